From an optimization exercise on the open Yosys and OpenROAD flow, aimed at small area; shortcuts taken in it are not production practice.
Where RTL was checked, it was by simulation tests only, not by an equivalence proof against the original.
Runs are listed by start time; runs that overlapped did not see each other's results, and the first one shown may already differ from the original design.
Not every run is shown, and edits may drop behaviour that the tests do not exercise.
Function not checked in runs 2 to 4 and 6: the RTL went through the layout flow alone.
Power is estimated from default activity; no workload was simulated.

==> design.v <==
`timescale 1ns / 1ps
module peak_find (
    input  wire        clk,
    input  wire        reset,
    input  wire        in_v,
    input  wire        lower,
    input  wire [6:0]  idx,
    input  wire [31:0] din,
    output reg  [6:0]  peak,
    output wire        cap      
);
    wire [30:0] m;
    sqsum u_sq (.re(din[15:0]), .im(din[31:16]), .m(m));
    reg  [30:0] best;
    wire        gt  = (m > best);
    wire        upd = in_v & lower & gt;
    assign cap = upd | (in_v & lower & (best == 31'd0) & (idx == peak));
    always @(posedge clk) begin
        best <= ~in_v ? 31'd0 : upd ? m : best;
        if (reset)
            peak <= 7'd0;
        else if (upd)
            peak <= idx;
    end
endmodule
module onehot_mux #(parameter N = 32, parameter LN = 5) (
    input  wire [N*32-1:0] d,
    input  wire [LN-1:0]   sel,
    output reg  [31:0]     q
);
    wire [N-1:0] oh = {{(N-1){1'b0}}, 1'b1} << sel;
    integer i;
    always @* begin
        q = 32'd0;
        for (i = 0; i < N; i = i + 1)
            q = q | (d[i*32 +: 32] & {32{oh[i]}});
    end
endmodule
module sqsum(input wire [15:0] re, input wire [15:0] im, output wire [30:0] m);
  wire w1 = (re[0] & re[11]) ^ (re[1] & re[10]);
  wire w2 = (re[0] & re[11]) & (re[1] & re[10]);
  wire w3 = (re[0] & re[13]) ^ (re[1] & re[12]) ^ (re[2] & re[11]);
  wire w4 = ((re[0] & re[13]) & (re[1] & re[12])) | ((re[0] & re[13]) & (re[2] & re[11])) | ((re[1] & re[12]) & (re[2] & re[11]));
  wire w5 = (re[3] & re[10]) ^ (re[4] & re[9]);
  wire w6 = (re[3] & re[10]) & (re[4] & re[9]);
  wire w7 = (re[0] & re[14]) ^ (re[1] & re[13]) ^ (re[2] & re[12]);
  wire w8 = ((re[0] & re[14]) & (re[1] & re[13])) | ((re[0] & re[14]) & (re[2] & re[12])) | ((re[1] & re[13]) & (re[2] & re[12]));
  wire w9 = (re[3] & re[11]) ^ (re[4] & re[10]);
  wire w10 = (re[3] & re[11]) & (re[4] & re[10]);
  wire w11 = ~(re[15] & re[0]) ^ (re[1] & re[14]) ^ (re[2] & re[13]);
  wire w12 = (~(re[15] & re[0]) & (re[1] & re[14])) | (~(re[15] & re[0]) & (re[2] & re[13])) | ((re[1] & re[14]) & (re[2] & re[13]));
  wire w13 = (re[3] & re[12]) ^ (re[4] & re[11]) ^ (re[5] & re[10]);
  wire w14 = ((re[3] & re[12]) & (re[4] & re[11])) | ((re[3] & re[12]) & (re[5] & re[10])) | ((re[4] & re[11]) & (re[5] & re[10]));
  wire w15 = (re[6] & re[9]) ^ (re[7] & re[8]) ^ re[8];
  wire w16 = ((re[6] & re[9]) & (re[7] & re[8])) | ((re[6] & re[9]) & re[8]) | ((re[7] & re[8]) & re[8]);
  wire w17 = ~(im[15] & im[0]) ^ (im[1] & im[14]);
  wire w18 = ~(im[15] & im[0]) & (im[1] & im[14]);
  wire w19 = ~(re[15] & re[1]) ^ (re[2] & re[14]) ^ (re[3] & re[13]);
  wire w20 = (~(re[15] & re[1]) & (re[2] & re[14])) | (~(re[15] & re[1]) & (re[3] & re[13])) | ((re[2] & re[14]) & (re[3] & re[13]));
  wire w21 = (re[4] & re[12]) ^ (re[5] & re[11]) ^ (re[6] & re[10]);
  wire w22 = ((re[4] & re[12]) & (re[5] & re[11])) | ((re[4] & re[12]) & (re[6] & re[10])) | ((re[5] & re[11]) & (re[6] & re[10]));
  wire w23 = (re[7] & re[9]) ^ ~(im[15] & im[1]) ^ (im[2] & im[14]);
  wire w24 = ((re[7] & re[9]) & ~(im[15] & im[1])) | ((re[7] & re[9]) & (im[2] & im[14])) | (~(im[15] & im[1]) & (im[2] & im[14]));
  wire w25 = ~(re[15] & re[2]) ^ (re[3] & re[14]) ^ (re[4] & re[13]);
  wire w26 = (~(re[15] & re[2]) & (re[3] & re[14])) | (~(re[15] & re[2]) & (re[4] & re[13])) | ((re[3] & re[14]) & (re[4] & re[13]));
  wire w27 = (re[5] & re[12]) ^ (re[6] & re[11]) ^ (re[7] & re[10]);
  wire w28 = ((re[5] & re[12]) & (re[6] & re[11])) | ((re[5] & re[12]) & (re[7] & re[10])) | ((re[6] & re[11]) & (re[7] & re[10]));
  wire w29 = (re[8] & re[9]) ^ re[9] ^ ~(im[15] & im[2]);
  wire w30 = ((re[8] & re[9]) & re[9]) | ((re[8] & re[9]) & ~(im[15] & im[2])) | (re[9] & ~(im[15] & im[2]));
  wire w31 = ~(re[15] & re[3]) ^ (re[4] & re[14]) ^ (re[5] & re[13]);
  wire w32 = (~(re[15] & re[3]) & (re[4] & re[14])) | (~(re[15] & re[3]) & (re[5] & re[13])) | ((re[4] & re[14]) & (re[5] & re[13]));
  wire w33 = ~(re[15] & re[4]) ^ (re[5] & re[14]) ^ (re[6] & re[13]);
  wire w34 = (~(re[15] & re[4]) & (re[5] & re[14])) | (~(re[15] & re[4]) & (re[6] & re[13])) | ((re[5] & re[14]) & (re[6] & re[13]));
  wire w35 = (re[0] & re[7]) ^ (re[1] & re[6]);
  wire w36 = (re[0] & re[7]) & (re[1] & re[6]);
  wire w37 = (re[0] & re[9]) ^ (re[1] & re[8]) ^ (re[2] & re[7]);
  wire w38 = ((re[0] & re[9]) & (re[1] & re[8])) | ((re[0] & re[9]) & (re[2] & re[7])) | ((re[1] & re[8]) & (re[2] & re[7]));
  wire w39 = (re[3] & re[6]) ^ (re[4] & re[5]);
  wire w40 = (re[3] & re[6]) & (re[4] & re[5]);
  wire w41 = (re[0] & re[10]) ^ (re[1] & re[9]) ^ (re[2] & re[8]);
  wire w42 = ((re[0] & re[10]) & (re[1] & re[9])) | ((re[0] & re[10]) & (re[2] & re[8])) | ((re[1] & re[9]) & (re[2] & re[8]));
  wire w43 = (re[3] & re[7]) ^ (re[4] & re[6]);
  wire w44 = (re[3] & re[7]) & (re[4] & re[6]);
  wire w45 = (re[2] & re[9]) ^ (re[3] & re[8]) ^ (re[4] & re[7]);
  wire w46 = ((re[2] & re[9]) & (re[3] & re[8])) | ((re[2] & re[9]) & (re[4] & re[7])) | ((re[3] & re[8]) & (re[4] & re[7]));
  wire w47 = (re[5] & re[6]) ^ re[6] ^ (im[0] & im[11]);
  wire w48 = ((re[5] & re[6]) & re[6]) | ((re[5] & re[6]) & (im[0] & im[11])) | (re[6] & (im[0] & im[11]));
  wire w49 = (im[1] & im[10]) ^ (im[2] & im[9]) ^ (im[3] & im[8]);
  wire w50 = ((im[1] & im[10]) & (im[2] & im[9])) | ((im[1] & im[10]) & (im[3] & im[8])) | ((im[2] & im[9]) & (im[3] & im[8]));
  wire w51 = (re[0] & re[12]) ^ (re[1] & re[11]) ^ (re[2] & re[10]);
  wire w52 = ((re[0] & re[12]) & (re[1] & re[11])) | ((re[0] & re[12]) & (re[2] & re[10])) | ((re[1] & re[11]) & (re[2] & re[10]));
  wire w53 = (re[3] & re[9]) ^ (re[4] & re[8]) ^ (re[5] & re[7]);
  wire w54 = ((re[3] & re[9]) & (re[4] & re[8])) | ((re[3] & re[9]) & (re[5] & re[7])) | ((re[4] & re[8]) & (re[5] & re[7]));
  wire w55 = (im[0] & im[12]) ^ (im[1] & im[11]) ^ (im[2] & im[10]);
  wire w56 = ((im[0] & im[12]) & (im[1] & im[11])) | ((im[0] & im[12]) & (im[2] & im[10])) | ((im[1] & im[11]) & (im[2] & im[10]));
  wire w57 = (im[3] & im[9]) ^ (im[4] & im[8]);
  wire w58 = (im[3] & im[9]) & (im[4] & im[8]);
  wire w59 = (re[5] & re[8]) ^ (re[6] & re[7]) ^ re[7];
  wire w60 = ((re[5] & re[8]) & (re[6] & re[7])) | ((re[5] & re[8]) & re[7]) | ((re[6] & re[7]) & re[7]);
  wire w61 = (im[0] & im[13]) ^ (im[1] & im[12]) ^ (im[2] & im[11]);
  wire w62 = ((im[0] & im[13]) & (im[1] & im[12])) | ((im[0] & im[13]) & (im[2] & im[11])) | ((im[1] & im[12]) & (im[2] & im[11]));
  wire w63 = (im[3] & im[10]) ^ (im[4] & im[9]) ^ (im[5] & im[8]);
  wire w64 = ((im[3] & im[10]) & (im[4] & im[9])) | ((im[3] & im[10]) & (im[5] & im[8])) | ((im[4] & im[9]) & (im[5] & im[8]));
  wire w65 = (im[6] & im[7]) ^ im[7] ^ w3;
  wire w66 = ((im[6] & im[7]) & im[7]) | ((im[6] & im[7]) & w3) | (im[7] & w3);
  wire w67 = (re[5] & re[9]) ^ (re[6] & re[8]) ^ (im[0] & im[14]);
  wire w68 = ((re[5] & re[9]) & (re[6] & re[8])) | ((re[5] & re[9]) & (im[0] & im[14])) | ((re[6] & re[8]) & (im[0] & im[14]));
  wire w69 = (im[1] & im[13]) ^ (im[2] & im[12]) ^ (im[3] & im[11]);
  wire w70 = ((im[1] & im[13]) & (im[2] & im[12])) | ((im[1] & im[13]) & (im[3] & im[11])) | ((im[2] & im[12]) & (im[3] & im[11]));
  wire w71 = (im[4] & im[10]) ^ (im[5] & im[9]) ^ (im[6] & im[8]);
  wire w72 = ((im[4] & im[10]) & (im[5] & im[9])) | ((im[4] & im[10]) & (im[6] & im[8])) | ((im[5] & im[9]) & (im[6] & im[8]));
  wire w73 = w7 ^ w9 ^ w4;
  wire w74 = (w7 & w9) | (w7 & w4) | (w9 & w4);
  wire w75 = (im[2] & im[13]) ^ (im[3] & im[12]) ^ (im[4] & im[11]);
  wire w76 = ((im[2] & im[13]) & (im[3] & im[12])) | ((im[2] & im[13]) & (im[4] & im[11])) | ((im[3] & im[12]) & (im[4] & im[11]));
  wire w77 = (im[5] & im[10]) ^ (im[6] & im[9]) ^ (im[7] & im[8]);
  wire w78 = ((im[5] & im[10]) & (im[6] & im[9])) | ((im[5] & im[10]) & (im[7] & im[8])) | ((im[6] & im[9]) & (im[7] & im[8]));
  wire w79 = im[8] ^ w11 ^ w13;
  wire w80 = (im[8] & w11) | (im[8] & w13) | (w11 & w13);
  wire w81 = w15 ^ w17 ^ w8;
  wire w82 = (w15 & w17) | (w15 & w8) | (w17 & w8);
  wire w83 = (im[3] & im[13]) ^ (im[4] & im[12]) ^ (im[5] & im[11]);
  wire w84 = ((im[3] & im[13]) & (im[4] & im[12])) | ((im[3] & im[13]) & (im[5] & im[11])) | ((im[4] & im[12]) & (im[5] & im[11]));
  wire w85 = (im[6] & im[10]) ^ (im[7] & im[9]) ^ 1'b1;
  wire w86 = ((im[6] & im[10]) & (im[7] & im[9])) | ((im[6] & im[10]) & 1'b1) | ((im[7] & im[9]) & 1'b1);
  wire w87 = w19 ^ w21 ^ w23;
  wire w88 = (w19 & w21) | (w19 & w23) | (w21 & w23);
  wire w89 = w12 ^ w14 ^ w16;
  wire w90 = (w12 & w14) | (w12 & w16) | (w14 & w16);
  wire w91 = (im[3] & im[14]) ^ (im[4] & im[13]) ^ (im[5] & im[12]);
  wire w92 = ((im[3] & im[14]) & (im[4] & im[13])) | ((im[3] & im[14]) & (im[5] & im[12])) | ((im[4] & im[13]) & (im[5] & im[12]));
  wire w93 = (im[6] & im[11]) ^ (im[7] & im[10]) ^ (im[8] & im[9]);
  wire w94 = ((im[6] & im[11]) & (im[7] & im[10])) | ((im[6] & im[11]) & (im[8] & im[9])) | ((im[7] & im[10]) & (im[8] & im[9]));
  wire w95 = im[9] ^ w25 ^ w27;
  wire w96 = (im[9] & w25) | (im[9] & w27) | (w25 & w27);
  wire w97 = w29 ^ w20 ^ w22;
  wire w98 = (w29 & w20) | (w29 & w22) | (w20 & w22);
  wire w99 = (re[6] & re[12]) ^ (re[7] & re[11]) ^ (re[8] & re[10]);
  wire w100 = ((re[6] & re[12]) & (re[7] & re[11])) | ((re[6] & re[12]) & (re[8] & re[10])) | ((re[7] & re[11]) & (re[8] & re[10]));
  wire w101 = ~(im[15] & im[3]) ^ (im[4] & im[14]) ^ (im[5] & im[13]);
  wire w102 = (~(im[15] & im[3]) & (im[4] & im[14])) | (~(im[15] & im[3]) & (im[5] & im[13])) | ((im[4] & im[14]) & (im[5] & im[13]));
  wire w103 = (im[6] & im[12]) ^ (im[7] & im[11]) ^ (im[8] & im[10]);
  wire w104 = ((im[6] & im[12]) & (im[7] & im[11])) | ((im[6] & im[12]) & (im[8] & im[10])) | ((im[7] & im[11]) & (im[8] & im[10]));
  wire w105 = w31 ^ w26 ^ w28;
  wire w106 = (w31 & w26) | (w31 & w28) | (w26 & w28);
  wire w107 = (re[7] & re[12]) ^ (re[8] & re[11]) ^ (re[9] & re[10]);
  wire w108 = ((re[7] & re[12]) & (re[8] & re[11])) | ((re[7] & re[12]) & (re[9] & re[10])) | ((re[8] & re[11]) & (re[9] & re[10]));
  wire w109 = re[10] ^ ~(im[15] & im[4]) ^ (im[5] & im[14]);
  wire w110 = (re[10] & ~(im[15] & im[4])) | (re[10] & (im[5] & im[14])) | (~(im[15] & im[4]) & (im[5] & im[14]));
  wire w111 = (im[6] & im[13]) ^ (im[7] & im[12]) ^ (im[8] & im[11]);
  wire w112 = ((im[6] & im[13]) & (im[7] & im[12])) | ((im[6] & im[13]) & (im[8] & im[11])) | ((im[7] & im[12]) & (im[8] & im[11]));
  wire w113 = (im[9] & im[10]) ^ im[10] ^ w33;
  wire w114 = ((im[9] & im[10]) & im[10]) | ((im[9] & im[10]) & w33) | (im[10] & w33);
  wire w115 = ~(re[15] & re[5]) ^ (re[6] & re[14]) ^ (re[7] & re[13]);
  wire w116 = (~(re[15] & re[5]) & (re[6] & re[14])) | (~(re[15] & re[5]) & (re[7] & re[13])) | ((re[6] & re[14]) & (re[7] & re[13]));
  wire w117 = (re[8] & re[12]) ^ (re[9] & re[11]) ^ ~(im[15] & im[5]);
  wire w118 = ((re[8] & re[12]) & (re[9] & re[11])) | ((re[8] & re[12]) & ~(im[15] & im[5])) | ((re[9] & re[11]) & ~(im[15] & im[5]));
  wire w119 = (im[6] & im[14]) ^ (im[7] & im[13]) ^ (im[8] & im[12]);
  wire w120 = ((im[6] & im[14]) & (im[7] & im[13])) | ((im[6] & im[14]) & (im[8] & im[12])) | ((im[7] & im[13]) & (im[8] & im[12]));
  wire w121 = ~(re[15] & re[6]) ^ (re[7] & re[14]) ^ (re[8] & re[13]);
  wire w122 = (~(re[15] & re[6]) & (re[7] & re[14])) | (~(re[15] & re[6]) & (re[8] & re[13])) | ((re[7] & re[14]) & (re[8] & re[13]));
  wire w123 = (re[9] & re[12]) ^ (re[10] & re[11]) ^ re[11];
  wire w124 = ((re[9] & re[12]) & (re[10] & re[11])) | ((re[9] & re[12]) & re[11]) | ((re[10] & re[11]) & re[11]);
  wire w125 = ~(im[15] & im[6]) ^ (im[7] & im[14]) ^ (im[8] & im[13]);
  wire w126 = (~(im[15] & im[6]) & (im[7] & im[14])) | (~(im[15] & im[6]) & (im[8] & im[13])) | ((im[7] & im[14]) & (im[8] & im[13]));
  wire w127 = ~(re[15] & re[7]) ^ (re[8] & re[14]) ^ (re[9] & re[13]);
  wire w128 = (~(re[15] & re[7]) & (re[8] & re[14])) | (~(re[15] & re[7]) & (re[9] & re[13])) | ((re[8] & re[14]) & (re[9] & re[13]));
  wire w129 = ~(re[15] & re[8]) ^ (re[9] & re[14]) ^ (re[10] & re[13]);
  wire w130 = (~(re[15] & re[8]) & (re[9] & re[14])) | (~(re[15] & re[8]) & (re[10] & re[13])) | ((re[9] & re[14]) & (re[10] & re[13]));
  wire w131 = (re[0] & re[5]) ^ (re[1] & re[4]) ^ (re[2] & re[3]);
  wire w132 = ((re[0] & re[5]) & (re[1] & re[4])) | ((re[0] & re[5]) & (re[2] & re[3])) | ((re[1] & re[4]) & (re[2] & re[3]));
  wire w133 = (re[0] & re[6]) ^ (re[1] & re[5]);
  wire w134 = (re[0] & re[6]) & (re[1] & re[5]);
  wire w135 = (re[2] & re[5]) ^ (re[3] & re[4]) ^ re[4];
  wire w136 = ((re[2] & re[5]) & (re[3] & re[4])) | ((re[2] & re[5]) & re[4]) | ((re[3] & re[4]) & re[4]);
  wire w137 = (im[0] & im[7]) ^ (im[1] & im[6]) ^ (im[2] & im[5]);
  wire w138 = ((im[0] & im[7]) & (im[1] & im[6])) | ((im[0] & im[7]) & (im[2] & im[5])) | ((im[1] & im[6]) & (im[2] & im[5]));
  wire w139 = (re[0] & re[8]) ^ (re[1] & re[7]) ^ (re[2] & re[6]);
  wire w140 = ((re[0] & re[8]) & (re[1] & re[7])) | ((re[0] & re[8]) & (re[2] & re[6])) | ((re[1] & re[7]) & (re[2] & re[6]));
  wire w141 = (re[3] & re[5]) ^ (im[0] & im[8]) ^ (im[1] & im[7]);
  wire w142 = ((re[3] & re[5]) & (im[0] & im[8])) | ((re[3] & re[5]) & (im[1] & im[7])) | ((im[0] & im[8]) & (im[1] & im[7]));
  wire w143 = (im[2] & im[6]) ^ (im[3] & im[5]);
  wire w144 = (im[2] & im[6]) & (im[3] & im[5]);
  wire w145 = re[5] ^ (im[0] & im[9]) ^ (im[1] & im[8]);
  wire w146 = (re[5] & (im[0] & im[9])) | (re[5] & (im[1] & im[8])) | ((im[0] & im[9]) & (im[1] & im[8]));
  wire w147 = (im[2] & im[7]) ^ (im[3] & im[6]) ^ (im[4] & im[5]);
  wire w148 = ((im[2] & im[7]) & (im[3] & im[6])) | ((im[2] & im[7]) & (im[4] & im[5])) | ((im[3] & im[6]) & (im[4] & im[5]));
  wire w149 = im[5] ^ w37 ^ w39;
  wire w150 = (im[5] & w37) | (im[5] & w39) | (w37 & w39);
  wire w151 = (im[0] & im[10]) ^ (im[1] & im[9]) ^ (im[2] & im[8]);
  wire w152 = ((im[0] & im[10]) & (im[1] & im[9])) | ((im[0] & im[10]) & (im[2] & im[8])) | ((im[1] & im[9]) & (im[2] & im[8]));
  wire w153 = (im[3] & im[7]) ^ (im[4] & im[6]) ^ w41;
  wire w154 = ((im[3] & im[7]) & (im[4] & im[6])) | ((im[3] & im[7]) & w41) | ((im[4] & im[6]) & w41);
  wire w155 = w43 ^ w38 ^ w40;
  wire w156 = (w43 & w38) | (w43 & w40) | (w38 & w40);
  wire w157 = (im[4] & im[7]) ^ (im[5] & im[6]) ^ im[6];
  wire w158 = ((im[4] & im[7]) & (im[5] & im[6])) | ((im[4] & im[7]) & im[6]) | ((im[5] & im[6]) & im[6]);
  wire w159 = w1 ^ w45 ^ w47;
  wire w160 = (w1 & w45) | (w1 & w47) | (w45 & w47);
  wire w161 = w49 ^ w42 ^ w44;
  wire w162 = (w49 & w42) | (w49 & w44) | (w42 & w44);
  wire w163 = (im[5] & im[7]) ^ w2 ^ w51;
  wire w164 = ((im[5] & im[7]) & w2) | ((im[5] & im[7]) & w51) | (w2 & w51);
  wire w165 = w53 ^ w55 ^ w57;
  wire w166 = (w53 & w55) | (w53 & w57) | (w55 & w57);
  wire w167 = w46 ^ w48 ^ w50;
  wire w168 = (w46 & w48) | (w46 & w50) | (w48 & w50);
  wire w169 = w5 ^ w59 ^ w61;
  wire w170 = (w5 & w59) | (w5 & w61) | (w59 & w61);
  wire w171 = w63 ^ w65 ^ w52;
  wire w172 = (w63 & w65) | (w63 & w52) | (w65 & w52);
  wire w173 = w54 ^ w56 ^ w58;
  wire w174 = (w54 & w56) | (w54 & w58) | (w56 & w58);
  wire w175 = w6 ^ w67 ^ w69;
  wire w176 = (w6 & w67) | (w6 & w69) | (w67 & w69);
  wire w177 = w71 ^ w73 ^ w60;
  wire w178 = (w71 & w73) | (w71 & w60) | (w73 & w60);
  wire w179 = w62 ^ w64 ^ w66;
  wire w180 = (w62 & w64) | (w62 & w66) | (w64 & w66);
  wire w181 = w10 ^ w75 ^ w77;
  wire w182 = (w10 & w75) | (w10 & w77) | (w75 & w77);
  wire w183 = w79 ^ w81 ^ w68;
  wire w184 = (w79 & w81) | (w79 & w68) | (w81 & w68);
  wire w185 = w70 ^ w72 ^ w74;
  wire w186 = (w70 & w72) | (w70 & w74) | (w72 & w74);
  wire w187 = w18 ^ w83 ^ w85;
  wire w188 = (w18 & w83) | (w18 & w85) | (w83 & w85);
  wire w189 = w87 ^ w89 ^ w76;
  wire w190 = (w87 & w89) | (w87 & w76) | (w89 & w76);
  wire w191 = w78 ^ w80 ^ w82;
  wire w192 = (w78 & w80) | (w78 & w82) | (w80 & w82);
  wire w193 = w24 ^ w91 ^ w93;
  wire w194 = (w24 & w91) | (w24 & w93) | (w91 & w93);
  wire w195 = w95 ^ w97 ^ w84;
  wire w196 = (w95 & w97) | (w95 & w84) | (w97 & w84);
  wire w197 = w86 ^ w88 ^ w90;
  wire w198 = (w86 & w88) | (w86 & w90) | (w88 & w90);
  wire w199 = w30 ^ w99 ^ w101;
  wire w200 = (w30 & w99) | (w30 & w101) | (w99 & w101);
  wire w201 = w103 ^ w105 ^ w92;
  wire w202 = (w103 & w105) | (w103 & w92) | (w105 & w92);
  wire w203 = w94 ^ w96 ^ w98;
  wire w204 = (w94 & w96) | (w94 & w98) | (w96 & w98);
  wire w205 = w32 ^ w107 ^ w109;
  wire w206 = (w32 & w107) | (w32 & w109) | (w107 & w109);
  wire w207 = w111 ^ w113 ^ w100;
  wire w208 = (w111 & w113) | (w111 & w100) | (w113 & w100);
  wire w209 = w102 ^ w104 ^ w106;
  wire w210 = (w102 & w104) | (w102 & w106) | (w104 & w106);
  wire w211 = (im[9] & im[11]) ^ w34 ^ w115;
  wire w212 = ((im[9] & im[11]) & w34) | ((im[9] & im[11]) & w115) | (w34 & w115);
  wire w213 = w117 ^ w119 ^ w108;
  wire w214 = (w117 & w119) | (w117 & w108) | (w119 & w108);
  wire w215 = w110 ^ w112 ^ w114;
  wire w216 = (w110 & w112) | (w110 & w114) | (w112 & w114);
  wire w217 = (im[9] & im[12]) ^ (im[10] & im[11]) ^ im[11];
  wire w218 = ((im[9] & im[12]) & (im[10] & im[11])) | ((im[9] & im[12]) & im[11]) | ((im[10] & im[11]) & im[11]);
  wire w219 = w121 ^ w123 ^ w125;
  wire w220 = (w121 & w123) | (w121 & w125) | (w123 & w125);
  wire w221 = w116 ^ w118 ^ w120;
  wire w222 = (w116 & w118) | (w116 & w120) | (w118 & w120);
  wire w223 = (re[10] & re[12]) ^ ~(im[15] & im[7]) ^ (im[8] & im[14]);
  wire w224 = ((re[10] & re[12]) & ~(im[15] & im[7])) | ((re[10] & re[12]) & (im[8] & im[14])) | (~(im[15] & im[7]) & (im[8] & im[14]));
  wire w225 = (im[9] & im[13]) ^ (im[10] & im[12]) ^ w127;
  wire w226 = ((im[9] & im[13]) & (im[10] & im[12])) | ((im[9] & im[13]) & w127) | ((im[10] & im[12]) & w127);
  wire w227 = w122 ^ w124 ^ w126;
  wire w228 = (w122 & w124) | (w122 & w126) | (w124 & w126);
  wire w229 = (re[11] & re[12]) ^ re[12] ^ ~(im[15] & im[8]);
  wire w230 = ((re[11] & re[12]) & re[12]) | ((re[11] & re[12]) & ~(im[15] & im[8])) | (re[12] & ~(im[15] & im[8]));
  wire w231 = (im[9] & im[14]) ^ (im[10] & im[13]) ^ (im[11] & im[12]);
  wire w232 = ((im[9] & im[14]) & (im[10] & im[13])) | ((im[9] & im[14]) & (im[11] & im[12])) | ((im[10] & im[13]) & (im[11] & im[12]));
  wire w233 = im[12] ^ w129 ^ w128;
  wire w234 = (im[12] & w129) | (im[12] & w128) | (w129 & w128);
  wire w235 = ~(re[15] & re[9]) ^ (re[10] & re[14]) ^ (re[11] & re[13]);
  wire w236 = (~(re[15] & re[9]) & (re[10] & re[14])) | (~(re[15] & re[9]) & (re[11] & re[13])) | ((re[10] & re[14]) & (re[11] & re[13]));
  wire w237 = ~(im[15] & im[9]) ^ (im[10] & im[14]) ^ (im[11] & im[13]);
  wire w238 = (~(im[15] & im[9]) & (im[10] & im[14])) | (~(im[15] & im[9]) & (im[11] & im[13])) | ((im[10] & im[14]) & (im[11] & im[13]));
  wire w239 = ~(re[15] & re[10]) ^ (re[11] & re[14]) ^ (re[12] & re[13]);
  wire w240 = (~(re[15] & re[10]) & (re[11] & re[14])) | (~(re[15] & re[10]) & (re[12] & re[13])) | ((re[11] & re[14]) & (re[12] & re[13]));
  wire w241 = re[13] ^ ~(im[15] & im[10]) ^ (im[11] & im[14]);
  wire w242 = (re[13] & ~(im[15] & im[10])) | (re[13] & (im[11] & im[14])) | (~(im[15] & im[10]) & (im[11] & im[14]));
  wire w243 = (re[0] & re[3]) ^ (re[1] & re[2]) ^ re[2];
  wire w244 = ((re[0] & re[3]) & (re[1] & re[2])) | ((re[0] & re[3]) & re[2]) | ((re[1] & re[2]) & re[2]);
  wire w245 = (re[0] & re[4]) ^ (re[1] & re[3]);
  wire w246 = (re[0] & re[4]) & (re[1] & re[3]);
  wire w247 = re[3] ^ (im[0] & im[5]) ^ (im[1] & im[4]);
  wire w248 = (re[3] & (im[0] & im[5])) | (re[3] & (im[1] & im[4])) | ((im[0] & im[5]) & (im[1] & im[4]));
  wire w249 = (im[2] & im[3]) ^ im[3];
  wire w250 = (im[2] & im[3]) & im[3];
  wire w251 = (re[2] & re[4]) ^ (im[0] & im[6]) ^ (im[1] & im[5]);
  wire w252 = ((re[2] & re[4]) & (im[0] & im[6])) | ((re[2] & re[4]) & (im[1] & im[5])) | ((im[0] & im[6]) & (im[1] & im[5]));
  wire w253 = (im[2] & im[4]) ^ w133 ^ w132;
  wire w254 = ((im[2] & im[4]) & w133) | ((im[2] & im[4]) & w132) | (w133 & w132);
  wire w255 = (im[3] & im[4]) ^ im[4] ^ w35;
  wire w256 = ((im[3] & im[4]) & im[4]) | ((im[3] & im[4]) & w35) | (im[4] & w35);
  wire w257 = w135 ^ w137 ^ w134;
  wire w258 = (w135 & w137) | (w135 & w134) | (w137 & w134);
  wire w259 = w36 ^ w139 ^ w141;
  wire w260 = (w36 & w139) | (w36 & w141) | (w139 & w141);
  wire w261 = w143 ^ w136 ^ w138;
  wire w262 = (w143 & w136) | (w143 & w138) | (w136 & w138);
  wire w263 = w145 ^ w147 ^ w149;
  wire w264 = (w145 & w147) | (w145 & w149) | (w147 & w149);
  wire w265 = w140 ^ w142 ^ w144;
  wire w266 = (w140 & w142) | (w140 & w144) | (w142 & w144);
  wire w267 = w151 ^ w153 ^ w155;
  wire w268 = (w151 & w153) | (w151 & w155) | (w153 & w155);
  wire w269 = w146 ^ w148 ^ w150;
  wire w270 = (w146 & w148) | (w146 & w150) | (w148 & w150);
  wire w271 = w157 ^ w159 ^ w161;
  wire w272 = (w157 & w159) | (w157 & w161) | (w159 & w161);
  wire w273 = w152 ^ w154 ^ w156;
  wire w274 = (w152 & w154) | (w152 & w156) | (w154 & w156);
  wire w275 = w163 ^ w165 ^ w167;
  wire w276 = (w163 & w165) | (w163 & w167) | (w165 & w167);
  wire w277 = w158 ^ w160 ^ w162;
  wire w278 = (w158 & w160) | (w158 & w162) | (w160 & w162);
  wire w279 = w169 ^ w171 ^ w173;
  wire w280 = (w169 & w171) | (w169 & w173) | (w171 & w173);
  wire w281 = w164 ^ w166 ^ w168;
  wire w282 = (w164 & w166) | (w164 & w168) | (w166 & w168);
  wire w283 = w175 ^ w177 ^ w179;
  wire w284 = (w175 & w177) | (w175 & w179) | (w177 & w179);
  wire w285 = w170 ^ w172 ^ w174;
  wire w286 = (w170 & w172) | (w170 & w174) | (w172 & w174);
  wire w287 = w181 ^ w183 ^ w185;
  wire w288 = (w181 & w183) | (w181 & w185) | (w183 & w185);
  wire w289 = w176 ^ w178 ^ w180;
  wire w290 = (w176 & w178) | (w176 & w180) | (w178 & w180);
  wire w291 = w187 ^ w189 ^ w191;
  wire w292 = (w187 & w189) | (w187 & w191) | (w189 & w191);
  wire w293 = w182 ^ w184 ^ w186;
  wire w294 = (w182 & w184) | (w182 & w186) | (w184 & w186);
  wire w295 = w193 ^ w195 ^ w197;
  wire w296 = (w193 & w195) | (w193 & w197) | (w195 & w197);
  wire w297 = w188 ^ w190 ^ w192;
  wire w298 = (w188 & w190) | (w188 & w192) | (w190 & w192);
  wire w299 = w199 ^ w201 ^ w203;
  wire w300 = (w199 & w201) | (w199 & w203) | (w201 & w203);
  wire w301 = w194 ^ w196 ^ w198;
  wire w302 = (w194 & w196) | (w194 & w198) | (w196 & w198);
  wire w303 = w205 ^ w207 ^ w209;
  wire w304 = (w205 & w207) | (w205 & w209) | (w207 & w209);
  wire w305 = w200 ^ w202 ^ w204;
  wire w306 = (w200 & w202) | (w200 & w204) | (w202 & w204);
  wire w307 = w211 ^ w213 ^ w215;
  wire w308 = (w211 & w213) | (w211 & w215) | (w213 & w215);
  wire w309 = w206 ^ w208 ^ w210;
  wire w310 = (w206 & w208) | (w206 & w210) | (w208 & w210);
  wire w311 = w217 ^ w219 ^ w221;
  wire w312 = (w217 & w219) | (w217 & w221) | (w219 & w221);
  wire w313 = w212 ^ w214 ^ w216;
  wire w314 = (w212 & w214) | (w212 & w216) | (w214 & w216);
  wire w315 = w223 ^ w225 ^ w227;
  wire w316 = (w223 & w225) | (w223 & w227) | (w225 & w227);
  wire w317 = w218 ^ w220 ^ w222;
  wire w318 = (w218 & w220) | (w218 & w222) | (w220 & w222);
  wire w319 = w229 ^ w231 ^ w233;
  wire w320 = (w229 & w231) | (w229 & w233) | (w231 & w233);
  wire w321 = w224 ^ w226 ^ w228;
  wire w322 = (w224 & w226) | (w224 & w228) | (w226 & w228);
  wire w323 = w130 ^ w235 ^ w237;
  wire w324 = (w130 & w235) | (w130 & w237) | (w235 & w237);
  wire w325 = w230 ^ w232 ^ w234;
  wire w326 = (w230 & w232) | (w230 & w234) | (w232 & w234);
  wire w327 = (im[12] & im[13]) ^ im[13] ^ w239;
  wire w328 = ((im[12] & im[13]) & im[13]) | ((im[12] & im[13]) & w239) | (im[13] & w239);
  wire w329 = w241 ^ w236 ^ w238;
  wire w330 = (w241 & w236) | (w241 & w238) | (w236 & w238);
  wire w331 = ~(re[15] & re[11]) ^ (re[12] & re[14]) ^ ~(im[15] & im[11]);
  wire w332 = (~(re[15] & re[11]) & (re[12] & re[14])) | (~(re[15] & re[11]) & ~(im[15] & im[11])) | ((re[12] & re[14]) & ~(im[15] & im[11]));
  wire w333 = (im[12] & im[14]) ^ w240 ^ w242;
  wire w334 = ((im[12] & im[14]) & w240) | ((im[12] & im[14]) & w242) | (w240 & w242);
  wire w335 = ~(re[15] & re[12]) ^ (re[13] & re[14]) ^ re[14];
  wire w336 = (~(re[15] & re[12]) & (re[13] & re[14])) | (~(re[15] & re[12]) & re[14]) | ((re[13] & re[14]) & re[14]);
  wire w337 = ~(im[15] & im[12]) ^ (im[13] & im[14]) ^ im[14];
  wire w338 = (~(im[15] & im[12]) & (im[13] & im[14])) | (~(im[15] & im[12]) & im[14]) | ((im[13] & im[14]) & im[14]);
  wire w339 = (re[0] & re[1]) ^ re[1];
  wire w340 = (re[0] & re[1]) & re[1];
  wire w341 = (im[0] & im[3]) ^ (im[1] & im[2]);
  wire w342 = (im[0] & im[3]) & (im[1] & im[2]);
  wire w343 = (im[0] & im[4]) ^ (im[1] & im[3]) ^ w245;
  wire w344 = ((im[0] & im[4]) & (im[1] & im[3])) | ((im[0] & im[4]) & w245) | ((im[1] & im[3]) & w245);
  wire w345 = w131 ^ w247 ^ w249;
  wire w346 = (w131 & w247) | (w131 & w249) | (w247 & w249);
  wire w347 = w251 ^ w253 ^ w248;
  wire w348 = (w251 & w253) | (w251 & w248) | (w253 & w248);
  wire w349 = w255 ^ w257 ^ w252;
  wire w350 = (w255 & w257) | (w255 & w252) | (w257 & w252);
  wire w351 = w259 ^ w261 ^ w256;
  wire w352 = (w259 & w261) | (w259 & w256) | (w261 & w256);
  wire w353 = w263 ^ w265 ^ w260;
  wire w354 = (w263 & w265) | (w263 & w260) | (w265 & w260);
  wire w355 = w267 ^ w269 ^ w264;
  wire w356 = (w267 & w269) | (w267 & w264) | (w269 & w264);
  wire w357 = w271 ^ w273 ^ w268;
  wire w358 = (w271 & w273) | (w271 & w268) | (w273 & w268);
  wire w359 = w275 ^ w277 ^ w272;
  wire w360 = (w275 & w277) | (w275 & w272) | (w277 & w272);
  wire w361 = w279 ^ w281 ^ w276;
  wire w362 = (w279 & w281) | (w279 & w276) | (w281 & w276);
  wire w363 = w283 ^ w285 ^ w280;
  wire w364 = (w283 & w285) | (w283 & w280) | (w285 & w280);
  wire w365 = w287 ^ w289 ^ w284;
  wire w366 = (w287 & w289) | (w287 & w284) | (w289 & w284);
  wire w367 = w291 ^ w293 ^ w288;
  wire w368 = (w291 & w293) | (w291 & w288) | (w293 & w288);
  wire w369 = w295 ^ w297 ^ w292;
  wire w370 = (w295 & w297) | (w295 & w292) | (w297 & w292);
  wire w371 = w299 ^ w301 ^ w296;
  wire w372 = (w299 & w301) | (w299 & w296) | (w301 & w296);
  wire w373 = w303 ^ w305 ^ w300;
  wire w374 = (w303 & w305) | (w303 & w300) | (w305 & w300);
  wire w375 = w307 ^ w309 ^ w304;
  wire w376 = (w307 & w309) | (w307 & w304) | (w309 & w304);
  wire w377 = w311 ^ w313 ^ w308;
  wire w378 = (w311 & w313) | (w311 & w308) | (w313 & w308);
  wire w379 = w315 ^ w317 ^ w312;
  wire w380 = (w315 & w317) | (w315 & w312) | (w317 & w312);
  wire w381 = w319 ^ w321 ^ w316;
  wire w382 = (w319 & w321) | (w319 & w316) | (w321 & w316);
  wire w383 = w323 ^ w325 ^ w320;
  wire w384 = (w323 & w325) | (w323 & w320) | (w325 & w320);
  wire w385 = w327 ^ w329 ^ w324;
  wire w386 = (w327 & w329) | (w327 & w324) | (w329 & w324);
  wire w387 = w331 ^ w333 ^ w328;
  wire w388 = (w331 & w333) | (w331 & w328) | (w333 & w328);
  wire w389 = w335 ^ w337 ^ w332;
  wire w390 = (w335 & w337) | (w335 & w332) | (w337 & w332);
  wire w391 = ~(re[15] & re[13]) ^ ~(im[15] & im[13]) ^ w336;
  wire w392 = (~(re[15] & re[13]) & ~(im[15] & im[13])) | (~(re[15] & re[13]) & w336) | (~(im[15] & im[13]) & w336);
  wire w393 = ~(re[15] & re[14]) ^ re[15] ^ ~(im[15] & im[14]);
  wire w394 = (~(re[15] & re[14]) & re[15]) | (~(re[15] & re[14]) & ~(im[15] & im[14])) | (re[15] & ~(im[15] & im[14]));
  wire w395 = (im[0] & im[1]) ^ im[1];
  wire w396 = (im[0] & im[1]) & im[1];
  wire w397 = (re[0] & re[2]) ^ (im[0] & im[2]) ^ w340;
  wire w398 = ((re[0] & re[2]) & (im[0] & im[2])) | ((re[0] & re[2]) & w340) | ((im[0] & im[2]) & w340);
  wire w399 = im[2] ^ w243 ^ w341;
  wire w400 = (im[2] & w243) | (im[2] & w341) | (w243 & w341);
  wire w401 = w244 ^ w343 ^ w342;
  wire w402 = (w244 & w343) | (w244 & w342) | (w343 & w342);
  wire w403 = w246 ^ w345 ^ w344;
  wire w404 = (w246 & w345) | (w246 & w344) | (w345 & w344);
  wire w405 = w250 ^ w347 ^ w346;
  wire w406 = (w250 & w347) | (w250 & w346) | (w347 & w346);
  wire w407 = w254 ^ w349 ^ w348;
  wire w408 = (w254 & w349) | (w254 & w348) | (w349 & w348);
  wire w409 = w258 ^ w351 ^ w350;
  wire w410 = (w258 & w351) | (w258 & w350) | (w351 & w350);
  wire w411 = w262 ^ w353 ^ w352;
  wire w412 = (w262 & w353) | (w262 & w352) | (w353 & w352);
  wire w413 = w266 ^ w355 ^ w354;
  wire w414 = (w266 & w355) | (w266 & w354) | (w355 & w354);
  wire w415 = w270 ^ w357 ^ w356;
  wire w416 = (w270 & w357) | (w270 & w356) | (w357 & w356);
  wire w417 = w274 ^ w359 ^ w358;
  wire w418 = (w274 & w359) | (w274 & w358) | (w359 & w358);
  wire w419 = w278 ^ w361 ^ w360;
  wire w420 = (w278 & w361) | (w278 & w360) | (w361 & w360);
  wire w421 = w282 ^ w363 ^ w362;
  wire w422 = (w282 & w363) | (w282 & w362) | (w363 & w362);
  wire w423 = w286 ^ w365 ^ w364;
  wire w424 = (w286 & w365) | (w286 & w364) | (w365 & w364);
  wire w425 = w290 ^ w367 ^ w366;
  wire w426 = (w290 & w367) | (w290 & w366) | (w367 & w366);
  wire w427 = w294 ^ w369 ^ w368;
  wire w428 = (w294 & w369) | (w294 & w368) | (w369 & w368);
  wire w429 = w298 ^ w371 ^ w370;
  wire w430 = (w298 & w371) | (w298 & w370) | (w371 & w370);
  wire w431 = w302 ^ w373 ^ w372;
  wire w432 = (w302 & w373) | (w302 & w372) | (w373 & w372);
  wire w433 = w306 ^ w375 ^ w374;
  wire w434 = (w306 & w375) | (w306 & w374) | (w375 & w374);
  wire w435 = w310 ^ w377 ^ w376;
  wire w436 = (w310 & w377) | (w310 & w376) | (w377 & w376);
  wire w437 = w314 ^ w379 ^ w378;
  wire w438 = (w314 & w379) | (w314 & w378) | (w379 & w378);
  wire w439 = w318 ^ w381 ^ w380;
  wire w440 = (w318 & w381) | (w318 & w380) | (w381 & w380);
  wire w441 = w322 ^ w383 ^ w382;
  wire w442 = (w322 & w383) | (w322 & w382) | (w383 & w382);
  wire w443 = w326 ^ w385 ^ w384;
  wire w444 = (w326 & w385) | (w326 & w384) | (w385 & w384);
  wire w445 = w330 ^ w387 ^ w386;
  wire w446 = (w330 & w387) | (w330 & w386) | (w387 & w386);
  wire w447 = w334 ^ w389 ^ w388;
  wire w448 = (w334 & w389) | (w334 & w388) | (w389 & w388);
  wire w449 = w338 ^ w391 ^ w390;
  wire w450 = (w338 & w391) | (w338 & w390) | (w391 & w390);
  wire w451 = im[15] ^ w393 ^ w392;
  wire w452 = (im[15] & w393) | (im[15] & w392) | (w393 & w392);
  wire [30:0] ra = {w451, w449, w447, w445, w443, w441, w439, w437, w435, w433, w431, w429, w427, w425, w423, w421, w419, w417, w415, w413, w411, w409, w407, w405, w403, w401, w399, w397, w339, 1'b0, re[0]};
  wire [30:0] rb = {w450, w448, w446, w444, w442, w440, w438, w436, w434, w432, w430, w428, w426, w424, w422, w420, w418, w416, w414, w412, w410, w408, w406, w404, w402, w400, w398, w396, w395, 1'b0, im[0]};
  assign m = ra + rb;
endmodule
`timescale 1ns / 1ps
module pitch_correction(
    input wire clk,
    input wire reset,
    input wire [31:0] S_AXIS_DATA_0_tdata,
    input wire  S_AXIS_DATA_0_tlast,
    output wire S_AXIS_DATA_0_tready,
    input wire  S_AXIS_DATA_0_tvalid,
    output wire [31:0] m_axis_data_tdata,
    output wire        m_axis_data_tlast,
    input  wire        m_axis_data_tready,
    output wire        m_axis_data_tvalid,
    output wire [15:0] m_axis_config_tdata,
    input  wire m_axis_config_tready,
    output wire m_axis_config_tvalid,
    output wire [31:0] monitor_fft_out,
    output wire monitor_fft_vld,
    output wire [31:0] monitor_pitch_out,
    output wire monitor_pitch_vld,
    input wire pitch_enable
    );
    localparam LS = 3;               
    localparam S  = 1 << LS;
    localparam F  = S - 1;           
    localparam NT = 256 / S;         
    wire        in_v = S_AXIS_DATA_0_tvalid;
    wire [31:0] din  = S_AXIS_DATA_0_tdata;
    reg rst_d, cfg_v;
    always @(posedge clk) begin
        rst_d <= reset;
        cfg_v <= rst_d;
    end
    assign m_axis_config_tvalid = cfg_v;
    assign m_axis_config_tdata  = 16'h0001;
    assign m_axis_data_tlast    = 1'b0;
    assign monitor_fft_out      = din;
    assign monitor_fft_vld      = in_v;
    localparam FILLING = 2'd0, READY = 2'd1, EMPTYING = 2'd2;
    reg  [1:0] state;
    reg  [7:0] wp;        
    reg  [7:0] rp;        
    reg        ovld;
    wire       acc     = ovld & m_axis_data_tready;
    wire       lastacc = acc & (rp == 8'd255);
    always @(posedge clk) begin
        if (reset) begin
            state <= FILLING;
            wp    <= 8'd0;
            rp    <= 8'd0;
            ovld  <= 1'b0;
        end else begin
            if (in_v)
                wp <= wp + 8'd1;
            case (state)
                FILLING:  if (wp == 8'd255) state <= READY;
                READY:    if (acc) state <= EMPTYING;
                EMPTYING: if (lastacc) state <= FILLING;
                default:  state <= state;
            endcase
            if (state == READY)
                ovld <= 1'b1;
            else if (state == FILLING || lastacc)
                ovld <= 1'b0;
            if (acc)
                rp <= rp + 8'd1;
            else if (state == FILLING)
                rp <= 8'd0;
        end
    end
    wire [6:0] peak;
    wire       cap_p;
    peak_find u_peak (
        .clk(clk), .reset(reset), .in_v(in_v), .lower(~wp[7]),
        .idx(wp[6:0]), .din(din), .peak(peak), .cap(cap_p)
    );
    wire [31:0] dconj = {(~din[31:16]) + 16'd1, din[15:0]};
    reg [31:0] c_p, c_10, c_128p, c_138;
    always @(posedge clk) begin
        if (cap_p)
            c_p <= dconj;
        if (in_v && wp == 8'd10)
            c_10 <= dconj;
        if (in_v && wp == 8'd138)
            c_138 <= dconj;
        if (in_v && wp == {1'b1, peak})
            c_128p <= dconj;
    end
    reg  [8191:0] ring;
    always @(posedge clk)
        ring <= {ring[8159:0], in_v ? dconj : ring[8191:8160]};
    wire [NT*32-1:0] taps;
    genvar g;
    generate
        for (g = 0; g < NT; g = g + 1) begin : g_tap
            assign taps[g*32 +: 32] = ring[g*S*32 +: 32];
        end
    endgenerate
    reg  [7:0]    pf;
    reg  [LS-1:0] n;
    reg  [31:0]   q [0:F-1];
    wire          aligned = (pf[LS-1:0] == {LS{1'b0}});
    wire          empty   = (n == {LS{1'b0}});
    wire          fetch   = aligned & ((n != F[LS-1:0]) | acc);
    wire          push    = fetch & ~(empty & acc);
    wire          pop     = acc & ~empty;
    wire [LS-1:0] wpos    = n - {{(LS-1){1'b0}}, pop};
    wire [31:0]   tap;
    onehot_mux #(.N(NT), .LN(8-LS)) u_tap (.d(taps), .sel(pf[7:LS]), .q(tap));
    always @(posedge clk) begin
        if (!ovld) begin
            pf <= 8'd0;
            n  <= {LS{1'b0}};
        end else begin
            pf <= pf + {7'd0, ~fetch};
            n  <= n + {{(LS-1){1'b0}}, push} - {{(LS-1){1'b0}}, pop};
        end
    end
    generate
        for (g = 0; g < F; g = g + 1) begin : g_q
            if (g < F - 1) begin : g_mid
                always @(posedge clk)
                    if (push && wpos == g)
                        q[g] <= tap;
                    else if (pop)
                        q[g] <= q[g + 1];
            end else begin : g_last
                always @(posedge clk)
                    if (push && wpos == g)
                        q[g] <= tap;
            end
        end
    endgenerate
    wire [31:0] stream = empty ? tap : q[0];
    wire        swap_a = (rp[6:0] == 7'd10);
    wire        swap_b = (rp[6:0] == peak);
    wire [31:0] rd = swap_a ? (rp[7] ? c_128p : c_p) :
                     swap_b ? (rp[7] ? c_138  : c_10) : stream;
    assign m_axis_data_tdata    = pitch_enable ? rd : din;
    assign m_axis_data_tvalid   = pitch_enable ? ovld : in_v;
    assign S_AXIS_DATA_0_tready = pitch_enable | m_axis_data_tready;
    assign monitor_pitch_out    = rd;
    assign monitor_pitch_vld    = ovld;
endmodule
==> run.sh <==
#!/bin/bash
# synth_recipe.tcl (not shown) runs the flow's synth.tcl, then flattens the netlist and writes it again
# the make line also repeats each setting of config.mk as NAME=value (left out here)
make -C /OpenROAD-flow-scripts/flow DESIGN_CONFIG=/design/flow/config.mk WORK_HOME=/design/flow/orfs CLKGATE_MAP_FILE= SYNTH_SCRIPT=/design/flow/synth_recipe.tcl finish
==> config.mk <==
export PLATFORM = sky130hd
export DESIGN_NAME = pitch_correction
export DESIGN_NICKNAME = pitch_correction
export VERILOG_FILES = /design/flow/design.v
export SDC_FILE = /design/flow/constraint.sdc
export NUM_CORES = 8
export LEC_CHECK = 0
export CAP_MARGIN = 40
export CORE_MARGIN = 2
export CORE_UTILIZATION = 40
export SLEW_MARGIN = 50
==> constraint.sdc <==
create_clock -name core_clock -period 15.0 [get_ports {clk}]
set_input_delay 3.0000 -clock core_clock [delete_from_list [all_inputs] [get_ports {clk}]]
set_output_delay 3.0000 -clock core_clock [all_outputs]
set_load 0.01 [all_outputs]
==> out/qor.yml, run 1 <==
drive_gt1_frac: 0.1300
hold_viol_final: 0
critPathArrivalTime_ns: 11.73
crit_path_max_fanout: 32
track_usage: 0.1457
mostFrequentLayoutCell: "dfxtp_1"
hp-class: "reg2reg"
syn2layout_area_growth_pct: 17.15
top_level_ports: 157
crit_required_ns: 15.68
yosysWarnings: 4
fin_cells: 19568
fin_skew_ns: 0.05877
die_w_um: 709.3
grt_pass1_vias: 81724
ir_drop_mv: 0.3412
io_buffer_count: 137
grt_max_degree: 67
worst_hold_slack_ns: 0.2672
initial_core_util: 0.4008
grt_pass1_wl_um: 540600
drv_slew: 0
num-fill-cells: 41972
syn_area_per_cell_um2: 17.05
grt_setup_unrepaired: "no"
synth.area.top_cells: "dfxtp_1 (83%), edfxtp_1 (5.3%), fa_1 (2.0%)"
cts_tree: "built"
period_needed_ns: 11.05
viasPerCell: 4.222
rows: 259
max_freq_ghz: 0.09049
regArea_mm2: 0.1760
critPathMostFrequentCell: "fa_1"
drtIter0Drc: 4722
setup_violations: 0
syn_inst: 11669
antenna_found_initial: 62
max_cap_viol_count: 0
multi_input_area_mm2: 0.02084
dp_cells: 18252
clockBufferDepth: 4
start_kind: "input port"
timing.final.ws_setup_ns: 3.949
fin_area_mm2: 0.2331
cpMaxStageDelayCell: "clkdlybuf4s50_1"
dieArea_mm2: 0.5031
end_kind: "flop"
slowest_delay_ns: 0.97
nets: 12644
yosys_register_bits: 8614
via_count: 82610
period_share: 0.7368
synth_top_area_frac: 0.8312
synth_ff_type: "dfxtp_1"
async_flop_share: 0
clock-sinks: 8614
fin_tns_setup_ns: 0
antenna_left: 0
wl_per_cell_um: 19.05
grt_overflow: 0
maxSlewHeadroom: 0.4679
pre_cts_ws_ns: 2.699
dpl_cell_area_mm2: 0.2087
cts_setup_buffers: 0
hpwl_um: 221400
cts-root-buf: "clkbuf_16"
outcome: "no timing/DRC/antenna violations"
ys_seq_area_frac: 0.8844
tightest_slew_ns: 0.7945
cts.clk_slew.worst_paths_ns: 0.06
wl_um: 372800
numCtsBuffers: 711
drc: 0
core_area_mm2: 0.4965
cts_resized: 0
crit_family: "adder cells"
synth.largest_area_cell: "dfxtp_1"
place_congestion: 0.8005
hold_buffers: 0
powerDensity_mw_per_mm2: 201.6
crit_buf_inv: 5
die_h_um: 709.3
final_cell_mix: "dfxtp_1 (8259), clkbuf_16 (720), edfxtp_1 (352)"
ys_types: 70
h-tree-depth: 6
clk-insertion-delay-late_ns: 1.10
crit_type: "in2reg"
drtPass1Iterations: 7
synth_edf_count: 352
netlist_area_mm2: 0.1990
p_leak_nw: 92.81
worst register-to-register path, delay by kind of cell (launching register included):
kind                   cells  cell delay [ns]
AOI/OAI and AO/OA          1             0.30
buffers and inverters      4             1.94
DFF                        1             0.59
muxes                      1             0.27
and+or+nand+nor            4             1.55
kinds of logic after synthesis:
| family | share of synthesized area |
|---|---|
| DFF | 0.8844 |
| xor gates and xnor gates | 0.003830 |
| AOI/OAI and AO/OA | 0.02510 |
| other | 0.00003774 |
| and+or+nand+nor | 0.02957 |
| muxes | 0.01797 |
| buffers and inverters | 0.01337 |
| adders and majority gates | 0.02574 |
final cells by class:
type,instances,share of cell area
Antenna cell,21,0.0002255
Clock buffer,1033,0.08929
Clock inverter,260,0.01476
Inverter,244,0.003929
Multi-Input combinational cell,2467,0.08941
Sequential cell,8614,0.7550
Tap cell,6655,0.03572
Timing Repair Buffer,274,0.01170
layer usage:
metal / GRT usage / part of all wire / routed length (µm)
met1: 0.2141 / 0.49 / 183600
met2: 0.2200 / 0.43 / 159800
met3: 0.02452 / 0.052 / 19430
met4: 0.04441 / 0.027 / 9956
met5: 0 / 0.000075 / 28
cells in the mapped netlist, drive strengths merged, types with 4 or more instances:
| master | count |
|---|---|
| nand3b | 5 |
| a21oi | 30 |
| and2 | 183 |
| o211ai | 6 |
| ha | 99 |
| a221oi | 12 |
| or4 | 29 |
| inv | 244 |
| edfxtp | 352 |
| a32oi | 73 |
| o21a | 13 |
| a21boi | 4 |
| or3 | 7 |
| mux2 | 290 |
| and3 | 168 |
| o21ai | 67 |
| nor3 | 20 |
| nand2 | 173 |
| nand2b | 13 |
| xnor2 | 57 |
| nand3 | 147 |
| and4 | 6 |
| mux2i | 31 |
| a2111oi | 56 |
| a21o | 21 |
| a31oi | 39 |
| a211oi | 40 |
| nor2 | 143 |
| a22o | 11 |
| nor2b | 74 |
| nand4 | 91 |
| dfxtp | 8262 |
| nor4 | 15 |
| a22oi | 272 |
| buf | 156 |
| clkbuf | 203 |
| xor2 | 30 |
| fa | 194 |
sequential cells by signal (all words and copies together) (netlist names):
signal	flops
wp	8
n	3
ring	8192
c_128p	32
rp	8
u_peak.best	31
rst_d	1
pf	8
c_138	32
c_p	32
cfg_v	1
c_10	32
ovld	1
state	2
q	224
u_peak.peak	7
metrics by stage:
step,power (mW),utilization
3_5_place_dp,28.93,0.4204
5_1_grt,48.91,0.4694
6_report,46.99,0.4695
3_3_place_gp,28.93,0.4193
2_1_floorplan,27.37,-
4_1_cts,47.43,0.4692
power by group:
group / switching, mW / total, mW / internal [mW]
clock: 8.07 / 18.6 / 10.5
combinational: 2.91 / 4.87 / 1.96
sequential: 0.114 / 23.5 / 23.4
path summary, 6_finish.rpt:
kind	startpoint	endpoint	slack (ns)	cells after the start
worst max-delay path	S_AXIS_DATA_0_tdata[9]	c_p[14]	3.95	28
worst min-delay path	ring[3529]	ring[3561]	0.27	0
worst max register to register	pf[7]	q[5][24]	10.22	10
worst min register to register	ring[3529]	ring[3561]	0.27	0
==> run 2, diff against run 1 <==
--- a/design.v
+++ b/design.v
@@ -1,38 +1,41 @@
 `timescale 1ns / 1ps
-module peak_find (
-    input  wire        clk,
-    input  wire        reset,
-    input  wire        in_v,
-    input  wire        lower,
-    input  wire [6:0]  idx,
-    input  wire [31:0] din,
-    output reg  [6:0]  peak,
-    output wire        cap      
+module aomux #(parameter N = 32) (
+    input  wire [N*32-1:0] d,
+    input  wire [N-1:0]    s,
+    output wire [31:0]     q
 );
-    wire [30:0] m;
-    sqsum u_sq (.re(din[15:0]), .im(din[31:16]), .m(m));
-    reg  [30:0] best;
-    wire        gt  = (m > best);
-    wire        upd = in_v & lower & gt;
-    assign cap = upd | (in_v & lower & (best == 31'd0) & (idx == peak));
-    always @(posedge clk) begin
-        best <= ~in_v ? 31'd0 : upd ? m : best;
-        if (reset)
-            peak <= 7'd0;
-        else if (upd)
-            peak <= idx;
-    end
+    localparam G = (N + 2) / 3;
+    wire [G*3*32-1:0] dd = {{(G*3-N)*32{1'b0}}, d};
+    wire [G*3-1:0]    ss = {{(G*3-N){1'b0}}, s};
+    genvar b, k;
+    generate
+        for (b = 0; b < 32; b = b + 1) begin : g_bit
+            wire [G-1:0] t;
+            for (k = 0; k < G; k = k + 1) begin : g_grp
+                if (3*k + 2 < N) begin : g3
+                    ao3n u (.a1(dd[(3*k)*32+b]),   .a2(ss[3*k]),
+                            .b1(dd[(3*k+1)*32+b]), .b2(ss[3*k+1]),
+                            .c1(dd[(3*k+2)*32+b]), .c2(ss[3*k+2]), .y(t[k]));
+                end else if (3*k + 1 < N) begin : g2
+                    ao2n u (.a1(dd[(3*k)*32+b]),   .a2(ss[3*k]),
+                            .b1(dd[(3*k+1)*32+b]), .b2(ss[3*k+1]), .y(t[k]));
+                end else begin : g1
+                    assign t[k] = ~(dd[(3*k)*32+b] & ss[3*k]);
+                end
+            end
+            assign q[b] = ~&t;
+        end
+    endgenerate
 endmodule
-module onehot_mux #(parameter N = 32, parameter LN = 5) (
-    input  wire [N*32-1:0] d,
-    input  wire [LN-1:0]   sel,
-    output reg  [31:0]     q
+module ao3n (
+    input  wire a1, a2, b1, b2, c1, c2,
+    output wire y
 );
-    wire [N-1:0] oh = {{(N-1){1'b0}}, 1'b1} << sel;
-    integer i;
-    always @* begin
-        q = 32'd0;
-        for (i = 0; i < N; i = i + 1)
-            q = q | (d[i*32 +: 32] & {32{oh[i]}});
-    end
+    assign y = ~((a1 & a2) | (b1 & b2) | (c1 & c2));
+endmodule
+module ao2n (
+    input  wire a1, a2, b1, b2,
+    output wire y
+);
+    assign y = ~((a1 & a2) | (b1 & b2));
 endmodule
@@ -564,20 +567,19 @@
     end
-    wire [6:0] peak;
-    wire       cap_p;
-    peak_find u_peak (
-        .clk(clk), .reset(reset), .in_v(in_v), .lower(~wp[7]),
-        .idx(wp[6:0]), .din(din), .peak(peak), .cap(cap_p)
-    );
-    wire [31:0] dconj = {(~din[31:16]) + 16'd1, din[15:0]};
-    reg [31:0] c_p, c_10, c_128p, c_138;
+    wire        lower = ~wp[7];
+    wire [30:0] msq;
+    sqsum u_sq (.re(din[15:0]), .im(din[31:16]), .m(msq));
+    reg  [30:0] best;
+    reg  [6:0]  peak;
+    wire        upd = in_v & lower & (msq > best);
+    wire        cap_x = in_v & lower & ((msq > best) | (wp[6:0] == 7'd10) |
+                                        ((best == 31'd0) & (wp[6:0] == peak)));
+    wire        cap_y = in_v & wp[7] & ((wp[6:0] == 7'd10) | (wp[6:0] == peak));
     always @(posedge clk) begin
-        if (cap_p)
-            c_p <= dconj;
-        if (in_v && wp == 8'd10)
-            c_10 <= dconj;
-        if (in_v && wp == 8'd138)
-            c_138 <= dconj;
-        if (in_v && wp == {1'b1, peak})
-            c_128p <= dconj;
+        best <= ~in_v ? 31'd0 : upd ? msq : best;
+        if (reset)
+            peak <= 7'd0;
+        else if (upd)
+            peak <= wp[6:0];
     end
+    wire [31:0]   dconj = {(~din[31:16]) + 16'd1, din[15:0]};
     reg  [8191:0] ring;
@@ -593,4 +595,4 @@
     reg  [7:0]    pf;
-    reg  [LS-1:0] n;
-    reg  [31:0]   q [0:F-1];
+    reg  [LS-1:0] n, hd, tl;
+    reg  [F*32-1:0] q;
     wire          aligned = (pf[LS-1:0] == {LS{1'b0}});
@@ -600,5 +602,5 @@
     wire          pop     = acc & ~empty;
-    wire [LS-1:0] wpos    = n - {{(LS-1){1'b0}}, pop};
+    wire [NT-1:0] tsel    = {{(NT-1){1'b0}}, 1'b1} << pf[7:LS];
     wire [31:0]   tap;
-    onehot_mux #(.N(NT), .LN(8-LS)) u_tap (.d(taps), .sel(pf[7:LS]), .q(tap));
+    aomux #(.N(NT)) u_tap (.d(taps), .s(tsel), .q(tap));
     always @(posedge clk) begin
@@ -607,2 +609,4 @@
             n  <= {LS{1'b0}};
+            hd <= {LS{1'b0}};
+            tl <= {LS{1'b0}};
         end else begin
@@ -610,2 +614,6 @@
             n  <= n + {{(LS-1){1'b0}}, push} - {{(LS-1){1'b0}}, pop};
+            if (pop)
+                hd <= (hd == F - 1) ? {LS{1'b0}} : hd + 1'b1;
+            if (push)
+                tl <= (tl == F - 1) ? {LS{1'b0}} : tl + 1'b1;
         end
@@ -614,21 +622,28 @@
         for (g = 0; g < F; g = g + 1) begin : g_q
-            if (g < F - 1) begin : g_mid
-                always @(posedge clk)
-                    if (push && wpos == g)
-                        q[g] <= tap;
-                    else if (pop)
-                        q[g] <= q[g + 1];
-            end else begin : g_last
-                always @(posedge clk)
-                    if (push && wpos == g)
-                        q[g] <= tap;
-            end
+            always @(posedge clk)
+                if (push && tl == g)
+                    q[g*32 +: 32] <= tap;
         end
     endgenerate
-    wire [31:0] stream = empty ? tap : q[0];
-    wire        swap_a = (rp[6:0] == 7'd10);
-    wire        swap_b = (rp[6:0] == peak);
-    wire [31:0] rd = swap_a ? (rp[7] ? c_128p : c_p) :
-                     swap_b ? (rp[7] ? c_138  : c_10) : stream;
-    assign m_axis_data_tdata    = pitch_enable ? rd : din;
+    wire [F:0]  ssel = {empty, {{(F-1){1'b0}}, ~empty} << hd};
+    wire [31:0] stream;
+    aomux #(.N(F + 1)) u_stream (.d({tap, q}), .s(ssel), .q(stream));
+    reg         cap_xd, cap_yd;
+    reg  [31:0] cx, cy;
+    wire        swp = (rp[6:0] == 7'd10) | (rp[6:0] == peak);
+    always @(posedge clk) begin
+        cap_xd <= cap_x;
+        cap_yd <= cap_y;
+        if (cap_xd | (acc & swp & ~rp[7]))
+            cx <= stream;
+        if (cap_yd | (acc & swp & rp[7]))
+            cy <= stream;
+    end
+    wire [3:0]  osel = {~pitch_enable,
+                        pitch_enable & swp & rp[7],
+                        pitch_enable & swp & ~rp[7],
+                        pitch_enable & ~swp};
+    wire [31:0] rd;
+    aomux #(.N(4)) u_out (.d({din, cy, cx, stream}), .s(osel), .q(rd));
+    assign m_axis_data_tdata    = rd;
     assign m_axis_data_tvalid   = pitch_enable ? ovld : in_v;
--- a/config.mk
+++ b/config.mk
@@ -10,2 +10,6 @@
 export CORE_UTILIZATION = 40
+export CTS_BUF_LIST = sky130_fd_sc_hd__clkbuf_8
+export CTS_CLUSTER_DIAMETER = 40
+export CTS_CLUSTER_SIZE = 18
 export SLEW_MARGIN = 50
+export SYNTH_HIERARCHICAL = 1
==> out/qor.yml, run 2 <==
antenna_left: 0  # unchanged
drtIter0Drc: 6219  # +32%
fin_skew_ns: 0.09800  # +0.03923 ns
p_leak_nw: 85.31  # -8.1%
swShare: 0.2522  # +0.01607
yosys_register_bits: 8558  # -0.65%
crit_path_max_fanout: 24  # -25%
cts-root-buf: "clkbuf_8"
final_cell_mix: "dfxtp_1 (8270), clkbuf_8 (686), a222oi_1 (416)"
end_kind: "flop"
antenna_found_initial: 50  # -19%
hold_buffers: 0  # unchanged
clk-insertion-delay-late_ns: 1.23  # +0.13 ns
mostFrequentLayoutCell: "dfxtp_1"
final_core_utilization: 0.4477  # -0.02178
cts_resized: 0  # unchanged
start_kind: "input port"
syn_area_per_cell_um2: 17.75  # +4.1%
die_w_um: 699.1  # -1.4%
cts.clk_slew.worst_paths_ns: 0.10  # +0.04 ns
drc: 0  # unchanged
wl_per_cell_um: 18.21  # -4.4%
period_needed_ns: 10.19  # -0.8647 ns
die_h_um: 699.1  # -1.4%
syn2layout_area_growth_pct: 11.61
clock-sinks: 8558  # -0.65%
synth.top_cells.by_count: "dfxtp_1 (8270), a222oi_1 (416), edfxtp_1 (288), inv_1 (274), fa_1 (194)"
grt_pass1_wl_um: 488200  # -9.7%
top_level_ports: 157  # unchanged
netlist_area_mm2: 0.1933  # -2.9%
critPathArrivalTime_ns: 11.25  # -0.48 ns
p_int_mw: 30.06  # -16%
drive_gt1_frac: 0.1050  # -0.02504
io_buffer_count: 137  # unchanged
cts_tree: "built"
p_switching_mw: 10.14  # -8.6%
hp-class: "reg2reg"
max_freq_ghz: 0.09817  # +8.5%
timing.final.ws_setup_ns: 4.813  # +0.8648 ns
outcome: "no timing/DRC/antenna violations"
grt_pass1_vias: 75046  # -8.2%
numCtsBuffers: 624  # -12%
synth_ff_type: "dfxtp_1"
crit_required_ns: 16.06  # +0.38 ns
seq_power_share: 0.579  # +0.078
hold_viol_final: 0  # unchanged
async_flop_share: 0  # unchanged
hpwl_um: 202200  # -8.7%
dieArea_mm2: 0.4887  # -2.9%
synth_edf_count: 288  # -18%
crit_type: "in2reg"
p_clk_frac: 0.297  # -0.098
core_area_mm2: 0.4818  # -3.0%
syn_inst: 10891  # -6.7%
synth.area.top_cells: "dfxtp_1 (86%), edfxtp_1 (4.5%), a222oi_1 (2.2%)"
track_usage: 0.1342  # -0.01144
ys_seq_area_frac: 0.9014  # +0.01700
powerDensity_mw_per_mm2: 186.4  # -7.5%
fin_tns_setup_ns: 0  # unchanged
cts_setup_buffers: 0  # unchanged
nets: 11975  # -5.3%
ir_drop_mv: 0.3064  # -10%
pwr-share-comb: 0.124  # +0.020
grt_max_degree: 53  # -21%
largest_reg_flops: 8192  # unchanged
yosysWarnings: 7  # +3
clockBufferDepth: 4  # unchanged
reg_top3: "ring (8192), q (224)"
rows: 255  # -1.5%
pre_cts_ws_ns: 3.606  # +0.9066 ns
dp_cells: 17445  # -4.4%
tightest_slew_ns: 0.7707  # -0.02377 ns
via_count: 77671  # -6.0%
drv_slew: 0  # unchanged
wl_um: 336000  # -9.9%
viasPerCell: 4.209  # -0.30%
grt_setup_unrepaired: "no"
synth_most_common_cell: "dfxtp_1"
h-tree-depth: 6  # unchanged
initial_core_util: 0.4012  # about the same
drtPass1Iterations: 10  # +3
largest_register: "ring"
grt_overflow: 0  # unchanged
synth_top_area_frac: 0.8566  # +0.02537
setup_violations: 0  # unchanged
max_cap_viol_count: 0  # unchanged
synth.largest_area_cell: "dfxtp_1"
place_congestion: 0.7725  # -3.5%
fin_cells: 18453  # -5.7%
ys_types: 80  # +14%
maxSlewHeadroom: 0.4862  # +0.01832
period_share: 0.6791  # -0.05765
[run 2: changes by cell type in the layout (fill, tap and decap cells not counted), moves of 70 or more]
cell,previous run,this run
clkinv_2,121,51
nor2_1,134,51
and3_1,166,7
clkbuf_16,720,0
a32oi_1,73,1
mux2_2,290,30
a222oi_1,2,416
a22oi_1,272,1
clkbuf_8,162,686
inv_1,244,334
clkbuf_1,151,0
[run 2: worst paths after layout]
| kind | slack, ns | cells after the start | to | from |
|---|---|---|---|---|
| max | 4.81 | 26 | best[28] | S_AXIS_DATA_0_tdata[5] |
| min | 0.27 | 0 | ring[1139] | ring[1107] |
| max reg2reg | 10.85 | 10 | cx[28] | pf[7] |
| min reg2reg | 0.27 | 0 | ring[1139] | ring[1107] |
[run 2: critical path: stages]
cell and delay (ns):
clkdlybuf4s50_1 0.46, buf_4 0.35, inv_1 0.25, nor2_1 0.21, fa_1 0.42, inv_1 0.10
fa_1 0.41, inv_1 0.09, fa_1 0.44, fa_1 0.54, fa_1 0.44, fa_1 0.49
ha_1 0.49, and3_1 0.27, and3_1 0.26, inv_1 0.06, o32a_1 0.39, and2_1 0.18
a211oi_2 0.28, ha_1 0.22, nand4_1 0.18, nor4_1 0.47, a21boi_0 0.50, o21ai_4 0.20
buf_4 0.32, mux2i_1 0.16
[run 2: metal layers]
layer / global-route usage / wire length (µm)
met5: 0 / 27
met4: 0.03803 / 7922
met3: 0.02207 / 18090
met2: 0.1981 / 139900
met1: 0.2030 / 170100
[run 2: cell type report]
cell class	instances	area, µm²
Inverter	275	1032
Sequential cell	8558	174200
Tap cell	6425	8039
Antenna cell	14	35.03
Timing Repair Buffer	272	2430
Clock buffer	686	9442
Clock inverter	308	3039
Fill cell	41690	266100
Multi-Input combinational cell	1915	17480
[run 2: modules after synthesis (local to each module, per instance), excerpt]
module            area (µm²)  times used  flip-flops and latches  cells
pitch_correction      178700           1                    8558   9244
ao3n                   10.01         416                       0      1
sqsum                   8333           1                       0    972
ao2n                   12.51          64                       0      1
[run 2: kinds of logic (layout without fill, tap and decap cells)]
family,after synthesis,after routing,share of synthesized area
xor+xnor,77,77,0.003489
buf+inv,433,1541,0.01031
flops,8558,8558,0.9014
fa+ha+maj,290,290,0.02631
mux,73,73,0.004001
other cells,2,31,0.00003886
simple gates,760,760,0.02092
compound gates,698,698,0.03357
[run 2: per-stage QoR]
step	area (µm²)	hold slack, ns	power [mW]
final	215700	0.2706	40.20
after global routing	215700	0.2531	42.14
after CTS	215700	0.2291	40.62
after detailed placement	203200	0.3121	28.77
after global placement	203000	0.3095	28.79
after floorplan	193300	0.3096	27.47
[run 2: power groups by stage]
stage / clock (mW) / sequential [mW] / combinational, mW
after CTS: 12.3 / 23.3 / 5.01
after detailed placement: 0 / 23.8 / 4.98
after global routing: 13.2 / 23.3 / 5.64
after global placement: 0 / 23.8 / 5.01
final: 11.9 / 23.3 / 4.99
after floorplan: 0 / 23.7 / 3.73
==> run 3, diff against run 2 <==
--- a/config.mk
+++ b/config.mk
@@ -10,5 +10,5 @@
 export CORE_UTILIZATION = 40
-export CTS_BUF_LIST = sky130_fd_sc_hd__clkbuf_8
-export CTS_CLUSTER_DIAMETER = 40
-export CTS_CLUSTER_SIZE = 18
+export CTS_BUF_LIST = sky130_fd_sc_hd__clkbuf_4
+export CTS_CLUSTER_DIAMETER = 30
+export CTS_CLUSTER_SIZE = 10
 export SLEW_MARGIN = 50
==> out/qor.yml, run 3 <==
top_level_ports: 157  # unchanged
via_count: 80819  # +4.1%
viasPerCell: 4.242  # +0.77%
worst_hold_slack_ns: 0.1815  # -0.08905 ns
end_kind: "output pin"
track_usage: 0.1397  # +0.005429
cpMaxStageDelayCell: "clkdlybuf4s50_1"
wl_um: 339900  # +1.2%
max_freq_ghz: 0.09996  # +1.8%
syn_inst: 10891  # unchanged
tightest_slew_ns: 0.7578  # -0.01289 ns
mostFrequentLayoutCell: "dfxtp_1"
fin_area_mm2: 0.2163  # +0.26%
synth.top_cells.by_count: "dfxtp_1 (8270), a222oi_1 (416), edfxtp_1 (288), inv_1 (274), fa_1 (194)"
ir_drop_mv: 0.3051  # -0.41%
grt_setup_unrepaired: "no"
drive_gt1_frac: 0.1451  # +0.04015
cts-root-buf: "clkbuf_4"
max_cap_viol_count: 0  # unchanged
reg2reg_slack_ns: 10.76  # -0.09 ns
die_w_um: 699.1  # unchanged
crit_path_max_fanout: 16  # -33%
clock-sinks: 8558  # unchanged
cts_tree: "built"
place_congestion: 0.7725  # unchanged
fin_total_pwr_mw: 40.54  # +0.84%
largest_reg_flops: 8192  # unchanged
swShare: 0.2481  # -0.004169
dpl_cell_area_mm2: 0.2032  # unchanged
grt_pass1_vias: 80117  # +6.8%
hold_viol_final: 0  # unchanged
clk-insertion-delay-late_ns: 1.68  # +0.45 ns
num-fill-cells: 42048  # +0.86%
reg2regPathDepth: 10  # unchanged
dieArea_mm2: 0.4887  # unchanged
fin_cells: 19054  # +3.3%
drtIter0Drc: 6132  # -1.4%
nets: 12519  # +4.5%
initial_core_util: 0.4012  # unchanged
antenna_left: 0  # unchanged
syn2layout_area_growth_pct: 11.90
yosysWarnings: 7  # unchanged
fin_skew_ns: 0.2036  # +0.1057 ns
grt_max_degree: 53  # unchanged
p_switching_mw: 10.06  # -0.82%
crit_buf_inv: 4  # -3
h-tree-depth: 7  # +1
powerDensity_mw_per_mm2: 187.5  # +0.58%
slowest_delay_ns: 0.66  # +0.12 ns
crit_type: "reg2out"
grt_overflow: 0  # unchanged
seq_power_share: 0.574  # -0.005
rows: 255  # unchanged
largest_register: "ring"
die_h_um: 699.1  # unchanged
final_core_utilization: 0.4489  # +0.001158
synth_edf_count: 288  # unchanged
ys_types: 80  # unchanged
fin_tns_setup_ns: 0  # unchanged
maxSlewHeadroom: 0.4948  # +0.008596
synth_most_common_cell: "dfxtp_1"
pwr-share-comb: 0.123  # about the same
final_cell_mix: "dfxtp_1 (8270), clkbuf_4 (1260), a222oi_1 (416)"
antenna_found_initial: 52  # +4.0%
regArea_mm2: 0.1742  # unchanged
async_flop_share: 0  # unchanged
synth.area.top_cells: "dfxtp_1 (86%), edfxtp_1 (4.5%), a222oi_1 (2.2%)"
crit_family: "buffers and inverters"
drv_slew: 0  # unchanged
p_int_mw: 30.48  # +1.4%
hpwl_um: 202200  # unchanged
cts_resized: 0  # unchanged
period_needed_ns: 10.00  # -0.1824 ns
cp.depth: 13  # -50%
netlist_area_mm2: 0.1933  # unchanged
dp_cells: 17445  # unchanged
numCtsBuffers: 1168  # +87%
reg_top3: "ring (8192), q (224)"
p_leak_nw: 86.24  # +1.1%
outcome: "no timing/DRC/antenna violations"
synth_top_area_frac: 0.8566  # unchanged
p_clk_frac: 0.303  # +0.006
core_area_mm2: 0.4818  # unchanged
yosys_register_bits: 8558  # unchanged
wl_per_cell_um: 17.84  # -2.0%
synth.largest_area_cell: "dfxtp_1"
timing.final.ws_setup_ns: 4.996  # +0.1824 ns
cts_setup_buffers: 0  # unchanged
drc: 0  # unchanged
start_kind: "flop"
drtPass1Iterations: 10  # unchanged
period_share: 0.6669  # -0.01216
pre_cts_ws_ns: 3.606  # unchanged
clockBufferDepth: 5  # +1
io_buffer_count: 137  # unchanged
crit_required_ns: 12.00  # -4.06 ns
grt_pass1_wl_um: 499600  # +2.3%
critPathArrivalTime_ns: 7.00  # -4.25 ns
cts.clk_slew.worst_paths_ns: 0.11  # about the same
ys_seq_area_frac: 0.9014  # unchanged
setup_violations: 0  # unchanged
holdPathStages: 0  # unchanged
path_cells: "inv_1 -> or3_1 -> nor2_4 -> buf_4 -> buf_4 -> a222oi_1 -> nand3_1 -> or3_1 -> a22oi_2 -> nand3_1 -> a222oi_1 -> a21bo_1 -> clkdlybuf4s50_1"
hp-class: "reg2reg"
multi_input_area_mm2: 0.01748  # unchanged
hold_buffers: 0  # unchanged
synth_ff_type: "dfxtp_1"
syn_area_per_cell_um2: 17.75  # unchanged
==> run 3: worst reg2reg max path: stages (launching register included) <==
cell	delay, ns
dfxtp_1	0.55
inv_1	0.19
or3_1	0.58
nor2_4	0.34
buf_4	0.52
buf_4	0.51
a222oi_1	0.28
nand3_1	0.21
or3_1	0.46
a22oi_2	0.11
nand3_1	0.18
==> run 3: worst paths after layout <==
kind	start	end
setup / recovery	pf[7]	monitor_pitch_out[19]
hold / removal	ring[883]	ring[915]
setup reg to reg	pf[7]	cy[19]
hold reg to reg	ring[883]	ring[915]
==> run 3: layout make-up <==
type	instances	area share
diodes	32	0.0003703
clock buffers	1260	0.04374
clock inverters	317	0.01634
inverters	275	0.004773
multi-input cells	1915	0.08081
flip-flops and latches	8558	0.8055
well taps	6425	0.03717
repair buffers	272	0.01124
==> run 3: kinds of logic (layout without fill, tap and decap cells) <==
kind of cell / Yosys count / count (layout) / synth area share
muxes: 73 / 73 / 0.004001
xor gates and xnor gates: 77 / 77 / 0.003489
AOI/OAI and AO/OA: 698 / 698 / 0.03357
buffers and inverters: 433 / 2124 / 0.01031
other: 2 / 49 / 0.00003886
adders and majority gates: 290 / 290 / 0.02631
and+or+nand+nor: 760 / 760 / 0.02092
DFF: 8558 / 8558 / 0.9014
==> run 3: power groups by stage <==
stage,registers (mW),clock network [mW],logic (mW)
2_1_floorplan,23.7,0,3.73
3_3_place_gp,23.8,0,5.01
3_5_place_dp,23.8,0,4.98
4_1_cts,23.3,12.8,5.01
5_1_grt,23.3,13.8,5.64
6_report,23.3,12.3,4.99
==> run 3: modules after synthesis (local to each module, per instance), a selection <==
| module | area [µm²] | flops+latches | times used |
|---|---|---|---|
| pitch_correction | 178700 | 8558 | 1 |
| sqsum | 8333 | 0 | 1 |
| ao2n | 12.51 | 0 | 64 |
| ao3n | 10.01 | 0 | 416 |
==> run 3: metal layers <==
| layer | up-vias | wire length (µm) | GRT usage |
|---|---|---|---|
| li1 | 38831 | - | - |
| met1 | 39484 | 170300 | 0.2021 |
| met2 | 2063 | 143800 | 0.1997 |
| met3 | 441 | 19520 | 0.03738 |
| met4 | 0 | 6343 | 0.05257 |
| met5 | - | 0 | 0 |
==> run 4, diff against run 3 <==
==> flow/run.sh (new file) <==
#!/bin/bash
# Own layout flow: the standard flow (standard.sh, standard synthesis
# included), with clock tree synthesis run without dummy loads and the port
# buffers made with the smallest buffer.  Each tool's full output stays in
# orfs/logs/; make's output goes to flow_make.log.
set -euo pipefail
export CTS_ARGS="-sink_clustering_enable -repair_clock_nets -dont_use_dummy_load -buf_list sky130_fd_sc_hd__clkbuf_4 -sink_clustering_size 12 -sink_clustering_max_diameter 40"
export BUFFER_PORTS_ARGS="-buffer_cell sky130_fd_sc_hd__buf_1"
export RECOVER_POWER=100
bash standard.sh finish > flow_make.log 2>&1
==> standard.sh (new file) <==
#!/bin/bash
# synth_recipe.tcl (not shown) runs the flow's synth.tcl, then flattens the netlist and writes it again
# the make line also repeats each setting of config.mk as NAME=value (left out here)
make -C /OpenROAD-flow-scripts/flow DESIGN_CONFIG=/design/flow/config.mk WORK_HOME=/design/flow/orfs CLKGATE_MAP_FILE= SYNTH_SCRIPT=/design/flow/synth_recipe.tcl "${@:-finish}"
==> config.mk (replaced) <==
export PLATFORM = sky130hd
export DESIGN_NAME = pitch_correction
export DESIGN_NICKNAME = pitch_correction
export VERILOG_FILES = /design/flow/design.v
export SDC_FILE = /design/flow/constraint.sdc
export NUM_CORES = 8
export LEC_CHECK = 0
export CAP_MARGIN = 20
export CORE_MARGIN = 2
export CORE_UTILIZATION = 65
export SLEW_MARGIN = 20
export SYNTH_HIERARCHICAL = 1
removed: run.sh
==> out/qor.yml, run 4 <==
grt_max_degree: 52  # -1.9%
max_cap_viol_count: 36  # +36
cts_tree: "built"
ir_drop_mv: 0.3778  # +24%
setup_violations: 0  # unchanged
synth.area.top_cells: "dfxtp_1 (86%), edfxtp_1 (4.5%), a222oi_1 (2.2%)"
drtIter0Drc: 6562  # +7.0%
crit_path_max_fanout: 17  # +1
crit_type: "reg2out"
maxSlewHeadroom: -1.308  # -1.803
final_cell_mix: "dfxtp_1 (8270), clkbuf_4 (804), a222oi_1 (416)"
reg2regPathDepth: 10  # unchanged
clockBufferDepth: 4  # -1
largest_register: "ring"
powerDensity_mw_per_mm2: 180.2  # -3.8%
antenna_left: 0  # unchanged
dieArea_mm2: 0.3017  # -38%
ys_types: 80  # unchanged
holdPathEnd: "ring[2401]"
antenna_found_initial: 32  # -38%
core_area_mm2: 0.2963  # -39%
multi_input_area_mm2: 0.01733  # -0.84%
p_leak_nw: 81.90  # -5.0%
drtPass1Iterations: 8  # -2
clk-insertion-delay-late_ns: 1.62  # -0.06 ns
rr_startpoint: "pf[7]"
tightest_slew_ns: 3.462  # +2.705 ns
holdPathStages: 0  # unchanged
period_share: 0.8317  # +0.1647
wl_um: 346100  # +1.8%
syn_area_per_cell_um2: 17.75  # unchanged
die_h_um: 549.3  # -21%
synth_top_area_frac: 0.8566  # unchanged
nets: 12143  # -3.0%
async_flop_share: 0  # unchanged
rows: 200  # -22%
fin_tns_setup_ns: 0  # unchanged
cts.clk_slew.worst_paths_ns: 0.11  # about the same
yosysWarnings: 7  # unchanged
largest_reg_flops: 8192  # unchanged
numCtsBuffers: 803  # -31%
drive_gt1_frac: 0.08745  # -0.05766
reg2reg_slack_ns: 7.55  # -3.21 ns
top_level_ports: 157  # unchanged
ys_seq_area_frac: 0.9014  # unchanged
drv_slew: 817  # +817
end_kind: "output pin"
place_congestion: 0.8162  # +5.7%
viasPerCell: 5.021  # +18%
dpl_cell_area_mm2: 0.1992  # -2.0%
reg2reg_to: "cx[12]"
grt_pass1_vias: 80296  # +0.22%
start_kind: "flop"
syn_inst: 10891  # unchanged
yosys_register_bits: 8558  # unchanged
netlist_area_mm2: 0.1933  # unchanged
hold_viol_final: 0  # unchanged
critPathArrivalTime_ns: 9.48  # +2.48 ns
syn2layout_area_growth_pct: 6.064
cts_resized: 0  # unchanged
fin_area_mm2: 0.2050  # -5.2%
grt_overflow: 0  # unchanged
synth.largest_area_cell: "dfxtp_1"
track_usage: 0.2298  # +0.09012
max_freq_ghz: 0.08016  # -20%
synth.top_cells.by_count: "dfxtp_1 (8270), a222oi_1 (416), edfxtp_1 (288), inv_1 (274), fa_1 (194)"
cts_setup_buffers: 0  # unchanged
clock-sinks: 8558  # unchanged
hp-start: "ring[2369]"
via_count: 79191  # -2.0%
so_faults: "max-capacitance violations, max-slew violations"
grt_setup_unrepaired: "no"
fin_total_pwr_mw: 36.95  # -8.9%
regArea_mm2: 0.1742  # unchanged
outcome: "finished with violations"
die_w_um: 549.3  # -21%
fin_skew_ns: 0.1940  # -0.009615 ns
period_needed_ns: 12.48  # +2.471 ns
wl_per_cell_um: 21.94  # +23%
reg_top3: "ring (8192), q (224)"
initial_core_util: 0.6523  # +0.2511
hold_buffers: 0  # unchanged
synth_edf_count: 288  # unchanged
grt_pass1_wl_um: 509400  # +2.0%
mostFrequentLayoutCell: "dfxtp_1"
synth_most_common_cell: "dfxtp_1"
hp-class: "reg2reg"
h-tree-depth: 6  # -1
num-fill-cells: 19926  # -53%
crit_required_ns: 12.00  # about the same
io_buffer_count: 137  # unchanged
drc: 0  # unchanged
synth_ff_type: "dfxtp_1"
cts-root-buf: "clkbuf_4"
hpwl_um: 204600  # +1.2%
==> run 4: logic make-up (layout without fill, tap and decap cells) <==
kind of cell / Yosys count / count (layout) / share of synthesized area
DFF: 8558 / 8558 / 0.9014
AOI/OAI and AO/OA: 698 / 698 / 0.03357
muxes: 73 / 73 / 0.004001
buffers and inverters: 433 / 1339 / 0.01031
and+or+nand+nor: 760 / 760 / 0.02092
other: 2 / 37 / 0.00003886
adders and majority gates: 290 / 290 / 0.02631
xor gates and xnor gates: 77 / 77 / 0.003489
==> run 4: routing by layer <==
metal	part of all wire	up-vias	global-route usage
met4	0.026	6	0.06839
met1	0.48	38912	0.3455
li1	-	37499	-
met3	0.057	637	0.04072
met5	0.000081	-	0
met2	0.43	2137	0.3438
==> run 4: worst max-delay path, cell delays in order (launching register included) <==
cell and delay [ns]:
dfxtp_1 0.55, inv_1 0.18, or3_1 0.58, nor2_4 0.13, clkbuf_1 1.84, clkbuf_1 2.16
a222oi_1 0.62, nand4_1 0.32, or3_1 0.39, a22oi_2 0.09, nand3_1 0.18, a222oi_1 0.29
a21bo_1 0.35, buf_1 0.15
==> run 4: layout make-up <==
| cell class | instances | share of cell area |
|---|---|---|
| sequential | 8558 | 0.8498 |
| multi-input combinational | 1915 | 0.08454 |
| clock buffer | 803 | 0.02941 |
| tap | 3939 | 0.02404 |
| timing repair buffer | 261 | 0.006885 |
| inverter | 275 | 0.005036 |
| antenna | 20 | 0.0002442 |
==> run 4: metrics by stage <==
stage / instances / setup WS [ns] / util / hold WS, ns
3_5_place_dp: 14947 / 3.758 / 0.6723 / 0.3121
3_3_place_gp: 14939 / 3.841 / 0.6717 / 0.3095
2_1_floorplan: 10906 / 5.373 / - / 0.3096
4_1_cts: 15750 / 4.524 / 0.6926 / 0.2043
5_1_grt: 15756 / 2.395 / 0.6917 / 0.2087
6_report: 15771 / 2.525 / 0.6919 / 0.2173
==> run 4: power by group <==
part           switching (mW)  total, mW  leakage [nW]  internal (mW)
clock                    6.15       8.62          3.69           2.46
combinational            3.10       5.05          8.16           1.95
sequential              0.110       23.3          70.0           23.2
==> run 4: worst max path at each step <==
stage | start | endpoint | slack, ns | cells after the start
global placement | S_AXIS_DATA_0_tdata[12] | cap_xd | 3.84 | 24
global route | pf[7] | m_axis_data_tdata[12] | 2.40 | 13
finish | pf[7] | monitor_pitch_out[20] | 2.52 | 13
detailed placement | S_AXIS_DATA_0_tdata[5] | best[0] | 3.76 | 26
CTS | pf[3] | monitor_pitch_out[18] | 4.52 | 11
floorplan | S_AXIS_DATA_0_tdata[11] | best[10] | 5.37 | 24
==> run 4: Yosys stat by module, one instance, submodules excluded, a selection <==
module,flops+latches,copies in the design
ao2n,0,64
ao3n,0,416
sqsum,0,1
pitch_correction,8558,1
==> run 5, diff against run 4 <==
==> design.v (replaced) <==
`timescale 1ns / 1ps
module aomux #(parameter N = 32) (
    input  wire [N*32-1:0] d,
    input  wire [N-1:0]    s,
    output wire [31:0]     q
);
    localparam G = (N + 2) / 3;
    wire [G*3*32-1:0] dd = {{(G*3-N)*32{1'b0}}, d};
    wire [G*3-1:0]    ss = {{(G*3-N){1'b0}}, s};
    genvar b, k;
    generate
        for (b = 0; b < 32; b = b + 1) begin : g_bit
            wire [G-1:0] t;
            for (k = 0; k < G; k = k + 1) begin : g_grp
                if (3*k + 2 < N) begin : g3
                    ao3n u (.a1(dd[(3*k)*32+b]),   .a2(ss[3*k]),
                            .b1(dd[(3*k+1)*32+b]), .b2(ss[3*k+1]),
                            .c1(dd[(3*k+2)*32+b]), .c2(ss[3*k+2]), .y(t[k]));
                end else if (3*k + 1 < N) begin : g2
                    ao2n u (.a1(dd[(3*k)*32+b]),   .a2(ss[3*k]),
                            .b1(dd[(3*k+1)*32+b]), .b2(ss[3*k+1]), .y(t[k]));
                end else begin : g1
                    assign t[k] = ~(dd[(3*k)*32+b] & ss[3*k]);
                end
            end
            assign q[b] = ~&t;
        end
    endgenerate
endmodule
module ao3n (
    input  wire a1, a2, b1, b2, c1, c2,
    output wire y
);
    assign y = ~((a1 & a2) | (b1 & b2) | (c1 & c2));
endmodule
module ao2n (
    input  wire a1, a2, b1, b2,
    output wire y
);
    assign y = ~((a1 & a2) | (b1 & b2));
endmodule
module sqsum (
    input  wire [15:0] re,
    input  wire [15:0] im,
    output wire [30:0] x
);
    wire w1 = ~(~(re[15] & ~re[0]) ^ ~(re[1] & re[14]));
    wire w2 = ~(re[15] & ~re[0]) | ~(re[1] & re[14]);
    wire w3 = ~(~(re[0] & re[11]) ^ ~(re[1] & re[10]));
    wire w4 = ~(re[0] & re[11]) | ~(re[1] & re[10]);
    wire w5, w6;
    fadd u_w5 (.a(~(re[0] & re[13])), .b(~(re[1] & re[12])), .c(~(re[2] & re[11])), .s(w5), .co(w6));
    wire w7 = ~(~(re[3] & re[10]) ^ ~(re[4] & re[9]));
    wire w8 = ~(re[3] & re[10]) | ~(re[4] & re[9]);
    wire w9, w10;
    fadd u_w9 (.a(~(re[0] & re[14])), .b(~(re[1] & re[13])), .c(~(re[2] & re[12])), .s(w9), .co(w10));
    wire w11 = ~(~(re[3] & re[11]) ^ ~(re[4] & re[10]));
    wire w12 = ~(re[3] & re[11]) | ~(re[4] & re[10]);
    wire w13, w14;
    fadd u_w13 (.a(~(re[2] & re[13])), .b(~(re[3] & re[12])), .c(~(re[4] & re[11])), .s(w13), .co(w14));
    wire w15, w16;
    fadd u_w15 (.a(~(re[5] & re[10])), .b(~(re[6] & re[9])), .c(~(re[7] & re[8])), .s(w15), .co(w16));
    wire w17, w18;
    fadd u_w17 (.a(~re[8]), .b(~re[15]), .c(~(im[15] & ~im[0])), .s(w17), .co(w18));
    wire w19, w20;
    fadd u_w19 (.a(~(im[1] & im[14])), .b(~(im[2] & im[13])), .c(~(im[3] & im[12])), .s(w19), .co(w20));
    wire w21, w22;
    fadd u_w21 (.a(~(re[15] & ~re[1])), .b(~(re[2] & re[14])), .c(~(re[3] & re[13])), .s(w21), .co(w22));
    wire w23, w24;
    fadd u_w23 (.a(~(re[4] & re[12])), .b(~(re[5] & re[11])), .c(~(re[6] & re[10])), .s(w23), .co(w24));
    wire w25, w26;
    fadd u_w25 (.a(~(re[7] & re[9])), .b(~(im[15] & ~im[1])), .c(~(im[2] & im[14])), .s(w25), .co(w26));
    wire w27, w28;
    fadd u_w27 (.a(~(re[15] & ~re[2])), .b(~(re[3] & re[14])), .c(~(re[4] & re[13])), .s(w27), .co(w28));
    wire w29, w30;
    fadd u_w29 (.a(~(re[5] & re[12])), .b(~(re[6] & re[11])), .c(~(re[7] & re[10])), .s(w29), .co(w30));
    wire w31, w32;
    fadd u_w31 (.a(~(re[8] & re[9])), .b(~re[9]), .c(~(im[15] & ~im[2])), .s(w31), .co(w32));
    wire w33, w34;
    fadd u_w33 (.a(~(re[15] & ~re[3])), .b(~(re[4] & re[14])), .c(~(re[5] & re[13])), .s(w33), .co(w34));
    wire w35, w36;
    fadd u_w35 (.a(~(re[15] & ~re[4])), .b(~(re[5] & re[14])), .c(~(re[6] & re[13])), .s(w35), .co(w36));
    wire w37 = ~(~(re[0] & re[7]) ^ ~(re[1] & re[6]));
    wire w38 = ~(re[0] & re[7]) | ~(re[1] & re[6]);
    wire w39, w40;
    fadd u_w39 (.a(~(re[0] & re[9])), .b(~(re[1] & re[8])), .c(~(re[2] & re[7])), .s(w39), .co(w40));
    wire w41 = ~(~(re[3] & re[6]) ^ ~(re[4] & re[5]));
    wire w42 = ~(re[3] & re[6]) | ~(re[4] & re[5]);
    wire w43, w44;
    fadd u_w43 (.a(~(re[0] & re[10])), .b(~(re[1] & re[9])), .c(~(re[2] & re[8])), .s(w43), .co(w44));
    wire w45 = ~(~(re[3] & re[7]) ^ ~(re[4] & re[6]));
    wire w46 = ~(re[3] & re[7]) | ~(re[4] & re[6]);
    wire w47, w48;
    fadd u_w47 (.a(~(re[2] & re[9])), .b(~(re[3] & re[8])), .c(~(re[4] & re[7])), .s(w47), .co(w48));
    wire w49, w50;
    fadd u_w49 (.a(~(re[5] & re[6])), .b(~re[6]), .c(~(im[0] & im[11])), .s(w49), .co(w50));
    wire w51, w52;
    fadd u_w51 (.a(~(im[1] & im[10])), .b(~(im[2] & im[9])), .c(~(im[3] & im[8])), .s(w51), .co(w52));
    wire w53, w54;
    fadd u_w53 (.a(~(re[0] & re[12])), .b(~(re[1] & re[11])), .c(~(re[2] & re[10])), .s(w53), .co(w54));
    wire w55, w56;
    fadd u_w55 (.a(~(re[3] & re[9])), .b(~(re[4] & re[8])), .c(~(re[5] & re[7])), .s(w55), .co(w56));
    wire w57, w58;
    fadd u_w57 (.a(~(im[0] & im[12])), .b(~(im[1] & im[11])), .c(~(im[2] & im[10])), .s(w57), .co(w58));
    wire w59 = ~(~(im[3] & im[9]) ^ ~(im[4] & im[8]));
    wire w60 = ~(im[3] & im[9]) | ~(im[4] & im[8]);
    wire w61, w62;
    fadd u_w61 (.a(~(re[5] & re[8])), .b(~(re[6] & re[7])), .c(~re[7]), .s(w61), .co(w62));
    wire w63, w64;
    fadd u_w63 (.a(~(im[0] & im[13])), .b(~(im[1] & im[12])), .c(~(im[2] & im[11])), .s(w63), .co(w64));
    wire w65, w66;
    fadd u_w65 (.a(~(im[3] & im[10])), .b(~(im[4] & im[9])), .c(~(im[5] & im[8])), .s(w65), .co(w66));
    wire w67, w68;
    fadd u_w67 (.a(~(im[6] & im[7])), .b(~im[7]), .c(w5), .s(w67), .co(w68));
    wire w69, w70;
    fadd u_w69 (.a(~(re[5] & re[9])), .b(~(re[6] & re[8])), .c(~(im[0] & im[14])), .s(w69), .co(w70));
    wire w71, w72;
    fadd u_w71 (.a(~(im[1] & im[13])), .b(~(im[2] & im[12])), .c(~(im[3] & im[11])), .s(w71), .co(w72));
    wire w73, w74;
    fadd u_w73 (.a(~(im[4] & im[10])), .b(~(im[5] & im[9])), .c(~(im[6] & im[8])), .s(w73), .co(w74));
    wire w75, w76;
    fadd u_w75 (.a(w9), .b(w11), .c(w6), .s(w75), .co(w76));
    wire w77, w78;
    fadd u_w77 (.a(~(im[4] & im[11])), .b(~(im[5] & im[10])), .c(~(im[6] & im[9])), .s(w77), .co(w78));
    wire w79, w80;
    fadd u_w79 (.a(~(im[7] & im[8])), .b(~im[8]), .c(~im[15]), .s(w79), .co(w80));
    wire w81, w82;
    fadd u_w81 (.a(w1), .b(w13), .c(w15), .s(w81), .co(w82));
    wire w83, w84;
    fadd u_w83 (.a(w17), .b(w19), .c(w10), .s(w83), .co(w84));
    wire w85, w86;
    fadd u_w85 (.a(~(im[3] & im[13])), .b(~(im[4] & im[12])), .c(~(im[5] & im[11])), .s(w85), .co(w86));
    wire w87, w88;
    fadd u_w87 (.a(~(im[6] & im[10])), .b(~(im[7] & im[9])), .c(w2), .s(w87), .co(w88));
    wire w89, w90;
    fadd u_w89 (.a(w21), .b(w23), .c(w25), .s(w89), .co(w90));
    wire w91, w92;
    fadd u_w91 (.a(w14), .b(w16), .c(w18), .s(w91), .co(w92));
    wire w93, w94;
    fadd u_w93 (.a(~(im[3] & im[14])), .b(~(im[4] & im[13])), .c(~(im[5] & im[12])), .s(w93), .co(w94));
    wire w95, w96;
    fadd u_w95 (.a(~(im[6] & im[11])), .b(~(im[7] & im[10])), .c(~(im[8] & im[9])), .s(w95), .co(w96));
    wire w97, w98;
    fadd u_w97 (.a(~im[9]), .b(w27), .c(w29), .s(w97), .co(w98));
    wire w99, w100;
    fadd u_w99 (.a(w31), .b(w22), .c(w24), .s(w99), .co(w100));
    wire w101, w102;
    fadd u_w101 (.a(~(re[6] & re[12])), .b(~(re[7] & re[11])), .c(~(re[8] & re[10])), .s(w101), .co(w102));
    wire w103, w104;
    fadd u_w103 (.a(~(im[15] & ~im[3])), .b(~(im[4] & im[14])), .c(~(im[5] & im[13])), .s(w103), .co(w104));
    wire w105, w106;
    fadd u_w105 (.a(~(im[6] & im[12])), .b(~(im[7] & im[11])), .c(~(im[8] & im[10])), .s(w105), .co(w106));
    wire w107, w108;
    fadd u_w107 (.a(w33), .b(w28), .c(w30), .s(w107), .co(w108));
    wire w109, w110;
    fadd u_w109 (.a(~(re[7] & re[12])), .b(~(re[8] & re[11])), .c(~(re[9] & re[10])), .s(w109), .co(w110));
    wire w111, w112;
    fadd u_w111 (.a(~re[10]), .b(~(im[15] & ~im[4])), .c(~(im[5] & im[14])), .s(w111), .co(w112));
    wire w113, w114;
    fadd u_w113 (.a(~(im[6] & im[13])), .b(~(im[7] & im[12])), .c(~(im[8] & im[11])), .s(w113), .co(w114));
    wire w115, w116;
    fadd u_w115 (.a(~(im[9] & im[10])), .b(~im[10]), .c(w35), .s(w115), .co(w116));
    wire w117, w118;
    fadd u_w117 (.a(~(re[15] & ~re[5])), .b(~(re[6] & re[14])), .c(~(re[7] & re[13])), .s(w117), .co(w118));
    wire w119, w120;
    fadd u_w119 (.a(~(re[8] & re[12])), .b(~(re[9] & re[11])), .c(~(im[15] & ~im[5])), .s(w119), .co(w120));
    wire w121, w122;
    fadd u_w121 (.a(~(im[6] & im[14])), .b(~(im[7] & im[13])), .c(~(im[8] & im[12])), .s(w121), .co(w122));
    wire w123, w124;
    fadd u_w123 (.a(~(re[15] & ~re[6])), .b(~(re[7] & re[14])), .c(~(re[8] & re[13])), .s(w123), .co(w124));
    wire w125, w126;
    fadd u_w125 (.a(~(re[9] & re[12])), .b(~(re[10] & re[11])), .c(~re[11]), .s(w125), .co(w126));
    wire w127, w128;
    fadd u_w127 (.a(~(im[15] & ~im[6])), .b(~(im[7] & im[14])), .c(~(im[8] & im[13])), .s(w127), .co(w128));
    wire w129, w130;
    fadd u_w129 (.a(~(re[15] & ~re[7])), .b(~(re[8] & re[14])), .c(~(re[9] & re[13])), .s(w129), .co(w130));
    wire w131, w132;
    fadd u_w131 (.a(~(re[15] & ~re[8])), .b(~(re[9] & re[14])), .c(~(re[10] & re[13])), .s(w131), .co(w132));
    wire w133, w134;
    fadd u_w133 (.a(~(re[0] & re[5])), .b(~(re[1] & re[4])), .c(~(re[2] & re[3])), .s(w133), .co(w134));
    wire w135 = ~(~(re[0] & re[6]) ^ ~(re[1] & re[5]));
    wire w136 = ~(re[0] & re[6]) | ~(re[1] & re[5]);
    wire w137, w138;
    fadd u_w137 (.a(~(re[2] & re[5])), .b(~(re[3] & re[4])), .c(~re[4]), .s(w137), .co(w138));
    wire w139, w140;
    fadd u_w139 (.a(~(im[0] & im[7])), .b(~(im[1] & im[6])), .c(~(im[2] & im[5])), .s(w139), .co(w140));
    wire w141, w142;
    fadd u_w141 (.a(~(re[0] & re[8])), .b(~(re[1] & re[7])), .c(~(re[2] & re[6])), .s(w141), .co(w142));
    wire w143, w144;
    fadd u_w143 (.a(~(re[3] & re[5])), .b(~(im[0] & im[8])), .c(~(im[1] & im[7])), .s(w143), .co(w144));
    wire w145 = ~(~(im[2] & im[6]) ^ ~(im[3] & im[5]));
    wire w146 = ~(im[2] & im[6]) | ~(im[3] & im[5]);
    wire w147, w148;
    fadd u_w147 (.a(~re[5]), .b(~(im[0] & im[9])), .c(~(im[1] & im[8])), .s(w147), .co(w148));
    wire w149, w150;
    fadd u_w149 (.a(~(im[2] & im[7])), .b(~(im[3] & im[6])), .c(~(im[4] & im[5])), .s(w149), .co(w150));
    wire w151, w152;
    fadd u_w151 (.a(~im[5]), .b(w39), .c(w41), .s(w151), .co(w152));
    wire w153, w154;
    fadd u_w153 (.a(~(im[0] & im[10])), .b(~(im[1] & im[9])), .c(~(im[2] & im[8])), .s(w153), .co(w154));
    wire w155, w156;
    fadd u_w155 (.a(~(im[3] & im[7])), .b(~(im[4] & im[6])), .c(w43), .s(w155), .co(w156));
    wire w157, w158;
    fadd u_w157 (.a(w45), .b(w40), .c(w42), .s(w157), .co(w158));
    wire w159, w160;
    fadd u_w159 (.a(~(im[4] & im[7])), .b(~(im[5] & im[6])), .c(~im[6]), .s(w159), .co(w160));
    wire w161, w162;
    fadd u_w161 (.a(w3), .b(w47), .c(w49), .s(w161), .co(w162));
    wire w163, w164;
    fadd u_w163 (.a(w51), .b(w44), .c(w46), .s(w163), .co(w164));
    wire w165, w166;
    fadd u_w165 (.a(~(im[5] & im[7])), .b(w4), .c(w53), .s(w165), .co(w166));
    wire w167, w168;
    fadd u_w167 (.a(w55), .b(w57), .c(w59), .s(w167), .co(w168));
    wire w169, w170;
    fadd u_w169 (.a(w48), .b(w50), .c(w52), .s(w169), .co(w170));
    wire w171, w172;
    fadd u_w171 (.a(w7), .b(w61), .c(w63), .s(w171), .co(w172));
    wire w173, w174;
    fadd u_w173 (.a(w65), .b(w67), .c(w54), .s(w173), .co(w174));
    wire w175, w176;
    fadd u_w175 (.a(w56), .b(w58), .c(w60), .s(w175), .co(w176));
    wire w177, w178;
    fadd u_w177 (.a(w8), .b(w69), .c(w71), .s(w177), .co(w178));
    wire w179, w180;
    fadd u_w179 (.a(w73), .b(w75), .c(w62), .s(w179), .co(w180));
    wire w181, w182;
    fadd u_w181 (.a(w64), .b(w66), .c(w68), .s(w181), .co(w182));
    wire w183, w184;
    fadd u_w183 (.a(w12), .b(w77), .c(w79), .s(w183), .co(w184));
    wire w185, w186;
    fadd u_w185 (.a(w81), .b(w83), .c(w70), .s(w185), .co(w186));
    wire w187, w188;
    fadd u_w187 (.a(w72), .b(w74), .c(w76), .s(w187), .co(w188));
    wire w189, w190;
    fadd u_w189 (.a(w20), .b(w85), .c(w87), .s(w189), .co(w190));
    wire w191, w192;
    fadd u_w191 (.a(w89), .b(w91), .c(w78), .s(w191), .co(w192));
    wire w193, w194;
    fadd u_w193 (.a(w80), .b(w82), .c(w84), .s(w193), .co(w194));
    wire w195, w196;
    fadd u_w195 (.a(w26), .b(w93), .c(w95), .s(w195), .co(w196));
    wire w197, w198;
    fadd u_w197 (.a(w97), .b(w99), .c(w86), .s(w197), .co(w198));
    wire w199, w200;
    fadd u_w199 (.a(w88), .b(w90), .c(w92), .s(w199), .co(w200));
    wire w201, w202;
    fadd u_w201 (.a(w32), .b(w101), .c(w103), .s(w201), .co(w202));
    wire w203, w204;
    fadd u_w203 (.a(w105), .b(w107), .c(w94), .s(w203), .co(w204));
    wire w205, w206;
    fadd u_w205 (.a(w96), .b(w98), .c(w100), .s(w205), .co(w206));
    wire w207, w208;
    fadd u_w207 (.a(w34), .b(w109), .c(w111), .s(w207), .co(w208));
    wire w209, w210;
    fadd u_w209 (.a(w113), .b(w115), .c(w102), .s(w209), .co(w210));
    wire w211, w212;
    fadd u_w211 (.a(w104), .b(w106), .c(w108), .s(w211), .co(w212));
    wire w213, w214;
    fadd u_w213 (.a(~(im[9] & im[11])), .b(w36), .c(w117), .s(w213), .co(w214));
    wire w215, w216;
    fadd u_w215 (.a(w119), .b(w121), .c(w110), .s(w215), .co(w216));
    wire w217, w218;
    fadd u_w217 (.a(w112), .b(w114), .c(w116), .s(w217), .co(w218));
    wire w219, w220;
    fadd u_w219 (.a(~(im[9] & im[12])), .b(~(im[10] & im[11])), .c(~im[11]), .s(w219), .co(w220));
    wire w221, w222;
    fadd u_w221 (.a(w123), .b(w125), .c(w127), .s(w221), .co(w222));
    wire w223, w224;
    fadd u_w223 (.a(w118), .b(w120), .c(w122), .s(w223), .co(w224));
    wire w225, w226;
    fadd u_w225 (.a(~(re[10] & re[12])), .b(~(im[15] & ~im[7])), .c(~(im[8] & im[14])), .s(w225), .co(w226));
    wire w227, w228;
    fadd u_w227 (.a(~(im[9] & im[13])), .b(~(im[10] & im[12])), .c(w129), .s(w227), .co(w228));
    wire w229, w230;
    fadd u_w229 (.a(w124), .b(w126), .c(w128), .s(w229), .co(w230));
    wire w231, w232;
    fadd u_w231 (.a(~(re[11] & re[12])), .b(~re[12]), .c(~(im[15] & ~im[8])), .s(w231), .co(w232));
    wire w233, w234;
    fadd u_w233 (.a(~(im[9] & im[14])), .b(~(im[10] & im[13])), .c(~(im[11] & im[12])), .s(w233), .co(w234));
    wire w235, w236;
    fadd u_w235 (.a(~im[12]), .b(w131), .c(w130), .s(w235), .co(w236));
    wire w237, w238;
    fadd u_w237 (.a(~(re[15] & ~re[9])), .b(~(re[10] & re[14])), .c(~(re[11] & re[13])), .s(w237), .co(w238));
    wire w239, w240;
    fadd u_w239 (.a(~(im[15] & ~im[9])), .b(~(im[10] & im[14])), .c(~(im[11] & im[13])), .s(w239), .co(w240));
    wire w241, w242;
    fadd u_w241 (.a(~(re[15] & ~re[10])), .b(~(re[11] & re[14])), .c(~(re[12] & re[13])), .s(w241), .co(w242));
    wire w243, w244;
    fadd u_w243 (.a(~re[13]), .b(~(im[15] & ~im[10])), .c(~(im[11] & im[14])), .s(w243), .co(w244));
    wire w245, w246;
    fadd u_w245 (.a(~(re[0] & re[3])), .b(~(re[1] & re[2])), .c(~re[2]), .s(w245), .co(w246));
    wire w247 = ~(~(re[0] & re[4]) ^ ~(re[1] & re[3]));
    wire w248 = ~(re[0] & re[4]) | ~(re[1] & re[3]);
    wire w249, w250;
    fadd u_w249 (.a(~re[3]), .b(~(im[0] & im[5])), .c(~(im[1] & im[4])), .s(w249), .co(w250));
    wire w251 = ~(~(im[2] & im[3]) ^ ~im[3]);
    wire w252 = ~(im[2] & im[3]) | ~im[3];
    wire w253, w254;
    fadd u_w253 (.a(~(re[2] & re[4])), .b(~(im[0] & im[6])), .c(~(im[1] & im[5])), .s(w253), .co(w254));
    wire w255, w256;
    fadd u_w255 (.a(~(im[2] & im[4])), .b(w135), .c(w134), .s(w255), .co(w256));
    wire w257, w258;
    fadd u_w257 (.a(~(im[3] & im[4])), .b(~im[4]), .c(w37), .s(w257), .co(w258));
    wire w259, w260;
    fadd u_w259 (.a(w137), .b(w139), .c(w136), .s(w259), .co(w260));
    wire w261, w262;
    fadd u_w261 (.a(w38), .b(w141), .c(w143), .s(w261), .co(w262));
    wire w263, w264;
    fadd u_w263 (.a(w145), .b(w138), .c(w140), .s(w263), .co(w264));
    wire w265, w266;
    fadd u_w265 (.a(w147), .b(w149), .c(w151), .s(w265), .co(w266));
    wire w267, w268;
    fadd u_w267 (.a(w142), .b(w144), .c(w146), .s(w267), .co(w268));
    wire w269, w270;
    fadd u_w269 (.a(w153), .b(w155), .c(w157), .s(w269), .co(w270));
    wire w271, w272;
    fadd u_w271 (.a(w148), .b(w150), .c(w152), .s(w271), .co(w272));
    wire w273, w274;
    fadd u_w273 (.a(w159), .b(w161), .c(w163), .s(w273), .co(w274));
    wire w275, w276;
    fadd u_w275 (.a(w154), .b(w156), .c(w158), .s(w275), .co(w276));
    wire w277, w278;
    fadd u_w277 (.a(w165), .b(w167), .c(w169), .s(w277), .co(w278));
    wire w279, w280;
    fadd u_w279 (.a(w160), .b(w162), .c(w164), .s(w279), .co(w280));
    wire w281, w282;
    fadd u_w281 (.a(w171), .b(w173), .c(w175), .s(w281), .co(w282));
    wire w283, w284;
    fadd u_w283 (.a(w166), .b(w168), .c(w170), .s(w283), .co(w284));
    wire w285, w286;
    fadd u_w285 (.a(w177), .b(w179), .c(w181), .s(w285), .co(w286));
    wire w287, w288;
    fadd u_w287 (.a(w172), .b(w174), .c(w176), .s(w287), .co(w288));
    wire w289, w290;
    fadd u_w289 (.a(w183), .b(w185), .c(w187), .s(w289), .co(w290));
    wire w291, w292;
    fadd u_w291 (.a(w178), .b(w180), .c(w182), .s(w291), .co(w292));
    wire w293, w294;
    fadd u_w293 (.a(w189), .b(w191), .c(w193), .s(w293), .co(w294));
    wire w295, w296;
    fadd u_w295 (.a(w184), .b(w186), .c(w188), .s(w295), .co(w296));
    wire w297, w298;
    fadd u_w297 (.a(w195), .b(w197), .c(w199), .s(w297), .co(w298));
    wire w299, w300;
    fadd u_w299 (.a(w190), .b(w192), .c(w194), .s(w299), .co(w300));
    wire w301, w302;
    fadd u_w301 (.a(w201), .b(w203), .c(w205), .s(w301), .co(w302));
    wire w303, w304;
    fadd u_w303 (.a(w196), .b(w198), .c(w200), .s(w303), .co(w304));
    wire w305, w306;
    fadd u_w305 (.a(w207), .b(w209), .c(w211), .s(w305), .co(w306));
    wire w307, w308;
    fadd u_w307 (.a(w202), .b(w204), .c(w206), .s(w307), .co(w308));
    wire w309, w310;
    fadd u_w309 (.a(w213), .b(w215), .c(w217), .s(w309), .co(w310));
    wire w311, w312;
    fadd u_w311 (.a(w208), .b(w210), .c(w212), .s(w311), .co(w312));
    wire w313, w314;
    fadd u_w313 (.a(w219), .b(w221), .c(w223), .s(w313), .co(w314));
    wire w315, w316;
    fadd u_w315 (.a(w214), .b(w216), .c(w218), .s(w315), .co(w316));
    wire w317, w318;
    fadd u_w317 (.a(w225), .b(w227), .c(w229), .s(w317), .co(w318));
    wire w319, w320;
    fadd u_w319 (.a(w220), .b(w222), .c(w224), .s(w319), .co(w320));
    wire w321, w322;
    fadd u_w321 (.a(w231), .b(w233), .c(w235), .s(w321), .co(w322));
    wire w323, w324;
    fadd u_w323 (.a(w226), .b(w228), .c(w230), .s(w323), .co(w324));
    wire w325, w326;
    fadd u_w325 (.a(w132), .b(w237), .c(w239), .s(w325), .co(w326));
    wire w327, w328;
    fadd u_w327 (.a(w232), .b(w234), .c(w236), .s(w327), .co(w328));
    wire w329, w330;
    fadd u_w329 (.a(~(im[12] & im[13])), .b(~im[13]), .c(w241), .s(w329), .co(w330));
    wire w331, w332;
    fadd u_w331 (.a(w243), .b(w238), .c(w240), .s(w331), .co(w332));
    wire w333, w334;
    fadd u_w333 (.a(~(re[15] & ~re[11])), .b(~(re[12] & re[14])), .c(~(im[15] & ~im[11])), .s(w333), .co(w334));
    wire w335, w336;
    fadd u_w335 (.a(~(im[12] & im[14])), .b(w242), .c(w244), .s(w335), .co(w336));
    wire w337, w338;
    fadd u_w337 (.a(~(re[15] & ~re[12])), .b(~(re[13] & re[14])), .c(~re[14]), .s(w337), .co(w338));
    wire w339, w340;
    fadd u_w339 (.a(~(im[15] & ~im[12])), .b(~(im[13] & im[14])), .c(~im[14]), .s(w339), .co(w340));
    wire w341 = ~(~(re[0] & re[1]) ^ ~re[1]);
    wire w342 = ~(re[0] & re[1]) | ~re[1];
    wire w343 = ~(~(im[0] & im[3]) ^ ~(im[1] & im[2]));
    wire w344 = ~(im[0] & im[3]) | ~(im[1] & im[2]);
    wire w345, w346;
    fadd u_w345 (.a(~(im[0] & im[4])), .b(~(im[1] & im[3])), .c(w247), .s(w345), .co(w346));
    wire w347, w348;
    fadd u_w347 (.a(w133), .b(w249), .c(w251), .s(w347), .co(w348));
    wire w349, w350;
    fadd u_w349 (.a(w253), .b(w255), .c(w250), .s(w349), .co(w350));
    wire w351, w352;
    fadd u_w351 (.a(w257), .b(w259), .c(w254), .s(w351), .co(w352));
    wire w353, w354;
    fadd u_w353 (.a(w261), .b(w263), .c(w258), .s(w353), .co(w354));
    wire w355, w356;
    fadd u_w355 (.a(w265), .b(w267), .c(w262), .s(w355), .co(w356));
    wire w357, w358;
    fadd u_w357 (.a(w269), .b(w271), .c(w266), .s(w357), .co(w358));
    wire w359, w360;
    fadd u_w359 (.a(w273), .b(w275), .c(w270), .s(w359), .co(w360));
    wire w361, w362;
    fadd u_w361 (.a(w277), .b(w279), .c(w274), .s(w361), .co(w362));
    wire w363, w364;
    fadd u_w363 (.a(w281), .b(w283), .c(w278), .s(w363), .co(w364));
    wire w365, w366;
    fadd u_w365 (.a(w285), .b(w287), .c(w282), .s(w365), .co(w366));
    wire w367, w368;
    fadd u_w367 (.a(w289), .b(w291), .c(w286), .s(w367), .co(w368));
    wire w369, w370;
    fadd u_w369 (.a(w293), .b(w295), .c(w290), .s(w369), .co(w370));
    wire w371, w372;
    fadd u_w371 (.a(w297), .b(w299), .c(w294), .s(w371), .co(w372));
    wire w373, w374;
    fadd u_w373 (.a(w301), .b(w303), .c(w298), .s(w373), .co(w374));
    wire w375, w376;
    fadd u_w375 (.a(w305), .b(w307), .c(w302), .s(w375), .co(w376));
    wire w377, w378;
    fadd u_w377 (.a(w309), .b(w311), .c(w306), .s(w377), .co(w378));
    wire w379, w380;
    fadd u_w379 (.a(w313), .b(w315), .c(w310), .s(w379), .co(w380));
    wire w381, w382;
    fadd u_w381 (.a(w317), .b(w319), .c(w314), .s(w381), .co(w382));
    wire w383, w384;
    fadd u_w383 (.a(w321), .b(w323), .c(w318), .s(w383), .co(w384));
    wire w385, w386;
    fadd u_w385 (.a(w325), .b(w327), .c(w322), .s(w385), .co(w386));
    wire w387, w388;
    fadd u_w387 (.a(w329), .b(w331), .c(w326), .s(w387), .co(w388));
    wire w389, w390;
    fadd u_w389 (.a(w333), .b(w335), .c(w330), .s(w389), .co(w390));
    wire w391, w392;
    fadd u_w391 (.a(w337), .b(w339), .c(w334), .s(w391), .co(w392));
    wire w393, w394;
    fadd u_w393 (.a(~(re[15] & ~re[13])), .b(~(im[15] & ~im[13])), .c(w338), .s(w393), .co(w394));
    wire w395, w396;
    fadd u_w395 (.a(~(re[15] & ~re[14])), .b(~re[15]), .c(~(im[15] & ~im[14])), .s(w395), .co(w396));
    wire w397 = ~(~(im[0] & im[1]) ^ ~im[1]);
    wire w398 = ~(im[0] & im[1]) | ~im[1];
    wire w399, w400;
    fadd u_w399 (.a(~(re[0] & re[2])), .b(~(im[0] & im[2])), .c(w342), .s(w399), .co(w400));
    wire w401, w402;
    fadd u_w401 (.a(~im[2]), .b(w245), .c(w343), .s(w401), .co(w402));
    wire w403, w404;
    fadd u_w403 (.a(w246), .b(w345), .c(w344), .s(w403), .co(w404));
    wire w405, w406;
    fadd u_w405 (.a(w248), .b(w347), .c(w346), .s(w405), .co(w406));
    wire w407, w408;
    fadd u_w407 (.a(w252), .b(w349), .c(w348), .s(w407), .co(w408));
    wire w409, w410;
    fadd u_w409 (.a(w256), .b(w351), .c(w350), .s(w409), .co(w410));
    wire w411, w412;
    fadd u_w411 (.a(w260), .b(w353), .c(w352), .s(w411), .co(w412));
    wire w413, w414;
    fadd u_w413 (.a(w264), .b(w355), .c(w354), .s(w413), .co(w414));
    wire w415, w416;
    fadd u_w415 (.a(w268), .b(w357), .c(w356), .s(w415), .co(w416));
    wire w417, w418;
    fadd u_w417 (.a(w272), .b(w359), .c(w358), .s(w417), .co(w418));
    wire w419, w420;
    fadd u_w419 (.a(w276), .b(w361), .c(w360), .s(w419), .co(w420));
    wire w421, w422;
    fadd u_w421 (.a(w280), .b(w363), .c(w362), .s(w421), .co(w422));
    wire w423, w424;
    fadd u_w423 (.a(w284), .b(w365), .c(w364), .s(w423), .co(w424));
    wire w425, w426;
    fadd u_w425 (.a(w288), .b(w367), .c(w366), .s(w425), .co(w426));
    wire w427, w428;
    fadd u_w427 (.a(w292), .b(w369), .c(w368), .s(w427), .co(w428));
    wire w429, w430;
    fadd u_w429 (.a(w296), .b(w371), .c(w370), .s(w429), .co(w430));
    wire w431, w432;
    fadd u_w431 (.a(w300), .b(w373), .c(w372), .s(w431), .co(w432));
    wire w433, w434;
    fadd u_w433 (.a(w304), .b(w375), .c(w374), .s(w433), .co(w434));
    wire w435, w436;
    fadd u_w435 (.a(w308), .b(w377), .c(w376), .s(w435), .co(w436));
    wire w437, w438;
    fadd u_w437 (.a(w312), .b(w379), .c(w378), .s(w437), .co(w438));
    wire w439, w440;
    fadd u_w439 (.a(w316), .b(w381), .c(w380), .s(w439), .co(w440));
    wire w441, w442;
    fadd u_w441 (.a(w320), .b(w383), .c(w382), .s(w441), .co(w442));
    wire w443, w444;
    fadd u_w443 (.a(w324), .b(w385), .c(w384), .s(w443), .co(w444));
    wire w445, w446;
    fadd u_w445 (.a(w328), .b(w387), .c(w386), .s(w445), .co(w446));
    wire w447, w448;
    fadd u_w447 (.a(w332), .b(w389), .c(w388), .s(w447), .co(w448));
    wire w449, w450;
    fadd u_w449 (.a(w336), .b(w391), .c(w390), .s(w449), .co(w450));
    wire w451, w452;
    fadd u_w451 (.a(w340), .b(w393), .c(w392), .s(w451), .co(w452));
    wire w453, w454;
    fadd u_w453 (.a(~im[15]), .b(w395), .c(w394), .s(w453), .co(w454));
    wire [30:0] ra = {w453, w451, w449, w447, w445, w443, w441, w439, w437, w435, w433, w431, w429, w427, w425, w423, w421, w419, w417, w415, w413, w411, w409, w407, w405, w403, w401, w399, w341, 1'b1, ~re[0]};
    wire [30:0] rb = {w452, w450, w448, w446, w444, w442, w440, w438, w436, w434, w432, w430, w428, w426, w424, w422, w420, w418, w416, w414, w412, w410, w408, w406, w404, w402, w400, w398, w397, 1'b1, ~im[0]};
    assign x = ra + rb + 31'd1;
endmodule
module fadd (
    input  wire a, b, c,
    output wire s, co
);
    assign s  = a ^ b ^ c;
    assign co = (a & b) | (a & c) | (b & c);
endmodule
`timescale 1ns / 1ps
module pitch_correction(
    input wire clk,
    input wire reset,
    input wire [31:0] S_AXIS_DATA_0_tdata,
    input wire  S_AXIS_DATA_0_tlast,
    output wire S_AXIS_DATA_0_tready,
    input wire  S_AXIS_DATA_0_tvalid,
    output wire [31:0] m_axis_data_tdata,
    output wire        m_axis_data_tlast,
    input  wire        m_axis_data_tready,
    output wire        m_axis_data_tvalid,
    output wire [15:0] m_axis_config_tdata,
    input  wire m_axis_config_tready,
    output wire m_axis_config_tvalid,
    output wire [31:0] monitor_fft_out,
    output wire monitor_fft_vld,
    output wire [31:0] monitor_pitch_out,
    output wire monitor_pitch_vld,
    input wire pitch_enable
    );
    localparam LS = 3;               
    localparam S  = 1 << LS;
    localparam F  = S - 1;           
    localparam NT = 256 / S;         
    wire        in_v = S_AXIS_DATA_0_tvalid;
    wire [31:0] din  = S_AXIS_DATA_0_tdata;
    reg rst_d, cfg_v;
    always @(posedge clk) begin
        rst_d <= reset;
        cfg_v <= rst_d;
    end
    assign m_axis_config_tvalid = cfg_v;
    assign m_axis_config_tdata  = 16'h0001;
    assign m_axis_data_tlast    = 1'b0;
    assign monitor_fft_out      = din;
    assign monitor_fft_vld      = in_v;
    localparam FILLING = 2'd0, READY = 2'd1, EMPTYING = 2'd2;
    reg  [1:0] state;
    reg  [7:0] wp;        
    reg  [7:0] rp;        
    reg        ovld;
    wire       acc     = ovld & m_axis_data_tready;
    wire       lastacc = acc & (rp == 8'd255);
    always @(posedge clk) begin
        if (reset) begin
            state <= FILLING;
            wp    <= 8'd0;
            rp    <= 8'd0;
            ovld  <= 1'b0;
        end else begin
            if (in_v)
                wp <= wp + 8'd1;
            case (state)
                FILLING:  if (wp == 8'd255) state <= READY;
                READY:    if (acc) state <= EMPTYING;
                EMPTYING: if (lastacc) state <= FILLING;
                default:  state <= state;
            endcase
            if (state == READY)
                ovld <= 1'b1;
            else if (state == FILLING || lastacc)
                ovld <= 1'b0;
            if (acc)
                rp <= rp + 8'd1;
            else if (state == FILLING)
                rp <= 8'd0;
        end
    end
    wire        lower = ~wp[7];
    wire [30:0] xsq;
    sqsum u_sq (.re(din[15:0]), .im(din[31:16]), .x(xsq));
    reg  [30:0] nb;
    reg  [6:0]  peak;
    wire        gt  = (xsq < nb);
    wire        upd = in_v & lower & gt;
    wire        cap_x = in_v & lower & (gt | (wp[6:0] == 7'd10) |
                                        ((&nb) & (wp[6:0] == peak)));
    wire        cap_y = in_v & wp[7] & ((wp[6:0] == 7'd10) | (wp[6:0] == peak));
    always @(posedge clk) begin
        nb <= ~in_v ? {31{1'b1}} : upd ? xsq : nb;
        if (reset)
            peak <= 7'd0;
        else if (upd)
            peak <= wp[6:0];
    end
    wire [31:0]   dconj = {(~din[31:16]) + 16'd1, din[15:0]};
    reg  [8191:0] ring;
    always @(posedge clk)
        ring <= {ring[8159:0], in_v ? dconj : ring[8191:8160]};
    wire [NT*32-1:0] taps;
    genvar g;
    generate
        for (g = 0; g < NT; g = g + 1) begin : g_tap
            assign taps[g*32 +: 32] = ring[g*S*32 +: 32];
        end
    endgenerate
    reg  [7:0]    pf;
    reg  [LS-1:0] n, hd, tl;
    reg  [F*32-1:0] q;
    wire          aligned = (pf[LS-1:0] == {LS{1'b0}});
    wire          empty   = (n == {LS{1'b0}});
    wire          fetch   = aligned & ((n != F[LS-1:0]) | acc);
    wire          push    = fetch & ~(empty & acc);
    wire          pop     = acc & ~empty;
    wire [NT-1:0] tsel    = {{(NT-1){1'b0}}, 1'b1} << pf[7:LS];
    wire [31:0]   tap;
    aomux #(.N(NT)) u_tap (.d(taps), .s(tsel), .q(tap));
    always @(posedge clk) begin
        if (!ovld) begin
            pf <= 8'd0;
            n  <= {LS{1'b0}};
            hd <= {LS{1'b0}};
            tl <= {LS{1'b0}};
        end else begin
            pf <= pf + {7'd0, ~fetch};
            n  <= n + {{(LS-1){1'b0}}, push} - {{(LS-1){1'b0}}, pop};
            if (pop)
                hd <= (hd == F - 1) ? {LS{1'b0}} : hd + 1'b1;
            if (push)
                tl <= (tl == F - 1) ? {LS{1'b0}} : tl + 1'b1;
        end
    end
    generate
        for (g = 0; g < F; g = g + 1) begin : g_q
            always @(posedge clk)
                if (push && tl == g)
                    q[g*32 +: 32] <= tap;
        end
    endgenerate
    wire [F:0]  ssel = {empty, {{(F-1){1'b0}}, ~empty} << hd};
    wire [31:0] stream;
    aomux #(.N(F + 1)) u_stream (.d({tap, q}), .s(ssel), .q(stream));
    reg         cap_xd, cap_yd;
    reg  [31:0] cx, cy;
    wire        swp = (rp[6:0] == 7'd10) | (rp[6:0] == peak);
    always @(posedge clk) begin
        cap_xd <= cap_x;
        cap_yd <= cap_y;
        if (cap_xd | (acc & swp & ~rp[7]))
            cx <= stream;
        if (cap_yd | (acc & swp & rp[7]))
            cy <= stream;
    end
    wire [3:0]  osel = {~pitch_enable,
                        pitch_enable & swp & rp[7],
                        pitch_enable & swp & ~rp[7],
                        pitch_enable & ~swp};
    wire [31:0] rd;
    aomux #(.N(4)) u_out (.d({din, cy, cx, stream}), .s(osel), .q(rd));
    assign m_axis_data_tdata    = rd;
    assign m_axis_data_tvalid   = pitch_enable ? ovld : in_v;
    assign S_AXIS_DATA_0_tready = pitch_enable | m_axis_data_tready;
    assign monitor_pitch_out    = rd;
    assign monitor_pitch_vld    = ovld;
endmodule
==> flow/run.sh (replaced) <==
#!/bin/bash
# Own layout flow: the standard flow (standard.sh, standard synthesis
# included), with clock tree synthesis run without dummy loads and the port
# buffers made with the smallest buffer (repair_design still resizes them).
# Each tool's full output stays in orfs/logs/; make's output goes to
# flow_make.log.
set -euo pipefail
export CTS_ARGS="-sink_clustering_enable -repair_clock_nets -dont_use_dummy_load -buf_list sky130_fd_sc_hd__clkbuf_4 -root_buf sky130_fd_sc_hd__clkbuf_16 -sink_clustering_size 11 -sink_clustering_max_diameter 35"
export BUFFER_PORTS_ARGS="-buffer_cell sky130_fd_sc_hd__buf_1"
bash standard.sh finish > flow_make.log 2>&1
--- a/config.mk
+++ b/config.mk
@@ -7,6 +7,6 @@
 export LEC_CHECK = 0
-export CAP_MARGIN = 20
+export CAP_MARGIN = 40
 export CORE_MARGIN = 2
-export CORE_UTILIZATION = 65
-export SLEW_MARGIN = 20
+export CORE_UTILIZATION = 40
+export SLEW_MARGIN = 50
 export SYNTH_HIERARCHICAL = 1
==> out/qor.yml, run 5 <==
outcome: "no timing/DRC/antenna violations"
crit_path_max_fanout: 26  # +9
hpwl_um: 208100  # +1.7%
syn_inst: 10645  # -2.3%
synth.area.top_cells: "dfxtp_1 (86%), edfxtp_1 (4.5%), fa_1 (2.2%)"
crit_required_ns: 16.18  # +4.18 ns
dp_cells: 17207  # +15%
antenna_found_initial: 46  # +44%
cts_setup_buffers: 0  # unchanged
fin_cells: 18143  # +15%
powerDensity_mw_per_mm2: 178.1  # -1.2%
yosysWarnings: 7  # unchanged
ir_drop_mv: 0.2905  # -23%
top_level_ports: 157  # unchanged
core_area_mm2: 0.4783  # +61%
synth_edf_count: 288  # unchanged
synth.top_cells.by_count: "dfxtp_1 (8270), a222oi_1 (416), nand2_1 (300), edfxtp_1 (288), fa_1 (214)"
antenna_left: 0  # unchanged
ys_seq_area_frac: 0.9070  # +0.005596
tightest_slew_ns: 0.7630  # -2.699 ns
final_cell_mix: "dfxtp_1 (8270), clkbuf_4 (916), a222oi_1 (416)"
clock-sinks: 8558  # unchanged
async_flop_share: 0  # unchanged
reg_top3: "ring (8192), q (224)"
mostFrequentLayoutCell: "dfxtp_1"
die_h_um: 697.0  # +27%
hold_buffers: 0  # unchanged
timing.final.ws_setup_ns: 4.748  # +2.224 ns
slowest_delay_ns: 0.60  # -1.56 ns
p_leak_nw: 81.30  # -0.72%
drtPass1Iterations: 10  # +2
largest_reg_flops: 8192  # unchanged
nets: 12062  # -0.67%
initial_core_util: 0.4016  # -0.2507
cts_resized: 0  # unchanged
drc: 0  # unchanged
setup_violations: 0  # unchanged
fin_area_mm2: 0.2085  # +1.7%
cts-root-buf: "clkbuf_16"
reg2reg_slack_ns: 10.83  # +3.28 ns
fin_skew_ns: 0.3214  # +0.1274 ns
crit_family: "adder cells"
place_congestion: 0.7871  # -3.6%
die_w_um: 697.0  # +27%
dpl_cell_area_mm2: 0.2015  # +1.2%
via_count: 78170  # -1.3%
max_cap_viol_count: 0  # -100%
grt_overflow: 0  # unchanged
synth.largest_area_cell: "dfxtp_1"
grt_pass1_wl_um: 500400  # -1.8%
drive_gt1_frac: 0.1118  # +0.02430
drtIter0Drc: 6219  # -5.2%
period_share: 0.6834  # -0.1482
ys_types: 72  # -10%
h-tree-depth: 6  # unchanged
pre_cts_ws_ns: 3.373  # -0.3848 ns
fin_tns_setup_ns: 0  # unchanged
yosys_register_bits: 8558  # unchanged
viasPerCell: 4.309  # -14%
grt_setup_unrepaired: "no"
grt_pass1_vias: 76614  # -4.6%
syn_area_per_cell_um2: 18.04  # +1.7%
syn2layout_area_growth_pct: 8.530
clk-insertion-delay-late_ns: 1.44  # -0.18 ns
synth_ff_type: "dfxtp_1"
critPathMostFrequentCell: "fa_1"
crit_buf_inv: 4  # unchanged
io_buffer_count: 137  # unchanged
largest_register: "ring"
drv_slew: 0  # -100%
rows: 254  # +27%
final_core_utilization: 0.4358  # -0.2560
start_kind: "input port"
cts_tree: "built"
wl_um: 345500  # -0.17%
cts.clk_slew.worst_paths_ns: 0.10  # about the same
cpMaxStageDelayCell: "fa_1"
critPathArrivalTime_ns: 11.43  # +1.95 ns
wl_per_cell_um: 19.04  # -13%
end_kind: "flop"
maxSlewHeadroom: 0.4876  # +1.796
grt_max_degree: 48  # -7.7%
clockBufferDepth: 4  # unchanged
netlist_area_mm2: 0.1921  # -0.62%
numCtsBuffers: 912  # +14%
max_freq_ghz: 0.09755  # +22%
crit_type: "in2reg"
synth_most_common_cell: "dfxtp_1"
dieArea_mm2: 0.4858  # +61%
period_needed_ns: 10.25  # -2.224 ns
synth_top_area_frac: 0.8619  # +0.005318
hp-class: "reg2reg"
hold_viol_final: 0  # unchanged
track_usage: 0.1390  # -0.09076
run 5: cell types whose count changed after synthesis, sizes merged, moves of 10 or more:
| cell | change |
|---|---|
| inv | -165 |
| and2 | -142 |
| nand2 | +128 |
| mux2i | -33 |
| mux2 | +30 |
| fa | +20 |
| nor2b | -14 |
| a21oi | -11 |
| ha | -11 |
| nor3 | -10 |
| xor2 | -10 |
run 5: path summary, 6_finish.rpt:
| kind | startpoint | to | cells past startpoint |
|---|---|---|---|
| max | S_AXIS_DATA_0_tdata[4] | nb[6] | 26 |
| max reg2reg | pf[6] | cy[4] | 9 |
| min reg2reg | ring[5458] | ring[5490] | 0 |
| min | ring[5458] | ring[5490] | 0 |
run 5: Yosys stat by module, one instance, submodules excluded, excerpt:
module	cells	flip-flops and latches	times used
ao2n	1	0	64
sqsum	552	0	1
fadd	1	0	212
pitch_correction	9206	8558	1
ao3n	1	0	416
run 5: cells by family after synthesis:
kind of cell	count (synthesis)	synth area share
simple gates	720	0.01812
flops	8558	0.9070
mux	70	0.004299
other cells	2	0.00003910
compound gates	670	0.03288
buf+inv	263	0.006989
fa+ha+maj	299	0.02784
xor+xnor	63	0.002873
run 5: worst reg2reg max path: stages, from the launching register on:
cell	delay [ns]
dfxtp_1	0.64
or3b_2	0.63
nor2_4	0.45
buf_4	0.47
buf_4	0.56
a222oi_1	0.36
nand4_1	0.25
or3_1	0.48
a22oi_2	0.11
nand3_1	0.16
run 5: final cells by class:
type | instances | area (µm²)
fill | 41970 | 269800
timing repair buffer | 303 | 1969
multi-input combinational | 1839 | 16950
tap | 6400 | 8008
clock buffer | 912 | 6864
sequential | 8558 | 174200
inverter | 110 | 412.9
antenna | 21 | 52.55
run 5: metal layers:
layer,part of all wire,vias up,track usage
met3,0.062,585,0.02962
met5,0.00035,-,0
li1,-,37235,-
met2,0.41,2093,0.2010
met1,0.50,38239,0.2087
met4,0.024,18,0.04137
run 5: power breakdown:
group,switching [mW],internal [mW]
logic,2.76,2.03
registers,0.102,23.2
clock network,6.27,2.79
run 5: metrics by stage:
| stage | hold WS, ns | power [mW] |
|---|---|---|
| floorplan | 0.3096 | 27.38 |
| global placement | 0.3095 | 28.61 |
| detailed placement | 0.3121 | 28.58 |
| CTS | 0.1211 | 37.55 |
| global route | 0.1162 | 39.06 |
| finish | 0.1117 | 37.13 |
==> run 6, diff against run 5 <==
--- a/design.v
+++ b/design.v
@@ -532,6 +532,6 @@
     );
-    localparam LS = 3;               
-    localparam S  = 1 << LS;
+    localparam S  = 6;               
+    localparam NT = 43;              
     localparam F  = S - 1;           
-    localparam NT = 256 / S;         
+    localparam LF = 3;               
     wire        in_v = S_AXIS_DATA_0_tvalid;
@@ -608,11 +608,12 @@
     endgenerate
-    reg  [7:0]    pf;
-    reg  [LS-1:0] n, hd, tl;
+    reg  [5:0]    pt;
+    reg  [2:0]    ph;
+    reg  [LF-1:0] n, hd, tl;
     reg  [F*32-1:0] q;
-    wire          aligned = (pf[LS-1:0] == {LS{1'b0}});
-    wire          empty   = (n == {LS{1'b0}});
-    wire          fetch   = aligned & ((n != F[LS-1:0]) | acc);
+    wire          aligned = (ph == 3'd0);
+    wire          empty   = (n == {LF{1'b0}});
+    wire          fetch   = aligned & ((n != F[LF-1:0]) | acc);
     wire          push    = fetch & ~(empty & acc);
     wire          pop     = acc & ~empty;
-    wire [NT-1:0] tsel    = {{(NT-1){1'b0}}, 1'b1} << pf[7:LS];
+    wire [NT-1:0] tsel    = {{(NT-1){1'b0}}, 1'b1} << pt;
     wire [31:0]   tap;
@@ -621,13 +622,23 @@
         if (!ovld) begin
-            pf <= 8'd0;
-            n  <= {LS{1'b0}};
-            hd <= {LS{1'b0}};
-            tl <= {LS{1'b0}};
+            pt <= 6'd0;
+            ph <= 3'd0;
+            n  <= {LF{1'b0}};
+            hd <= {LF{1'b0}};
+            tl <= {LF{1'b0}};
         end else begin
-            pf <= pf + {7'd0, ~fetch};
-            n  <= n + {{(LS-1){1'b0}}, push} - {{(LS-1){1'b0}}, pop};
+            if (!fetch) begin
+                if (pt == NT - 1 && ph == 3'd3) begin
+                    pt <= 6'd0;
+                    ph <= 3'd0;
+                end else if (ph == S - 1) begin
+                    pt <= pt + 6'd1;
+                    ph <= 3'd0;
+                end else
+                    ph <= ph + 3'd1;
+            end
+            n  <= n + {{(LF-1){1'b0}}, push} - {{(LF-1){1'b0}}, pop};
             if (pop)
-                hd <= (hd == F - 1) ? {LS{1'b0}} : hd + 1'b1;
+                hd <= (hd == F - 1) ? {LF{1'b0}} : hd + 1'b1;
             if (push)
-                tl <= (tl == F - 1) ? {LS{1'b0}} : tl + 1'b1;
+                tl <= (tl == F - 1) ? {LF{1'b0}} : tl + 1'b1;
         end
--- a/config.mk
+++ b/config.mk
@@ -9,3 +9,3 @@
 export CORE_MARGIN = 2
-export CORE_UTILIZATION = 40
+export CORE_UTILIZATION = 55
 export SLEW_MARGIN = 50
==> out/qor.yml, run 6 <==
ir_drop_mv: 0.3783  # +30%
cts_setup_buffers: 0  # unchanged
io_buffer_count: 137  # unchanged
synth_top_family_by_area: "compound AO/OA/AOI/OAI gates"
yosys_register_bits: 8495  # -0.74%
cts_resized: 0  # unchanged
yosys.area_share.simple: 0.02040  # +0.002286
grt_pass1_wl_um: 549900  # +9.9%
hp-class: "reg2reg"
ys_types: 66  # -8.3%
largest_reg_flops: 8192  # unchanged
max_freq_ghz: 0.09766  # +0.12%
setup_violations: 0  # unchanged
synth.area.top_cells: "dfxtp_1 (87%), edfxtp_1 (3.5%), a222oi_1 (2.8%)"
critPathArrivalTime_ns: 11.39  # -0.04 ns
viasPerCell: 4.919  # +14%
fin_area_mm2: 0.2051  # -1.6%
mostFrequentLayoutCell: "dfxtp_1"
track_usage: 0.2123  # +0.07326
seq_power_share: 0.624  # -0.003
reg_top3: "ring (8192), q (160)"
fin_tns_setup_ns: 0  # unchanged
synth.top_cells.by_count: "dfxtp_1 (8271), a222oi_1 (544), nand2_1 (373), edfxtp_1 (224), fa_1 (214)"
synth_ff_type: "dfxtp_1"
largest_register: "ring"
syn2layout_area_growth_pct: 7.267
netlist_area_mm2: 0.1912  # -0.48%
synth.largest_area_cell: "dfxtp_1"
drtIter0Drc: 7203  # +16%
synth_xor_area_frac: 0.002795  # -0.00007791
ys_seq_area_frac: 0.9014  # -0.005615
fin_total_pwr_mw: 37.09  # -0.10%
synth_mux_area_frac: 0.004065  # -0.0002347
synth_edf_count: 224  # -22%
drv_slew: 0  # unchanged
period_needed_ns: 10.24  # -0.01213 ns
grt_setup_unrepaired: "no"
syn_inst: 10750  # +0.99%
p_leak_nw: 80.53  # -0.94%
p_clk_frac: 0.242  # -0.002
outcome: "no timing/DRC/antenna violations"
dieArea_mm2: 0.3523  # -27%
die_w_um: 593.6  # -15%
crit_type: "in2reg"
timing.final.ws_setup_ns: 4.761  # +0.01213 ns
synth_compound_area_frac: 0.03553  # +0.002657
grt_pass1_vias: 83152  # +8.5%
place_congestion: 0.8547  # +8.6%
wl_per_cell_um: 23.02  # +21%
clock-sinks: 8495  # -0.74%
hold_buffers: 0  # unchanged
top_level_ports: 157  # unchanged
p_int_mw: 27.72  # -0.96%
cts.clk_slew.worst_paths_ns: 0.09  # about the same
max_cap_viol_count: 0  # unchanged
num-fill-cells: 25929  # -38%
period_share: 0.6826  # -0.0008087
numCtsBuffers: 891  # -2.3%
pwr-share-comb: 0.135  # +0.006
drtPass1Iterations: 7  # -3
via_count: 80638  # +3.2%
crit_required_ns: 16.15  # -0.03 ns
synth_top_area_frac: 0.8662  # +0.004223
final_core_utilization: 0.5928  # +0.1569
cts_tree: "built"
p_switching_mw: 9.362  # +2.5%
end_kind: "flop"
rows: 216  # -15%
yosysWarnings: 7  # unchanged
clk-insertion-delay-late_ns: 1.34  # -0.10 ns
h-tree-depth: 6  # unchanged
synth_fa_ha_area_frac: 0.02869  # +0.0008530
core_area_mm2: 0.3459  # -28%
powerDensity_mw_per_mm2: 180.9  # +1.6%
grt_overflow: 0  # unchanged
fin_skew_ns: 0.1293  # -0.1921 ns
syn_area_per_cell_um2: 17.78  # -1.4%
die_h_um: 593.6  # -15%
reg2reg_slack_ns: 10.41  # -0.42 ns
nets: 12124  # +0.51%
antenna_left: 0  # unchanged
antenna_found_initial: 40  # -13%
drive_gt1_frac: 0.09997  # -0.01178
crit_path_max_fanout: 22  # -15%
grt_max_degree: 40  # -17%
synth_most_common_cell: "dfxtp_1"
maxSlewHeadroom: 0.4719  # -0.01574
cts-root-buf: "clkbuf_16"
hold_viol_final: 0  # unchanged
initial_core_util: 0.5526  # +0.1510
swShare: 0.2524  # +0.006493
drc: 0  # unchanged
clockBufferDepth: 4  # unchanged
tightest_slew_ns: 0.7921  # +0.02910 ns
pre_cts_ws_ns: 3.612  # +0.2390 ns
start_kind: "input port"
wl_um: 377400  # +9.2%
async_flop_share: 0  # unchanged
dpl_cell_area_mm2: 0.1982  # -1.6%
hpwl_um: 230300  # +11%
final_cell_mix: "dfxtp_1 (8271), clkbuf_4 (901), a222oi_1 (544)"
run 6: final timing paths:
check | start | to | cells after the start
worst max-delay path | S_AXIS_DATA_0_tdata[18] | nb[20] | 25
worst min-delay path | ring[7021] | ring[7053] | 0
worst max register to register | pt[0] | cy[27] | 10
worst min register to register | ring[7021] | ring[7053] | 0
run 6: modules after synthesis (local to each module, per instance), excerpt:
module	times used	flip-flops and latches
sqsum	1	0
fadd	212	0
pitch_correction	1	8495
ao3n	544	0
run 6: final cells by class:
cell class	instances	area (µm²)	share of cell area
sequential	8495	172300	0.8403
multi-input combinational	2003	17930	0.08746
antenna	41	102.6	0.0005003
inverter	115	431.7	0.002105
clock buffer	891	6706	0.03271
timing repair buffer	269	1847	0.009006
tap	4578	5728	0.02793
run 6: metal layers:
metal / vias to the layer above / global-route usage / share of wire
met5: - / 0 / 0.00023
met4: 14 / 0.08339 / 0.034
met3: 654 / 0.03852 / 0.060
met2: 2290 / 0.3264 / 0.45
met1: 39873 / 0.3002 / 0.46
li1: 37807 / - / -
run 6: cell families after synthesis:
logic type                 Yosys count
DFF                               8495
and+or+nand+nor                    811
AOI/OAI and AO/OA                  734
adders and majority gates          310
buffers and inverters              267
muxes                               70
xor gates and xnor gates            61
other                                2
run 6: stage by stage:
step,cells,hold WS [ns]
final,16392,0.2054
after global routing,16364,0.1912
after CTS,16349,0.1877
after detailed placement,15458,0.3121
after global placement,15428,0.3095
after floorplan,10765,0.3096
run 6: worst max-delay path, cell delays in order:
cell and delay, ns:
clkbuf_2 0.08, buf_4 0.40, inv_1 0.30, nand2_1 0.25, fa_1 0.51, fa_1 0.60
fa_1 0.45, fa_1 0.53, fa_1 0.57, fa_1 0.49, ha_1 0.41, a21o_1 0.22
a21o_1 0.17, a221oi_1 0.35, and2_1 0.24, o211ai_1 0.11, xnor2_1 0.34, ha_1 0.32
nand4_1 0.16, nor4_1 0.12, a221oi_1 0.39, o2111ai_1 0.19, o21ba_4 0.55, buf_16 0.22
mux2_2 0.35
run 6: power by group through the flow:
stage / clock network [mW] / logic [mW] / registers [mW]
detailed placement: 0 / 4.92 / 23.6
CTS: 9.32 / 4.95 / 23.1
global placement: 0 / 4.92 / 23.6
global route: 10.2 / 5.48 / 23.2
finish: 8.97 / 4.99 / 23.1
floorplan: 0 / 3.50 / 23.6
==> run 7, diff against run 6 <==
--- a/design.v
+++ b/design.v
@@ -532,6 +532,5 @@
     );
-    localparam S  = 6;               
-    localparam NT = 43;              
-    localparam F  = S - 1;           
-    localparam LF = 3;               
+    localparam LS = 3;               
+    localparam S  = 1 << LS;
+    localparam NT = 256 / S;         
     wire        in_v = S_AXIS_DATA_0_tvalid;
@@ -608,49 +607,14 @@
     endgenerate
-    reg  [5:0]    pt;
-    reg  [2:0]    ph;
-    reg  [LF-1:0] n, hd, tl;
-    reg  [F*32-1:0] q;
-    wire          aligned = (ph == 3'd0);
-    wire          empty   = (n == {LF{1'b0}});
-    wire          fetch   = aligned & ((n != F[LF-1:0]) | acc);
-    wire          push    = fetch & ~(empty & acc);
-    wire          pop     = acc & ~empty;
-    wire [NT-1:0] tsel    = {{(NT-1){1'b0}}, 1'b1} << pt;
-    wire [31:0]   tap;
+    reg  [7:0]      stl;
+    reg  [(S-1)*32-1:0] dl;
+    wire [NT-1:0]   tsel = {{(NT-1){1'b0}}, 1'b1} << stl[7:LS];
+    wire [31:0]     tap;
     aomux #(.N(NT)) u_tap (.d(taps), .s(tsel), .q(tap));
     always @(posedge clk) begin
-        if (!ovld) begin
-            pt <= 6'd0;
-            ph <= 3'd0;
-            n  <= {LF{1'b0}};
-            hd <= {LF{1'b0}};
-            tl <= {LF{1'b0}};
-        end else begin
-            if (!fetch) begin
-                if (pt == NT - 1 && ph == 3'd3) begin
-                    pt <= 6'd0;
-                    ph <= 3'd0;
-                end else if (ph == S - 1) begin
-                    pt <= pt + 6'd1;
-                    ph <= 3'd0;
-                end else
-                    ph <= ph + 3'd1;
-            end
-            n  <= n + {{(LF-1){1'b0}}, push} - {{(LF-1){1'b0}}, pop};
-            if (pop)
-                hd <= (hd == F - 1) ? {LF{1'b0}} : hd + 1'b1;
-            if (push)
-                tl <= (tl == F - 1) ? {LF{1'b0}} : tl + 1'b1;
-        end
+        stl <= ovld ? stl + {7'd0, ~m_axis_data_tready} : 8'd0;
+        dl  <= {dl[(S-2)*32-1:0], tap};
     end
-    generate
-        for (g = 0; g < F; g = g + 1) begin : g_q
-            always @(posedge clk)
-                if (push && tl == g)
-                    q[g*32 +: 32] <= tap;
-        end
-    endgenerate
-    wire [F:0]  ssel = {empty, {{(F-1){1'b0}}, ~empty} << hd};
-    wire [31:0] stream;
-    aomux #(.N(F + 1)) u_stream (.d({tap, q}), .s(ssel), .q(stream));
+    wire [S-1:0] ssel = {{(S-1){1'b0}}, 1'b1} << stl[LS-1:0];
+    wire [31:0]  stream;
+    aomux #(.N(S)) u_stream (.d({dl, tap}), .s(ssel), .q(stream));
     reg         cap_xd, cap_yd;
--- a/flow/run.sh
+++ b/flow/run.sh
@@ -7,3 +7,3 @@
 set -euo pipefail
-export CTS_ARGS="-sink_clustering_enable -repair_clock_nets -dont_use_dummy_load -buf_list sky130_fd_sc_hd__clkbuf_4 -root_buf sky130_fd_sc_hd__clkbuf_16 -sink_clustering_size 11 -sink_clustering_max_diameter 35"
+export CTS_ARGS="-sink_clustering_enable -repair_clock_nets -dont_use_dummy_load -buf_list sky130_fd_sc_hd__clkbuf_4 -root_buf sky130_fd_sc_hd__clkbuf_16 -sink_clustering_size 12 -sink_clustering_max_diameter 30"
 export BUFFER_PORTS_ARGS="-buffer_cell sky130_fd_sc_hd__buf_1"
--- a/config.mk
+++ b/config.mk
@@ -9,3 +9,3 @@
 export CORE_MARGIN = 2
-export CORE_UTILIZATION = 55
+export CORE_UTILIZATION = 70
 export SLEW_MARGIN = 50
==> out/qor.yml, run 7 <==
maxSlewHeadroom: 0.4897  # +0.01776
yosysWarnings: 7  # unchanged
netlist_area_mm2: 0.1893  # -1.0%
drv_slew: 0  # unchanged
dp_cells: 14253  # -7.8%
mostFrequentLayoutCell: "dfxtp_1"
hp-class: "reg2reg"
core_area_mm2: 0.2684  # -22%
syn_inst: 10590  # -1.5%
track_usage: 0.2449  # +0.03259
wl_um: 334600  # -11%
syn2layout_area_growth_pct: 6.406
nets: 11905  # -1.8%
dieArea_mm2: 0.2745  # -22%
crit_required_ns: 16.05  # -0.10 ns
drc: 0  # unchanged
max_cap_viol_count: 0  # unchanged
yosys_register_bits: 8549  # +0.64%
synth_most_common_cell: "dfxtp_1"
rows: 190  # -12%
hpwl_um: 195600  # -15%
wl_per_cell_um: 22.10  # -4.0%
drtPass1Iterations: 9  # +2
syn_area_per_cell_um2: 17.87  # +0.50%
period_needed_ns: 10.25  # +0.008500 ns
ys_seq_area_frac: 0.9077  # +0.006325
crit_path_max_fanout: 23  # +4.5%
max_freq_ghz: 0.09758  # about the same
ys_types: 72  # +9.1%
largest_register: "ring"
ir_drop_mv: 0.3584  # -5.3%
place_congestion: 0.8370  # -2.1%
hold_buffers: 0  # unchanged
powerDensity_mw_per_mm2: 184.2  # +1.8%
io_buffer_count: 137  # unchanged
period_share: 0.6832  # about the same
synth.largest_area_cell: "dfxtp_1"
critPathMostFrequentCell: "fa_1"
dpl_cell_area_mm2: 0.1948  # -1.7%
antenna_found_initial: 33  # -18%
h-tree-depth: 6  # unchanged
synth_ff_type: "dfxtp_1"
cts.clk_slew.worst_paths_ns: 0.09  # about the same
critPathArrivalTime_ns: 11.30  # -0.09 ns
synth_edf_count: 64  # -71%
largest_reg_flops: 8192  # unchanged
die_h_um: 524.0  # -12%
drtIter0Drc: 5932  # -18%
final_cell_mix: "dfxtp_1 (8484), clkbuf_4 (877), a222oi_1 (416)"
fin_tns_setup_ns: 0  # unchanged
outcome: "no timing/DRC/antenna violations"
synth.top_cells.by_count: "dfxtp_1 (8485), a222oi_1 (416), nand2_1 (296), fa_1 (213), inv_1 (105)"
clockBufferDepth: 4  # unchanged
p_leak_nw: 80.09  # -0.55%
async_flop_share: 0  # unchanged
start_kind: "input port"
hold_viol_final: 0  # unchanged
fin_skew_ns: 0.1740  # +0.04472 ns
initial_core_util: 0.7051  # +0.1525
grt_setup_unrepaired: "no"
reg_top3: "ring (8192), dl (224)"
setup_violations: 0  # unchanged
cts_resized: 0  # unchanged
slowest_delay_ns: 0.64  # +0.04 ns
clk-insertion-delay-late_ns: 1.36  # +0.02 ns
drive_gt1_frac: 0.1022  # +0.002195
cpMaxStageDelayCell: "fa_1"
clock-sinks: 8549  # +0.64%
synth_top_area_frac: 0.8975  # +0.03136
via_count: 77271  # -4.2%
grt_overflow: 0  # unchanged
grt_max_degree: 39  # -2.5%
cts_tree: "built"
cts_setup_buffers: 0  # unchanged
fin_cells: 15139  # -7.6%
grt_pass1_vias: 79478  # -4.4%
end_kind: "flop"
cts-root-buf: "clkbuf_16"
antenna_left: 0  # unchanged
grt_pass1_wl_um: 494600  # -10%
die_w_um: 524.0  # -12%
fin_area_mm2: 0.2014  # -1.8%
synth.area.top_cells: "dfxtp_1 (90%), fa_1 (2.3%), a222oi_1 (2.2%)"
viasPerCell: 5.104  # +3.8%
top_level_ports: 157  # unchanged
crit_type: "in2reg"
numCtsBuffers: 867  # -2.7%
tightest_slew_ns: 0.7637  # -0.02845 ns
[run 7: metal layers]
metal | track usage | part of all wire
met5 | 0 | 0.00029
met4 | 0.07716 | 0.024
met3 | 0.04642 | 0.059
met2 | 0.3645 | 0.43
met1 | 0.3674 | 0.48
[run 7: Yosys stat by module, one instance, submodules excluded, excerpt]
module,cell area [µm²],cells inside,times used,flip-flops and latches
sqsum,2942,555,1,0
fadd,20.02,1,212,0
ao2n,12.51,1,64,0
ao3n,10.01,1,416,0
pitch_correction,175800,9148,1,8549
[run 7: final cells by class]
type | count | area [µm²]
clock buffer | 867 | 6526
inverter | 105 | 394.1
antenna | 18 | 45.04
tap | 3552 | 4444
fill | 15724 | 67010
timing repair buffer | 248 | 1627
multi-input combinational | 1800 | 16560
sequential | 8549 | 171800
[run 7: cell families (layout without fill, tap and decap cells)]
logic type | after synthesis | after routing | share of synthesized area
AND/OR/NAND/NOR | 693 | 693 | 0.01756
other | 2 | 35 | 0.00003968
XOR/XNOR | 62 | 62 | 0.002869
buffers and inverters | 256 | 1220 | 0.006842
AO/OA/AOI/OAI | 664 | 664 | 0.03301
adder cells (fa/ha/maj) | 295 | 295 | 0.02795
multiplexers | 69 | 69 | 0.004053
flip-flops | 8549 | 8549 | 0.9077
[run 7: per-stage QoR]
step                      power, mW  hold slack [ns]  setup slack (ns)  utilization
after floorplan               27.22           0.3096             4.971            -
after global placement        28.70           0.3095             2.695       0.7241
after detailed placement      28.72           0.3121             3.564       0.7257
after CTS                     37.34           0.1991             4.887       0.7500
after global routing          38.81           0.1849             4.387       0.7502
final                         37.09           0.2128             4.752       0.7503
[run 7: worst max-delay path, delay by kind of cell]
| kind | cells | cell delay, ns |
|---|---|---|
| XOR/XNOR | 1 | 0.23 |
| adder cells (fa/ha/maj) | 8 | 3.92 |
| AO/OA/AOI/OAI | 8 | 2.22 |
| buffers and inverters | 4 | 1.20 |
| multiplexers | 1 | 0.39 |
| AND/OR/NAND/NOR | 3 | 0.32 |
[run 7: path summary, 6_finish.rpt]
kind,start,endpoint,slack (ns),cells past startpoint
worst max register to register,stl[6],cx[22],10.88,8
worst min register to register,ring[7559],ring[7591],0.21,0
worst max-delay path,S_AXIS_DATA_0_tdata[13],nb[19],4.75,25
worst min-delay path,ring[7559],ring[7591],0.21,0
[run 7: power breakdown]
part           internal [mW]  switching [mW]  total, mW
Clock                   2.66            6.15       8.82
Combinational           2.03            3.02       5.05
Sequential              23.1           0.125       23.2
==> run 8, diff against run 7 <==
--- a/flow/run.sh
+++ b/flow/run.sh
@@ -7,3 +7,3 @@
 set -euo pipefail
-export CTS_ARGS="-sink_clustering_enable -repair_clock_nets -dont_use_dummy_load -buf_list sky130_fd_sc_hd__clkbuf_4 -root_buf sky130_fd_sc_hd__clkbuf_16 -sink_clustering_size 12 -sink_clustering_max_diameter 30"
+export CTS_ARGS="-sink_clustering_enable -repair_clock_nets -dont_use_dummy_load -buf_list sky130_fd_sc_hd__clkbuf_4 -root_buf sky130_fd_sc_hd__clkbuf_16 -sink_clustering_size 11 -sink_clustering_max_diameter 35"
 export BUFFER_PORTS_ARGS="-buffer_cell sky130_fd_sc_hd__buf_1"
--- a/config.mk
+++ b/config.mk
@@ -9,3 +9,3 @@
 export CORE_MARGIN = 2
-export CORE_UTILIZATION = 70
+export CORE_UTILIZATION = 55
 export SLEW_MARGIN = 50
==> out/qor.yml, run 8 <==
fin_skew_ns: 0.1735  # -0.0005870 ns
hp-class: "reg2reg"
cpMaxStageDelayCell: "fa_1"
grt-busiest-layer: "met2"
setup_violations: 0  # unchanged
crit_type: "in2reg"
netlist_area_mm2: 0.1893  # unchanged
synth_top_area_frac: 0.8975  # unchanged
yosys_register_bits: 8549  # unchanged
grt_pass1_wl_um: 494800  # about the same
p_int_mw: 27.81  # about the same
cts.clk_slew.worst_paths_ns: 0.10  # about the same
rows: 215  # +13%
end_kind: "flop"
top_level_ports: 157  # unchanged
start_kind: "input port"
grt_pass1_vias: 79715  # +0.30%
track_usage: 0.1902  # -0.05471
yosysWarnings: 7  # unchanged
final_core_utilization: 0.5926  # -0.1577
drv_slew: 0  # unchanged
final_cell_mix: "dfxtp_1 (8484), clkbuf_4 (894), a222oi_1 (416)"
antenna_left: 0  # unchanged
p_switching_mw: 9.280  # -0.20%
p_clk_frac: 0.242  # +0.004
clock-sinks: 8549  # unchanged
hold_viol_final: 0  # unchanged
hpwl_um: 199100  # +1.8%
cp-startpoint: "S_AXIS_DATA_0_tdata[14]"
io_buffer_count: 137  # unchanged
syn_inst: 10590  # unchanged
synth.area.top_cells: "dfxtp_1 (90%), fa_1 (2.3%), a222oi_1 (2.2%)"
antenna_found_initial: 42  # +27%
synth_most_common_cell: "dfxtp_1"
dieArea_mm2: 0.3488  # +27%
slowest_delay_ns: 0.58  # -0.06 ns
hold_buffers: 0  # unchanged
synth_ff_type: "dfxtp_1"
largest_register: "ring"
tightest_slew_ns: 0.7449  # -0.01880 ns
swShare: 0.2502  # -0.0005599
rr_startpoint: "stl[3]"
wl_um: 332200  # -0.73%
cp.depth: 25  # unchanged
use_met2: 0.2861  # -0.07835
nets: 11956  # +0.43%
mostFrequentLayoutCell: "dfxtp_1"
period_needed_ns: 10.33  # +0.08548 ns
drtIter0Drc: 5832  # -1.7%
reg_top3: "ring (8192), dl (224)"
crit_required_ns: 16.17  # +0.12 ns
crit_family: "adder cells"
grt_overflow: 0  # unchanged
via_count: 76857  # -0.54%
largest_reg_flops: 8192  # unchanged
drive_gt1_frac: 0.1063  # +0.004113
numCtsBuffers: 891  # +2.8%
cts_setup_buffers: 0  # unchanged
wl_per_cell_um: 20.50  # -7.3%
max_cap_viol_count: 0  # unchanged
powerDensity_mw_per_mm2: 182.7  # -0.82%
grtUsageMet3: 0.03814  # -0.008277
core_area_mm2: 0.3427  # +28%
crit_path_max_fanout: 30  # +30%
met1_usage: 0.2771  # -0.09034
cts_resized: 0  # unchanged
die_w_um: 590.6  # +13%
syn2layout_area_growth_pct: 7.307
p_leak_nw: 80.36  # +0.33%
grt_max_degree: 49  # +26%
async_flop_share: 0  # unchanged
syn_area_per_cell_um2: 17.87  # unchanged
viasPerCell: 4.743  # -7.1%
fin_tns_setup_ns: 0  # unchanged
max_freq_ghz: 0.09677  # -0.83%
synth.top_cells.by_count: "dfxtp_1 (8485), a222oi_1 (416), nand2_1 (296), fa_1 (213), inv_1 (105)"
die_h_um: 590.6  # +13%
drtPass1Iterations: 8  # -1
critPathArrivalTime_ns: 11.51  # +0.21 ns
place_congestion: 0.8476  # +1.3%
clockBufferDepth: 4  # unchanged
outcome: "no timing/DRC/antenna violations"
ys_seq_area_frac: 0.9077  # unchanged
maxSlewHeadroom: 0.5034  # +0.01374
crit_buf_inv: 3  # -1
crit_path_end: "nb[20]"
reg2regPathDepth: 9  # +1
cts-root-buf: "clkbuf_16"
grt_setup_unrepaired: "no"
period_share: 0.6889  # +0.005699
synth.largest_area_cell: "dfxtp_1"
cts_tree: "built"
clk-insertion-delay-late_ns: 1.39  # +0.03 ns
drc: 0  # unchanged
ir_drop_mv: 0.2909  # -19%
pwr-share-comb: 0.133  # -0.003
initial_core_util: 0.5522  # -0.1529
h-tree-depth: 6  # unchanged
critPathMostFrequentCell: "fa_1"
synth_edf_count: 64  # unchanged
ys_types: 72  # unchanged
reg2reg_to: "cx[4]"
reg2reg_slack_ns: 10.73  # -0.15 ns
seq_power_share: 0.626  # about the same
## run 8: changes by cell type in the layout (fill, tap and decap cells not counted), moves of 8 or more
cell	delta
clkbuf_4	+17
clkbuf_2	+10
buf_8	+8
diode_2	+8
buf_4	+26
buf_6	-10
## run 8: worst min-delay path by stage
stage | from | endpoint | slack (ns) | depth (start not counted)
2_1_floorplan | rst_d | cfg_v | 0.31 | 0
3_3_place_gp | ring[5311] | ring[5343] | 0.31 | 0
3_5_place_dp | ring[1009] | ring[1041] | 0.31 | 0
4_1_cts | ring[6295] | ring[6327] | 0.20 | 0
5_1_grt | dl[22] | dl[54] | 0.22 | 0
6_report | ring[3648] | ring[3680] | 0.21 | 0
## run 8: layout make-up
type                    count  area, µm²
diodes                     26      65.06
fillers                 25794     139600
clock buffers             891       6706
flip-flops and latches   8549     171800
multi-input cells        1800      16570
repair buffers            275       1862
well taps                4557       5702
inverters                 105      394.1
## run 8: power by group through the flow
| stage | clock network, mW | logic [mW] | registers, mW |
|---|---|---|---|
| 2_1_floorplan | 0 | 3.54 | 23.7 |
| 5_1_grt | 10.2 | 5.49 | 23.3 |
| 3_5_place_dp | 0 | 4.88 | 23.7 |
| 6_report | 8.96 | 4.92 | 23.2 |
| 4_1_cts | 9.35 | 4.92 | 23.2 |
| 3_3_place_gp | 0 | 4.89 | 23.7 |
## run 8: kinds of logic after synthesis
family,Yosys count,synth area share
multiplexers,69,0.004053
buffers and inverters,256,0.006842
other,2,0.00003968
adder cells (fa/ha/maj),295,0.02795
XOR/XNOR,62,0.002869
AND/OR/NAND/NOR,693,0.01756
AO/OA/AOI/OAI,664,0.03301
flip-flops,8549,0.9077
## run 8: Yosys stat by module (local to each module, per instance), a selection
module | area [µm²] | cells | flip-flops and latches
ao2n | 12.51 | 1 | 0
ao3n | 10.01 | 1 | 0
fadd | 20.02 | 1 | 0
pitch_correction | 175800 | 9148 | 8549
sqsum | 2942 | 555 | 0
## run 8: per-layer routing
layer | routed length (µm) | vias up | part of all wire
li1 | - | 36725 | -
met5 | 0 | - | 0
met4 | 9048 | 0 | 0.027
met1 | 160900 | 37547 | 0.48
met2 | 144100 | 1980 | 0.43
met3 | 18120 | 605 | 0.055
## run 8: through the flow
step	setup slack (ns)	hold WS [ns]	total power [mW]	instances	cell area [µm²]
finish	4.667	0.2080	37.10	16203	203100
global route	4.442	0.2190	38.98	16182	203000
global placement	3.310	0.3095	28.61	15248	195700
CTS	4.805	0.2047	37.49	16176	203000
detailed placement	3.362	0.3121	28.62	15285	196300
floorplan	4.971	0.3096	27.22	10605	189300
==> run 9, diff against run 8 <==
--- a/flow/run.sh
+++ b/flow/run.sh
@@ -7,3 +7,3 @@
 set -euo pipefail
-export CTS_ARGS="-sink_clustering_enable -repair_clock_nets -dont_use_dummy_load -buf_list sky130_fd_sc_hd__clkbuf_4 -root_buf sky130_fd_sc_hd__clkbuf_16 -sink_clustering_size 11 -sink_clustering_max_diameter 35"
+export CTS_ARGS="-sink_clustering_enable -repair_clock_nets -dont_use_dummy_load -buf_list sky130_fd_sc_hd__clkbuf_4 -root_buf sky130_fd_sc_hd__clkbuf_16 -sink_clustering_size 11 -sink_clustering_max_diameter 30"
 export BUFFER_PORTS_ARGS="-buffer_cell sky130_fd_sc_hd__buf_1"
--- a/config.mk
+++ b/config.mk
@@ -7,6 +7,6 @@
 export LEC_CHECK = 0
-export CAP_MARGIN = 40
+export CAP_MARGIN = 20
 export CORE_MARGIN = 2
-export CORE_UTILIZATION = 55
-export SLEW_MARGIN = 50
+export CORE_UTILIZATION = 70
+export SLEW_MARGIN = 20
 export SYNTH_HIERARCHICAL = 1
==> out/qor.yml, run 9 <==
outcome: "no timing/DRC/antenna violations"
hpwl_um: 193900  # -2.7%
powerDensity_mw_per_mm2: 184.8  # +1.2%
h-tree-depth: 6  # unchanged
ys_seq_area_frac: 0.9077  # unchanged
crit_required_ns: 16.02  # -0.15 ns
holdPathEnd: "ring[5497]"
ys_types: 72  # unchanged
dpl_cell_area_mm2: 0.1944  # -0.98%
critPathArrivalTime_ns: 11.80  # +0.29 ns
worst_hold_slack_ns: 0.2184  # +0.01034 ns
largest_reg_flops: 8192  # unchanged
crit_type: "in2reg"
clockBufferDepth: 4  # unchanged
syn_area_per_cell_um2: 17.87  # unchanged
setup_violations: 0  # unchanged
timing.final.ws_setup_ns: 4.224  # -0.4421 ns
wl_per_cell_um: 21.94  # +7.0%
numCtsBuffers: 917  # +2.9%
critPathMostFrequentCell: "fa_1"
fin_area_mm2: 0.2013  # -0.87%
reg2reg_to: "cy[22]"
regArea_mm2: 0.1718  # about the same
synth_most_common_cell: "dfxtp_1"
largest_register: "ring"
netlist_area_mm2: 0.1893  # unchanged
place_congestion: 0.8370  # -1.3%
seq_power_share: 0.624  # -0.002
cts_resized: 0  # unchanged
yosysWarnings: 7  # unchanged
cpMaxStageDelayCell: "fa_1"
async_flop_share: 0  # unchanged
crit_family: "adder cells"
max_freq_ghz: 0.09280  # -4.1%
reg2regPathDepth: 8  # -1
tightest_slew_ns: 1.197  # +0.4520 ns
synth.largest_area_cell: "dfxtp_1"
synth_ff_type: "dfxtp_1"
reg2reg_slack_ns: 10.51  # -0.22 ns
num-fill-cells: 15843  # -39%
crit_buf_inv: 3  # unchanged
reg_top3: "ring (8192), dl (224)"
fin_total_pwr_mw: 37.20  # +0.29%
period_needed_ns: 10.78  # +0.4421 ns
fin_tns_setup_ns: 0  # unchanged
cp.depth: 24  # -4.0%
period_share: 0.7184  # +0.02948
maxSlewHeadroom: 0.2020  # -0.3014
pre_cts_ws_ns: 2.723  # -0.6394 ns
cts-root-buf: "clkbuf_16"
viasPerCell: 5.090  # +7.3%
hp-start: "ring[5465]"
rows: 190  # -12%
start_kind: "input port"
grt_pass1_wl_um: 491200  # -0.73%
p_int_mw: 27.92  # +0.38%
wl_um: 332800  # +0.18%
nets: 11932  # -0.20%
cts_setup_buffers: 0  # unchanged
hold_viol_final: 0  # unchanged
cts_tree: "built"
yosys_register_bits: 8549  # unchanged
synth.top_cells.by_count: "dfxtp_1 (8485), a222oi_1 (416), nand2_1 (296), fa_1 (213), inv_1 (105)"
antenna_left: 0  # unchanged
slowest_delay_ns: 0.66  # +0.08 ns
drtIter0Drc: 6140  # +5.3%
drtPass1Iterations: 10  # +2
p_switching_mw: 9.284  # about the same
grt_overflow: 0  # unchanged
drv_slew: 0  # unchanged
grt_pass1_vias: 79247  # -0.59%
grt_setup_unrepaired: "no"
antenna_found_initial: 35  # -17%
clock-sinks: 8549  # unchanged
path_cells: "clkbuf_2 -> nand2b_1 -> fa_1 -> fa_1 -> fa_1 -> fa_1 -> fa_1 -> fa_1 -> ha_1 -> a21oi_1 -> o21ai_0 -> inv_1 -> o311ai_1 -> a221o_1 -> a311oi_2 -> xnor2_1 -> ha_1 -> nand4_1 -> nor4_1 -> a221oi_1 -> o2111ai_1 -> a31oi_4 -> buf_4 -> mux2_2"
io_buffer_count: 137  # unchanged
holdPathStages: 0  # unchanged
top_level_ports: 157  # unchanged
die_w_um: 524.0  # -11%
max_cap_viol_count: 0  # unchanged
ir_drop_mv: 0.3388  # +16%
syn_inst: 10590  # unchanged
multi_input_area_mm2: 0.01654  # -0.19%
initial_core_util: 0.7051  # +0.1529
crit_path_max_fanout: 23  # -23%
syn2layout_area_growth_pct: 6.372
core_area_mm2: 0.2684  # -22%
die_h_um: 524.0  # -11%
cts.clk_slew.worst_paths_ns: 0.08  # -0.02 ns
synth_edf_count: 64  # unchanged
p_clk_frac: 0.242  # about the same
track_usage: 0.2434  # +0.05326
clk-insertion-delay-late_ns: 1.35  # -0.04 ns
drc: 0  # unchanged
drive_gt1_frac: 0.1039  # -0.002367
grt_max_degree: 39  # -20%
rr_startpoint: "stl[4]"
via_count: 77195  # +0.44%
swShare: 0.2495  # -0.0006324
dieArea_mm2: 0.2745  # -21%
synth.area.top_cells: "dfxtp_1 (90%), fa_1 (2.3%), a222oi_1 (2.2%)"
final_cell_mix: "dfxtp_1 (8485), clkbuf_4 (918), a222oi_1 (416)"
end_kind: "flop"
mostFrequentLayoutCell: "dfxtp_1"
p_leak_nw: 80.15  # -0.25%
pwr-share-comb: 0.134  # about the same
synth_top_area_frac: 0.8975  # unchanged
fin_skew_ns: 0.2083  # +0.03488 ns
hold_buffers: 0  # unchanged
hp-class: "reg2reg"
run 9: cell counts after synthesis:
Identical to the previous run, type by type.
run 9: layer usage:
metal,vias up,wire length [µm],GRT usage,part of all wire
li1,36672,-,-,-
met1,37832,161200,0.3670,0.48
met2,2144,143200,0.3567,0.43
met3,535,19830,0.04722,0.060
met4,12,8487,0.08320,0.026
met5,-,78,0,0.00023
run 9: worst max path at each step:
stage / start / endpoint
finish: S_AXIS_DATA_0_tdata[16] / nb[14]
global route: S_AXIS_DATA_0_tdata[16] / nb[14]
CTS: S_AXIS_DATA_0_tdata[13] / nb[14]
detailed placement: S_AXIS_DATA_0_tdata[13] / nb[11]
global placement: S_AXIS_DATA_0_tdata[13] / nb[2]
floorplan: S_AXIS_DATA_0_tdata[2] / nb[27]
run 9: area by class of cell:
cell class,count,share of cell area
multi-input combinational,1800,0.08216
timing repair buffer,225,0.006010
sequential,8549,0.8533
antenna,17,0.0002113
inverter,105,0.001958
tap,3552,0.02208
clock buffer,917,0.03428
run 9: cell families (layout without fill, tap and decap cells):
logic type / after synthesis / in the layout / share of synthesized area
flops: 8549 / 8549 / 0.9077
mux: 69 / 69 / 0.004053
xor+xnor: 62 / 62 / 0.002869
simple gates: 693 / 693 / 0.01756
buf+inv: 256 / 1247 / 0.006842
compound gates: 664 / 664 / 0.03301
fa+ha+maj: 295 / 295 / 0.02795
other cells: 2 / 34 / 0.00003968
run 9: power by group through the flow:
stage	Clock [mW]	Combinational (mW)	Sequential [mW]
floorplan	0	3.54	23.7
global placement	0	4.98	23.7
detailed placement	0	4.96	23.7
CTS	9.26	5.01	23.2
global route	10.1	5.56	23.3
finish	8.99	5.00	23.2
run 9: worst register-to-register path, stage by stage, from the launching register on:
cell and delay [ns]:
dfxtp_1 0.44, nand2b_1 0.74, nor2_4 0.29, buf_4 0.49
a222oi_1 0.59, nand4_1 0.34, or3_1 0.60, a222oi_1 0.45
nand3_1 0.22
run 9: modules after synthesis (local to each module, per instance), excerpt:
| module | flip-flops and latches | cells |
|---|---|---|
| ao2n | 0 | 1 |
| ao3n | 0 | 1 |
| fadd | 0 | 1 |
| pitch_correction | 8549 | 9148 |
| sqsum | 0 | 555 |
run 9: per-stage QoR:
stage	instances	utilization
after global routing	15149	0.7499
after CTS	15147	0.7499
after floorplan	10605	-
after global placement	14228	0.7241
after detailed placement	14230	0.7242
final	15165	0.7501
==> run 10, diff against run 9 <==
--- a/flow/run.sh
+++ b/flow/run.sh
@@ -7,3 +7,3 @@
 set -euo pipefail
-export CTS_ARGS="-sink_clustering_enable -repair_clock_nets -dont_use_dummy_load -buf_list sky130_fd_sc_hd__clkbuf_4 -root_buf sky130_fd_sc_hd__clkbuf_16 -sink_clustering_size 11 -sink_clustering_max_diameter 30"
+export CTS_ARGS="-sink_clustering_enable -repair_clock_nets -dont_use_dummy_load -buf_list sky130_fd_sc_hd__clkbuf_8 -root_buf sky130_fd_sc_hd__clkbuf_16 -sink_clustering_size 20 -sink_clustering_max_diameter 35"
 export BUFFER_PORTS_ARGS="-buffer_cell sky130_fd_sc_hd__buf_1"
==> out/qor.yml, run 10 <==
synth.top_cells.by_count: "dfxtp_1 (8485), a222oi_1 (416), nand2_1 (296), fa_1 (213), inv_1 (105)"
drv_slew: 0  # unchanged
synth_most_common_cell: "dfxtp_1"
grt_pass1_vias: 77119  # -2.7%
syn_area_per_cell_um2: 17.87  # unchanged
viasPerCell: 5.072  # -0.37%
io_buffer_count: 137  # unchanged
end_kind: "flop"
cts_tree: "built"
final_cell_mix: "dfxtp_1 (8485), clkbuf_8 (660), a222oi_1 (416)"
grt_max_degree: 39  # unchanged
holdPathStages: 0  # unchanged
outcome: "no timing/DRC/antenna violations"
worst_hold_slack_ns: 0.2296  # +0.01117 ns
wl_per_cell_um: 22.44  # +2.3%
ys_types: 72  # unchanged
core_area_mm2: 0.2684  # unchanged
tightest_slew_ns: 1.208  # +0.01139 ns
antenna_found_initial: 33  # -5.7%
clockBufferDepth: 4  # unchanged
reg2reg_slack_ns: 10.56  # +0.05 ns
hp-start: "ring[349]"
ir_drop_mv: 0.3343  # -1.3%
cts_setup_buffers: 0  # unchanged
top_level_ports: 157  # unchanged
final_core_utilization: 0.7583  # +0.008181
clock-sinks: 8549  # unchanged
rows: 190  # unchanged
reg2regPathDepth: 8  # unchanged
grt_overflow: 0  # unchanged
synth_top_area_frac: 0.8975  # unchanged
numCtsBuffers: 661  # -28%
synth_edf_count: 64  # unchanged
hold_buffers: 0  # unchanged
syn2layout_area_growth_pct: 7.532
max_freq_ghz: 0.08826  # -4.9%
critPathMostFrequentCell: "fa_1"
setup_violations: 0  # unchanged
drtIter0Drc: 6408  # +4.4%
drc: 0  # unchanged
initial_core_util: 0.7051  # unchanged
mostFrequentLayoutCell: "dfxtp_1"
drive_gt1_frac: 0.08360  # -0.02032
fin_skew_ns: 0.1287  # -0.07963 ns
h-tree-depth: 6  # unchanged
die_w_um: 524.0  # unchanged
period_share: 0.7553  # +0.03697
reg_top3: "ring (8192), dl (224)"
slowest_delay_ns: 0.80  # +0.14 ns
ys_seq_area_frac: 0.9077  # unchanged
p_leak_nw: 80.69  # +0.66%
fin_tns_setup_ns: 0  # unchanged
powerDensity_mw_per_mm2: 188.8  # +2.2%
period_needed_ns: 11.33  # +0.5545 ns
crit_type: "in2reg"
syn_inst: 10590  # unchanged
reg2reg_to: "cx[22]"
hold_viol_final: 0  # unchanged
cpMaxStageDelayCell: "buf_1"
clk-insertion-delay-late_ns: 1.10  # -0.25 ns
synth.area.top_cells: "dfxtp_1 (90%), fa_1 (2.3%), a222oi_1 (2.2%)"
wl_um: 334500  # +0.51%
via_count: 75594  # -2.1%
rr_startpoint: "stl[4]"
die_h_um: 524.0  # unchanged
synth_ff_type: "dfxtp_1"
largest_register: "ring"
nets: 11676  # -2.1%
netlist_area_mm2: 0.1893  # unchanged
antenna_left: 0  # unchanged
grt_pass1_wl_um: 488700  # -0.49%
max_cap_viol_count: 0  # unchanged
dieArea_mm2: 0.2745  # unchanged
crit_family: "adder cells"
crit_path_max_fanout: 23  # unchanged
crit_buf_inv: 4  # +1
yosys_register_bits: 8549  # unchanged
largest_reg_flops: 8192  # unchanged
drtPass1Iterations: 9  # -1
start_kind: "input port"
crit_required_ns: 15.84  # -0.18 ns
cts-root-buf: "clkbuf_16"
critPathArrivalTime_ns: 12.17  # +0.37 ns
hp-class: "reg2reg"
cts_resized: 0  # unchanged
track_usage: 0.2431  # -0.0003051
hpwl_um: 193900  # unchanged
grt_setup_unrepaired: "no"
yosysWarnings: 7  # unchanged
async_flop_share: 0  # unchanged
synth.largest_area_cell: "dfxtp_1"
maxSlewHeadroom: 0.1945  # -0.007591
holdPathEnd: "ring[381]"
place_congestion: 0.8370  # unchanged
cts.clk_slew.worst_paths_ns: 0.10  # +0.02 ns
-- run 10: changes by cell type in the layout (fill, tap and decap cells not counted) --
cell      previous run  this run
buf_1              125       126
clkbuf_2            11        10
clkbuf_4           918         2
clkbuf_8             0       660
diode_2             17        13
-- run 10: cells by family (layout without fill, tap and decap cells) --
kind of cell               Yosys count  after routing  share of synthesized area
AOI/OAI and AO/OA                  664            664                    0.03301
and+or+nand+nor                    693            693                    0.01756
buffers and inverters              256            991                   0.006842
muxes                               69             69                   0.004053
xor gates and xnor gates            62             62                   0.002869
other                                2             30                 0.00003968
DFF                               8549           8549                     0.9077
adders and majority gates          295            295                    0.02795
-- run 10: layout make-up --
cell class,count,area [µm²]
Inverter,105,394.1
Tap cell,3552,4444
Timing Repair Buffer,225,1209
Fill cell,15250,64880
Antenna cell,13,32.53
Clock buffer,661,9109
Sequential cell,8549,171800
Multi-Input combinational cell,1800,16540
-- run 10: how the worst max path moves through the flow --
| stage | startpoint | endpoint | cells after the start |
|---|---|---|---|
| 2_1_floorplan | S_AXIS_DATA_0_tdata[2] | nb[27] | 25 |
| 3_3_place_gp | S_AXIS_DATA_0_tdata[13] | nb[2] | 25 |
| 3_5_place_dp | S_AXIS_DATA_0_tdata[13] | nb[11] | 25 |
| 4_1_cts | S_AXIS_DATA_0_tdata[13] | nb[14] | 25 |
| 5_1_grt | S_AXIS_DATA_0_tdata[13] | nb[14] | 25 |
| 6_report | S_AXIS_DATA_0_tdata[13] | nb[14] | 25 |
-- run 10: metrics by stage --
step	area [µm²]	total power, mW	setup WS, ns	std cells
after floorplan	189300	27.22	4.971	10605
after global placement	194300	28.70	2.695	14228
after detailed placement	194400	28.69	2.723	14230
after CTS	203500	38.68	3.759	14891
after global routing	203500	40.06	3.149	14896
final	203500	38.43	3.670	14905
-- run 10: report_power, final --
group	internal [mW]	switching, mW
sequential	23.1	0.126
clock	3.95	6.28
combinational	2.02	2.96
-- run 10: worst reg2reg max path, cell delays in order, from the launching register on --
cell and delay (ns):
dfxtp_1 0.43, nand2b_1 0.74, nor2_4 0.29, buf_4 0.50, a222oi_1 0.58, nand4_1 0.34
or3_1 0.60, a222oi_1 0.44, nand3_1 0.22
-- run 10: layer usage --
layer | GRT usage | wire, µm | vias up
li1 | - | - | 35793
met1 | 0.3688 | 161700 | 37226
met2 | 0.3578 | 142800 | 2009
met3 | 0.04524 | 20170 | 566
met4 | 0.07740 | 9792 | 0
met5 | 0 | 0 | -
-- run 10: modules after synthesis (local to each module, per instance), a selection --
| module | copies in the design | cells |
|---|---|---|
| ao2n | 64 | 1 |
| ao3n | 416 | 1 |
| sqsum | 1 | 555 |
| fadd | 212 | 1 |
| pitch_correction | 1 | 9148 |
==> run 11, diff against run 10 <==
--- a/design.v
+++ b/design.v
@@ -584,9 +584,11 @@
     reg  [6:0]  peak;
-    wire        gt  = (xsq < nb);
-    wire        upd = in_v & lower & gt;
+    wire        first = (wp[6:0] == 7'd0);
+    wire        gt    = first ? ~&xsq : (xsq < nb);
+    wire        upd   = in_v & lower & gt;
     wire        cap_x = in_v & lower & (gt | (wp[6:0] == 7'd10) |
-                                        ((&nb) & (wp[6:0] == peak)));
+                                        (~first & (&nb) & (wp[6:0] == peak)));
     wire        cap_y = in_v & wp[7] & ((wp[6:0] == 7'd10) | (wp[6:0] == peak));
     always @(posedge clk) begin
-        nb <= ~in_v ? {31{1'b1}} : upd ? xsq : nb;
+        if (in_v & lower & (first | gt))
+            nb <= xsq;
         if (reset)
--- a/flow/run.sh
+++ b/flow/run.sh
@@ -7,3 +7,3 @@
 set -euo pipefail
-export CTS_ARGS="-sink_clustering_enable -repair_clock_nets -dont_use_dummy_load -buf_list sky130_fd_sc_hd__clkbuf_8 -root_buf sky130_fd_sc_hd__clkbuf_16 -sink_clustering_size 20 -sink_clustering_max_diameter 35"
+export CTS_ARGS="-sink_clustering_enable -repair_clock_nets -dont_use_dummy_load -buf_list sky130_fd_sc_hd__clkbuf_4 -root_buf sky130_fd_sc_hd__clkbuf_16 -sink_clustering_size 11 -sink_clustering_max_diameter 30"
 export BUFFER_PORTS_ARGS="-buffer_cell sky130_fd_sc_hd__buf_1"
==> out/qor.yml, run 11 <==
drtPass1Iterations: 7  # -2
core_area_mm2: 0.2684  # unchanged
initial_core_util: 0.7049  # about the same
clockBufferDepth: 4  # unchanged
largest_register: "ring"
synth_top_area_frac: 0.8945  # -0.002983
synth.top_cells.by_count: "dfxtp_1 (8454), a222oi_1 (416), nand2_1 (265), fa_1 (213), inv_1 (104)"
end_kind: "flop"
top_level_ports: 157  # unchanged
powerDensity_mw_per_mm2: 184.6  # -2.2%
syn2layout_area_growth_pct: 6.405
die_h_um: 523.9  # about the same
grt_setup_unrepaired: "no"
max_cap_viol_count: 0  # unchanged
pre_cts_ws_ns: 3.111  # +0.3879 ns
mostFrequentLayoutCell: "dfxtp_1"
cts-root-buf: "clkbuf_16"
period_needed_ns: 10.83  # -0.5048 ns
critPathArrivalTime_ns: 11.63  # -0.54 ns
final_core_utilization: 0.7501  # -0.008195
track_usage: 0.2407  # -0.002463
hold_viol_final: 0  # unchanged
antenna_left: 0  # unchanged
syn_area_per_cell_um2: 17.97  # +0.54%
fin_area_mm2: 0.2013  # -1.1%
drv_slew: 0  # unchanged
tightest_slew_ns: 1.144  # -0.06437 ns
crit_buf_inv: 2  # -2
netlist_area_mm2: 0.1892  # about the same
antenna_found_initial: 33  # unchanged
crit_required_ns: 15.80  # -0.04 ns
clock-sinks: 8549  # unchanged
cts_tree: "built"
wl_per_cell_um: 21.75  # -3.1%
dieArea_mm2: 0.2745  # about the same
hp-class: "reg2reg"
drtIter0Drc: 5870  # -8.4%
pwr-share-comb: 0.129  # about the same
synth_ff_type: "dfxtp_1"
synth_most_common_cell: "dfxtp_1"
ir_drop_mv: 0.4355  # +30%
cpMaxStageDelayCell: "nor2_4"
reg2reg_slack_ns: 10.66  # +0.10 ns
hpwl_um: 191400  # -1.3%
via_count: 76874  # +1.7%
setup_violations: 0  # unchanged
fin_skew_ns: 0.2201  # +0.09142 ns
cts_setup_buffers: 0  # unchanged
reg_top3: "ring (8192), dl (224)"
p_leak_nw: 80.03  # -0.81%
start_kind: "input port"
drive_gt1_frac: 0.1025  # +0.01893
slowest_delay_ns: 0.70  # -0.10 ns
wl_um: 328900  # -1.7%
max_freq_ghz: 0.09238  # +4.7%
dp_cells: 14178  # -0.37%
num-fill-cells: 15995  # +4.9%
cts_resized: 0  # unchanged
p_switching_mw: 9.275  # -1.0%
dpl_cell_area_mm2: 0.1943  # about the same
yosysWarnings: 7  # unchanged
grt_pass1_wl_um: 486900  # -0.37%
synth_edf_count: 95  # +48%
place_congestion: 0.8596  # +2.7%
h-tree-depth: 6  # unchanged
synth.largest_area_cell: "dfxtp_1"
grt_max_degree: 35  # -10%
syn_inst: 10530  # -0.57%
maxSlewHeadroom: 0.2340  # +0.03957
crit_path_max_fanout: 31  # +35%
nets: 11885  # +1.8%
outcome: "no timing/DRC/antenna violations"
p_clk_frac: 0.242  # -0.024
grt_pass1_vias: 79051  # +2.5%
drc: 0  # unchanged
fin_cells: 15121  # +1.4%
ys_seq_area_frac: 0.9096  # +0.001940
async_flop_share: 0  # unchanged
seq_power_share: 0.629  # +0.025
die_w_um: 523.9  # about the same
numCtsBuffers: 922  # +39%
synth.area.top_cells: "dfxtp_1 (89%), fa_1 (2.3%), a222oi_1 (2.2%)"
viasPerCell: 5.084  # +0.24%
period_share: 0.7217  # -0.03365
critPathMostFrequentCell: "fa_1"
fin_tns_setup_ns: 0  # unchanged
crit_type: "in2reg"
yosys_register_bits: 8549  # unchanged
final_cell_mix: "dfxtp_1 (8454), clkbuf_4 (922), a222oi_1 (416)"
hold_buffers: 0  # unchanged
swShare: 0.2496  # +0.005727
grt_overflow: 0  # unchanged
largest_reg_flops: 8192  # unchanged
timing.final.ws_setup_ns: 4.175  # +0.5048 ns
cts.clk_slew.worst_paths_ns: 0.11  # about the same
clk-insertion-delay-late_ns: 1.37  # +0.27 ns
ys_types: 73  # +1.4%
rows: 190  # unchanged
path_cells: "clkbuf_2 -> nand2_1 -> fa_1 -> fa_1 -> fa_1 -> fa_1 -> fa_1 -> fa_1 -> ha_1 -> a21oi_1 -> o21ai_0 -> inv_1 -> o311ai_1 -> a221o_1 -> a211oi_1 -> xnor2_1 -> ha_1 -> nand4_1 -> nor4_1 -> a221oi_1 -> or4b_1 -> a31o_2 -> nor2b_1 -> nor2_4"
io_buffer_count: 137  # unchanged
p_int_mw: 27.88  # -4.0%
crit_family: "adder cells"
-- run 11: cell types whose count changed after synthesis, sizes merged, moves of 6 or more --
| cell | change |
|---|---|
| clkbuf | -6 |
| dfxtp | -31 |
| edfxtp | +31 |
| mux2 | -28 |
| nand2 | -31 |
| nand4 | +6 |
| o21ai | -6 |
-- run 11: metrics by stage --
step / hold WS [ns] / power [mW]
after floorplan: 0.3096 / 27.23
after global placement: 0.3096 / 28.56
after detailed placement: 0.3121 / 28.60
after CTS: 0.1832 / 37.40
after global routing: 0.1717 / 38.89
final: 0.2064 / 37.16
-- run 11: area by class of cell --
cell class	count	area [µm²]	area share
clock buffer	922	6939	0.03447
sequential	8549	172100	0.8549
multi-input combinational	1750	16220	0.08056
timing repair buffer	222	1170	0.005811
antenna	21	52.55	0.0002610
inverter	105	394.1	0.001958
tap	3552	4444	0.02208
-- run 11: worst reg2reg max path: stages, from the launching register on --
cell and delay (ns):
dfxtp_1 0.46, nand2b_1 0.76, nor2_4 0.34, buf_4 0.52, a222oi_1 0.58, nand3_1 0.20
or3_1 0.50, a222oi_1 0.48, nand3_1 0.24
-- run 11: kinds of logic after synthesis --
kind of cell	synth area share
AOI/OAI and AO/OA	0.03278
other	0.00003969
xor gates and xnor gates	0.002916
and+or+nand+nor	0.01743
muxes	0.002460
buffers and inverters	0.006732
adders and majority gates	0.02803
DFF	0.9096
-- run 11: per-layer routing --
layer  up-vias  routed length [µm]  track usage  share of wire
li1      36490                   -            -              -
met1     37673              158500       0.3613           0.48
met2      2154              142100       0.3555           0.43
met3       553               19880      0.04729          0.060
met4         4                8345      0.07908          0.025
met5         -                  39            0        0.00012
-- run 11: Yosys stat by module, one instance, submodules excluded, excerpt --
module            times used  cell area (µm²)
pitch_correction           1           175800
sqsum                      1             2942
fadd                     212            20.02
ao2n                      64            12.51
ao3n                     416            10.01
-- run 11: path summary, 6_finish.rpt --
path / from / endpoint / cells past startpoint
worst max register to register: stl[3] / cx[2] / 8
worst min-delay path: ring[5269] / ring[5301] / 0
worst min register to register: ring[5269] / ring[5301] / 0
worst max-delay path: S_AXIS_DATA_0_tdata[5] / nb[27] / 24
-- run 11: power by group through the flow --
| stage | Sequential [mW] | Combinational (mW) | Clock (mW) |
|---|---|---|---|
| global route | 23.4 | 5.31 | 10.2 |
| global placement | 23.9 | 4.68 | 0 |
| CTS | 23.4 | 4.74 | 9.29 |
| finish | 23.4 | 4.78 | 9.01 |
| floorplan | 23.8 | 3.40 | 0 |
| detailed placement | 23.9 | 4.71 | 0 |
==> run 12, diff against run 11 <==
--- a/flow/run.sh
+++ b/flow/run.sh
@@ -7,3 +7,3 @@
 set -euo pipefail
-export CTS_ARGS="-sink_clustering_enable -repair_clock_nets -dont_use_dummy_load -buf_list sky130_fd_sc_hd__clkbuf_4 -root_buf sky130_fd_sc_hd__clkbuf_16 -sink_clustering_size 11 -sink_clustering_max_diameter 30"
+export CTS_ARGS="-sink_clustering_enable -repair_clock_nets -dont_use_dummy_load -buf_list sky130_fd_sc_hd__clkbuf_4 -root_buf sky130_fd_sc_hd__clkbuf_16 -sink_clustering_size 12 -sink_clustering_max_diameter 28"
 export BUFFER_PORTS_ARGS="-buffer_cell sky130_fd_sc_hd__buf_1"
--- a/config.mk
+++ b/config.mk
@@ -9,3 +9,3 @@
 export CORE_MARGIN = 2
-export CORE_UTILIZATION = 70
+export CORE_UTILIZATION = 80
 export SLEW_MARGIN = 20
==> out/qor.yml, run 12 <==
outcome: "stopped before the end"
failed_stage: "detailed placement"
first-error: "Error: detail_place.tcl, 38 bad optional access"
async_flop_share: 0  # unchanged
netlist_area_mm2: 0.1892  # unchanged
place_congestion: 0.8774  # +2.1%
die_w_um: 490.3  # -6.4%
syn_area_per_cell_um2: 17.97  # unchanged
synth_compound_area_frac: 0.03278  # unchanged
synth_ff_type: "dfxtp_1"
yosys_register_bits: 8549  # unchanged
yosys.area_share.simple: 0.01743  # unchanged
synth.top_cells.by_count: "dfxtp_1 (8454), a222oi_1 (416), nand2_1 (265), fa_1 (213), inv_1 (104)"
yosysWarnings: 7  # unchanged
synth_edf_count: 95  # unchanged
rows: 178  # -6.3%
synth_xor_area_frac: 0.002916  # unchanged
synth.largest_area_cell: "dfxtp_1"
syn_inst: 10530  # unchanged
synth_most_common_cell: "dfxtp_1"
synth_top_area_frac: 0.8945  # unchanged
synth_mux_area_frac: 0.002460  # unchanged
initial_core_util: 0.8045  # +0.09954
io_buffer_count: 137  # unchanged
top_level_ports: 157  # unchanged
synth_fa_ha_area_frac: 0.02803  # unchanged
ys_seq_area_frac: 0.9096  # unchanged
synth_top_family_by_area: "compound AO/OA/AOI/OAI gates"
synth.area.top_cells: "dfxtp_1 (89%), fa_1 (2.3%), a222oi_1 (2.2%)"
die_h_um: 490.3  # -6.4%
ys_types: 73  # unchanged
-- run 12: cell counts after synthesis --
No cell type changed its count.
-- run 12: per-stage QoR --
stage	total power [mW]	worst slack, ns	area [µm²]	hold WS, ns	instances
after floorplan	27.23	3.731	189300	0.3096	10545
after global placement	28.48	3.572	193800	0.3096	13782
-- run 12: worst max path at each step --
stage	start	to	slack [ns]	depth (start not counted)
3_3_place_gp	S_AXIS_DATA_0_tdata[12]	nb[28]	3.57	25
2_1_floorplan	S_AXIS_DATA_0_tdata[2]	nb[0]	3.73	24
-- run 12: kinds of logic after synthesis --
kind of cell	Yosys count
buffers and inverters	246
muxes	42
other	2
AOI/OAI and AO/OA	655
and+or+nand+nor	677
DFF	8549
adders and majority gates	296
xor gates and xnor gates	63
-- run 12: per-module statistics from Yosys, one instance, submodules excluded, excerpt --
| module | area [µm²] | cells |
|---|---|---|
| ao2n | 12.51 | 1 |
| ao3n | 10.01 | 1 |
| fadd | 20.02 | 1 |
| pitch_correction | 175800 | 9088 |
| sqsum | 2942 | 555 |
-- run 12: power groups by stage --
stage / registers (mW) / logic (mW) / clock network, mW
floorplan: 23.8 / 3.40 / 0
global placement: 23.9 / 4.60 / 0
==> run 13, diff against run 12 <==
--- a/design.v
+++ b/design.v
@@ -19,4 +19,5 @@
                 end else if (3*k + 1 < N) begin : g2
-                    ao2n u (.a1(dd[(3*k)*32+b]),   .a2(ss[3*k]),
-                            .b1(dd[(3*k+1)*32+b]), .b2(ss[3*k+1]), .y(t[k]));
+                    ao3n u (.a1(dd[(3*k)*32+b]),   .a2(ss[3*k]),
+                            .b1(dd[(3*k+1)*32+b]), .b2(ss[3*k+1]),
+                            .c1(dd[(3*k+1)*32+b]), .c2(ss[3*k+1]), .y(t[k]));
                 end else begin : g1
@@ -35,8 +36,2 @@
 endmodule
-module ao2n (
-    input  wire a1, a2, b1, b2,
-    output wire y
-);
-    assign y = ~((a1 & a2) | (b1 & b2));
-endmodule
 module sqsum (
--- a/flow/run.sh
+++ b/flow/run.sh
@@ -7,3 +7,3 @@
 set -euo pipefail
-export CTS_ARGS="-sink_clustering_enable -repair_clock_nets -dont_use_dummy_load -buf_list sky130_fd_sc_hd__clkbuf_4 -root_buf sky130_fd_sc_hd__clkbuf_16 -sink_clustering_size 12 -sink_clustering_max_diameter 28"
+export CTS_ARGS="-sink_clustering_enable -repair_clock_nets -dont_use_dummy_load -buf_list sky130_fd_sc_hd__clkbuf_4 -root_buf sky130_fd_sc_hd__clkbuf_16 -sink_clustering_size 11 -sink_clustering_max_diameter 30"
 export BUFFER_PORTS_ARGS="-buffer_cell sky130_fd_sc_hd__buf_1"
--- a/config.mk
+++ b/config.mk
@@ -9,3 +9,3 @@
 export CORE_MARGIN = 2
-export CORE_UTILIZATION = 80
+export CORE_UTILIZATION = 70
 export SLEW_MARGIN = 20
==> out/qor.yml, run 13 <==
pre_cts_ws_ns: 3.074
synth.largest_area_cell: "dfxtp_1"
cts.clk_slew.worst_paths_ns: 0.10
core_area_mm2: 0.2684
wl_um: 331300
initial_core_util: 0.7043  # -0.1001
critPathArrivalTime_ns: 11.60
numCtsBuffers: 920
antenna_left: 1
tightest_slew_ns: 1.095
via_count: 77157
num-fill-cells: 16009
die_w_um: 523.7  # +6.8%
largest_reg_flops: 8192
p_leak_nw: 80.03
crit_required_ns: 15.80
grt_pass1_vias: 79240
final_core_utilization: 0.7493
ir_drop_mv: 0.4012
mostFrequentLayoutCell: "dfxtp_1"
netlist_area_mm2: 0.1890  # about the same
swShare: 0.2498
start_kind: "input port"
io_buffer_count: 137  # unchanged
cts_resized: 0
grt_setup_unrepaired: "no"
track_usage: 0.2426
h-tree-depth: 6
drv_slew: 0
period_needed_ns: 10.79
clockBufferDepth: 4
dieArea_mm2: 0.2742
crit_type: "in2reg"
max_cap_viol_count: 0
cts-root-buf: "clkbuf_16"
cts_tree: "built"
drtIter0Drc: 6454
clock-sinks: 8549
end_kind: "flop"
timing.final.ws_setup_ns: 4.206
largest_register: "ring"
crit_path_max_fanout: 31
wl_per_cell_um: 21.91
cts_setup_buffers: 0
synth_edf_count: 95  # unchanged
top_level_ports: 157  # unchanged
place_congestion: 0.8485  # -3.3%
pwr-share-comb: 0.128
hpwl_um: 195100
hold_viol_final: 0
final_cell_mix: "dfxtp_1 (8454), clkbuf_4 (919), a222oi_1 (480)"
antenna_found_initial: 41
hp-class: "reg2reg"
synth_most_common_cell: "dfxtp_1"
rows: 190  # +6.7%
setup_violations: 0
clk-insertion-delay-late_ns: 1.31
seq_power_share: 0.629
yosys_register_bits: 8549  # unchanged
yosysWarnings: 7  # unchanged
ys_seq_area_frac: 0.9104  # about the same
synth_ff_type: "dfxtp_1"
outcome: "finished with violations"
grt_pass1_wl_um: 489200
viasPerCell: 5.102
powerDensity_mw_per_mm2: 184.7
period_share: 0.7196
syn_area_per_cell_um2: 17.95  # about the same
p_int_mw: 27.87
synth.top_cells.by_count: "dfxtp_1 (8454), a222oi_1 (480), nand2_1 (265), fa_1 (213), inv_1 (104)"
grt_overflow: 0
reg_top3: "ring (8192), dl (224)"
syn_inst: 10530  # unchanged
hold_buffers: 0
async_flop_share: 0  # unchanged
maxSlewHeadroom: 0.2699
fin_skew_ns: 0.1813
drc: 0
max_freq_ghz: 0.09264
drive_gt1_frac: 0.09696
ys_types: 72  # -1.4%
p_switching_mw: 9.279
syn2layout_area_growth_pct: 6.393
nets: 11888
p_clk_frac: 0.243
grt_max_degree: 49
die_h_um: 523.7  # +6.8%
drtPass1Iterations: 11
so_faults: "antenna violations"
synth_top_area_frac: 0.8953  # about the same
synth.area.top_cells: "dfxtp_1 (90%), a222oi_1 (2.5%), fa_1 (2.3%)"
fin_tns_setup_ns: 0
-- run 13: layer usage --
metal / GRT usage / part of all wire
met4: 0.07944 / 0.023
met3: 0.04606 / 0.063
met5: 0 / 0.000066
met2: 0.3613 / 0.44
met1: 0.3628 / 0.48
-- run 13: logic make-up (layout without fill, tap and decap cells) --
kind of cell	after synthesis	in the layout	synth area share
simple gates	677	677	0.01745
flops	8549	8549	0.9104
other cells	2	37	0.00003973
compound gates	655	655	0.03196
buf+inv	246	1252	0.006738
mux	42	42	0.002462
xor+xnor	63	63	0.002919
fa+ha+maj	296	296	0.02805
-- run 13: worst max-delay path, stage by stage --
cell and delay [ns]:
buf_1 0.43, inv_1 0.42, nand2_1 0.21, fa_1 0.43
fa_1 0.57, fa_1 0.46, fa_1 0.50, fa_1 0.58
fa_1 0.49, ha_1 0.45, and2_1 0.18, nand4_1 0.15
a211oi_1 0.26, o21ai_0 0.18, nand3_1 0.21, a31oi_1 0.13
xnor2_1 0.45, ha_1 0.34, nand4_1 0.15, nor4_1 0.10
a221oi_1 0.27, or4b_1 0.46, a31o_2 0.27, nor2b_1 0.17
nor2_4 0.71
-- run 13: cell type report --
type,instances,area [µm²],share of cell area
Antenna cell,20,50.05,0.0002488
Multi-Input combinational cell,1750,16010,0.07961
Inverter,105,394.1,0.001960
Sequential cell,8549,172100,0.8557
Timing Repair Buffer,227,1201,0.005972
Tap cell,3552,4444,0.02210
Clock buffer,920,6924,0.03443
-- run 13: Yosys stat by module (local to each module, per instance), a selection --
module	flip-flops and latches	cells
pitch_correction	8549	9088
sqsum	0	555
fadd	0	1
ao3n	0	1
-- run 13: worst paths after layout --
| path | startpoint | slack, ns | cells past startpoint | to |
|---|---|---|---|---|
| setup / recovery | S_AXIS_DATA_0_tdata[4] | 4.21 | 25 | nb[14] |
| hold reg to reg | ring[1754] | 0.16 | 0 | ring[1786] |
| hold / removal | ring[1754] | 0.16 | 0 | ring[1786] |
| setup reg to reg | stl[3] | 10.27 | 8 | cy[3] |
-- run 13: per-stage QoR --
| stage | cells | hold slack [ns] | area, µm² | total power, mW |
|---|---|---|---|---|
| global route | 15105 | 0.1450 | 201100 | 38.88 |
| detailed placement | 14183 | 0.3121 | 194100 | 28.58 |
| global placement | 14183 | 0.3095 | 194100 | 28.52 |
| finish | 15123 | 0.1613 | 201100 | 37.15 |
| floorplan | 10545 | 0.3096 | 189100 | 27.23 |
| CTS | 15103 | 0.1353 | 201100 | 37.38 |
-- run 13: power by group through the flow --
stage               Combinational (mW)  Clock [mW]  Sequential (mW)
global placement                  4.65           0             23.9
finish                            4.77        9.01             23.4
global route                      5.31        10.2             23.4
detailed placement                4.69           0             23.9
floorplan                         3.40           0             23.8
CTS                               4.72        9.28             23.4
==> run 14, diff against run 13 <==
--- a/config.mk
+++ b/config.mk
@@ -7,6 +7,6 @@
 export LEC_CHECK = 0
-export CAP_MARGIN = 20
+export CAP_MARGIN = 10
 export CORE_MARGIN = 2
 export CORE_UTILIZATION = 70
-export SLEW_MARGIN = 20
+export SLEW_MARGIN = 10
 export SYNTH_HIERARCHICAL = 1
==> out/qor.yml, run 14 <==
hpwl_um: 195100  # unchanged
critPathMostFrequentCell: "fa_1"
end_kind: "flop"
drive_gt1_frac: 0.09696  # unchanged
rr_startpoint: "stl[3]"
period_share: 0.7196  # unchanged
synth.top_cells.by_count: "dfxtp_1 (8454), a222oi_1 (480), nand2_1 (265), fa_1 (213), inv_1 (104)"
fin_tns_setup_ns: 0  # unchanged
crit_path_max_fanout: 31  # unchanged
max_cap_viol_count: 0  # unchanged
grt_max_degree: 49  # unchanged
cts.clk_slew.worst_paths_ns: 0.10  # about the same
fin_area_mm2: 0.2011  # unchanged
fin_skew_ns: 0.1813  # unchanged
antenna_found_initial: 41  # unchanged
crit_required_ns: 15.80  # about the same
dieArea_mm2: 0.2742  # unchanged
grt_pass1_vias: 79240  # unchanged
cts_resized: 0  # unchanged
p_leak_nw: 80.03  # unchanged
cts_tree: "built"
outcome: "finished with violations"
die_h_um: 523.7  # unchanged
wl_um: 331300  # unchanged
syn_area_per_cell_um2: 17.95  # unchanged
dpl_cell_area_mm2: 0.1941  # unchanged
grt_overflow: 0  # unchanged
ys_types: 72  # unchanged
rows: 190  # unchanged
core_area_mm2: 0.2684  # unchanged
slowest_delay_ns: 0.71  # about the same
holdPathStages: 0  # unchanged
powerDensity_mw_per_mm2: 184.7  # unchanged
clockBufferDepth: 4  # unchanged
ir_drop_mv: 0.4012  # unchanged
hold_buffers: 0  # unchanged
dp_cells: 14183  # unchanged
maxSlewHeadroom: 0.2699  # unchanged
swShare: 0.2498  # unchanged
die_w_um: 523.7  # unchanged
initial_core_util: 0.7043  # unchanged
drtPass1Iterations: 11  # unchanged
drc: 0  # unchanged
reg2reg_slack_ns: 10.27  # about the same
holdPathEnd: "ring[1786]"
via_count: 77157  # unchanged
fin_cells: 15123  # unchanged
reg2reg_to: "cy[3]"
synth_edf_count: 95  # unchanged
top_level_ports: 157  # unchanged
clk-insertion-delay-late_ns: 1.31  # about the same
start_kind: "input port"
setup_violations: 0  # unchanged
synth.largest_area_cell: "dfxtp_1"
yosys_register_bits: 8549  # unchanged
grt_pass1_wl_um: 489200  # unchanged
seq_power_share: 0.629  # about the same
hold_viol_final: 0  # unchanged
netlist_area_mm2: 0.1890  # unchanged
p_switching_mw: 9.279  # unchanged
h-tree-depth: 6  # unchanged
p_clk_frac: 0.243  # about the same
drtIter0Drc: 6454  # unchanged
hp-class: "reg2reg"
place_congestion: 0.8485  # unchanged
cpMaxStageDelayCell: "nor2_4"
grt_setup_unrepaired: "no"
cts_setup_buffers: 0  # unchanged
largest_register: "ring"
yosysWarnings: 7  # unchanged
synth_most_common_cell: "dfxtp_1"
syn_inst: 10530  # unchanged
viasPerCell: 5.102  # unchanged
wl_per_cell_um: 21.91  # unchanged
clock-sinks: 8549  # unchanged
largest_reg_flops: 8192  # unchanged
tightest_slew_ns: 1.095  # unchanged
antenna_left: 1  # unchanged
io_buffer_count: 137  # unchanged
syn2layout_area_growth_pct: 6.393  # unchanged
synth_top_area_frac: 0.8953  # unchanged
reg2regPathDepth: 8  # unchanged
pwr-share-comb: 0.128  # about the same
crit_type: "in2reg"
period_needed_ns: 10.79  # unchanged
hp-start: "ring[1754]"
final_cell_mix: "dfxtp_1 (8454), clkbuf_4 (919), a222oi_1 (480)"
mostFrequentLayoutCell: "dfxtp_1"
critPathArrivalTime_ns: 11.60  # about the same
so_faults: "antenna violations"
cts-root-buf: "clkbuf_16"
p_int_mw: 27.87  # unchanged
synth_ff_type: "dfxtp_1"
synth.area.top_cells: "dfxtp_1 (90%), a222oi_1 (2.5%), fa_1 (2.3%)"
drv_slew: 0  # unchanged
async_flop_share: 0  # unchanged
ys_seq_area_frac: 0.9104  # unchanged
max_freq_ghz: 0.09264  # unchanged
track_usage: 0.2426  # unchanged
reg_top3: "ring (8192), dl (224)"
numCtsBuffers: 920  # unchanged
nets: 11888  # unchanged
[run 14: critical path: cells and delay by family]
family                     cells  cell delay [ns]
AOI/OAI and AO/OA              5             1.11
adders and majority gates      8             3.82
xor gates and xnor gates       1             0.45
buffers and inverters          2             0.85
and+or+nand+nor                9             2.34
[run 14: how the worst max path moves through the flow]
stage	start	to	slack, ns	cells after the start
3_3_place_gp	S_AXIS_DATA_0_tdata[8]	nb[28]	3.14	24
4_1_cts	S_AXIS_DATA_0_tdata[8]	nb[14]	4.38	24
6_report	S_AXIS_DATA_0_tdata[4]	nb[14]	4.21	25
3_5_place_dp	S_AXIS_DATA_0_tdata[4]	nb[28]	3.07	25
5_1_grt	S_AXIS_DATA_0_tdata[4]	nb[14]	3.82	25
2_1_floorplan	S_AXIS_DATA_0_tdata[2]	nb[0]	3.73	24
[run 14: Yosys stat by module (local to each module, per instance), excerpt]
module,cells,copies in the design,area [µm²]
ao3n,1,480,10.01
pitch_correction,9088,1,175800
fadd,1,212,20.02
sqsum,555,1,2942
[run 14: power by group through the flow]
stage	registers, mW	clock network [mW]	logic (mW)
global placement	23.9	0	4.65
finish	23.4	9.01	4.77
detailed placement	23.9	0	4.69
floorplan	23.8	0	3.40
CTS	23.4	9.28	4.72
global route	23.4	10.2	5.31
[run 14: area by class of cell]
type,instances,area (µm²)
clock buffers,920,6924
flip-flops and latches,8549,172100
well taps,3552,4444
inverters,105,394.1
repair buffers,227,1201
fillers,16009,67270
multi-input cells,1750,16010
diodes,20,50.05
[run 14: layer usage]
metal	track usage	part of all wire	vias up
met2	0.3613	0.44	2307
li1	-	-	36657
met4	0.07944	0.023	4
met1	0.3628	0.48	37689
met5	0	0.000066	-
met3	0.04606	0.063	500
[run 14: logic make-up (layout without fill, tap and decap cells)]
logic type / count (synthesis) / after routing / share of synthesized area
AOI/OAI and AO/OA: 655 / 655 / 0.03196
xor gates and xnor gates: 63 / 63 / 0.002919
muxes: 42 / 42 / 0.002462
and+or+nand+nor: 677 / 677 / 0.01745
other: 2 / 37 / 0.00003973
adders and majority gates: 296 / 296 / 0.02805
buffers and inverters: 246 / 1252 / 0.006738
DFF: 8549 / 8549 / 0.9104
[run 14: stage by stage]
stage,setup slack [ns],total power [mW],util,hold WS (ns)
floorplan,3.731,27.23,-,0.3096
global placement,3.143,28.52,0.7234,0.3095
detailed placement,3.074,28.58,0.7234,0.3121
CTS,4.385,37.38,0.7492,0.1353
global route,3.821,38.88,0.7492,0.1450
finish,4.206,37.15,0.7493,0.1613
==> run 15, diff against run 14 <==
--- a/config.mk
+++ b/config.mk
@@ -7,6 +7,6 @@
 export LEC_CHECK = 0
-export CAP_MARGIN = 10
+export CAP_MARGIN = 20
 export CORE_MARGIN = 2
-export CORE_UTILIZATION = 70
-export SLEW_MARGIN = 10
+export CORE_UTILIZATION = 68
+export SLEW_MARGIN = 20
 export SYNTH_HIERARCHICAL = 1
==> out/qor.yml, run 15 <==
fin_tns_setup_ns: 0  # unchanged
crit_family: "adder cells"
yosysWarnings: 7  # unchanged
top_level_ports: 157  # unchanged
synth_edf_count: 95  # unchanged
p_leak_nw: 80.14  # +0.13%
synth_ff_type: "dfxtp_1"
hold_buffers: 0  # unchanged
synth.top_cells.by_count: "dfxtp_1 (8454), a222oi_1 (480), nand2_1 (265), fa_1 (213), inv_1 (104)"
hp-class: "reg2reg"
clock-sinks: 8549  # unchanged
core_area_mm2: 0.2765  # +3.0%
grt_pass1_vias: 79151  # -0.11%
reg2reg_slack_ns: 10.35  # +0.08 ns
cts_resized: 0  # unchanged
grt_pass1_wl_um: 483900  # -1.1%
num-fill-cells: 17205  # +7.5%
critPathMostFrequentCell: "fa_1"
worst_hold_slack_ns: 0.2077  # +0.04639 ns
drv_slew: 0  # unchanged
start_kind: "input port"
hpwl_um: 196300  # +0.61%
cp.depth: 25  # unchanged
place_congestion: 0.8422  # -0.74%
max_cap_viol_count: 0  # unchanged
mostFrequentLayoutCell: "dfxtp_1"
largest_register: "ring"
powerDensity_mw_per_mm2: 184.2  # -0.27%
wl_um: 325600  # -1.7%
clockBufferDepth: 4  # unchanged
die_h_um: 531.3  # +1.4%
nets: 11904  # +0.13%
largest_reg_flops: 8192  # unchanged
drive_gt1_frac: 0.09847  # +0.001508
slowest_delay_ns: 0.72  # about the same
numCtsBuffers: 928  # +0.87%
reg_top3: "ring (8192), dl (224)"
antenna_found_initial: 23  # -44%
crit_path_max_fanout: 31  # unchanged
syn2layout_area_growth_pct: 6.608
cts_setup_buffers: 0  # unchanged
setup_violations: 0  # unchanged
fin_skew_ns: 0.2237  # +0.04237 ns
track_usage: 0.2316  # -0.01096
cpMaxStageDelayCell: "buf_1"
end_kind: "flop"
wl_per_cell_um: 21.29  # -2.8%
synth.largest_area_cell: "dfxtp_1"
period_needed_ns: 10.87  # +0.07077 ns
drtIter0Drc: 6155  # -4.6%
crit_path_end: "nb[27]"
crit_required_ns: 15.82  # +0.02 ns
clk-insertion-delay-late_ns: 1.38  # +0.07 ns
dieArea_mm2: 0.2822  # +2.9%
tightest_slew_ns: 1.198  # +0.1032 ns
viasPerCell: 5.031  # -1.4%
crit_buf_inv: 3  # +1
period_share: 0.7244  # +0.004718
rr_startpoint: "stl[3]"
netlist_area_mm2: 0.1890  # unchanged
reg2reg_to: "cx[26]"
crit_type: "in2reg"
cts.clk_slew.worst_paths_ns: 0.10  # about the same
drtPass1Iterations: 14  # +3
async_flop_share: 0  # unchanged
initial_core_util: 0.6837  # -0.02064
via_count: 76953  # -0.26%
reg2regPathDepth: 8  # unchanged
outcome: "no timing/DRC/antenna violations"
holdPathStages: 0  # unchanged
maxSlewHeadroom: 0.1992  # -0.07067
cp-startpoint: "S_AXIS_DATA_0_tdata[30]"
grt_overflow: 0  # unchanged
syn_inst: 10530  # unchanged
cts_tree: "built"
cts-root-buf: "clkbuf_16"
yosys_register_bits: 8549  # unchanged
syn_area_per_cell_um2: 17.95  # unchanged
max_freq_ghz: 0.09204  # -0.65%
grt_setup_unrepaired: "no"
regArea_mm2: 0.1721  # unchanged
antenna_left: 0  # -1
rows: 193  # +1.6%
hold_viol_final: 0  # unchanged
final_cell_mix: "dfxtp_1 (8454), clkbuf_4 (930), a222oi_1 (480)"
io_buffer_count: 137  # unchanged
die_w_um: 531.3  # +1.4%
ir_drop_mv: 0.3857  # -3.9%
ys_types: 72  # unchanged
synth_most_common_cell: "dfxtp_1"
synth.area.top_cells: "dfxtp_1 (90%), a222oi_1 (2.5%), fa_1 (2.3%)"
multi_input_area_mm2: 0.01601  # unchanged
synth_top_area_frac: 0.8953  # unchanged
drc: 0  # unchanged
ys_seq_area_frac: 0.9104  # unchanged
grt_max_degree: 47  # -4.1%
h-tree-depth: 6  # unchanged
critPathArrivalTime_ns: 11.69  # +0.09 ns
-- run 15: changes by cell type in the layout (fill, tap and decap cells not counted), sizes merged --
cell,change
clkbuf,+14
diode,+3
buf,+2
-- run 15: final cells by class --
cell class              instances  area share
diodes                         23   0.0002856
inverters                     105    0.001956
multi-input cells            1750     0.07945
well taps                    3705     0.02300
flip-flops and latches       8549      0.8540
repair buffers                235    0.006687
clock buffers                 928     0.03466
-- run 15: worst min path at each step --
stage | start | to | slack [ns]
CTS | ring[790] | ring[822] | 0.20
floorplan | rst_d | cfg_v | 0.31
global route | ring[790] | ring[822] | 0.19
finish | ring[665] | ring[697] | 0.21
detailed placement | ring[1504] | ring[1536] | 0.31
global placement | ring[7743] | ring[7775] | 0.31
-- run 15: cell families (layout without fill, tap and decap cells) --
logic type / after synthesis / in the layout / share of synthesized area
AO/OA/AOI/OAI: 655 / 655 / 0.03196
XOR/XNOR: 63 / 63 / 0.002919
adder cells (fa/ha/maj): 296 / 296 / 0.02805
buffers and inverters: 246 / 1268 / 0.006738
flip-flops: 8549 / 8549 / 0.9104
multiplexers: 42 / 42 / 0.002462
other: 2 / 40 / 0.00003973
AND/OR/NAND/NOR: 677 / 677 / 0.01745
-- run 15: metrics by stage --
step / util / instance area [µm²] / setup slack, ns / power [mW] / instances
after detailed placement: 0.7033 / 194500 / 2.983 / 28.60 / 14342
after CTS: 0.7286 / 201500 / 4.279 / 37.43 / 15270
final: 0.7289 / 201500 / 4.135 / 37.12 / 15295
after global routing: 0.7287 / 201500 / 3.819 / 38.93 / 15273
after floorplan: - / 189100 / 3.731 / 27.23 / 10545
after global placement: 0.7029 / 194300 / 2.931 / 28.59 / 14335
-- run 15: per-module statistics from Yosys, one instance, submodules excluded, a selection --
module | copies in the design | flip-flops and latches
ao3n | 480 | 0
fadd | 212 | 0
pitch_correction | 1 | 8549
sqsum | 1 | 0
-- run 15: report_power, final --
group	leakage (nW)	switching (mW)	total (mW)	internal [mW]
clock	4.28	6.17	9.01	2.84
combinational	6.37	2.94	4.74	1.81
sequential	69.5	0.124	23.4	23.2
-- run 15: routing by layer --
| layer | GRT usage | vias to the layer above | part of all wire |
|---|---|---|---|
| met1 | 0.3439 | 37588 | 0.48 |
| met2 | 0.3450 | 2102 | 0.44 |
| li1 | - | 36704 | - |
| met4 | 0.07618 | 12 | 0.024 |
| met3 | 0.04578 | 547 | 0.058 |
| met5 | 0 | - | 0.00025 |
==> run 16, diff against run 15 <==
--- a/flow/run.sh
+++ b/flow/run.sh
@@ -7,3 +7,3 @@
 set -euo pipefail
-export CTS_ARGS="-sink_clustering_enable -repair_clock_nets -dont_use_dummy_load -buf_list sky130_fd_sc_hd__clkbuf_4 -root_buf sky130_fd_sc_hd__clkbuf_16 -sink_clustering_size 11 -sink_clustering_max_diameter 30"
+export CTS_ARGS="-sink_clustering_enable -repair_clock_nets -dont_use_dummy_load -buf_list sky130_fd_sc_hd__clkbuf_4 -root_buf sky130_fd_sc_hd__clkbuf_16 -sink_clustering_size 11 -sink_clustering_max_diameter 32"
 export BUFFER_PORTS_ARGS="-buffer_cell sky130_fd_sc_hd__buf_1"
--- a/config.mk
+++ b/config.mk
@@ -9,3 +9,3 @@
 export CORE_MARGIN = 2
-export CORE_UTILIZATION = 68
+export CORE_UTILIZATION = 70
 export SLEW_MARGIN = 20
==> out/qor.yml, run 16 <==
outcome: "no timing/DRC/antenna violations"
final_core_utilization: 0.7482  # +0.01937
grt_max_degree: 49  # +4.3%
grt_pass1_vias: 78791  # -0.45%
dpl_cell_area_mm2: 0.1941  # -0.17%
top_level_ports: 157  # unchanged
num-fill-cells: 16035  # -6.8%
syn_area_per_cell_um2: 17.95  # unchanged
synth.largest_area_cell: "dfxtp_1"
fin_area_mm2: 0.2008  # -0.35%
drtPass1Iterations: 10  # -4
powerDensity_mw_per_mm2: 184.3  # about the same
hpwl_um: 195100  # -0.60%
start_kind: "input port"
yosys_register_bits: 8549  # unchanged
max_cap_viol_count: 0  # unchanged
maxSlewHeadroom: 0.2729  # +0.07370
wl_um: 330900  # +1.6%
end_kind: "flop"
final_cell_mix: "dfxtp_1 (8454), clkbuf_4 (885), a222oi_1 (480)"
h-tree-depth: 6  # unchanged
hold_viol_final: 0  # unchanged
place_congestion: 0.8485  # +0.75%
hp-class: "reg2reg"
synth_ff_type: "dfxtp_1"
fin_tns_setup_ns: 0  # unchanged
cts_tree: "built"
drtIter0Drc: 6782  # +10%
setup_violations: 0  # unchanged
grt_setup_unrepaired: "no"
wl_per_cell_um: 21.96  # +3.1%
clock-sinks: 8549  # unchanged
synth.area.top_cells: "dfxtp_1 (90%), a222oi_1 (2.5%), fa_1 (2.3%)"
largest_reg_flops: 8192  # unchanged
syn2layout_area_growth_pct: 6.234
antenna_found_initial: 38  # +65%
fin_cells: 15071  # -1.5%
period_share: 0.7200  # -0.004386
dieArea_mm2: 0.2742  # -2.8%
largest_register: "ring"
cts_setup_buffers: 0  # unchanged
crit_type: "in2reg"
ys_seq_area_frac: 0.9104  # unchanged
grt_pass1_wl_um: 489000  # +1.1%
dp_cells: 14183  # -1.1%
tightest_slew_ns: 1.091  # -0.1077 ns
crit_path_max_fanout: 31  # unchanged
critPathArrivalTime_ns: 11.62  # -0.07 ns
max_freq_ghz: 0.09260  # +0.61%
die_w_um: 523.7  # -1.4%
hold_buffers: 0  # unchanged
synth_most_common_cell: "dfxtp_1"
die_h_um: 523.7  # -1.4%
numCtsBuffers: 886  # -4.5%
core_area_mm2: 0.2684  # -2.9%
fin_skew_ns: 0.1741  # -0.04958 ns
synth_edf_count: 95  # unchanged
cts_resized: 0  # unchanged
async_flop_share: 0  # unchanged
cts.clk_slew.worst_paths_ns: 0.10  # about the same
track_usage: 0.2424  # +0.01079
rows: 190  # -1.6%
clk-insertion-delay-late_ns: 1.31  # -0.07 ns
netlist_area_mm2: 0.1890  # unchanged
syn_inst: 10530  # unchanged
initial_core_util: 0.7043  # +0.02064
p_leak_nw: 79.88  # -0.33%
drv_slew: 0  # unchanged
synth.top_cells.by_count: "dfxtp_1 (8454), a222oi_1 (480), nand2_1 (265), fa_1 (213), inv_1 (104)"
mostFrequentLayoutCell: "dfxtp_1"
synth_top_area_frac: 0.8953  # unchanged
via_count: 76996  # +0.056%
antenna_left: 0  # unchanged
nets: 11854  # -0.42%
period_needed_ns: 10.80  # -0.06579 ns
clockBufferDepth: 4  # unchanged
grt_overflow: 0  # unchanged
drc: 0  # unchanged
io_buffer_count: 137  # unchanged
crit_required_ns: 15.82  # about the same
ir_drop_mv: 0.3990  # +3.4%
drive_gt1_frac: 0.09430  # -0.004174
reg_top3: "ring (8192), dl (224)"
ys_types: 72  # unchanged
yosysWarnings: 7  # unchanged
cts-root-buf: "clkbuf_16"
viasPerCell: 5.109  # +1.5%
## run 16: changes by cell type in the layout (fill, tap and decap cells not counted), sizes merged
| cell | before | now |
|---|---|---|
| buf | 221 | 219 |
| clkbuf | 942 | 894 |
| diode | 23 | 2 |
## run 16: Yosys stat by module, one instance, submodules excluded, excerpt
module	flops+latches	cell area, µm²
sqsum	0	2942
ao3n	0	10.01
pitch_correction	8549	175800
fadd	0	20.02
## run 16: cell families after synthesis
logic type      synth area share
simple gates             0.01745
xor+xnor                0.002919
fa+ha+maj                0.02805
buf+inv                 0.006738
compound gates           0.03196
flops                     0.9104
other cells           0.00003973
mux                     0.002462
## run 16: power by group
part / internal (mW) / switching, mW
clock network: 2.72 / 6.15
logic: 1.81 / 2.96
registers: 23.2 / 0.127
total: 27.8 / 9.24
## run 16: worst max-delay path, cell delays in order
cell and delay, ns:
buf_1 0.43, inv_1 0.43, nand2_1 0.21, fa_1 0.43, fa_1 0.56, fa_1 0.45, fa_1 0.50, fa_1 0.58
fa_1 0.48, ha_1 0.45, and2_1 0.18, nand4_1 0.16, a211oi_1 0.25, o21ai_0 0.18, nand3_1 0.21, a31oi_1 0.12
xnor2_1 0.49, ha_1 0.35, nand4_1 0.15, nor4_1 0.10, a221oi_1 0.27, or4b_1 0.45, a31o_2 0.27, nor2b_1 0.17
nor2_4 0.71
## run 16: worst paths after layout
| path | from | depth (start not counted) | slack (ns) | endpoint |
|---|---|---|---|---|
| setup / recovery | S_AXIS_DATA_0_tdata[4] | 25 | 4.20 | nb[11] |
| hold / removal | ring[439] | 0 | 0.20 | ring[471] |
| setup reg to reg | stl[3] | 8 | 10.28 | cy[3] |
| hold reg to reg | ring[439] | 0 | 0.20 | ring[471] |
## run 16: area by class of cell
class	instances	area, µm²	share of cell area
Timing Repair Buffer	227	1201	0.005981
Clock buffer	886	6669	0.03321
Sequential cell	8549	172100	0.8570
Multi-Input combinational cell	1750	16010	0.07973
Antenna cell	2	5.005	0.00002492
Tap cell	3552	4444	0.02213
Inverter	105	394.1	0.001963
## run 16: routing by layer
metal | global-route usage | vias up | wire, µm
met2 | 0.3598 | 2297 | 143600
met5 | 0 | - | 41
li1 | - | 36554 | -
met3 | 0.04566 | 548 | 21270
met4 | 0.07756 | 6 | 8155
met1 | 0.3648 | 37591 | 157800
## run 16: through the flow
stage	worst slack, ns	hold slack (ns)	total power [mW]
after global placement	3.143	0.3095	28.52
final	4.201	0.1979	37.00
after CTS	4.411	0.1866	37.25
after floorplan	3.731	0.3096	27.23
after global routing	3.862	0.1927	38.76
after detailed placement	3.074	0.3121	28.58
==> run 17, diff against run 16 <==
--- a/flow/run.sh
+++ b/flow/run.sh
@@ -7,3 +7,3 @@
 set -euo pipefail
-export CTS_ARGS="-sink_clustering_enable -repair_clock_nets -dont_use_dummy_load -buf_list sky130_fd_sc_hd__clkbuf_4 -root_buf sky130_fd_sc_hd__clkbuf_16 -sink_clustering_size 11 -sink_clustering_max_diameter 32"
+export CTS_ARGS="-sink_clustering_enable -repair_clock_nets -dont_use_dummy_load -buf_list sky130_fd_sc_hd__clkbuf_16 -root_buf sky130_fd_sc_hd__clkbuf_16 -sink_clustering_size 32 -sink_clustering_max_diameter 45"
 export BUFFER_PORTS_ARGS="-buffer_cell sky130_fd_sc_hd__buf_1"
==> out/qor.yml, run 17 <==
multi_input_area_mm2: 0.01601  # unchanged
syn_area_per_cell_um2: 17.95  # unchanged
synth.largest_area_cell: "dfxtp_1"
synth_most_common_cell: "dfxtp_1"
top_level_ports: 157  # unchanged
grt_pass1_wl_um: 516000  # +5.5%
final_cell_mix: "dfxtp_1 (8454), clkbuf_16 (537), a222oi_1 (480)"
drtPass1Iterations: 9  # -1
slowest_delay_ns: 0.70  # about the same
place_congestion: 0.8485  # unchanged
grt_pass1_vias: 79287  # +0.63%
num-fill-cells: 14460  # -9.8%
nets: 11505  # -2.9%
start_kind: "input port"
setup_violations: 0  # unchanged
regArea_mm2: 0.1721  # unchanged
tightest_slew_ns: 1.132  # +0.04115 ns
final_core_utilization: 0.7735  # +0.02529
crit_required_ns: 15.52  # -0.30 ns
clock-sinks: 8549  # unchanged
clk-insertion-delay-late_ns: 0.99  # -0.32 ns
drive_gt1_frac: 0.06599  # -0.02830
hpwl_um: 195100  # unchanged
hp-class: "reg2reg"
viasPerCell: 5.190  # +1.6%
crit_family: "adder cells"
period_share: 0.7382  # +0.01819
wl_per_cell_um: 23.94  # +9.0%
max_freq_ghz: 0.09032  # -2.5%
grt_max_degree: 49  # unchanged
track_usage: 0.2575  # +0.01503
antenna_left: 0  # unchanged
antenna_found_initial: 41  # +7.9%
die_h_um: 523.7  # unchanged
wl_um: 352600  # +6.6%
via_count: 76448  # -0.71%
ys_types: 72  # unchanged
reg_top3: "ring (8192), dl (224)"
critPathArrivalTime_ns: 11.59  # -0.03 ns
cpMaxStageDelayCell: "nor2_4"
hold_buffers: 0  # unchanged
dieArea_mm2: 0.2742  # unchanged
clockBufferDepth: 4  # unchanged
synth_edf_count: 95  # unchanged
io_buffer_count: 137  # unchanged
cts-root-buf: "clkbuf_16"
initial_core_util: 0.7043  # unchanged
cts_resized: 0  # unchanged
rows: 190  # unchanged
crit_path_max_fanout: 31  # unchanged
hold_viol_final: 0  # unchanged
cts_setup_buffers: 0  # unchanged
largest_register: "ring"
powerDensity_mw_per_mm2: 198.3  # +7.6%
die_w_um: 523.7  # unchanged
grt_overflow: 0  # unchanged
numCtsBuffers: 537  # -39%
syn2layout_area_growth_pct: 9.825
fin_tns_setup_ns: 0  # unchanged
h-tree-depth: 6  # unchanged
crit_type: "in2reg"
end_kind: "flop"
period_needed_ns: 11.07  # +0.2729 ns
ir_drop_mv: 0.3939  # -1.3%
core_area_mm2: 0.2684  # unchanged
ys_seq_area_frac: 0.9104  # unchanged
cts_tree: "built"
fin_skew_ns: 0.09188  # -0.08227 ns
maxSlewHeadroom: 0.2455  # -0.02743
dp_cells: 14183  # unchanged
largest_reg_flops: 8192  # unchanged
drtIter0Drc: 7017  # +3.5%
mostFrequentLayoutCell: "dfxtp_1"
synth_top_area_frac: 0.8953  # unchanged
cts.clk_slew.worst_paths_ns: 0.11  # about the same
grt_setup_unrepaired: "no"
crit_buf_inv: 2  # unchanged
p_leak_nw: 82.41  # +3.2%
yosys_register_bits: 8549  # unchanged
synth.top_cells.by_count: "dfxtp_1 (8454), a222oi_1 (480), nand2_1 (265), fa_1 (213), inv_1 (104)"
synth.area.top_cells: "dfxtp_1 (90%), a222oi_1 (2.5%), fa_1 (2.3%)"
fin_cells: 14729  # -2.3%
drc: 0  # unchanged
outcome: "no timing/DRC/antenna violations"
synth_ff_type: "dfxtp_1"
drv_slew: 0  # unchanged
max_cap_viol_count: 0  # unchanged
syn_inst: 10530  # unchanged
netlist_area_mm2: 0.1890  # unchanged
yosysWarnings: 7  # unchanged
critPathMostFrequentCell: "fa_1"
async_flop_share: 0  # unchanged
==> run 17: report_power, final <==
part / internal, mW / switching [mW] / leakage [nW]
sequential: 23.2 / 0.133 / 69.5
combinational: 1.81 / 2.96 / 6.30
clock: 6.34 / 6.68 / 6.62
==> run 17: cell families after synthesis <==
logic type | share of synthesized area
simple gates | 0.01745
mux | 0.002462
compound gates | 0.03196
fa+ha+maj | 0.02805
buf+inv | 0.006738
xor+xnor | 0.002919
flops | 0.9104
other cells | 0.00003973
==> run 17: worst paths after layout <==
check | cells after the start | end | slack [ns] | startpoint
max | 25 | nb[14] | 3.93 | S_AXIS_DATA_0_tdata[4]
min | 0 | ring[215] | 0.27 | ring[183]
max reg2reg | 8 | cy[24] | 10.44 | stl[3]
min reg2reg | 0 | ring[215] | 0.27 | ring[183]
==> run 17: Yosys stat by module (local to each module, per instance), a selection <==
module,flops+latches,copies in the design
ao3n,0,480
fadd,0,212
sqsum,0,1
pitch_correction,8549,1
==> run 17: through the flow <==
stage	setup WS [ns]	total power [mW]	area (µm²)	hold slack, ns
2_1_floorplan	3.731	27.23	189100	0.3096
3_3_place_gp	3.143	28.52	194100	0.3095
3_5_place_dp	3.074	28.58	194100	0.3121
4_1_cts	4.015	41.35	207600	0.2684
5_1_grt	3.514	42.72	207600	0.2717
6_report	3.928	41.17	207600	0.2676
==> run 17: layout make-up <==
type | instances | area share
diodes | 9 | 0.0001085
clock buffers | 537 | 0.06473
inverters | 105 | 0.001898
multi-input cells | 1750 | 0.07712
flip-flops and latches | 8549 | 0.8289
well taps | 3552 | 0.02141
repair buffers | 227 | 0.005786
==> run 17: routing by layer <==
metal  part of all wire  track usage
met1               0.46       0.3789
met2               0.45       0.4021
met3              0.057      0.03892
met4              0.027      0.07481
met5           0.000023            0
==> run 18, diff against run 17 <==
--- a/flow/run.sh
+++ b/flow/run.sh
@@ -7,3 +7,3 @@
 set -euo pipefail
-export CTS_ARGS="-sink_clustering_enable -repair_clock_nets -dont_use_dummy_load -buf_list sky130_fd_sc_hd__clkbuf_16 -root_buf sky130_fd_sc_hd__clkbuf_16 -sink_clustering_size 32 -sink_clustering_max_diameter 45"
+export CTS_ARGS="-sink_clustering_enable -repair_clock_nets -dont_use_dummy_load -buf_list sky130_fd_sc_hd__clkbuf_4 -root_buf sky130_fd_sc_hd__clkbuf_16 -sink_clustering_size 11 -sink_clustering_max_diameter 32"
 export BUFFER_PORTS_ARGS="-buffer_cell sky130_fd_sc_hd__buf_1"
--- a/config.mk
+++ b/config.mk
@@ -10,2 +10,4 @@
 export CORE_UTILIZATION = 70
+export GPL_ROUTABILITY_DRIVEN = 0
+export GPL_TIMING_DRIVEN = 0
 export SLEW_MARGIN = 20
==> out/qor.yml, run 18 <==
die_w_um: 523.7  # unchanged
hpwl_um: 217900  # +12%
antenna_found_initial: 28  # -32%
largest_register: "ring"
fin_skew_ns: 0.1597  # +0.06782 ns
setup_violations: 0  # unchanged
end_kind: "flop"
via_count: 77985  # +2.0%
synth_ff_type: "dfxtp_1"
core_area_mm2: 0.2684  # unchanged
drtPass1Iterations: 7  # -2
dieArea_mm2: 0.2742  # unchanged
synth.area.top_cells: "dfxtp_1 (90%), a222oi_1 (2.5%), fa_1 (2.3%)"
grt_setup_unrepaired: "no"
antenna_left: 0  # unchanged
clockBufferDepth: 4  # unchanged
powerDensity_mw_per_mm2: 181.4  # -8.5%
cts_tree: "built"
synth_edf_count: 95  # unchanged
start_kind: "input port"
hold_viol_final: 0  # unchanged
clk-insertion-delay-late_ns: 1.36  # +0.37 ns
netlist_area_mm2: 0.1890  # unchanged
yosys_register_bits: 8549  # unchanged
drc: 0  # unchanged
grt_pass1_vias: 79828  # +0.68%
ir_drop_mv: 0.4808  # +22%
yosysWarnings: 7  # unchanged
viasPerCell: 5.101  # -1.7%
ys_seq_area_frac: 0.9104  # unchanged
track_usage: 0.2445  # -0.01300
period_needed_ns: 11.09  # +0.01281 ns
die_h_um: 523.7  # unchanged
syn2layout_area_growth_pct: 7.900
hp-class: "reg2reg"
outcome: "no timing/DRC/antenna violations"
cts.clk_slew.worst_paths_ns: 0.10  # about the same
cts_resized: 0  # unchanged
initial_core_util: 0.7043  # unchanged
syn_inst: 10530  # unchanged
mostFrequentLayoutCell: "dfxtp_1"
max_cap_viol_count: 0  # unchanged
wl_per_cell_um: 21.91  # -8.5%
cpMaxStageDelayCell: "buf_1"
rows: 190  # unchanged
timing.final.ws_setup_ns: 3.915  # -0.01281 ns
crit_family: "adder cells"
p_leak_nw: 81.23  # -1.4%
fin_cells: 15289  # +3.8%
async_flop_share: 0  # unchanged
h-tree-depth: 6  # unchanged
crit_path_max_fanout: 20  # -35%
grt_max_degree: 34  # -31%
wl_um: 335000  # -5.0%
dp_cells: 14382  # +1.4%
pre_cts_ws_ns: 2.759  # -0.3151 ns
num-fill-cells: 15810  # +9.3%
critPathMostFrequentCell: "fa_1"
grt_overflow: 0  # unchanged
largest_reg_flops: 8192  # unchanged
clock-sinks: 8549  # unchanged
synth.largest_area_cell: "dfxtp_1"
cts-root-buf: "clkbuf_16"
maxSlewHeadroom: 0.1961  # -0.04935
crit_required_ns: 15.90  # +0.38 ns
io_buffer_count: 136  # -0.73%
synth_top_area_frac: 0.8953  # unchanged
syn_area_per_cell_um2: 17.95  # unchanged
dpl_cell_area_mm2: 0.1973  # +1.6%
fin_total_pwr_mw: 36.99  # -10%
synth_most_common_cell: "dfxtp_1"
drtIter0Drc: 6219  # -11%
slowest_delay_ns: 0.80  # +0.10 ns
nets: 12047  # +4.7%
fin_tns_setup_ns: 0  # unchanged
max_freq_ghz: 0.09021  # -0.12%
cts_setup_buffers: 0  # unchanged
reg_top3: "ring (8192), dl (224)"
synth.top_cells.by_count: "dfxtp_1 (8454), a222oi_1 (480), nand2_1 (265), fa_1 (213), inv_1 (104)"
final_cell_mix: "dfxtp_1 (8454), clkbuf_4 (879), a222oi_1 (480)"
period_share: 0.7390  # +0.0008540
critPathArrivalTime_ns: 11.98  # +0.39 ns
drv_slew: 0  # unchanged
tightest_slew_ns: 1.206  # +0.07403 ns
grt_pass1_wl_um: 492800  # -4.5%
top_level_ports: 157  # unchanged
fin_area_mm2: 0.2040  # -1.8%
crit_type: "in2reg"
drive_gt1_frac: 0.1060  # +0.03999
hold_buffers: 0  # unchanged
crit_buf_inv: 3  # +1
ys_types: 72  # unchanged
numCtsBuffers: 880  # +64%
==> run 18: Yosys stat by module (local to each module, per instance), a selection <==
module	times used	cells inside
ao3n	480	1
fadd	212	1
pitch_correction	1	9088
sqsum	1	555
==> run 18: per-stage QoR <==
stage | hold WS [ns] | utilization
global placement | 0.3096 | 0.7230
CTS | 0.1947 | 0.7597
floorplan | 0.3096 | -
finish | 0.2312 | 0.7600
global route | 0.2061 | 0.7598
detailed placement | 0.3121 | 0.7350
==> run 18: final timing paths <==
kind                                               from         end  slack (ns)  cells past startpoint
worst max register to register                   stl[4]      cy[17]       10.46                     11
worst max-delay path            S_AXIS_DATA_0_tdata[29]      nb[23]        3.91                     26
worst min-delay path                         ring[2874]  ring[2906]        0.23                      0
worst min register to register               ring[2874]  ring[2906]        0.23                      0
==> run 18: final cells by class <==
| type | count | area, µm² | share of cell area |
|---|---|---|---|
| Timing Repair Buffer | 285 | 3417 | 0.01675 |
| Buffer | 141 | 883.3 | 0.004331 |
| Multi-Input combinational cell | 1750 | 16040 | 0.07866 |
| Tap cell | 3552 | 4444 | 0.02179 |
| Inverter | 105 | 394.1 | 0.001932 |
| Antenna cell | 27 | 67.56 | 0.0003313 |
| Sequential cell | 8549 | 172100 | 0.8437 |
| Clock buffer | 880 | 6624 | 0.03247 |
==> run 18: kinds of logic after synthesis <==
kind of cell / count (synthesis) / synth area share
fa+ha+maj: 296 / 0.02805
buf+inv: 246 / 0.006738
flops: 8549 / 0.9104
compound gates: 655 / 0.03196
simple gates: 677 / 0.01745
xor+xnor: 63 / 0.002919
mux: 42 / 0.002462
other cells: 2 / 0.00003973
==> run 18: worst register-to-register path: stages (launching register included) <==
cell and delay (ns):
dfxtp_1 0.47, or2_2 0.17, clkbuf_1 0.75, nor2_4 0.31, buf_16 0.26, buf_16 0.17, buf_12 0.18, a222oi_1 0.47
nand4_1 0.18, or3_1 0.53, a222oi_1 0.46, nand3_1 0.21
==> run 18: layer usage <==
| metal | vias up | track usage | wire (µm) |
|---|---|---|---|
| li1 | 36993 | - | - |
| met1 | 38077 | 0.3527 | 155800 |
| met2 | 2282 | 0.3722 | 149600 |
| met3 | 615 | 0.05058 | 20250 |
| met4 | 18 | 0.08621 | 9200 |
| met5 | - | 0 | 119 |
==> run 18: report_power, final <==
part           switching, mW  internal, mW  leakage, nW
logic                   2.93          1.83         7.69
clock network           6.17          2.70         4.06
registers              0.125          23.2         69.5
total                   9.22          27.8         81.2
==> run 19, diff against run 18 <==
--- a/flow/run.sh
+++ b/flow/run.sh
@@ -7,3 +7,3 @@
 set -euo pipefail
-export CTS_ARGS="-sink_clustering_enable -repair_clock_nets -dont_use_dummy_load -buf_list sky130_fd_sc_hd__clkbuf_4 -root_buf sky130_fd_sc_hd__clkbuf_16 -sink_clustering_size 11 -sink_clustering_max_diameter 32"
+export CTS_ARGS="-sink_clustering_enable -repair_clock_nets -dont_use_dummy_load -buf_list sky130_fd_sc_hd__clkbuf_4 -root_buf sky130_fd_sc_hd__clkbuf_16 -sink_clustering_size 12 -sink_clustering_max_diameter 26"
 export BUFFER_PORTS_ARGS="-buffer_cell sky130_fd_sc_hd__buf_1"
--- a/config.mk
+++ b/config.mk
@@ -10,4 +10,2 @@
 export CORE_UTILIZATION = 70
-export GPL_ROUTABILITY_DRIVEN = 0
-export GPL_TIMING_DRIVEN = 0
 export SLEW_MARGIN = 20
==> out/qor.yml, run 19 <==
hold_buffers: 0  # unchanged
ys_types: 72  # unchanged
drc: 0  # unchanged
yosys.area_share.simple: 0.01745  # unchanged
initial_core_util: 0.7043  # unchanged
met1_usage: 0.3637  # +0.01103
place_congestion: 0.8485
synth_xor_area_frac: 0.002919  # unchanged
top_level_ports: 157  # unchanged
async_flop_share: 0  # unchanged
viasPerCell: 5.120  # +0.39%
nets: 12170  # +1.0%
grtUsageMet3: 0.06200  # +0.01142
rows: 190  # unchanged
period_share: 0.7197  # -0.01932
yosys_register_bits: 8549  # unchanged
pwr-share-comb: 0.120  # -0.009
wl_um: 340500  # +1.7%
clk-insertion-delay-late_ns: 1.31  # -0.05 ns
grt_overflow: 0  # unchanged
antenna_found_initial: 37  # +32%
synth.area.top_cells: "dfxtp_1 (90%), a222oi_1 (2.5%), fa_1 (2.3%)"
num-fill-cells: 15359  # -2.9%
synth_edf_count: 95  # unchanged
p_leak_nw: 82.32  # +1.3%
synth.top_cells.by_count: "dfxtp_1 (8454), a222oi_1 (480), nand2_1 (265), fa_1 (213), inv_1 (104)"
max_cap_viol_count: 0  # unchanged
synth_top_area_frac: 0.8953  # unchanged
holdPathEnd: "ring[5967]"
grt_setup_unrepaired: "no"
core_area_mm2: 0.2684  # unchanged
p_int_mw: 29.89  # +7.6%
cts_tree: "built"
period_needed_ns: 10.80  # -0.2897 ns
slowest_delay_ns: 0.71  # -0.09 ns
cpMaxStageDelayCell: "nor2_4"
start_kind: "input port"
hp-class: "reg2reg"
ys_seq_area_frac: 0.9104  # unchanged
outcome: "no timing/DRC/antenna violations"
netlist_area_mm2: 0.1890  # unchanged
tightest_slew_ns: 1.108  # -0.09816 ns
hp-start: "ring[5935]"
crit_family: "adder cells"
critPathArrivalTime_ns: 11.60  # -0.38 ns
cts.clk_slew.worst_paths_ns: 0.12  # +0.02 ns
drtPass1Iterations: 9  # +2
dieArea_mm2: 0.2742  # unchanged
crit_path_max_fanout: 31  # +55%
syn2layout_area_growth_pct: 8.702
synth_compound_area_frac: 0.03196  # unchanged
multi_input_area_mm2: 0.01601  # -0.20%
clock-sinks: 8549  # unchanged
synth_mux_area_frac: 0.002462  # unchanged
via_count: 78891  # +1.2%
largest_reg_flops: 8192  # unchanged
die_w_um: 523.7  # unchanged
crit_required_ns: 15.80  # -0.10 ns
regArea_mm2: 0.1721  # unchanged
end_kind: "flop"
reg2reg_slack_ns: 10.47  # about the same
drive_gt1_frac: 0.1185  # +0.01250
fin_tns_setup_ns: 0  # unchanged
fin_skew_ns: 0.1228  # -0.03690 ns
timing.final.ws_setup_ns: 4.205  # +0.2897 ns
antenna_left: 0  # unchanged
synth_fa_ha_area_frac: 0.02805  # unchanged
seq_power_share: 0.590  # -0.042
grt_max_degree: 49  # +44%
cts_resized: 0  # unchanged
grt_pass1_vias: 81997  # +2.7%
powerDensity_mw_per_mm2: 192.7  # +6.3%
wl_per_cell_um: 22.10  # +0.88%
synth.largest_area_cell: "dfxtp_1"
drv_slew: 0  # unchanged
fin_total_pwr_mw: 39.60  # +7.0%
crit_type: "in2reg"
reg_top3: "ring (8192), dl (224)"
holdPathStages: 0  # unchanged
h-tree-depth: 7  # +1
ir_drop_mv: 0.3992  # -17%
drtIter0Drc: 6771  # +8.9%
grt-busiest-layer: "met2"
swShare: 0.2450  # -0.004123
clockBufferDepth: 5  # +1
grt_pass1_wl_um: 503000  # +2.1%
cts-root-buf: "clkbuf_16"
final_cell_mix: "dfxtp_1 (8454), clkbuf_4 (1073), a222oi_1 (480)"
hpwl_um: 195100  # -10%
largest_register: "ring"
syn_inst: 10530  # unchanged
hold_viol_final: 0  # unchanged
critPathMostFrequentCell: "fa_1"
pre_cts_ws_ns: 3.074  # +0.3151 ns
reg2reg_to: "cx[3]"
synth_ff_type: "dfxtp_1"
syn_area_per_cell_um2: 17.95  # unchanged
maxSlewHeadroom: 0.2616  # +0.06544
max_freq_ghz: 0.09263  # +2.7%
io_buffer_count: 137  # +0.74%
setup_violations: 0  # unchanged
numCtsBuffers: 1202  # +37%
mostFrequentLayoutCell: "dfxtp_1"
crit_buf_inv: 2  # -1
use_met2: 0.3734  # +0.001198
rr_startpoint: "stl[3]"
yosysWarnings: 7  # unchanged
cts_setup_buffers: 0  # unchanged
p_clk_frac: 0.289  # +0.049
synth_top_family_by_area: "compound AO/OA/AOI/OAI gates"
synth_most_common_cell: "dfxtp_1"
reg2regPathDepth: 8  # -3
die_h_um: 523.7  # unchanged
cp.depth: 25  # -3.8%
track_usage: 0.2533  # +0.008849
p_switching_mw: 9.703  # +5.3%
[run 19: cell counts after synthesis]
Identical to the previous run, type by type.
[run 19: layout make-up]
class,instances,share of cell area
antenna,22,0.0002679
clock buffer,1202,0.05491
inverter,105,0.001918
multi-input combinational,1750,0.07792
sequential,8549,0.8375
tap,3552,0.02163
timing repair buffer,227,0.005845
[run 19: metal layers]
| layer | part of all wire | up-vias |
|---|---|---|
| li1 | - | 37279 |
| met1 | 0.47 | 38527 |
| met2 | 0.45 | 2511 |
| met3 | 0.065 | 572 |
| met4 | 0.023 | 2 |
| met5 | 0.000023 | - |
[run 19: cells by family after synthesis]
group           after synthesis
other cells                   2
buf+inv                     246
simple gates                677
compound gates              655
flops                      8549
fa+ha+maj                   296
xor+xnor                     63
mux                          42
[run 19: modules after synthesis (local to each module, per instance), excerpt]
module | cells inside | copies in the design | area, µm² | flip-flops and latches
pitch_correction | 9088 | 1 | 175800 | 8549
fadd | 1 | 212 | 20.02 | 0
sqsum | 555 | 1 | 2942 | 0
ao3n | 1 | 480 | 10.01 | 0
[run 19: worst reg2reg max path, cell delays in order (launching register included)]
cell	delay (ns)
dfxtp_1	0.45
nand2b_1	0.78
nor2_4	0.35
buf_4	0.32
a222oi_1	0.66
nand4_1	0.44
or3_1	0.64
a222oi_1	0.47
nand3_1	0.22
[run 19: worst max-delay path by stage]
stage | start | end | slack (ns)
global placement | S_AXIS_DATA_0_tdata[8] | nb[28] | 3.14
global route | S_AXIS_DATA_0_tdata[4] | nb[15] | 3.86
CTS | S_AXIS_DATA_0_tdata[8] | nb[18] | 4.38
finish | S_AXIS_DATA_0_tdata[4] | nb[19] | 4.20
detailed placement | S_AXIS_DATA_0_tdata[4] | nb[28] | 3.07
floorplan | S_AXIS_DATA_0_tdata[2] | nb[0] | 3.73
[run 19: power groups by stage]
stage | combinational (mW) | clock (mW) | sequential (mW)
after floorplan | 3.40 | 0 | 23.8
final | 4.76 | 11.5 | 23.4
after detailed placement | 4.69 | 0 | 23.9
after CTS | 4.72 | 11.8 | 23.4
after global routing | 5.31 | 12.7 | 23.4
after global placement | 4.65 | 0 | 23.9
[run 19: metrics by stage]
stage | instance area (µm²) | hold slack, ns | std cells | utilization
6_report | 205500 | 0.2497 | 15407 | 0.7656
5_1_grt | 205500 | 0.2379 | 15398 | 0.7655
4_1_cts | 205400 | 0.2459 | 15385 | 0.7654
3_5_place_dp | 194100 | 0.3121 | 14183 | 0.7234
3_3_place_gp | 194100 | 0.3095 | 14183 | 0.7234
2_1_floorplan | 189100 | 0.3096 | 10545 | -
==> run 20, diff against run 19 <==
--- a/flow/run.sh
+++ b/flow/run.sh
@@ -7,3 +7,3 @@
 set -euo pipefail
-export CTS_ARGS="-sink_clustering_enable -repair_clock_nets -dont_use_dummy_load -buf_list sky130_fd_sc_hd__clkbuf_4 -root_buf sky130_fd_sc_hd__clkbuf_16 -sink_clustering_size 12 -sink_clustering_max_diameter 26"
+export CTS_ARGS="-sink_clustering_enable -repair_clock_nets -dont_use_dummy_load -buf_list sky130_fd_sc_hd__clkbuf_4 -root_buf sky130_fd_sc_hd__clkbuf_16 -sink_clustering_size 11 -sink_clustering_max_diameter 32"
 export BUFFER_PORTS_ARGS="-buffer_cell sky130_fd_sc_hd__buf_1"
--- a/config.mk
+++ b/config.mk
@@ -9,3 +9,3 @@
 export CORE_MARGIN = 2
-export CORE_UTILIZATION = 70
+export CORE_UTILIZATION = 74
 export SLEW_MARGIN = 20
==> out/qor.yml, run 20 <==
outcome: "no timing/DRC/antenna violations"
dieArea_mm2: 0.2595  # -5.4%
critPathArrivalTime_ns: 11.40  # -0.20 ns
fin_skew_ns: 0.1606  # +0.03780 ns
p_leak_nw: 79.80  # -3.1%
cts-root-buf: "clkbuf_16"
wl_per_cell_um: 22.08  # about the same
synth_most_common_cell: "dfxtp_1"
antenna_left: 0  # unchanged
grt_pass1_vias: 79128  # -3.5%
clockBufferDepth: 4  # -1
crit_required_ns: 15.80  # about the same
drc: 0  # unchanged
hp-class: "reg2reg"
final_cell_mix: "dfxtp_1 (8454), clkbuf_4 (877), a222oi_1 (480)"
synth.largest_area_cell: "dfxtp_1"
grt_setup_unrepaired: "no"
pre_cts_ws_ns: 3.331  # +0.2570 ns
cts_setup_buffers: 0  # unchanged
period_needed_ns: 10.61  # -0.1879 ns
synth_top_area_frac: 0.8953  # unchanged
fin_total_pwr_mw: 36.94  # -6.7%
setup_violations: 0  # unchanged
yosys_register_bits: 8549  # unchanged
drive_gt1_frac: 0.09294  # -0.02554
hpwl_um: 197800  # +1.3%
syn2layout_area_growth_pct: 6.087
drv_slew: 0  # unchanged
track_usage: 0.2536  # +0.0003008
drtPass1Iterations: 10  # +1
grt_pass1_wl_um: 485700  # -3.4%
nets: 11839  # -2.7%
largest_register: "ring"
powerDensity_mw_per_mm2: 184.2  # -4.4%
crit_type: "in2reg"
core_area_mm2: 0.2542  # -5.3%
drtIter0Drc: 6730  # -0.61%
antenna_found_initial: 30  # -19%
async_flop_share: 0  # unchanged
hold_viol_final: 0  # unchanged
tightest_slew_ns: 1.288  # +0.1799 ns
numCtsBuffers: 877  # -27%
reg_top3: "ring (8192), dl (224)"
top_level_ports: 157  # unchanged
synth.top_cells.by_count: "dfxtp_1 (8454), a222oi_1 (480), nand2_1 (265), fa_1 (213), inv_1 (104)"
end_kind: "flop"
h-tree-depth: 6  # -1
synth.area.top_cells: "dfxtp_1 (90%), a222oi_1 (2.5%), fa_1 (2.3%)"
worst_hold_slack_ns: 0.2157  # -0.03396 ns
initial_core_util: 0.7438  # +0.03946
clock-sinks: 8549  # unchanged
cts.clk_slew.worst_paths_ns: 0.11  # about the same
largest_reg_flops: 8192  # unchanged
timing.final.ws_setup_ns: 4.392  # +0.1879 ns
max_freq_ghz: 0.09427  # +1.8%
clk-insertion-delay-late_ns: 1.33  # +0.02 ns
crit_path_max_fanout: 31  # unchanged
mostFrequentLayoutCell: "dfxtp_1"
synth_edf_count: 95  # unchanged
max_cap_viol_count: 0  # unchanged
io_buffer_count: 137  # unchanged
ys_seq_area_frac: 0.9104  # unchanged
viasPerCell: 5.171  # +0.99%
cts_tree: "built"
maxSlewHeadroom: 0.1396  # -0.1220
place_congestion: 0.8716  # +2.7%
wl_um: 328800  # -3.4%
syn_inst: 10530  # unchanged
yosysWarnings: 7  # unchanged
fin_tns_setup_ns: 0  # unchanged
final_core_utilization: 0.7891  # +0.02345
cts_resized: 0  # unchanged
via_count: 76992  # -2.4%
ir_drop_mv: 0.3600  # -9.8%
synth_ff_type: "dfxtp_1"
hold_buffers: 0  # unchanged
grt_overflow: 0  # unchanged
netlist_area_mm2: 0.1890  # unchanged
grt_max_degree: 65  # +33%
start_kind: "input port"
syn_area_per_cell_um2: 17.95  # unchanged
ys_types: 72  # unchanged
die_h_um: 509.4  # -2.7%
period_share: 0.7072  # -0.01253
rows: 185  # -2.6%
die_w_um: 509.4  # -2.7%
==> run 20: final cells by class <==
cell class / instances / area (µm²)
clock buffer: 877 / 6601
tap: 3366 / 4212
timing repair buffer: 221 / 1181
antenna: 21 / 52.55
inverter: 105 / 394.1
sequential: 8549 / 172100
multi-input combinational: 1750 / 16010
fill: 13428 / 53610
==> run 20: worst max-delay path, cell delays in order <==
cell       delay [ns]
clkbuf_2         0.58
nand2_1          0.33
fa_1             0.67
fa_1             0.48
fa_1             0.59
fa_1             0.48
fa_1             0.58
fa_1             0.44
ha_1             0.48
nand2_1          0.13
o21bai_1         0.26
nor2_1           0.10
a2111oi_0        0.53
a211o_1          0.18
a31oi_1          0.05
xnor2_1          0.31
ha_1             0.29
nand4_1          0.13
nor4_1           0.11
a221oi_1         0.25
or4b_1           0.46
a31o_2           0.31
nor2b_1          0.16
nor2_2           0.08
buf_4            0.39
==> run 20: worst paths after layout <==
| check | slack [ns] | endpoint | cells after the start | startpoint |
|---|---|---|---|---|
| worst min-delay path | 0.22 | ring[1629] | 0 | ring[1597] |
| worst max register to register | 10.28 | cx[22] | 8 | stl[4] |
| worst max-delay path | 4.39 | nb[27] | 25 | S_AXIS_DATA_0_tdata[15] |
| worst min register to register | 0.22 | ring[1629] | 0 | ring[1597] |
==> run 20: per-stage QoR <==
step	cells	cell area, µm²
5_1_grt	14870	200500
2_1_floorplan	10545	189100
4_1_cts	14867	200500
3_5_place_dp	13990	193900
3_3_place_gp	13989	193800
6_report	14889	200500
==> run 20: power by group <==
group          internal [mW]  switching (mW)  leakage (nW)  total (mW)
Combinational           1.81            2.89          6.27        4.70
Sequential              23.2           0.130          69.5        23.4
Clock                   2.69            6.17          4.04        8.87
==> run 20: cell families (layout without fill, tap and decap cells) <==
logic type	after synthesis	in the layout	synth area share
and+or+nand+nor	677	677	0.01745
buffers and inverters	246	1203	0.006738
AOI/OAI and AO/OA	655	655	0.03196
xor gates and xnor gates	63	63	0.002919
muxes	42	42	0.002462
other	2	38	0.00003973
adders and majority gates	296	296	0.02805
DFF	8549	8549	0.9104
==> run 20: routing by layer <==
metal	track usage	vias to the layer above	wire length (µm)
li1	-	36513	-
met1	0.3710	37679	153900
met2	0.3854	2227	146600
met3	0.04741	563	18660
met4	0.09050	10	9571
met5	0	-	76
==> run 20: Yosys stat by module (local to each module, per instance), excerpt <==
module	copies in the design	area, µm²	cells
pitch_correction	1	175800	9088
fadd	212	20.02	1
sqsum	1	2942	555
ao3n	480	10.01	1
==> run 21, diff against run 20 <==
--- a/flow/run.sh
+++ b/flow/run.sh
@@ -7,3 +7,3 @@
 set -euo pipefail
-export CTS_ARGS="-sink_clustering_enable -repair_clock_nets -dont_use_dummy_load -buf_list sky130_fd_sc_hd__clkbuf_4 -root_buf sky130_fd_sc_hd__clkbuf_16 -sink_clustering_size 11 -sink_clustering_max_diameter 32"
+export CTS_ARGS="-sink_clustering_enable -repair_clock_nets -dont_use_dummy_load -buf_list sky130_fd_sc_hd__clkbuf_4 -root_buf sky130_fd_sc_hd__clkbuf_16 -sink_clustering_size 12 -sink_clustering_max_diameter 32 -apply_ndr full"
 export BUFFER_PORTS_ARGS="-buffer_cell sky130_fd_sc_hd__buf_1"
--- a/config.mk
+++ b/config.mk
@@ -9,3 +9,3 @@
 export CORE_MARGIN = 2
-export CORE_UTILIZATION = 74
+export CORE_UTILIZATION = 70
 export SLEW_MARGIN = 20
==> out/qor.yml, run 21 <==
synth_most_common_cell: "dfxtp_1"
async_flop_share: 0  # unchanged
clk-insertion-delay-late_ns: 1.32  # about the same
cp.depth: 24  # -4.0%
initial_core_util: 0.7043  # -0.03946
p_leak_nw: 79.64  # -0.20%
topRoutingLayerUsed: "met4"
start_kind: "input port"
cpMaxStageDelayCell: "buf_1"
critPathArrivalTime_ns: 11.60  # +0.20 ns
crit_type: "in2reg"
syn_inst: 10530  # unchanged
yosys_register_bits: 8549  # unchanged
powerDensity_mw_per_mm2: 183.7  # -0.26%
netlist_area_mm2: 0.1890  # unchanged
setup_violations: 0  # unchanged
max_freq_ghz: 0.09253  # -1.9%
crit_required_ns: 15.79  # about the same
dieArea_mm2: 0.2742  # +5.7%
syn2layout_area_growth_pct: 6.048  # about the same
grt_pass1_vias: 78148  # -1.2%
crit_path_max_fanout: 31  # unchanged
largest_register: "ring"
max_cap_viol_count: 0  # unchanged
io_buffer_count: 137  # unchanged
reg_top3: "ring (8192), dl (224)"
drive_gt1_frac: 0.09027  # -0.002673
synth_top_area_frac: 0.8953  # unchanged
synth_ff_type: "dfxtp_1"
core_area_mm2: 0.2684  # +5.6%
yosysWarnings: 7  # unchanged
rows: 190  # +2.7%
final_core_utilization: 0.7469  # -0.04214
syn_area_per_cell_um2: 17.95  # unchanged
critPathMostFrequentCell: "fa_1"
ys_types: 72  # unchanged
crit_buf_inv: 3  # +1
numCtsBuffers: 835  # -4.8%
synth_edf_count: 95  # unchanged
cts-root-buf: "clkbuf_16"
nets: 11803  # -0.30%
die_w_um: 523.7  # +2.8%
die_h_um: 523.7  # +2.8%
antenna_left: 0  # unchanged
period_share: 0.7205  # +0.01333
synth.area.top_cells: "dfxtp_1 (90%), a222oi_1 (2.5%), fa_1 (2.3%)"
ys_seq_area_frac: 0.9104  # unchanged
synth.largest_area_cell: "dfxtp_1"
hold_buffers: 0  # unchanged
grt_max_degree: 49  # -25%
slowest_delay_ns: 0.73  # +0.06 ns
final_cell_mix: "dfxtp_1 (8454), clkbuf_4 (834), a222oi_1 (480)"
reg2regPathDepth: 8  # unchanged
cts_setup_buffers: 0  # unchanged
cts_tree: "built"
grt_setup_unrepaired: "no"
wl_met2_um: 144200  # -1.6%
cts.clk_slew.worst_paths_ns: 0.11  # about the same
maxSlewHeadroom: 0.2574  # +0.1177
outcome: "no timing/DRC/antenna violations"
drv_slew: 0  # unchanged
synth.top_cells.by_count: "dfxtp_1 (8454), a222oi_1 (480), nand2_1 (265), fa_1 (213), inv_1 (104)"
antenna_found_initial: 42  # +40%
wl_met3_um: 22140  # +19%
hold_viol_final: 0  # unchanged
worst_hold_slack_ns: 0.2008  # -0.01495 ns
met1_length_um: 157100  # +2.1%
h-tree-depth: 6  # unchanged
track_usage: 0.2464  # -0.007248
fin_tns_setup_ns: 0  # unchanged
fin_skew_ns: 0.1727  # +0.01211 ns
grt_overflow: 0  # unchanged
tightest_slew_ns: 1.114  # -0.1736 ns
mostFrequentLayoutCell: "dfxtp_1"
viasPerCell: 5.107  # -1.2%
drtPass1Iterations: 10  # unchanged
drc: 0  # unchanged
hp-class: "reg2reg"
ir_drop_mv: 0.3977  # +10%
place_congestion: 0.8485  # -2.7%
path_cells: "buf_1 -> inv_1 -> fa_1 -> fa_1 -> fa_1 -> fa_1 -> fa_1 -> fa_1 -> ha_1 -> a21oi_1 -> o21ai_0 -> inv_1 -> o311ai_1 -> a221o_1 -> a211oi_1 -> xnor2_1 -> ha_1 -> nand4_1 -> nor4_1 -> a221oi_1 -> or4b_1 -> a31o_2 -> nor2b_1 -> nor2_4"
holdPathStages: 0  # unchanged
end_kind: "flop"
clockBufferDepth: 4  # unchanged
top_level_ports: 157  # unchanged
crit_family: "adder cells"
grt_pass1_wl_um: 487700  # +0.41%
period_needed_ns: 10.81  # +0.2000 ns
wl_um: 330600  # +0.53%
wl_per_cell_um: 21.99  # -0.42%
num-fill-cells: 16043  # +19%
via_count: 76769  # -0.29%
largest_reg_flops: 8192  # unchanged
clock-sinks: 8549  # unchanged
drtIter0Drc: 6819  # +1.3%
hpwl_um: 195100  # -1.3%
cts_resized: 0  # unchanged
[run 21: cell counts after synthesis]
No cell type changed its count.
[run 21: cell type report]
class | instances | area (µm²) | area share
sequential | 8549 | 172100 | 0.8585
multi-input combinational | 1750 | 16010 | 0.07987
clock buffer | 835 | 6286 | 0.03136
tap | 3552 | 4444 | 0.02217
timing repair buffer | 227 | 1201 | 0.005992
inverter | 105 | 394.1 | 0.001966
antenna | 14 | 35.03 | 0.0001748
[run 21: path summary, 6_finish.rpt]
path | to | slack (ns) | start
setup / recovery | nb[11] | 4.19 | S_AXIS_DATA_0_tdata[8]
hold / removal | ring[1786] | 0.20 | ring[1754]
setup reg to reg | cy[3] | 10.36 | stl[3]
hold reg to reg | ring[1786] | 0.20 | ring[1754]
[run 21: modules after synthesis, one instance, submodules excluded, excerpt]
module | area [µm²] | flip-flops and latches
pitch_correction | 175800 | 8549
ao3n | 10.01 | 0
sqsum | 2942 | 0
fadd | 20.02 | 0
[run 21: worst register-to-register path, delay by kind of cell (launching register included)]
kind | cells | cell delay (ns)
AO/OA/AOI/OAI | 2 | 1.12
buffers and inverters | 1 | 0.33
flip-flops | 1 | 0.48
AND/OR/NAND/NOR | 5 | 2.43
[run 21: cell families after synthesis]
logic type	Yosys count	synth area share
multiplexers	42	0.002462
XOR/XNOR	63	0.002919
adder cells (fa/ha/maj)	296	0.02805
flip-flops	8549	0.9104
other	2	0.00003973
AO/OA/AOI/OAI	655	0.03196
AND/OR/NAND/NOR	677	0.01745
buffers and inverters	246	0.006738
[run 21: per-layer routing]
| layer | GRT usage | vias to the layer above |
|---|---|---|
| met1 | 0.3641 | 37504 |
| met3 | 0.05511 | 530 |
| li1 | - | 36460 |
| met5 | 0 | - |
| met2 | 0.3618 | 2275 |
| met4 | 0.08848 | 0 |
[run 21: power breakdown]
part	switching (mW)	leakage, nW	internal [mW]
Clock	6.10	3.85	2.57
Sequential	0.128	69.5	23.2
Combinational	2.97	6.30	1.81
Total	9.20	79.6	27.6
[run 21: through the flow]
step | worst slack (ns) | instances | total power [mW] | area [µm²]
global placement | 3.143 | 14183 | 28.52 | 194100
floorplan | 3.731 | 10545 | 27.23 | 189100
CTS | 4.387 | 15018 | 37.05 | 200400
global route | 3.840 | 15023 | 38.55 | 200400
detailed placement | 3.074 | 14183 | 28.58 | 194100
finish | 4.192 | 15032 | 36.83 | 200500
==> run 22, diff against run 21 <==
--- a/flow/run.sh
+++ b/flow/run.sh
@@ -3,3 +3,4 @@
 # included), with clock tree synthesis run without dummy loads and the port
-# buffers made with the smallest buffer (repair_design still resizes them).
+# buffers made with the smallest buffer (repair_design still resizes them);
+# clock nets get the non-default (wider) routing rule.
 # Each tool's full output stays in orfs/logs/; make's output goes to
==> out/qor.yml, run 22 <==
dpl_cell_area_mm2: 0.1941  # unchanged
synth.largest_area_cell: "dfxtp_1"
netlist_area_mm2: 0.1890  # unchanged
syn_inst: 10530  # unchanged
end_kind: "flop"
initial_core_util: 0.7043  # unchanged
pwr-share-comb: 0.130  # about the same
worst_hold_slack_ns: 0.2008  # unchanged
drc: 0  # unchanged
numCtsBuffers: 835  # unchanged
wl_per_cell_um: 21.99  # unchanged
clockBufferDepth: 4  # unchanged
drtIter0Drc: 6819  # unchanged
period_needed_ns: 10.81  # unchanged
p_int_mw: 27.63  # unchanged
hp-class: "reg2reg"
reg2reg_to: "cy[3]"
via_count: 76769  # unchanged
drtPass1Iterations: 10  # unchanged
p_switching_mw: 9.199  # unchanged
viasPerCell: 5.107  # unchanged
clk-insertion-delay-late_ns: 1.32  # about the same
synth_mux_area_frac: 0.002462  # unchanged
synth_fa_ha_area_frac: 0.02805  # unchanged
syn_area_per_cell_um2: 17.95  # unchanged
hold_viol_final: 0  # unchanged
grt_setup_unrepaired: "no"
cts_resized: 0  # unchanged
fin_tns_setup_ns: 0  # unchanged
clock-sinks: 8549  # unchanged
yosys_register_bits: 8549  # unchanged
swShare: 0.2498  # unchanged
nets: 11803  # unchanged
ys_seq_area_frac: 0.9104  # unchanged
holdPathStages: 0  # unchanged
grt_max_degree: 49  # unchanged
final_cell_mix: "dfxtp_1 (8454), clkbuf_4 (834), a222oi_1 (480)"
crit_path_max_fanout: 31  # unchanged
synth_ff_type: "dfxtp_1"
place_congestion: 0.8485  # unchanged
fin_area_mm2: 0.2005  # unchanged
crit_required_ns: 15.79  # about the same
die_h_um: 523.7  # unchanged
final_core_utilization: 0.7469  # unchanged
synth.area.top_cells: "dfxtp_1 (90%), a222oi_1 (2.5%), fa_1 (2.3%)"
pre_cts_ws_ns: 3.074  # unchanged
max_freq_ghz: 0.09253  # unchanged
largest_reg_flops: 8192  # unchanged
synth.top_cells.by_count: "dfxtp_1 (8454), a222oi_1 (480), nand2_1 (265), fa_1 (213), inv_1 (104)"
top_level_ports: 157  # unchanged
multi_input_area_mm2: 0.01601  # unchanged
io_buffer_count: 137  # unchanged
seq_power_share: 0.635  # about the same
synth_xor_area_frac: 0.002919  # unchanged
cts.clk_slew.worst_paths_ns: 0.11  # about the same
synth_compound_area_frac: 0.03196  # unchanged
p_leak_nw: 79.64  # unchanged
maxSlewHeadroom: 0.2574  # unchanged
critPathArrivalTime_ns: 11.60  # about the same
synth_most_common_cell: "dfxtp_1"
outcome: "no timing/DRC/antenna violations"
antenna_left: 0  # unchanged
setup_violations: 0  # unchanged
track_usage: 0.2464  # unchanged
crit_type: "in2reg"
reg2reg_slack_ns: 10.36  # about the same
wl_um: 330600  # unchanged
fin_skew_ns: 0.1727  # unchanged
rows: 190  # unchanged
grt_pass1_vias: 78148  # unchanged
p_clk_frac: 0.236  # about the same
cts_setup_buffers: 0  # unchanged
mostFrequentLayoutCell: "dfxtp_1"
rr_startpoint: "stl[3]"
start_kind: "input port"
drv_slew: 0  # unchanged
async_flop_share: 0  # unchanged
regArea_mm2: 0.1721  # unchanged
tightest_slew_ns: 1.114  # unchanged
drive_gt1_frac: 0.09027  # unchanged
grt_overflow: 0  # unchanged
period_share: 0.7205  # unchanged
dieArea_mm2: 0.2742  # unchanged
num-fill-cells: 16043  # unchanged
syn2layout_area_growth_pct: 6.048  # unchanged
hp-start: "ring[1754]"
ir_drop_mv: 0.3977  # unchanged
max_cap_viol_count: 0  # unchanged
ys_types: 72  # unchanged
die_w_um: 523.7  # unchanged
reg_top3: "ring (8192), dl (224)"
holdPathEnd: "ring[1786]"
cts-root-buf: "clkbuf_16"
timing.final.ws_setup_ns: 4.192  # unchanged
synth_edf_count: 95  # unchanged
synth_top_area_frac: 0.8953  # unchanged
largest_register: "ring"
hpwl_um: 195100  # unchanged
yosysWarnings: 7  # unchanged
yosys.area_share.simple: 0.01745  # unchanged
hold_buffers: 0  # unchanged
cts_tree: "built"
antenna_found_initial: 42  # unchanged
powerDensity_mw_per_mm2: 183.7  # unchanged
grt_pass1_wl_um: 487700  # unchanged
h-tree-depth: 6  # unchanged
reg2regPathDepth: 8  # unchanged
core_area_mm2: 0.2684  # unchanged
synth_top_family_by_area: "compound AO/OA/AOI/OAI gates"
==> run 22: per-stage QoR <==
| stage | total power [mW] | instances |
|---|---|---|
| global placement | 28.52 | 14183 |
| CTS | 37.05 | 15018 |
| floorplan | 27.23 | 10545 |
| global route | 38.55 | 15023 |
| finish | 36.83 | 15032 |
| detailed placement | 28.58 | 14183 |
==> run 22: worst max-delay path by stage <==
stage                           start  endpoint  slack, ns  depth (start not counted)
2_1_floorplan  S_AXIS_DATA_0_tdata[2]     nb[0]       3.73                         24
3_3_place_gp   S_AXIS_DATA_0_tdata[8]    nb[28]       3.14                         24
3_5_place_dp   S_AXIS_DATA_0_tdata[4]    nb[28]       3.07                         25
4_1_cts        S_AXIS_DATA_0_tdata[8]    nb[11]       4.39                         24
5_1_grt        S_AXIS_DATA_0_tdata[4]    nb[11]       3.84                         25
6_report       S_AXIS_DATA_0_tdata[8]    nb[11]       4.19                         24
==> run 22: kinds of logic after synthesis <==
group / count (synthesis)
other: 2
multiplexers: 42
flip-flops: 8549
buffers and inverters: 246
AND/OR/NAND/NOR: 677
XOR/XNOR: 63
adder cells (fa/ha/maj): 296
AO/OA/AOI/OAI: 655
==> run 22: Yosys stat by module (local to each module, per instance), a selection <==
module / copies in the design / flops+latches / cells inside / area, µm²
ao3n: 480 / 0 / 1 / 10.01
pitch_correction: 1 / 8549 / 9088 / 175800
sqsum: 1 / 0 / 555 / 2942
fadd: 212 / 0 / 1 / 20.02
==> run 22: area by class of cell <==
| cell class | instances | area share |
|---|---|---|
| sequential | 8549 | 0.8585 |
| multi-input combinational | 1750 | 0.07987 |
| clock buffer | 835 | 0.03136 |
| tap | 3552 | 0.02217 |
| timing repair buffer | 227 | 0.005992 |
| inverter | 105 | 0.001966 |
| antenna | 14 | 0.0001748 |
==> run 22: power by group through the flow <==
stage	combinational (mW)	sequential, mW	clock, mW
finish	4.78	23.4	8.67
global route	5.31	23.4	9.81
CTS	4.72	23.4	8.95
detailed placement	4.69	23.9	0
global placement	4.65	23.9	0
floorplan	3.40	23.8	0
==> run 22: routing by layer <==
layer  vias up  share of wire  GRT usage
li1      36460              -          -
met1     37504           0.48     0.3641
met2      2275           0.44     0.3618
met3       530          0.067    0.05511
met4         0          0.022    0.08848
met5         -              0          0
==> run 22: worst max-delay path, cell delays in order <==
cell and delay, ns:
buf_1 0.73, inv_1 0.21, fa_1 0.58, fa_1 0.58, fa_1 0.45, fa_1 0.51, fa_1 0.58, fa_1 0.42
ha_1 0.39, a21oi_1 0.27, o21ai_0 0.17, inv_1 0.09, o311ai_1 0.12, a221o_1 0.43, a211oi_1 0.33, xnor2_1 0.28
ha_1 0.33, nand4_1 0.11, nor4_1 0.09, a221oi_1 0.27, or4b_1 0.46, a31o_2 0.28, nor2b_1 0.17, nor2_4 0.70
==> run 23, diff against run 22 <==
--- a/flow/run.sh
+++ b/flow/run.sh
@@ -8,3 +8,3 @@
 set -euo pipefail
-export CTS_ARGS="-sink_clustering_enable -repair_clock_nets -dont_use_dummy_load -buf_list sky130_fd_sc_hd__clkbuf_4 -root_buf sky130_fd_sc_hd__clkbuf_16 -sink_clustering_size 12 -sink_clustering_max_diameter 32 -apply_ndr full"
+export CTS_ARGS="-sink_clustering_enable -repair_clock_nets -dont_use_dummy_load -buf_list sky130_fd_sc_hd__clkbuf_4 -root_buf sky130_fd_sc_hd__clkbuf_16 -sink_clustering_size 12 -sink_clustering_max_diameter 40 -apply_ndr full"
 export BUFFER_PORTS_ARGS="-buffer_cell sky130_fd_sc_hd__buf_1"
==> out/qor.yml, run 23 <==
drc: 0  # unchanged
wl_per_cell_um: 22.02  # +0.15%
slowest_delay_ns: 0.75  # +0.02 ns
synth.largest_area_cell: "dfxtp_1"
powerDensity_mw_per_mm2: 183.2  # -0.30%
top_level_ports: 157  # unchanged
fin_skew_ns: 0.1783  # +0.005595 ns
clockBufferDepth: 4  # unchanged
yosys_register_bits: 8549  # unchanged
drv_slew: 0  # unchanged
drtIter0Drc: 6733  # -1.3%
syn_inst: 10530  # unchanged
ir_drop_mv: 0.3935  # -1.1%
crit_buf_inv: 3  # unchanged
hold_viol_final: 0  # unchanged
dieArea_mm2: 0.2742  # unchanged
fin_tns_setup_ns: 0  # unchanged
crit_family: "adder cells"
start_kind: "input port"
crit_type: "in2reg"
initial_core_util: 0.7043  # unchanged
synth_top_area_frac: 0.8953  # unchanged
reg_top3: "ring (8192), dl (224)"
fin_cells: 14988  # -0.29%
viasPerCell: 5.107  # about the same
hpwl_um: 195100  # unchanged
tightest_slew_ns: 1.101  # -0.01345 ns
mostFrequentLayoutCell: "dfxtp_1"
ys_seq_area_frac: 0.9104  # unchanged
crit_path_max_fanout: 31  # unchanged
antenna_found_initial: 43  # +2.4%
grt_pass1_wl_um: 485700  # -0.42%
place_congestion: 0.8485  # unchanged
via_count: 76544  # -0.29%
maxSlewHeadroom: 0.2663  # +0.008965
synth.top_cells.by_count: "dfxtp_1 (8454), a222oi_1 (480), nand2_1 (265), fa_1 (213), inv_1 (104)"
fin_total_pwr_mw: 36.66  # -0.46%
grt_overflow: 0  # unchanged
hp-class: "reg2reg"
syn_area_per_cell_um2: 17.95  # unchanged
final_cell_mix: "dfxtp_1 (8454), clkbuf_4 (793), a222oi_1 (480)"
largest_register: "ring"
p_leak_nw: 79.46  # -0.24%
wl_um: 330100  # -0.15%
drtPass1Iterations: 9  # -1
max_cap_viol_count: 0  # unchanged
core_area_mm2: 0.2684  # unchanged
synth.area.top_cells: "dfxtp_1 (90%), a222oi_1 (2.5%), fa_1 (2.3%)"
clk-insertion-delay-late_ns: 1.28  # -0.04 ns
clock-sinks: 8549  # unchanged
grt_max_degree: 49  # unchanged
async_flop_share: 0  # unchanged
max_freq_ghz: 0.09227  # -0.28%
nets: 11762  # -0.35%
timing.final.ws_setup_ns: 4.162  # -0.03022 ns
yosysWarnings: 7  # unchanged
numCtsBuffers: 794  # -4.9%
hold_buffers: 0  # unchanged
outcome: "no timing/DRC/antenna violations"
synth_most_common_cell: "dfxtp_1"
synth_ff_type: "dfxtp_1"
die_h_um: 523.7  # unchanged
largest_reg_flops: 8192  # unchanged
cts-root-buf: "clkbuf_16"
path_cells: "buf_1 -> inv_1 -> fa_1 -> fa_1 -> fa_1 -> fa_1 -> fa_1 -> fa_1 -> ha_1 -> a21oi_1 -> o21ai_0 -> inv_1 -> o311ai_1 -> a221o_1 -> a311oi_2 -> xnor2_1 -> ha_1 -> nand4_1 -> nor4_1 -> a221oi_1 -> or4b_1 -> a31o_2 -> nor2b_1 -> nor2_4"
setup_violations: 0  # unchanged
cts_resized: 0  # unchanged
cpMaxStageDelayCell: "buf_1"
cts_tree: "built"
grt_setup_unrepaired: "no"
pre_cts_ws_ns: 3.074  # unchanged
synth_edf_count: 95  # unchanged
io_buffer_count: 137  # unchanged
drive_gt1_frac: 0.08700  # -0.003265
die_w_um: 523.7  # unchanged
h-tree-depth: 6  # unchanged
antenna_left: 0  # unchanged
critPathMostFrequentCell: "fa_1"
dp_cells: 14183  # unchanged
netlist_area_mm2: 0.1890  # unchanged
rows: 190  # unchanged
crit_required_ns: 15.79  # about the same
cts_setup_buffers: 0  # unchanged
period_share: 0.7225  # +0.002015
ys_types: 72  # unchanged
critPathArrivalTime_ns: 11.62  # +0.02 ns
syn2layout_area_growth_pct: 5.881
end_kind: "flop"
track_usage: 0.2456  # -0.0007537
period_needed_ns: 10.84  # +0.03022 ns
cts.clk_slew.worst_paths_ns: 0.11  # about the same
grt_pass1_vias: 77646  # -0.64%
[run 23: cell counts after synthesis]
Identical to the previous run, type by type.
[run 23: worst paths after layout]
kind / startpoint / end / slack (ns) / cells after the start
worst min register to register: ring[1591] / ring[1623] / 0.22 / 0
worst max-delay path: S_AXIS_DATA_0_tdata[8] / nb[18] / 4.16 / 24
worst max register to register: stl[3] / cy[3] / 10.39 / 8
worst min-delay path: ring[1591] / ring[1623] / 0.22 / 0
[run 23: cell families after synthesis]
group,synth area share
flops,0.9104
simple gates,0.01745
compound gates,0.03196
fa+ha+maj,0.02805
buf+inv,0.006738
xor+xnor,0.002919
mux,0.002462
other cells,0.00003973
[run 23: area by class of cell]
cell class                 count  area [µm²]
tap                         3552        4444
clock buffer                 794        5978
fill                       16109       68240
inverter                     105       394.1
antenna                       11       27.53
timing repair buffer         227        1201
sequential                  8549      172100
multi-input combinational   1750       16010
[run 23: Yosys stat by module (local to each module, per instance), a selection]
| module | cells inside | flip-flops and latches | copies in the design | area (µm²) |
|---|---|---|---|---|
| sqsum | 555 | 0 | 1 | 2942 |
| fadd | 1 | 0 | 212 | 20.02 |
| pitch_correction | 9088 | 8549 | 1 | 175800 |
| ao3n | 1 | 0 | 480 | 10.01 |
[run 23: stage by stage]
stage	util	hold WS (ns)	area [µm²]
finish	0.7457	0.2182	200200
global route	0.7457	0.1864	200100
CTS	0.7456	0.1661	200100
detailed placement	0.7234	0.3121	194100
global placement	0.7234	0.3095	194100
floorplan	-	0.3096	189100
[run 23: where the power goes]
part           internal, mW  switching [mW]
sequential             23.2           0.128
combinational          1.81            2.94
clock                  2.45            6.08
total                  27.5            9.15
[run 23: routing by layer]
layer	up-vias	GRT usage	routed length (µm)
li1	36337	-	-
met1	37390	0.3641	158000
met2	2270	0.3606	143600
met5	-	0	8
met3	545	0.05250	20820
met4	2	0.08982	7650
==> run 24, diff against run 23 <==
--- a/flow/run.sh
+++ b/flow/run.sh
@@ -8,3 +8,3 @@
 set -euo pipefail
-export CTS_ARGS="-sink_clustering_enable -repair_clock_nets -dont_use_dummy_load -buf_list sky130_fd_sc_hd__clkbuf_4 -root_buf sky130_fd_sc_hd__clkbuf_16 -sink_clustering_size 12 -sink_clustering_max_diameter 40 -apply_ndr full"
+export CTS_ARGS="-sink_clustering_enable -repair_clock_nets -dont_use_dummy_load -buf_list sky130_fd_sc_hd__clkbuf_4 -root_buf sky130_fd_sc_hd__clkbuf_16 -sink_clustering_size 12 -sink_clustering_max_diameter 36 -apply_ndr full"
 export BUFFER_PORTS_ARGS="-buffer_cell sky130_fd_sc_hd__buf_1"
==> out/qor.yml, run 24 <==
grt_overflow: 0  # unchanged
holdPathStages: 0  # unchanged
reg_top3: "ring (8192), dl (224)"
clk-insertion-delay-late_ns: 1.31  # +0.03 ns
clock-sinks: 8549  # unchanged
holdPathEnd: "ring[2330]"
cts_tree: "built"
reg2regPathDepth: 8  # unchanged
hold_buffers: 0  # unchanged
crit_path_max_fanout: 31  # unchanged
grt_pass1_vias: 77917  # +0.35%
grt_max_degree: 49  # unchanged
end_kind: "flop"
numCtsBuffers: 809  # +1.9%
synth_ff_type: "dfxtp_1"
die_h_um: 523.7  # unchanged
cp-startpoint: "S_AXIS_DATA_0_tdata[8]"
track_usage: 0.2463  # +0.0006645
antenna_found_initial: 38  # -12%
start_kind: "input port"
antenna_left: 0  # unchanged
multi_input_area_mm2: 0.01601  # unchanged
synth_top_area_frac: 0.8953  # unchanged
wl_per_cell_um: 22.01  # about the same
drive_gt1_frac: 0.08820  # +0.001197
wl_um: 330200  # about the same
reg2reg_slack_ns: 10.34  # -0.05 ns
via_count: 76778  # +0.31%
die_w_um: 523.7  # unchanged
critPathArrivalTime_ns: 11.60  # -0.02 ns
period_share: 0.7200  # -0.002563
hp-class: "reg2reg"
ir_drop_mv: 0.4011  # +2.0%
cts_resized: 0  # unchanged
powerDensity_mw_per_mm2: 183.4  # +0.12%
top_level_ports: 157  # unchanged
outcome: "no timing/DRC/antenna violations"
tightest_slew_ns: 1.094  # -0.006753 ns
syn_inst: 10530  # unchanged
worst_hold_slack_ns: 0.1968  # -0.02142 ns
dieArea_mm2: 0.2742  # unchanged
yosys_register_bits: 8549  # unchanged
final_cell_mix: "dfxtp_1 (8454), clkbuf_4 (808), a222oi_1 (480)"
cts.clk_slew.worst_paths_ns: 0.11  # about the same
rr_startpoint: "stl[3]"
drv_slew: 0  # unchanged
max_freq_ghz: 0.09260  # +0.36%
reg2reg_to: "cx[3]"
fin_tns_setup_ns: 0  # unchanged
hold_viol_final: 0  # unchanged
grt_pass1_wl_um: 487400  # +0.35%
hp-start: "ring[2298]"
async_flop_share: 0  # unchanged
synth.largest_area_cell: "dfxtp_1"
drtPass1Iterations: 10  # +1
h-tree-depth: 6  # unchanged
initial_core_util: 0.7043  # unchanged
crit_type: "in2reg"
num-fill-cells: 16091  # -0.11%
hpwl_um: 195100  # unchanged
synth_most_common_cell: "dfxtp_1"
ys_types: 72  # unchanged
p_leak_nw: 79.52  # about the same
largest_reg_flops: 8192  # unchanged
yosysWarnings: 7  # unchanged
synth.area.top_cells: "dfxtp_1 (90%), a222oi_1 (2.5%), fa_1 (2.3%)"
nets: 11777  # +0.13%
clockBufferDepth: 4  # unchanged
max_cap_viol_count: 0  # unchanged
crit_required_ns: 15.80  # about the same
maxSlewHeadroom: 0.2708  # +0.004502
io_buffer_count: 137  # unchanged
ys_seq_area_frac: 0.9104  # unchanged
fin_cells: 14998  # +0.067%
synth.top_cells.by_count: "dfxtp_1 (8454), a222oi_1 (480), nand2_1 (265), fa_1 (213), inv_1 (104)"
cts_setup_buffers: 0  # unchanged
drtIter0Drc: 6701  # -0.48%
netlist_area_mm2: 0.1890  # unchanged
core_area_mm2: 0.2684  # unchanged
setup_violations: 0  # unchanged
mostFrequentLayoutCell: "dfxtp_1"
grt_setup_unrepaired: "no"
viasPerCell: 5.119  # +0.24%
place_congestion: 0.8485  # unchanged
syn2layout_area_growth_pct: 5.934  # about the same
regArea_mm2: 0.1721  # unchanged
rows: 190  # unchanged
dp_cells: 14183  # unchanged
period_needed_ns: 10.80  # -0.03845 ns
synth_edf_count: 95  # unchanged
largest_register: "ring"
drc: 0  # unchanged
syn_area_per_cell_um2: 17.95  # unchanged
cts-root-buf: "clkbuf_16"
fin_skew_ns: 0.1777  # -0.0006310 ns
-- run 24: changes by cell type in the layout (fill, tap and decap cells not counted), sizes merged --
| cell | previous run | this run |
|---|---|---|
| diode | 11 | 6 |
| clkbuf | 802 | 817 |
-- run 24: power by group --
group / total (mW) / switching [mW] / internal [mW]
Combinational: 4.76 / 2.96 / 1.81
Sequential: 23.4 / 0.128 / 23.2
Clock: 8.58 / 6.09 / 2.49
Total: 36.7 / 9.17 / 27.6
-- run 24: area by class of cell --
cell class              instances  area share
clock buffers                 809     0.03042
repair buffers                227    0.005998
inverters                     105    0.001968
well taps                    3552     0.02219
flip-flops and latches       8549      0.8594
diodes                          6  0.00007498
multi-input cells            1750     0.07996
-- run 24: per-layer routing --
| metal | GRT usage | part of all wire | wire [µm] | vias to the layer above |
|---|---|---|---|---|
| li1 | - | - | - | 36387 |
| met1 | 0.3647 | 0.48 | 158200 | 37564 |
| met2 | 0.3609 | 0.44 | 143800 | 2270 |
| met3 | 0.05335 | 0.061 | 20250 | 557 |
| met4 | 0.09123 | 0.024 | 7837 | 0 |
| met5 | 0 | 0 | 0 | - |
-- run 24: kinds of logic (layout without fill, tap and decap cells) --
logic type,count (synthesis),count (layout),share of synthesized area
xor gates and xnor gates,63,63,0.002919
muxes,42,42,0.002462
AOI/OAI and AO/OA,655,655,0.03196
adders and majority gates,296,296,0.02805
buffers and inverters,246,1141,0.006738
and+or+nand+nor,677,677,0.01745
DFF,8549,8549,0.9104
other,2,23,0.00003973
-- run 24: modules after synthesis (local to each module, per instance), a selection --
module / area [µm²] / flops+latches / cells inside
ao3n: 10.01 / 0 / 1
sqsum: 2942 / 0 / 555
pitch_correction: 175800 / 8549 / 9088
fadd: 20.02 / 0 / 1
-- run 24: metrics by stage --
| step | utilization | power, mW | instance area, µm² | setup slack [ns] |
|---|---|---|---|---|
| global route | 0.7461 | 38.45 | 200200 | 3.829 |
| global placement | 0.7234 | 28.52 | 194100 | 3.143 |
| floorplan | - | 27.23 | 189100 | 3.731 |
| CTS | 0.7460 | 36.96 | 200200 | 4.378 |
| detailed placement | 0.7234 | 28.58 | 194100 | 3.074 |
| finish | 0.7461 | 36.72 | 200300 | 4.201 |
-- run 24: worst max path at each step --
stage               cells after the start     end  slack (ns)
floorplan                              24   nb[0]        3.73
global placement                       24  nb[28]        3.14
detailed placement                     25  nb[28]        3.07
CTS                                    24  nb[11]        4.38
global route                           25  nb[11]        3.83
finish                                 24  nb[11]        4.20
-- run 24: critical path: stages --
cell      delay (ns)
buf_1           0.75
inv_1           0.20
fa_1            0.57
fa_1            0.58
fa_1            0.45
fa_1            0.51
fa_1            0.58
fa_1            0.42
ha_1            0.42
and2_1          0.18
nand4_1         0.17
a211oi_1        0.26
o21ai_0         0.18
nand3_1         0.21
a31oi_1         0.13
xnor2_1         0.47
ha_1            0.34
nand4_1         0.14
nor4_1          0.10
a221oi_1        0.27
or4b_1          0.46
a31o_2          0.28
nor2b_1         0.17
nor2_4          0.71

static timing again, ports no longer ideal:
In the flow no input, the clock included, has a driving cell. The finished layouts below were timed again as built, in two steps. Step 1, drivers: a clkbuf_16 drives clk and a buf_2 each remaining input, both assumed. Step 2 times the ports against the registers' clock, not the clock port: input delays grow and output delays shrink by t, the midpoint of the rising clock arrivals with the driver on. a / b / c = ideal / step 1 / step 2; a / b = the first two.
run | t, ns | setup slack, ns | worst register clock-pin slew, ns
run 1 | 1.178 | 3.949 / 4.038 / 2.860 | 0.07 / 0.07
run 2 | 1.281 | 4.813 / 4.891 / 3.609 | 0.11 / 0.11
run 3 | 1.677 | 4.996 / 4.886 / 3.616 | 0.11 / 0.11
run 4 | 1.623 | 2.525 / 2.431 / 1.833 | 0.12 / 0.12
run 5 | 1.379 | 4.748 / 4.831 / 3.451 | 0.12 / 0.12
run 6 | 1.378 | 4.761 / 4.833 / 3.455 | 0.12 / 0.12
run 7 | 1.356 | 4.752 / 4.819 / 3.463 | 0.13 / 0.13
run 8 | 1.409 | 4.667 / 4.739 / 3.330 | 0.12 / 0.12
run 9 | 1.357 | 4.224 / 4.289 / 2.932 | 0.11 / 0.11
run 10 | 1.127 | 3.670 / 3.733 / 2.605 | 0.12 / 0.12
run 11 | 1.360 | 4.175 / 4.243 / 2.883 | 0.12 / 0.12
run 13 | 1.336 | 4.206 / 4.270 / 2.934 | 0.12 / 0.12
run 14 | 1.336 | 4.206 / 4.270 / 2.934 | 0.12 / 0.12
run 15 | 1.353 | 4.135 / 4.202 / 2.849 | 0.12 / 0.12
run 16 | 1.320 | 4.201 / 4.274 / 2.954 | 0.12 / 0.12
run 17 | 1.047 | 3.928 / 3.994 / 2.947 | 0.11 / 0.11
run 18 | 1.360 | 3.915 / 3.875 / 2.515 | 0.12 / 0.12
run 19 | 1.348 | 4.205 / 4.283 / 2.935 | 0.13 / 0.13
run 20 | 1.332 | 4.392 / 4.463 / 3.131 | 0.12 / 0.12
run 21 | 1.323 | 4.192 / 4.249 / 2.926 | 0.12 / 0.12
run 22 | 1.323 | 4.192 / 4.249 / 2.926 | 0.12 / 0.12
run 23 | 1.298 | 4.162 / 4.219 / 2.920 | 0.12 / 0.12
run 24 | 1.304 | 4.201 / 4.258 / 2.954 | 0.12 / 0.12
For run 18, which loses most, drivers alone change the setup slack by -0.040 ns; drivers and shift together by -1.400 ns.
